This is an optimization exercise on Yosys and OpenROAD, whose aim is small area, not a production implementation. Only simulation tests tie the RTL to the original design; equivalence was not proved. Runs are listed by start time; runs that overlapped did not see each other's results, and the first one shown may already differ from the original design. The series may have gaps, and a smaller design here may also do less where the tests do not look. Power and IR drop assume default switching activity.

==> flow/design.v <==
`timescale 1ns / 1ps
module maze_selector(
    input clk,
    input reset,
    input [7:0] sel,
    input send,
    output reg [maze_flat:0] maze,
    output reg [maze_player_dim:0] player_start,
    output reg [maze_player_dim:0] player_end
    );
localparam maze_flat = 399;
localparam maze_player_dim = 9;
localparam [maze_flat:0] MAZE_1 = {
	20'b10111111111111111111,
	20'b10000001000000101011,
	20'b11111101111110101011,
	20'b10000101000010000001,
	20'b11110001011010101101,
	20'b10010101001010101001,
	20'b11011101011111101011,
	20'b10000001000011000101,
	20'b10111111111100011101,
	20'b10000000000001011101,
	20'b11111101111111000001,
	20'b10000000010000011101,
	20'b11011101000111111001,
	20'b10100001010100000011,
	20'b10001101110001111111,
	20'b11110001000101000001,
	20'b10000100011000010111,
	20'b11110111000010100001,
	20'b10000001000010001101,
	20'b11111111111111111101};
localparam [maze_player_dim:0] START_1 = 10'b0000100000;
localparam [maze_player_dim:0] END_1 = 10'b1001010011;
localparam [maze_flat:0] MAZE_2 = {
	20'b11111111111111111111,
	20'b00001000000000000011,
	20'b11101110111111111101,
	20'b10001010001000001001,
	20'b10111010101011111101,
	20'b10100010101000001001,
	20'b10101111101011111011,
	20'b10001000100010001001,
	20'b10111110101110111111,
	20'b10100000001000001001,
	20'b10101011101011101101,
	20'b10001010001010100001,
	20'b11111111101110101111,
	20'b10000000001000000001,
	20'b10111110101110111011,
	20'b10101000100000001001,
	20'b11101011111011101011,
	20'b10001000001000101001,
	20'b10101111101011100000,
	20'b11111111111111111111};
localparam [maze_player_dim:0] START_2 = 10'b0000000001;
localparam [maze_player_dim:0] END_2 = 10'b1001110010;
localparam [maze_flat:0] MAZE_3 = {
	20'b11111111111111111111,
	20'b00000000000000100011,
	20'b11101110111111111011,
	20'b10001000000000100011,
	20'b11111011111010101111,
	20'b10000010101010001011,
	20'b10101110101110111011,
	20'b10100010000010001001,
	20'b11111010101111101011,
	20'b10000000100010000011,
	20'b10101110101111111111,
	20'b10100010100000000011,
	20'b11101110111110111011,
	20'b10100010001000001001,
	20'b10101011101111101111,
	20'b10001010100000100001,
	20'b10111010101110101011,
	20'b10101000100010101011,
	20'b10101011111010101000,
	20'b11111111111111111111};
localparam [maze_player_dim:0] START_3 = 10'b0000000001;
localparam [maze_player_dim:0] END_3 = 10'b1001110010;
localparam [maze_flat:0] MAZE_4 = {
	20'b11111111111111111111,
	20'b00000000100010001001,
	20'b10111110101011101101,
	20'b10001010101000001001,
	20'b10111010111011101011,
	20'b10100000101010000011,
	20'b10111011101011101111,
	20'b10100000100010101001,
	20'b10101011101110111011,
	20'b10101010100010100011,
	20'b11101010111010111011,
	20'b10101000100000001011,
	20'b10101110111011111011,
	20'b10001010001000100001,
	20'b11111010111110111011,
	20'b10100010000010000011,
	20'b10111011111011111011,
	20'b10100000000010000111,
	20'b10111110111000110000,
	20'b11111111111111111111};
localparam [maze_player_dim:0] START_4 = 10'b0000000001;
localparam [maze_player_dim:0] END_4 = 10'b1001110010;
localparam [maze_flat:0] MAZE_5 = {
	20'b11111111111111111111,
	20'b00000000100000000001,
	20'b11101011101111111011,
	20'b10001000100000001011,
	20'b10111010111011111011,
	20'b10001010100000001001,
	20'b11101111101111101011,
	20'b10000000001000101011,
	20'b10111010111010111011,
	20'b10100010001010100011,
	20'b10111011111011101111,
	20'b10001000100010001111,
	20'b10111110101111111111,
	20'b10000010001010001011,
	20'b10111010111010101011,
	20'b10100010000010100011,
	20'b11101010111010110111,
	20'b10001010001000100011,
	20'b11111011101111101000,
	20'b11111111111111111111};
localparam [maze_player_dim:0] START_5 = 10'b0000000001;
localparam [maze_player_dim:0] END_5 = 10'b1001110010;
localparam [maze_flat:0] MAZE_6 = {
	20'b11111111111111111111,
	20'b00100000000000100001,
	20'b10101111101011101111,
	20'b10001000101010000011,
	20'b11111110101010101011,
	20'b10000010001010101001,
	20'b10111111111010101011,
	20'b10001010100000101001,
	20'b10111010101110111111,
	20'b10001010001010100001,
	20'b11101011111010101101,
	20'b10001000100010001001,
	20'b10101011101111101011,
	20'b10100000101010001011,
	20'b11101110101010111111,
	20'b10001000101000001001,
	20'b11111010101111100011,
	20'b10000010001000001001,
	20'b11111111101111101100,
	20'b11111111111111111111};
localparam [maze_player_dim:0] START_6 = 10'b0000000001;
localparam [maze_player_dim:0] END_6 = 10'b1001110010;
localparam [maze_flat:0] MAZE_7 = {
	20'b11111111111111111111,
	20'b00001000000010001001,
	20'b10111111101010101011,
	20'b10000000001000100011,
	20'b11101111101111111011,
	20'b10001000101000001011,
	20'b10111110101111101011,
	20'b10100000100010101001,
	20'b11101111111010101111,
	20'b10100000000000100011,
	20'b10111111101010101111,
	20'b10000000101010001011,
	20'b11111110111010111011,
	20'b10000000100010000011,
	20'b10111011101110111111,
	20'b10101000001000000001,
	20'b10101011111011111111,
	20'b10001010000000000011,
	20'b11101110111011111000,
	20'b11111111111111111111};
localparam [maze_player_dim:0] START_7 = 10'b0000000001;
localparam [maze_player_dim:0] END_7 = 10'b1001110010;
localparam [maze_flat:0] MAZE_8 = {
	20'b11111111111111111111,
	20'b00000010000000001001,
	20'b10101110111111101011,
	20'b10101000101000101001,
	20'b10101010101011101011,
	20'b10101010101000101011,
	20'b10101011101110111111,
	20'b10101000001010000001,
	20'b10111111101011111011,
	20'b10001010001010101001,
	20'b10111010111010101011,
	20'b10101000101010100011,
	20'b10101011101010111011,
	20'b10000010100010100011,
	20'b11101110101110111011,
	20'b10001000000000001001,
	20'b10111011101111101101,
	20'b10101010100010000001,
	20'b10101010111011111100,
	20'b11111111111111111111};
localparam [maze_player_dim:0] START_8 = 10'b0000000001;
localparam [maze_player_dim:0] END_8 = 10'b1001110010;
localparam [maze_flat:0] MAZE_DEFAULT = {
	20'b11111111111111111111,
	20'b10000000000000000001,
	20'b10000000000000000001,
	20'b10000000000000000001,
	20'b10000000000000000001,
	20'b10000000000000000001,
	20'b10000000000000000001,
	20'b10000000000000000001,
	20'b10000000000000000001,
	20'b10000000000000000001,
	20'b10000000000000000001,
	20'b10000000000000000001,
	20'b10000000000000000001,
	20'b10000000000000000001,
	20'b10000000000000000001,
	20'b10000000000000000001,
	20'b10000000000000000001,
	20'b10000000000000000001,
	20'b10000000000000000001,
	20'b11111111111111111111};
localparam [maze_player_dim:0] START_DEFAULT = 10'b0100101001;
localparam [maze_player_dim:0] END_DEFAULT = 10'b0100101000;
always @* begin
	case(sel)
		8'b00000001: player_start = START_1;
		8'b00000010: player_start = START_2;
		8'b00000100: player_start = START_3;
		8'b00001000: player_start = START_4;
		8'b00010000: player_start = START_5;
		8'b00100000: player_start = START_6;
		8'b01000000: player_start = START_7;
		8'b10000000: player_start = START_8;
		default: player_start = START_DEFAULT;
	endcase
end
always @(posedge clk) begin
	if (reset || send) begin
		case(sel)
			8'b00000001:begin
				maze <= MAZE_1;
				player_end <= END_1;
			end
			8'b00000010:begin
				maze <= MAZE_2;
				player_end <= END_2;
			end
			8'b00000100:begin
				maze <= MAZE_3;
				player_end <= END_3;
			end
			8'b00001000:begin
				maze <= MAZE_4;
				player_end <= END_4;
			end
			8'b00010000:begin
				maze <= MAZE_5;
				player_end <= END_5;
			end
			8'b00100000:begin
				maze <= MAZE_6;
				player_end <= END_6;
			end
			8'b01000000:begin
				maze <= MAZE_7;
				player_end <= END_7;
			end
			8'b10000000:begin
				maze <= MAZE_8;
				player_end <= END_8;
			end
			default: begin
				maze <= MAZE_DEFAULT;
				player_end <= END_DEFAULT;
			end
		endcase
	end
end
endmodule
module hvsync_generator(clk, en, reset,vga_h_sync, vga_v_sync, inDisplayArea, CounterX, CounterY);
input clk;
input en;
input reset;
output vga_h_sync, vga_v_sync;
output inDisplayArea;
output [9:0] CounterX;
output [9:0] CounterY;
reg [9:0] CounterX;
reg [9:0] CounterY;
reg vga_HS;
reg vga_VS;
reg inDisplayArea;
always @(posedge clk)
begin
   if(reset)
      CounterX <= 0;
   else if(en) begin
      if(CounterX==10'h320)
         CounterX <= 0;
      else
         CounterX <= CounterX +1;
   end
end
always @(posedge clk)
begin
   if(reset)
      CounterY<=0;
   else if(en) begin
      if(CounterY==10'h209)     
         CounterY<=0;
      else if(CounterX==10'h320)     
         CounterY <= CounterY + 1;
   end
end
always @(posedge clk)
begin
   if(reset) begin
      vga_HS <= 0;
      vga_VS <= 0;
   end
   else if(en) begin
      vga_HS <= (CounterX>655 && CounterX<752); 	 
      vga_VS <= (CounterY==490 ||CounterY==491); 	 
   end
end
always @(posedge clk)
   if(reset)
      inDisplayArea<=0;
   else if(en)
      inDisplayArea <= (CounterX<640) && (CounterY<480);
assign vga_h_sync = ~vga_HS;
assign vga_v_sync = ~vga_VS;
endmodule
`timescale 1ns / 1ps
module display(clk, pix_en, flash_en, maze, player_pos, reset,vga_h_sync,vga_v_sync, vga_r, vga_g, vga_b, player_end, win
    );
localparam maze_width = 20;
localparam maze_height = 20;
localparam maze_dim = 19;
localparam maze_flat = 399;
localparam maze_player_dim = 9;
localparam maze_player_dim_split = 4;
input clk;
input pix_en;
input flash_en;
input [maze_flat:0] maze;
input [maze_player_dim:0] player_pos;
input reset;
output vga_h_sync;
output vga_v_sync;
input [maze_player_dim:0] player_end;
input win;
output reg [2:0] vga_r;
output reg [2:0] vga_g;
output reg [1:0] vga_b;
reg [maze_dim:0] maze_expand[maze_dim:0];
integer index_i;
integer index_j;
always@* begin
			for (index_i = 0; index_i < maze_width; index_i = index_i +1) begin
				for (index_j = 0; index_j < maze_height; index_j = index_j +1) begin
					maze_expand[index_i][index_j] = maze[index_i*maze_width+index_j];
				end
			end
end
wire inDisplayArea;
wire [9:0] CounterX;
wire [9:0] CounterY;
hvsync_generator uut (
		.clk(clk),
		.en(pix_en),
		.reset(reset),
		.vga_h_sync(vga_h_sync),
		.vga_v_sync(vga_v_sync),
		.inDisplayArea(inDisplayArea),
		.CounterX(CounterX),
		.CounterY(CounterY)
	);
reg [maze_player_dim_split:0] x;
reg [maze_player_dim_split:0] y;
reg [2:0] player_x;
reg [2:0] player_y;
reg [maze_player_dim_split:0] player_x_end;
reg [maze_player_dim_split:0] player_y_end;
reg [maze_player_dim_split:0] player_x_pos;
reg [maze_player_dim_split:0] player_y_pos;
reg green;
reg blue;
reg red;
reg flash;
always @* begin
	player_x_end = player_end[maze_player_dim_split+maze_player_dim_split+1:maze_player_dim_split+1];
	player_y_end = player_end[maze_player_dim_split:0];
	player_x_pos = player_pos[maze_player_dim_split+maze_player_dim_split+1:maze_player_dim_split+1];
	player_y_pos = player_pos[maze_player_dim_split:0];
	x = 0;
	y = 0;
	player_x = 0;
	player_y = 0;
	if(CounterX > 80 && CounterX <560 && inDisplayArea) begin
		x = (CounterX-80)/(480/maze_width);
		y = CounterY/(480/maze_width);
		player_x = (CounterX-(x*(480/maze_width)-80)/6);
		player_y = (CounterY-(x*(480/maze_width))/6);
		if(player_x_pos == x && player_y_pos == y && player_x > 0 && player_x < 7 && player_y > 0 && player_y < 7)
			blue = 1;
		else
			blue = 0;
		if((x == player_x_end && y == player_y_end) || (win && flash))
			red = 1;
		else
			red = 0;
		green = maze_expand[y][x];
	end
	else begin
		green = 0;
		blue = 0;
		red = 0;
	end
end
wire g = green;
wire b = blue;
wire r = red;
always @(posedge clk)
begin
	if (reset) begin
		vga_g <= 0;
		vga_r <= 0;
		vga_b <= 0;
	end
	else if (pix_en) begin
		vga_g[2:0] <= {g,g,g};
		vga_r[2:0] <= {r,r,r};
		vga_b[1:0] <= {b,b};
	end
end
always @ (posedge clk) begin
	if (reset)
		flash <= 0;
	else if (flash_en)
		flash <= ~flash;
end
endmodule
`timescale 1ns / 1ps
module player_logic(
	 input reset,
    input [maze_flat:0] maze,
    output reg [maze_player_dim:0] player_pos_out,
	 input [maze_player_dim:0] player_start,
	 input [maze_player_dim:0] player_end,
    input btnU,
    input btnD,
    input btnR,
    input btnL,
	 input btnC,
    input clk,
	 output reg win,
	 output reg rst,
	 output reg move
    );
localparam maze_width = 20;
localparam maze_height = 20;
localparam maze_flat = 399;
localparam maze_player_dim = 9;
localparam maze_player_dim_split = 4;
localparam DEBOUNCE_BITS = 10;
reg [DEBOUNCE_BITS-1:0] clk_debouncedv;
reg clk_debounce;
reg clk_debounce_d;
reg[2:0] step_U;
reg[2:0] step_L;
reg[2:0] step_D;
reg[2:0] step_R;
reg[2:0] step_C;
always @ (posedge clk) begin
	if (reset) begin
		clk_debouncedv <= 0;
		clk_debounce <= 0;
		clk_debounce_d <= 0;
	end
	else begin
		clk_debouncedv <= clk_debouncedv + 1;
		clk_debounce<=clk_debouncedv[DEBOUNCE_BITS-1];
		clk_debounce_d<=clk_debounce;
	end
end
always @ (posedge clk) begin
		  if (reset)
			 begin
				 step_U[2:0]  <= 0;
				 step_L[2:0]  <= 0;
				 step_D[2:0]  <= 0;
				 step_R[2:0]  <= 0;
				 step_C[2:0]  <= 0;
			 end
		   else if (clk_debounce)  
			 begin
				 step_U[2:0]  <= {btnU, step_U[2:1]};
				 step_L[2:0]  <= {btnL, step_L[2:1]};
				 step_D[2:0]  <= {btnD, step_D[2:1]};
				 step_R[2:0]  <= {btnR, step_R[2:1]};
				 step_C[2:0]  <= {btnC, step_C[2:1]};
			 end
		end
		wire is_btnU_posedge;
		assign is_btnU_posedge = ~ step_U[0] & step_U[1];
		wire is_btnL_posedge;
		assign is_btnL_posedge = ~ step_L[0] & step_L[1];
		wire is_btnD_posedge;
		assign is_btnD_posedge = ~ step_D[0] & step_D[1];
		wire is_btnR_posedge;
		assign is_btnR_posedge = ~ step_R[0] & step_R[1];
		wire is_btnC_posedge;
		assign is_btnC_posedge = ~ step_C[0] & step_C[1];
reg [maze_player_dim_split:0] playerX;
reg [maze_player_dim_split:0] playerY;
reg [maze_player_dim:0] next_pos;
reg next_rst;
reg next_move;
reg do_move;
reg [1:0] dir;
always @* begin
	next_pos = player_pos_out;
	next_rst = 0;
	next_move = 0;
	do_move = 0;
	dir = 0;
	if (clk_debounce_d && is_btnC_posedge) begin
		next_pos = player_start;
		next_rst = 1;
	end
	else if (clk_debounce_d && is_btnU_posedge) begin
		do_move = 1;
		dir = 3;
	end
	else if (clk_debounce_d && is_btnL_posedge) begin
		do_move = 1;
		dir = 0;
	end
	else if (clk_debounce_d && is_btnD_posedge) begin
		do_move = 1;
		dir = 1;
	end
	else if (clk_debounce_d && is_btnR_posedge) begin
		do_move = 1;
		dir = 2;
	end
	playerX = player_pos_out[maze_player_dim_split+maze_player_dim_split+1:maze_player_dim_split+1];
	playerY = player_pos_out[maze_player_dim_split:0];
	case(dir)
	0: playerX= playerX-1;
	1: playerY= playerY+1;
	2: playerX= playerX+1;
	3: playerY= playerY-1;
	endcase
	if (do_move) begin
		next_move = 1;
		if(playerX < maze_width && playerY < maze_height)
		begin
			if(maze[playerY*maze_width+playerX]==0 && player_pos_out != player_end)
			begin
				next_pos[maze_player_dim_split+maze_player_dim_split+1:maze_player_dim_split+1] = playerX;
				next_pos[maze_player_dim_split:0] = playerY;
			end
		end
	end
end
always @ (posedge clk) begin
	if (reset) begin
		player_pos_out <= player_start;
		rst <= 0;
		move <= 0;
		win <= 0;
	end
	else begin
		player_pos_out <= next_pos;
		rst <= next_rst;
		move <= next_move;
		win <= (next_pos == player_end);
	end
end
endmodule
`timescale 1ns / 1ps
module score(
	 input reset,
    input move,
    input win,
    input rst,
	 input clk,
    output reg [3:0] anode,
    output reg [7:0] cathode
    );
localparam DISP_COUNT = 2000;
localparam ONE_COUNT = 50000;
reg [15:0] score;
reg first_move;
reg clk_disp;
reg [10:0] clk_dispdv;
reg clk_one;
reg [15:0] clk_onedv;
always @ (posedge clk) begin
	if (reset) begin
		clk_dispdv <= 0;
		clk_disp <= 0;
		clk_onedv <= 0;
		clk_one <= 0;
	end
	else begin
		clk_dispdv <= clk_dispdv +1;
		if(clk_dispdv == DISP_COUNT) begin
			clk_disp <= ~clk_disp;
			clk_dispdv <= 0;
		end
		clk_onedv <= clk_onedv + 1;
		if(clk_onedv == ONE_COUNT) begin
			clk_one <= ~clk_one;
			clk_onedv <= 0;
		end
	end
end
wire disp_en = (clk_dispdv == DISP_COUNT) && !clk_disp;
reg [1:0] move_on;
reg [1:0] time_on;
reg [15:0] s;
reg fm;
reg [1:0] mo;
reg [1:0] to;
always @* begin
	s = score;
	fm = first_move;
	if(rst) begin
		s = 16'b1001100110011001;
		fm=0;
	end
	mo = {move_on[0], move};
	to = {time_on[0], clk_one};
	if(mo == 2'b01&& !win ) begin
				if(s[11:8] > 0)
					s[11:8] = s[11:8] - 1;
				else
				begin
					s[11:8] = 4'b1001;
					if(s[15:12] > 0)
						s[15:12] = s[15:12] - 1;
					else
						s[15:0] = 0;
				end
		fm = 1;
	end
	if (to == 2'b01 && !win && fm)begin
		if(s[3:0] > 0)
		s [3:0] = s[3:0] - 1;
		else
		begin
			s[3:0] = 4'b1001;
			if(s[7:4] > 0)
				s[7:4] = s[7:4] - 1;
			else
			begin
				s[7:4] = 4'b1001;
				if(s[11:8] > 0)
					s[11:8] = s[11:8] - 1;
				else
				begin
					s[11:8] = 4'b1001;
					if(s[15:12] > 0)
						s[15:12] = s[15:12] - 1;
					else
						s[15:0] = 0;
				end
			end
		end
	end
end
always @ (posedge clk) begin
	if (reset) begin
		score <= 16'b1001100110011001;
		first_move <= 0;
		move_on <= 0;
		time_on <= 0;
	end
	else begin
		score <= s;
		first_move <= fm;
		move_on <= mo;
		time_on <= to;
	end
end
reg [1:0] counter;
reg [1:0] cnt_next;
reg [3:0] usedDigits;
reg [3:0] anode_next;
always @* begin
	cnt_next = counter + 1;
	case(cnt_next)
		2'b00: begin
					anode_next = 4'b1110;
					usedDigits = score[3:0];
				 end
		2'b01: begin
					anode_next = 4'b1101;
					usedDigits = score[7:4];
				 end
		2'b10: begin
					anode_next = 4'b1011;
					usedDigits = score[11:8];
				 end
		default: begin
					anode_next = 4'b0111;
					usedDigits = score[15:12];
				 end
	endcase
end
always @ (posedge clk) begin
	if (reset) begin
		counter <= 0;
		anode <= 4'b1111;
		cathode <= 8'b11111111;
	end
	else if (disp_en) begin
		counter <= cnt_next;
		anode <= anode_next;
		case(usedDigits)
			4'b0000: cathode <= 8'b11000000;
			4'b0001: cathode <= 8'b11111001;
			4'b0010: cathode <= 8'b10100100;
			4'b0011: cathode <= 8'b10110000;
			4'b0100: cathode <= 8'b10011001;
			4'b0101: cathode <= 8'b10010010;
			4'b0110: cathode <= 8'b10000010;
			4'b0111: cathode <= 8'b11111000;
			4'b1000: cathode <= 8'b10000000;
			4'b1001: cathode <= 8'b10010000;
			4'b1111: cathode <= 8'b11111111;
			default: cathode <= cathode;
		endcase
	end
end
endmodule
`timescale 1ns / 1ps
module Maze(clk, rst, sw, BtnC, BtnU, BtnD, BtnL, BtnR, seg, an, vga_r, vga_g, vga_b, vga_h_sync, vga_v_sync
    );
localparam maze_width = 20;
localparam maze_height = 20;
localparam maze_dim = 19;
localparam maze_flat = 399;
localparam maze_player_dim = 9;
localparam maze_player_dim_split = 4;
localparam FLASH_BIT = 16;
input clk;
input rst;
input [7:0] sw;
input BtnC, BtnU, BtnD, BtnL, BtnR;
output wire [7:0] seg;
output wire [3:0] an;
output wire [2:0] vga_r;
output wire [2:0] vga_g;
output wire [1:0] vga_b;
output wire vga_h_sync;
output wire vga_v_sync;
	reg [27:0]	clk_div;
	always @ (posedge clk)
	begin : CLOCK_DIVIDER
		if (rst)
			clk_div <= 0;
		else
			clk_div <= clk_div + 1'b1;
	end
	wire pix_en = (clk_div[1:0] == 2'b01);
	wire flash_en = (clk_div[FLASH_BIT:0] == {1'b0, {FLASH_BIT{1'b1}}});
wire [maze_flat:0] maze;
wire win;
wire game_rst;
wire move;
wire [maze_player_dim:0] player_pos;
wire [maze_player_dim:0] player_start;
wire [maze_player_dim:0] player_end;
maze_selector select (
		.clk(clk),
		.reset(rst),
		.sel(sw),
		.send(game_rst),
		.maze(maze),
		.player_start(player_start),
		.player_end(player_end)
	);
display disp (
		.clk(clk),
		.pix_en(pix_en),
		.flash_en(flash_en),
		.maze(maze),
		.player_pos(player_pos),
		.reset(rst),
		.vga_h_sync(vga_h_sync),
		.vga_v_sync(vga_v_sync),
		.vga_r(vga_r),
		.vga_g(vga_g),
		.vga_b(vga_b),
		.player_end(player_end),
		.win(win)
	);
player_logic plogic (
		.reset(rst),
		.maze(maze),
		.player_pos_out(player_pos),
		.player_start(player_start),
		.player_end(player_end),
		.btnU(BtnU),
		.btnD(BtnD),
		.btnR(BtnR),
		.btnL(BtnL),
		.btnC(BtnC),
		.clk(clk),
		.win(win),
		.rst(game_rst),
		.move(move)
	);
	score score (
		.reset(rst),
		.move(move),
		.win(win),
		.rst(game_rst),
		.clk(clk),
		.anode(an),
		.cathode(seg)
	);
endmodule
==> flow/run.sh <==
#!/bin/bash
# synth_recipe.tcl (not shown) runs the flow's synth.tcl, then flattens the netlist and writes it again
# the make line also repeats each setting of config.mk as NAME=value (left out here)
make -C /OpenROAD-flow-scripts/flow DESIGN_CONFIG=/design/flow/config.mk WORK_HOME=/design/flow/orfs CLKGATE_MAP_FILE= SYNTH_SCRIPT=/design/flow/synth_recipe.tcl finish
==> flow/config.mk <==
export PLATFORM = sky130hd
export DESIGN_NAME = Maze
export DESIGN_NICKNAME = Maze
export VERILOG_FILES = /design/flow/design.v
export SDC_FILE = /design/flow/constraint.sdc
export NUM_CORES = 4
export LEC_CHECK = 0
export CAP_MARGIN = 20
export CORE_MARGIN = 2
export CORE_UTILIZATION = 40
export SLEW_MARGIN = 20
==> flow/constraint.sdc <==
create_clock -name core_clock -period 11.0 [get_ports {clk}]
set_input_delay 2.2000 -clock core_clock [delete_from_list [all_inputs] [get_ports {clk}]]
set_output_delay 2.2000 -clock core_clock [all_outputs]
set_load 0.01 [all_outputs]
==> results of run 1 <==
[flip-flops by register name, indices dropped and copies added, names as in the netlist, 4 cells and up]
name                   cells
select.maze              127
clk_div                   17
score.clk_onedv           16
score.score               16
score.clk_dispdv          11
disp.uut.CounterX         10
disp.uut.CounterY         10
plogic.clk_debouncedv     10
plogic.player_pos_out     10
score.cathode              7
score.anode                4
select.player_end          4
[routing by layer]
metal  routed length, um  vias to the layer above  global-route usage (%)
met5                   0                        -                       0
li1                    -                     9059                       -
met1               29700                     9337                    35.1
met3                5620                      220                    4.00
met4                3900                        0                    13.2
met2               31800                      940                    42.3
[timing repair]
action,CTS,global route
setup endpoints to repair,0,1
setup buffers,0,9
resized for setup,0,29
[worst register-to-register path: cells and delay by family, from the launching register on]
| family | cells | cell delay [ns] |
|---|---|---|
| simple gates | 15 | 2.76 |
| fa+ha+maj | 6 | 1.85 |
| buf+inv | 4 | 0.66 |
| compound gates | 16 | 3.74 |
| mux | 2 | 0.58 |
| flops | 1 | 0.35 |
| xor+xnor | 2 | 0.33 |
[kinds of logic (layout without fill, tap and decap cells)]
| kind of cell | after synthesis | in the layout | share of synthesized area [%] |
|---|---|---|---|
| adder cells (fa/ha/maj) | 71 | 71 | 4.66 |
| flip-flops | 276 | 276 | 34.1 |
| buffers and inverters | 243 | 257 | 4.81 |
| AO/OA/AOI/OAI | 630 | 630 | 21.6 |
| multiplexers | 70 | 70 | 4.00 |
| AND/OR/NAND/NOR | 1055 | 1055 | 25.2 |
| XOR/XNOR | 128 | 128 | 5.69 |
| other | 1 | 1 | 0.0187 |
[layout make-up]
cell class	instances	area, um2
clock buffers	38	842
clock inverters	19	151
fillers	4993	27500
inverters	95	357
multi-input cells	1955	12500
flip-flops and latches	276	6840
well taps	672	841
repair buffers	105	877
[through the flow]
step | power (mW) | hold slack [ns]
floorplan | 1.24 | 0.398
global placement | 1.31 | 0.410
detailed placement | 1.31 | 0.430
CTS | 2.33 | 0.443
global route | 2.39 | 0.462
finish | 2.32 | 0.433
[cells in the final DEF, fill, tap and decap left out, drive strengths merged, types with 25 or more instances in the layout]
cell type | netlist | layout
edfxtp | 131 | 131
clkbuf | 111 | 38
o21ai | 120 | 120
o211ai | 27 | 27
dfxtp | 145 | 145
or3 | 26 | 26
nand4 | 35 | 35
buf | 37 | 71
a31oi | 37 | 37
nor2 | 287 | 287
xnor2 | 68 | 68
mux2i | 46 | 46
a21oi | 152 | 152
ha | 62 | 62
and3 | 29 | 29
nand2 | 332 | 332
xor2 | 59 | 59
clkdlybuf4s50 | 0 | 34
inv | 88 | 93
nor3 | 60 | 60
nor2b | 25 | 25
nand3 | 116 | 116
a22oi | 45 | 45
[power by group]
part           switching, mW  total [mW]  internal (mW)
clock                  0.456        1.03          0.571
sequential            0.0396        1.14           1.10
combinational         0.0980       0.148         0.0504
[path summary, 6_finish.rpt]
path,to,startpoint,cells past startpoint,slack [ns]
worst max register to register,disp.vga_b[0],disp.uut.CounterX[4],45,0.60
worst min register to register,plogic.clk_debouncedv[0],plogic.clk_debouncedv[0],1,0.43
worst max-delay path,disp.vga_b[0],disp.uut.CounterX[4],45,0.60
worst min-delay path,plogic.clk_debouncedv[0],plogic.clk_debouncedv[0],1,0.43
==> summary.md, run 1 <==
| Metric | Value |
|---|---|
| Leading post-synthesis cells by cell area | sky130_fd_sc_hd__edfxtp_1, sky130_fd_sc_hd__dfxtp_1, sky130_fd_sc_hd__nand2_1 |
| Total nets after synthesis | 2558 |
| Worst Setup Start Kind | register |
| Max-slew headroom | between 15 and 20% |
| Number of buffers created by CTS | 31 |
| Count of placed standard cells in the final layout, fillers left out | between 3000 and 4000 |
| Placed cell areas | 21200 um2 |
| Unique masters post-synth | 113 |
| HPWL reported at the end of detailed placement | 51800 um |
| Layout cells sized above 1 | under 10% |
| Final RePlAce weighted congestion | approximately 1.1 |
| Most common cell in the synthesized netlist | sky130_fd_sc_hd__nand2_1 |
| Initial Util | 40.3% |
| Sequential fraction of the synthesis area | 34.1% |
| DRT iter0 DRCs | between 2000 and 2500 |
| Final cycle utilization of the critical path | between 90% and 100% |
| Diode count | 0 |
| Maximum fanout count along the critical path | 13 |
| Highest clock frequency the design can meet | about 96 MHz |
| Clock Root Buffer | sky130_fd_sc_hd__clkbuf_16 |
| Max H-tree Level | 1 |
| ANT nets after route | 0 |
| Final worst clock skew | 0.0230 ns |
| Average vias per placed instance | between 6 and 7 |
| Leakage | about 8.7 nW |
| Total negative slack | 0 ns |
| Total routing resource utilization after global routing | 26.5% |
| Syn avg cell area | approximately 8.1 um2 |
| Top flip-flop cell by instance count after synthesis | sky130_fd_sc_hd__dfxtp_1 |
| Critical-path cell with the highest stage delay | sky130_fd_sc_hd__fa_1 |
| Worst hold path class | reg2reg |
| Area growth from synthesis to layout | 11.6% |
| Type of destination of the critical path | register |
| Min Clock Period, post-route | around 10 ns |
| PnR worst setup slack | 0.599 ns |
| Syn. warnings | 7 |
| Die area | 52000 um2 |
| Number of hold violations in the final report | 0 |
| Input/output buffers | 35 |
| Final Slew Violations | 0 |
| Worst setup path category | reg2reg |
| CTS Hold Bufs | 0 |
| Maximum number of pins on one net before global-route repair | 83 |
| Worst-Skew Late Latency | slightly above 0.6 ns |
| Proportion of synthesized flip-flops having asynchronous set or reset | 0% |
| Netlist area before placement | around 20000 um2 |
| Clock slew at the register clock pins of the worst setup and hold paths | 0.08 ns |
| Inst Count DP | around 3100 |
| Die outline width | 228 um |
| Number of flops mapped to enable cells by yosys | roughly 130 |
| Pre-CTS setup slack | ~0.17 ns |
| First drt pass iteration count | 7 |
| Area fraction of the dominant cell type after synthesis | about a fifth |
| Number of nets at the end of the flow | around 2500 |
| Final Setup Violations | 0 |
| Post-detailed-route DRC marker count | 0 |
| Cell types with the highest counts after synthesis | sky130_fd_sc_hd__nand2_1, sky130_fd_sc_hd__nor2_1, sky130_fd_sc_hd__a21oi_1, sky130_fd_sc_hd__dfxtp_1, sky130_fd_sc_hd__edfxtp_1 |
| Post-Route WL | just over 70000 um |
| Global route overflow | 0 |
| Max capacitance violation total | 0 |
| Top cell type by total area after synthesis | sky130_fd_sc_hd__edfxtp_1 |
| Largest stage delay on the critical path | around 0.56 ns |
| Power density over cell area | a little over 100 nW/um2 |
| Synth Register Bits | approximately 280 |
| Final design instance area without fill | approximately 22000 um2 |
| Routed via count | 19600 |
| Vias in the first global route | ~19000 |
| # IOs | 37 |
| Share of the core filled with cells in the final layout | 44.9% |
| Gate count of the mapped netlist | 2474 |
| CTS Sinks | between 200 and 300 |
| Worst-Margin Slew | 1.26 ns |
| Clock Tree Buf Depth | 3 |
| Arrival time worst endpoint | between 10 and 15 ns |
| Routed length per instance | 22.5 um |
| Site Rows | between 80 and 90 |
| First-pass GRT wire length | between 100000 and 150000 um |
| Peak VDD IR | 0.105 mV |
| Number of buffer and inverter instances along the worst setup path | 4 |
| Critical path required time | roughly 12 ns |
| Die extent in y | between 200 and 250 um |
| Placeable core region | approximately 50000 um2 |
| Family with the most delay on the worst path | compound AO/OA/AOI/OAI gates |
| Most frequent CP cell | sky130_fd_sc_hd__ha_1 |
| Antenna violations before repair | 0 |
| Result of the run | finished clean |
| TritonCTS clock tree | done |
==> run 2, diff against run 1 <==
==> flow/design.v (replaced) <==
`timescale 1ns / 1ps
module maze_selector(
    input clk,
    input reset,
    input [7:0] sel,
    input send,
    input rom_player,
    input [4:0] player_row,
    input [4:0] display_row,
    output [19:0] row,
    output [9:0] player_start,
    output [9:0] player_end
    );
reg [3:0] idx;
reg [3:0] sel_idx;
always @* begin
	case(sel)
		8'b00000001: sel_idx = 4'd0;
		8'b00000010: sel_idx = 4'd1;
		8'b00000100: sel_idx = 4'd2;
		8'b00001000: sel_idx = 4'd3;
		8'b00010000: sel_idx = 4'd4;
		8'b00100000: sel_idx = 4'd5;
		8'b01000000: sel_idx = 4'd6;
		8'b10000000: sel_idx = 4'd7;
		default: sel_idx = 4'd8;
	endcase
end
wire load = reset || send;
wire [3:0] idx_next = load ? sel_idx : idx;
always @(posedge clk) begin
	if (load)
		idx <= sel_idx;
end
maze_rows rom (
		.idx(rom_player ? idx : idx_next),
		.y(rom_player ? player_row : display_row),
		.row(row)
	);
assign player_start = (sel_idx == 4'd0) ? 10'd32 : sel_idx[3] ? 10'd297 : 10'd1;
assign player_end = (idx == 4'd0) ? 10'd595 : idx[3] ? 10'd296 : 10'd626;
endmodule
module maze_rows(
    input [3:0] idx,
    input [4:0] y,
    output reg [19:0] row
    );
always @* begin
	case ({idx[2:0], y})
		8'd0: row = 20'b11111111111111111101;
		8'd1: row = 20'b10000001000010001101;
		8'd2: row = 20'b11110111000010100001;
		8'd3: row = 20'b10000100011000010111;
		8'd4: row = 20'b11110001000101000001;
		8'd5: row = 20'b10001101110001111111;
		8'd6: row = 20'b10100001010100000011;
		8'd7: row = 20'b11011101000111111001;
		8'd8: row = 20'b10000000010000011101;
		8'd9: row = 20'b11111101111111000001;
		8'd10: row = 20'b10000000000001011101;
		8'd11: row = 20'b10111111111100011101;
		8'd12: row = 20'b10000001000011000101;
		8'd13: row = 20'b11011101011111101011;
		8'd14: row = 20'b10010101001010101001;
		8'd15: row = 20'b11110001011010101101;
		8'd16: row = 20'b10000101000010000001;
		8'd17: row = 20'b11111101111110101011;
		8'd18: row = 20'b10000001000000101011;
		8'd19: row = 20'b10111111111111111111;
		8'd32: row = 20'b11111111111111111111;
		8'd33: row = 20'b10101111101011100000;
		8'd34: row = 20'b10001000001000101001;
		8'd35: row = 20'b11101011111011101011;
		8'd36: row = 20'b10101000100000001001;
		8'd37: row = 20'b10111110101110111011;
		8'd38: row = 20'b10000000001000000001;
		8'd39: row = 20'b11111111101110101111;
		8'd40: row = 20'b10001010001010100001;
		8'd41: row = 20'b10101011101011101101;
		8'd42: row = 20'b10100000001000001001;
		8'd43: row = 20'b10111110101110111111;
		8'd44: row = 20'b10001000100010001001;
		8'd45: row = 20'b10101111101011111011;
		8'd46: row = 20'b10100010101000001001;
		8'd47: row = 20'b10111010101011111101;
		8'd48: row = 20'b10001010001000001001;
		8'd49: row = 20'b11101110111111111101;
		8'd50: row = 20'b00001000000000000011;
		8'd51: row = 20'b11111111111111111111;
		8'd64: row = 20'b11111111111111111111;
		8'd65: row = 20'b10101011111010101000;
		8'd66: row = 20'b10101000100010101011;
		8'd67: row = 20'b10111010101110101011;
		8'd68: row = 20'b10001010100000100001;
		8'd69: row = 20'b10101011101111101111;
		8'd70: row = 20'b10100010001000001001;
		8'd71: row = 20'b11101110111110111011;
		8'd72: row = 20'b10100010100000000011;
		8'd73: row = 20'b10101110101111111111;
		8'd74: row = 20'b10000000100010000011;
		8'd75: row = 20'b11111010101111101011;
		8'd76: row = 20'b10100010000010001001;
		8'd77: row = 20'b10101110101110111011;
		8'd78: row = 20'b10000010101010001011;
		8'd79: row = 20'b11111011111010101111;
		8'd80: row = 20'b10001000000000100011;
		8'd81: row = 20'b11101110111111111011;
		8'd82: row = 20'b00000000000000100011;
		8'd83: row = 20'b11111111111111111111;
		8'd96: row = 20'b11111111111111111111;
		8'd97: row = 20'b10111110111000110000;
		8'd98: row = 20'b10100000000010000111;
		8'd99: row = 20'b10111011111011111011;
		8'd100: row = 20'b10100010000010000011;
		8'd101: row = 20'b11111010111110111011;
		8'd102: row = 20'b10001010001000100001;
		8'd103: row = 20'b10101110111011111011;
		8'd104: row = 20'b10101000100000001011;
		8'd105: row = 20'b11101010111010111011;
		8'd106: row = 20'b10101010100010100011;
		8'd107: row = 20'b10101011101110111011;
		8'd108: row = 20'b10100000100010101001;
		8'd109: row = 20'b10111011101011101111;
		8'd110: row = 20'b10100000101010000011;
		8'd111: row = 20'b10111010111011101011;
		8'd112: row = 20'b10001010101000001001;
		8'd113: row = 20'b10111110101011101101;
		8'd114: row = 20'b00000000100010001001;
		8'd115: row = 20'b11111111111111111111;
		8'd128: row = 20'b11111111111111111111;
		8'd129: row = 20'b11111011101111101000;
		8'd130: row = 20'b10001010001000100011;
		8'd131: row = 20'b11101010111010110111;
		8'd132: row = 20'b10100010000010100011;
		8'd133: row = 20'b10111010111010101011;
		8'd134: row = 20'b10000010001010001011;
		8'd135: row = 20'b10111110101111111111;
		8'd136: row = 20'b10001000100010001111;
		8'd137: row = 20'b10111011111011101111;
		8'd138: row = 20'b10100010001010100011;
		8'd139: row = 20'b10111010111010111011;
		8'd140: row = 20'b10000000001000101011;
		8'd141: row = 20'b11101111101111101011;
		8'd142: row = 20'b10001010100000001001;
		8'd143: row = 20'b10111010111011111011;
		8'd144: row = 20'b10001000100000001011;
		8'd145: row = 20'b11101011101111111011;
		8'd146: row = 20'b00000000100000000001;
		8'd147: row = 20'b11111111111111111111;
		8'd160: row = 20'b11111111111111111111;
		8'd161: row = 20'b11111111101111101100;
		8'd162: row = 20'b10000010001000001001;
		8'd163: row = 20'b11111010101111100011;
		8'd164: row = 20'b10001000101000001001;
		8'd165: row = 20'b11101110101010111111;
		8'd166: row = 20'b10100000101010001011;
		8'd167: row = 20'b10101011101111101011;
		8'd168: row = 20'b10001000100010001001;
		8'd169: row = 20'b11101011111010101101;
		8'd170: row = 20'b10001010001010100001;
		8'd171: row = 20'b10111010101110111111;
		8'd172: row = 20'b10001010100000101001;
		8'd173: row = 20'b10111111111010101011;
		8'd174: row = 20'b10000010001010101001;
		8'd175: row = 20'b11111110101010101011;
		8'd176: row = 20'b10001000101010000011;
		8'd177: row = 20'b10101111101011101111;
		8'd178: row = 20'b00100000000000100001;
		8'd179: row = 20'b11111111111111111111;
		8'd192: row = 20'b11111111111111111111;
		8'd193: row = 20'b11101110111011111000;
		8'd194: row = 20'b10001010000000000011;
		8'd195: row = 20'b10101011111011111111;
		8'd196: row = 20'b10101000001000000001;
		8'd197: row = 20'b10111011101110111111;
		8'd198: row = 20'b10000000100010000011;
		8'd199: row = 20'b11111110111010111011;
		8'd200: row = 20'b10000000101010001011;
		8'd201: row = 20'b10111111101010101111;
		8'd202: row = 20'b10100000000000100011;
		8'd203: row = 20'b11101111111010101111;
		8'd204: row = 20'b10100000100010101001;
		8'd205: row = 20'b10111110101111101011;
		8'd206: row = 20'b10001000101000001011;
		8'd207: row = 20'b11101111101111111011;
		8'd208: row = 20'b10000000001000100011;
		8'd209: row = 20'b10111111101010101011;
		8'd210: row = 20'b00001000000010001001;
		8'd211: row = 20'b11111111111111111111;
		8'd224: row = 20'b11111111111111111111;
		8'd225: row = 20'b10101010111011111100;
		8'd226: row = 20'b10101010100010000001;
		8'd227: row = 20'b10111011101111101101;
		8'd228: row = 20'b10001000000000001001;
		8'd229: row = 20'b11101110101110111011;
		8'd230: row = 20'b10000010100010100011;
		8'd231: row = 20'b10101011101010111011;
		8'd232: row = 20'b10101000101010100011;
		8'd233: row = 20'b10111010111010101011;
		8'd234: row = 20'b10001010001010101001;
		8'd235: row = 20'b10111111101011111011;
		8'd236: row = 20'b10101000001010000001;
		8'd237: row = 20'b10101011101110111111;
		8'd238: row = 20'b10101010101000101011;
		8'd239: row = 20'b10101010101011101011;
		8'd240: row = 20'b10101000101000101001;
		8'd241: row = 20'b10101110111111101011;
		8'd242: row = 20'b00000010000000001001;
		8'd243: row = 20'b11111111111111111111;
		default: row = 20'hfffff;
	endcase
	if (idx[3])
		row = (y == 5'd0 || y >= 5'd19) ? 20'hfffff : 20'h80001;
end
endmodule
module hvsync_generator(clk, en, reset, vga_h_sync, vga_v_sync, active, x, y, ux, uy, next_row);
input clk;
input en;
input reset;
output vga_h_sync, vga_v_sync;
output active;        
output [4:0] x;       
output [4:0] y;       
output [2:0] ux;      
output [2:0] uy;      
output [4:0] next_row;  
reg [2:0] ux;
reg [1:0] xt;
reg [5:0] xq;
reg [2:0] uy;
reg [1:0] yt;
reg [4:0] yq;
wire x_zero = (xq == 6'd60) && (xt == 2'd2) && (ux == 3'd0);    
wire x_end  = (xq == 6'd30) && (xt == 2'd0) && (ux == 3'd0);    
wire y_end  = (yq == 5'd21) && (yt == 2'd2) && (uy == 3'd1);    
always @(posedge clk)
begin
   if(reset || (en && x_end)) begin
      ux <= 3'd0;
      xt <= 2'd2;
      xq <= 6'd60;
   end
   else if(en) begin
      ux <= ux + 3'd1;
      if(ux == 3'd7) begin
         if(xt == 2'd2) begin
            xt <= 2'd0;
            xq <= xq + 6'd1;
         end
         else
            xt <= xt + 2'd1;
      end
   end
end
always @(posedge clk)
begin
   if(reset || (en && y_end)) begin
      uy <= 3'd0;
      yt <= 2'd0;
      yq <= 5'd0;
   end
   else if(en && x_end) begin
      uy <= uy + 3'd1;
      if(uy == 3'd7) begin
         if(yt == 2'd2) begin
            yt <= 2'd0;
            yq <= yq + 5'd1;
         end
         else
            yt <= yt + 2'd1;
      end
   end
end
wire hs = ((xq == 6'd24) && !(xt == 2'd0 && ux == 3'd0)) ||
          (xq == 6'd25) || (xq == 6'd26) || (xq == 6'd27) ||
          ((xq == 6'd28) && (xt == 2'd0) && (ux == 3'd0));
wire vs_band = (yq == 5'd20) && (yt == 2'd1);                     
wire vs = vs_band && (((uy == 3'd2) && !x_zero) || (uy == 3'd3) || ((uy == 3'd4) && x_zero));
assign vga_h_sync = ~hs;
assign vga_v_sync = ~vs;
assign x = xq[4:0];
assign y = yq;
assign active = (xq[5] == 1'b0) && (xq <= 6'd19) && !(xq == 6'd0 && xt == 2'd0 && ux == 3'd0) && (yq <= 5'd19);
wire line_last_of_row = (yt == 2'd2) && (uy == 3'd7);
assign next_row = (yq >= 5'd20) ? 5'd0 :
                  (xq[5] || xq <= 6'd19) ? yq :
                  (yq == 5'd19 && line_last_of_row) ? 5'd0 :
                  yq + {4'd0, line_last_of_row};
endmodule
`timescale 1ns / 1ps
module display(clk, pix_en, flash, rom_player, row, display_row, player_pos, reset, vga_h_sync, vga_v_sync, vga_r, vga_g, vga_b, player_end, win
    );
input clk;
input pix_en;
input flash;
input rom_player;
input [19:0] row;
output [4:0] display_row;
input [9:0] player_pos;
input reset;
output vga_h_sync;
output vga_v_sync;
input [9:0] player_end;
input win;
output reg [2:0] vga_r;
output reg [2:0] vga_g;
output reg [1:0] vga_b;
wire active;
wire [4:0] x;
wire [4:0] y;
wire [2:0] ux;
wire [2:0] uy;
hvsync_generator uut (
		.clk(clk),
		.en(pix_en),
		.reset(reset),
		.vga_h_sync(vga_h_sync),
		.vga_v_sync(vga_v_sync),
		.active(active),
		.x(x),
		.y(y),
		.ux(ux),
		.uy(uy),
		.next_row(display_row)
	);
reg [19:0] maze_row;
always @(posedge clk)
	if (!rom_player)
		maze_row <= row;
wire wall = maze_row[x];
wire [4:0] px = player_pos[9:5];
wire [4:0] py = player_pos[4:0];
wire [4:0] ex = player_end[9:5];
wire [4:0] ey = player_end[4:0];
wire [2:0] c = (px[4:2] == 3'd0) ? (px[0] ? 3'd1 : 3'd5) : (px[0] ? 3'd6 : 3'd2);
wire [2:0] player_x = ux - c;
wire [2:0] player_y = uy ^ {px[0], 2'b00};
wire blue = active && (x == px) && (y == py) &&
            (player_x != 3'd0) && (player_x != 3'd7) &&
            (player_y != 3'd0) && (player_y != 3'd7);
wire red = active && ((x == ex && y == ey) || (win && flash));
wire green = active && wall;
always @(posedge clk)
begin
	if (reset) begin
		vga_g <= 0;
		vga_r <= 0;
		vga_b <= 0;
	end
	else if (pix_en) begin
		vga_g[2:0] <= {green,green,green};
		vga_r[2:0] <= {red,red,red};
		vga_b[1:0] <= {blue,blue};
	end
end
endmodule
`timescale 1ns / 1ps
module player_logic(
	 input reset,
    output rom_player,
    output [4:0] rom_row,
    input [19:0] row,
    output reg [9:0] player_pos_out,
	 input [9:0] player_start,
	 input [9:0] player_end,
    input btnU,
    input btnD,
    input btnR,
    input btnL,
	 input btnC,
    input clk,
	 input debounce_bit,
	 output reg win,
	 output reg rst,
	 output reg move
    );
reg clk_debounce;
reg clk_debounce_d;
reg[2:0] step_U;
reg[2:0] step_L;
reg[2:0] step_D;
reg[2:0] step_R;
reg[2:0] step_C;
always @ (posedge clk) begin
	if (reset) begin
		clk_debounce <= 0;
		clk_debounce_d <= 0;
	end
	else begin
		clk_debounce <= debounce_bit;
		clk_debounce_d <= clk_debounce;
	end
end
always @ (posedge clk) begin
		  if (reset)
			 begin
				 step_U[2:0]  <= 0;
				 step_L[2:0]  <= 0;
				 step_D[2:0]  <= 0;
				 step_R[2:0]  <= 0;
				 step_C[2:0]  <= 0;
			 end
		   else if (clk_debounce)  
			 begin
				 step_U[2:0]  <= {btnU, step_U[2:1]};
				 step_L[2:0]  <= {btnL, step_L[2:1]};
				 step_D[2:0]  <= {btnD, step_D[2:1]};
				 step_R[2:0]  <= {btnR, step_R[2:1]};
				 step_C[2:0]  <= {btnC, step_C[2:1]};
			 end
		end
wire pC = clk_debounce_d & ~step_C[0] & step_C[1];
wire pU = clk_debounce_d & ~step_U[0] & step_U[1];
wire pL = clk_debounce_d & ~step_L[0] & step_L[1];
wire pD = clk_debounce_d & ~step_D[0] & step_D[1];
wire pR = clk_debounce_d & ~step_R[0] & step_R[1];
wire mU = ~pC & pU;
wire mL = ~pC & ~pU & pL;
wire mD = ~pC & ~pU & ~pL & pD;
wire mR = ~pC & ~pU & ~pL & ~pD & pR;
wire do_move = mU | mL | mD | mR;
wire [4:0] px = player_pos_out[9:5];
wire [4:0] py = player_pos_out[4:0];
wire [4:0] tx = mL ? px - 5'd1 : mR ? px + 5'd1 : px;
wire [4:0] ty = mU ? py - 5'd1 : mD ? py + 5'd1 : py;
wire qU = ~step_U[1] & step_U[2];
wire qL = ~qU & ~step_L[1] & step_L[2];
wire qD = ~qU & ~qL & ~step_D[1] & step_D[2];
wire qR = ~qU & ~qL & ~qD & ~step_R[1] & step_R[2];
wire [4:0] sx = player_start[9:5];
wire [4:0] sy = player_start[4:0];
wire [4:0] qx = qL ? sx - 5'd1 : qR ? sx + 5'd1 : sx;
wire [4:0] qy = qU ? sy - 5'd1 : qD ? sy + 5'd1 : sy;
assign rom_player = ~reset & (pC | (do_move & ~rst));
assign rom_row = pC ? qy : ty;
wire [4:0] col = pC ? qx : tx;
wire rom_wall = (col >= 5'd20) ? 1'b1 : row[col];
reg pre_wall;
always @ (posedge clk)
	if (pC)
		pre_wall <= rom_wall;
wire wall = rst ? pre_wall : rom_wall;
reg [9:0] next_pos;
always @* begin
	if (pC)
		next_pos = player_start;
	else if (do_move && !wall && player_pos_out != player_end)
		next_pos = {tx, ty};
	else
		next_pos = player_pos_out;
end
always @ (posedge clk) begin
	if (reset) begin
		player_pos_out <= player_start;
		rst <= 0;
		move <= 0;
		win <= 0;
	end
	else begin
		player_pos_out <= next_pos;
		rst <= pC;
		move <= do_move;
		win <= (next_pos == player_end);
	end
end
endmodule
`timescale 1ns / 1ps
module score(
	 input reset,
    input move,
    input win,
    input rst,
	 input clk,
    output reg [3:0] anode,
    output reg [7:0] cathode
    );
localparam DISP_COUNT = 2000;
localparam ONE_COUNT = 50000;
reg [15:0] score;
reg first_move;
reg clk_disp;
reg [10:0] clk_dispdv;
reg clk_one;
reg [15:0] clk_onedv;
always @ (posedge clk) begin
	if (reset) begin
		clk_dispdv <= 0;
		clk_disp <= 0;
		clk_onedv <= 0;
		clk_one <= 0;
	end
	else begin
		clk_dispdv <= clk_dispdv +1;
		if(clk_dispdv == DISP_COUNT) begin
			clk_disp <= ~clk_disp;
			clk_dispdv <= 0;
		end
		clk_onedv <= clk_onedv + 1;
		if(clk_onedv == ONE_COUNT) begin
			clk_one <= ~clk_one;
			clk_onedv <= 0;
		end
	end
end
wire disp_en = (clk_dispdv == DISP_COUNT) && !clk_disp;
reg move_on;
reg time_on;
reg [15:0] s;
reg fm;
always @* begin
	s = score;
	fm = first_move;
	if(rst) begin
		s = 16'b1001100110011001;
		fm=0;
	end
	if(move && !move_on && !win ) begin
				if(s[11:8] > 0)
					s[11:8] = s[11:8] - 1;
				else
				begin
					s[11:8] = 4'b1001;
					if(s[15:12] > 0)
						s[15:12] = s[15:12] - 1;
					else
						s[15:0] = 0;
				end
		fm = 1;
	end
	if (clk_one && !time_on && !win && fm)begin
		if(s[3:0] > 0)
		s [3:0] = s[3:0] - 1;
		else
		begin
			s[3:0] = 4'b1001;
			if(s[7:4] > 0)
				s[7:4] = s[7:4] - 1;
			else
			begin
				s[7:4] = 4'b1001;
				if(s[11:8] > 0)
					s[11:8] = s[11:8] - 1;
				else
				begin
					s[11:8] = 4'b1001;
					if(s[15:12] > 0)
						s[15:12] = s[15:12] - 1;
					else
						s[15:0] = 0;
				end
			end
		end
	end
end
always @ (posedge clk) begin
	if (reset) begin
		score <= 16'b1001100110011001;
		first_move <= 0;
		move_on <= 0;
		time_on <= 0;
	end
	else begin
		score <= s;
		first_move <= fm;
		move_on <= move;
		time_on <= clk_one;
	end
end
reg [1:0] counter;
reg [1:0] cnt_next;
reg [3:0] digit;
reg [3:0] usedDigits;
always @* begin
	cnt_next = counter + 1;
	case(cnt_next)
		2'b00: usedDigits = score[3:0];
		2'b01: usedDigits = score[7:4];
		2'b10: usedDigits = score[11:8];
		default: usedDigits = score[15:12];
	endcase
end
always @ (posedge clk) begin
	if (reset) begin
		counter <= 0;
		digit <= 4'b1111;
	end
	else if (disp_en) begin
		counter <= cnt_next;
		digit <= usedDigits;
	end
end
always @* begin
	if (digit == 4'b1111)
		anode = 4'b1111;
	else
		case(counter)
			2'b00: anode = 4'b1110;
			2'b01: anode = 4'b1101;
			2'b10: anode = 4'b1011;
			default: anode = 4'b0111;
		endcase
	case(digit)
		4'b0000: cathode = 8'b11000000;
		4'b0001: cathode = 8'b11111001;
		4'b0010: cathode = 8'b10100100;
		4'b0011: cathode = 8'b10110000;
		4'b0100: cathode = 8'b10011001;
		4'b0101: cathode = 8'b10010010;
		4'b0110: cathode = 8'b10000010;
		4'b0111: cathode = 8'b11111000;
		4'b1000: cathode = 8'b10000000;
		4'b1001: cathode = 8'b10010000;
		default: cathode = 8'b11111111;
	endcase
end
endmodule
`timescale 1ns / 1ps
module Maze(clk, rst, sw, BtnC, BtnU, BtnD, BtnL, BtnR, seg, an, vga_r, vga_g, vga_b, vga_h_sync, vga_v_sync
    );
input clk;
input rst;
input [7:0] sw;
input BtnC, BtnU, BtnD, BtnL, BtnR;
output wire [7:0] seg;
output wire [3:0] an;
output wire [2:0] vga_r;
output wire [2:0] vga_g;
output wire [1:0] vga_b;
output wire vga_h_sync;
output wire vga_v_sync;
	reg [17:0]	clk_div;
	always @ (posedge clk)
	begin : CLOCK_DIVIDER
		if (rst)
			clk_div <= 0;
		else
			clk_div <= clk_div + 1'b1;
	end
	wire pix_en = (clk_div[1:0] == 2'b01);
	wire flash = clk_div[17] ^ clk_div[16];
wire rom_player;
wire [4:0] player_row;
wire [4:0] display_row;
wire [19:0] maze_row;
wire win;
wire game_rst;
wire move;
wire [9:0] player_pos;
wire [9:0] player_start;
wire [9:0] player_end;
maze_selector select (
		.clk(clk),
		.reset(rst),
		.sel(sw),
		.send(game_rst),
		.rom_player(rom_player),
		.player_row(player_row),
		.display_row(display_row),
		.row(maze_row),
		.player_start(player_start),
		.player_end(player_end)
	);
display disp (
		.clk(clk),
		.pix_en(pix_en),
		.flash(flash),
		.rom_player(rom_player),
		.row(maze_row),
		.display_row(display_row),
		.player_pos(player_pos),
		.reset(rst),
		.vga_h_sync(vga_h_sync),
		.vga_v_sync(vga_v_sync),
		.vga_r(vga_r),
		.vga_g(vga_g),
		.vga_b(vga_b),
		.player_end(player_end),
		.win(win)
	);
player_logic plogic (
		.reset(rst),
		.rom_player(rom_player),
		.rom_row(player_row),
		.row(maze_row),
		.player_pos_out(player_pos),
		.player_start(player_start),
		.player_end(player_end),
		.btnU(BtnU),
		.btnD(BtnD),
		.btnR(BtnR),
		.btnL(BtnL),
		.btnC(BtnC),
		.clk(clk),
		.debounce_bit(clk_div[9]),
		.win(win),
		.rst(game_rst),
		.move(move)
	);
	score score (
		.reset(rst),
		.move(move),
		.win(win),
		.rst(game_rst),
		.clk(clk),
		.anode(an),
		.cathode(seg)
	);
endmodule
--- a/flow/config.mk
+++ b/flow/config.mk
@@ -5,7 +5,9 @@
 export SDC_FILE = /design/flow/constraint.sdc
 export NUM_CORES = 4
 export LEC_CHECK = 0
+export ABC_AREA = 1
 export CAP_MARGIN = 20
 export CORE_MARGIN = 2
-export CORE_UTILIZATION = 40
+export CORE_UTILIZATION = 60
 export SLEW_MARGIN = 20
+export SYNTH_MEMORY_MAX_BITS = 16384
==> run 2 against run 1 <==
  * Flip-flop and latch count shrank 118
  * Sequential share of layout area fell by 5.8 points
  * Synthesized area fell by 37%
  * Via count decreased by 28%
  * Maximum frequency rose by 41%
  * Die area decreased by 57%
==> summary.md, run 2 <==
| Metric | Value |
|---|---|
| Result of the run | finished clean |
| Most common cell after layout, fill and taps aside | sky130_fd_sc_hd__nand2_1 |
| Worst R2R Path Depth | 33 (-27%) |
| Path length in cells of the critical path | 32 (-29%) |
| Area fraction of the dominant cell type after synthesis | 21.6% (+2.0 points) |
| Final design instance area without fill | 13700 um2 (-39%) |
| ANT nets after route | 0 (unchanged) |
| Die area | 22400 um2 (-57%) |
| Area growth from synthesis to layout | 7.36% |
| Syn. warnings | 7 (unchanged) |
| First-pass GRT wire length | 65700 um (-40%) |
| Number of buffer and inverter instances along the worst setup path | 6 (+2) |
| PnR worst setup slack | 3.60 ns (+3.00 ns) |
| Arrival time worst endpoint | 7.77 ns (-3.13 ns) |
| Total routing resource utilization after global routing | 36.8% (+10 points) |
| Register name with the most flops | disp.maze_row |
| Max capacitance violation total | 0 (unchanged) |
| Unique masters post-synth | 57 (-50%) |
| Worst Setup Start Kind | primary input |
| Number of flops mapped to enable cells by yosys | 21 (-84%) |
| Max H-tree Level | 4 (+3) |
| Layout cells sized above 1 | 6.43% (-2.9 points) |
| Input/output buffers | 35 (unchanged) |
| Post-cts sizing count | 0 (unchanged) |
| Most frequent CP cell | sky130_fd_sc_hd__nand2_1 |
| Power density over cell area | 95.8 nW/um2 (-7.4%) |
| Number of buffers created by CTS | 17 (-45%) |
| Max-slew headroom | 47.5% (+32 points) |
| Die extent in y | 150 um (-34%) |
| Worst hold path class | reg2reg |
| Routed via count | 14100 (-28%) |
| Hold Worst Slack | 0.443 ns (+0.00915 ns) |
| Antenna violations before repair | 0 (unchanged) |
| Proportion of synthesized flip-flops having asynchronous set or reset | 0% (unchanged) |
| Clock Tree Buf Depth | 2 (-1) |
| Netlist area before placement | 12700 um2 (-37%) |
| Placed cell areas | 13000 um2 (-38%) |
| RSZ-0062 raised after global routing | false |
| Family with the most delay on the worst path | simple AND/OR/NAND/NOR gates |
| Clock Root Buffer | sky130_fd_sc_hd__clkbuf_16 |
| Min Clock Period, post-route | 7.40 ns (-3.00 ns) |
| Cell types with the highest counts after synthesis | sky130_fd_sc_hd__nand2_1, sky130_fd_sc_hd__nand3_1, sky130_fd_sc_hd__inv_1, sky130_fd_sc_hd__nor2_1, sky130_fd_sc_hd__dfxtp_1 |
| Site Rows | 53 (-35%) |
| Top cell type by total area after synthesis | sky130_fd_sc_hd__dfxtp_1 |
| Count of cells along the worst hold path | 2 (+1) |
| Gate count of the mapped netlist | 2070 (-16%) |
| Largest stage delay on the critical path | 0.53 ns (-0.03 ns) |
| Critical-path cell with the highest stage delay | sky130_fd_sc_hd__inv_2 |
| Post-detailed-route DRC marker count | 0 (unchanged) |
| Count of placed standard cells in the final layout, fillers left out | 2343 (-26%) |
| Global route overflow | 0 (unchanged) |
| DRT iter0 DRCs | 1717 (-20%) |
| TritonCTS clock tree | done |
| Routed length per instance | 17.7 um (-22%) |
| Clock slew at the register clock pins of the worst setup and hold paths | 0.07 ns (about the same) |
| Synth Register Bits | 158 (-43%) |
| CTS Hold Bufs | 0 (unchanged) |
| Final worst clock skew | 0.0165 ns (-0.00648 ns) |
| Pre-CTS setup slack | 3.46 ns (+3.29 ns) |
| Flip-flop count of the largest register, all copies and words added | 20 (-84%) |
| Syn avg cell area | 6.14 um2 (-24%) |
| Die outline width | 150 um (-34%) |
| Worst-Skew Late Latency | 0.43 ns (-0.18 ns) |
| CTS Sinks | 158 (-43%) |
| Vias in the first global route | 12700 (-32%) |
| Maximum fanout count along the critical path | 39 (+26) |
| Sequential fraction of the synthesis area | 26.5% (-7.5 points) |
| Initial Util | 60.9% (+21 points) |
| Placeable core region | 20900 um2 (-58%) |
| Highest clock frequency the design can meet | 135 MHz (+41%) |
| Final Setup Violations | 0 (unchanged) |
| Inst Count DP | 2311 (-25%) |
| # IOs | 37 (unchanged) |
| HPWL reported at the end of detailed placement | 30200 um (-42%) |
| Maximum number of pins on one net before global-route repair | 47 (-43%) |
| Post-Route WL | 41400 um (-42%) |
| Diode count | 0 (unchanged) |
| Total negative slack | 0 ns (unchanged) |
| First drt pass iteration count | 8 (+1) |
| Post-CTS setup repair buffer count | 0 (unchanged) |
| Leading post-synthesis cells by cell area | sky130_fd_sc_hd__dfxtp_1, sky130_fd_sc_hd__nand2_1, sky130_fd_sc_hd__nand3_1 |
| Number of nets at the end of the flow | 2119 (-17%) |
| Worst setup path category | in2reg |
| Number of hold violations in the final report | 0 (unchanged) |
| Commonest non-fill, non-tap cells in the layout | sky130_fd_sc_hd__nand2_1, sky130_fd_sc_hd__nand3_1, sky130_fd_sc_hd__inv_1 |
| Final cycle utilization of the critical path | 67.3% (-27 points) |
| Leakage | 6.22 nW (-29%) |
| Worst-Margin Slew | 0.787 ns (-0.471 ns) |
| Top flip-flop cell by instance count after synthesis | sky130_fd_sc_hd__dfxtp_1 |
| Total nets after synthesis | 2134 (-17%) |
| Peak VDD IR | 0.108 mV (+2.5%) |
| Most common cell in the synthesized netlist | sky130_fd_sc_hd__nand2_1 |
| Average vias per placed instance | 6.03 (-2.6%) |
| Type of destination of the critical path | register |
| Final RePlAce weighted congestion | 1.06 (-0.92%) |
| Critical path required time | 11.37 ns (-0.13 ns) |
| Final Slew Violations | 0 (unchanged) |
| Registers with the most flip-flops | disp.maze_row x20, clk_div x18 |
run 2: cell types whose count changed in the layout (fill, tap and decap cells not counted), moves of 43 or more:
cell	delta
sky130_fd_sc_hd__xnor2_1	-62
sky130_fd_sc_hd__inv_1	+149
sky130_fd_sc_hd__nand3_1	+144
sky130_fd_sc_hd__nand2_1	+261
sky130_fd_sc_hd__edfxtp_1	-110
sky130_fd_sc_hd__a22oi_1	-43
sky130_fd_sc_hd__nor2_1	-83
sky130_fd_sc_hd__mux2i_1	-43
sky130_fd_sc_hd__buf_4	-60
run 2: worst paths after layout:
| kind | start | endpoint | slack, ns |
|---|---|---|---|
| worst max-delay path | rst | plogic.win | 3.60 |
| worst max register to register | disp.uut.uy[0] | plogic.win | 5.10 |
| worst min-delay path | plogic.move | score.move_on | 0.44 |
| worst min register to register | plogic.move | score.move_on | 0.44 |
run 2: routing by layer:
metal  wire length (um)  track usage (%)  vias up
li1                   -                -     6744
met5                  0             1.14        -
met2              18300             57.5      884
met1              16800             48.4     6330
met3               4570             10.0      170
met4               1640             13.7        0
run 2: kinds of logic (layout without fill, tap and decap cells):
kind of cell               Yosys count  in the layout  synth area share (%)
AOI/OAI and AO/OA                  297            297                  13.4
xor gates and xnor gates            23             23                  1.58
adders and majority gates           49             49                  4.88
buffers and inverters              336            334                  11.1
DFF                                158            158                  26.5
muxes                                2              2                 0.167
other                                1              1                0.0295
and+or+nand+nor                   1204           1204                  42.3
run 2: where the power goes:
part	switching (mW)	leakage [nW]	internal (mW)
Sequential	0.00774	1.29	0.593
Clock	0.265	0.292	0.343
Combinational	0.0670	4.64	0.0329
run 2: final cells by class:
cell class / count / area (um2)
clock buffer: 21 / 480
clock inverter: 11 / 120
fill: 1892 / 7230
inverter: 257 / 965
multi-input combinational: 1576 / 7950
sequential: 158 / 3370
tap: 275 / 344
timing repair buffer: 45 / 425
run 2: worst min-delay path, stage by stage, from the launching register on:
cell and delay [ns]:
sky130_fd_sc_hd__dfxtp_1 0.30, sky130_fd_sc_hd__inv_1 0.06, sky130_fd_sc_hd__nor2_1 0.04
run 2: stage by stage:
| stage | power, mW | util [%] |
|---|---|---|
| finish | 1.31 | 65.4 |
| global route | 1.35 | 65.4 |
| CTS | 1.31 | 65.3 |
| detailed placement | 0.710 | 62.5 |
| global placement | 0.708 | 62.5 |
| floorplan | 0.681 | - |
==> run 3: too many edits to list; what changed since run 2 <==
flow/design.v: 708 -> 6498 lines; modules unchanged: 0
  Maze: edited, 91 -> 6497 lines, shown in part
  removed: maze_selector, maze_rows, hvsync_generator, display, player_logic, score
  code outside the modules changed too, not shown
==> module Maze as of run 3, first 106 of 6497 lines <==
module Maze(clk, rst, sw, BtnC, BtnU, BtnD, BtnL, BtnR, seg, an, vga_r, vga_g, vga_b, vga_h_sync, vga_v_sync);
  input clk;
  wire clk;
  input rst;
  wire rst;
  input [7:0] sw;
  wire [7:0] sw;
  input BtnC;
  wire BtnC;
  input BtnU;
  wire BtnU;
  input BtnD;
  wire BtnD;
  input BtnL;
  wire BtnL;
  input BtnR;
  wire BtnR;
  output [7:0] seg;
  wire [7:0] seg;
  output [3:0] an;
  wire [3:0] an;
  output [2:0] vga_r;
  wire [2:0] vga_r;
  output [2:0] vga_g;
  wire [2:0] vga_g;
  output [1:0] vga_b;
  wire [1:0] vga_b;
  output vga_h_sync;
  wire vga_h_sync;
  output vga_v_sync;
  wire vga_v_sync;
  wire [17:0] clk_div;
  reg [19:0] disp_maze_row ;
  reg [9:0] disp_player_pos ;
  wire [2:0] disp_player_y ;
  reg [2:0] disp_uut_ux ;
  wire [2:0] disp_uut_uy ;
  reg [4:0] disp_uut_x ;
  wire [5:0] disp_uut_xq ;
  reg [1:0] disp_uut_xt ;
  reg [4:0] disp_uut_y ;
  reg [1:0] disp_uut_yt ;
  reg disp_win ;
  reg game_rst;
  reg move;
  wire [3:0] n0;
  wire n1;
  wire n10;
  wire n100;
  wire n1000;
  wire n1001;
  wire n1002;
  wire n1003;
  wire n1004;
  wire n1005;
  wire n1006;
  wire n1007;
  wire n1008;
  wire n1009;
  wire n101;
  wire n1010;
  wire n1011;
  wire n1012;
  wire n1013;
  wire n1014;
  wire n1015;
  wire n1016;
  wire n1017;
  wire n1018;
  wire n1019;
  wire n102;
  wire n1020;
  wire n1021;
  wire n1022;
  wire n1023;
  wire n1024;
  wire n1025;
  wire n1026;
  wire n1027;
  wire n1028;
  wire n1029;
  wire n103;
  wire n1030;
  wire n1031;
  wire n1032;
  wire n1033;
  wire n1034;
  wire n1035;
  wire n1036;
  wire n1037;
  wire n1038;
  wire n1039;
  wire n104;
  wire n1040;
  wire n1041;
  wire n1042;
  wire n1043;
  wire n1044;
  wire n1045;
  wire n1046;
  wire n1047;
  wire n1048;
  wire n1049;
  wire n105;
  wire n1050;
  wire n1051;
--- a/flow/config.mk
+++ b/flow/config.mk
@@ -8,6 +8,5 @@
 export ABC_AREA = 1
 export CAP_MARGIN = 20
 export CORE_MARGIN = 2
-export CORE_UTILIZATION = 60
+export CORE_UTILIZATION = 65
 export SLEW_MARGIN = 20
-export SYNTH_MEMORY_MAX_BITS = 16384
==> run 3 against run 2 <==
  * Clock power shrank 4.1%
  * Via count down 15%
  * Sequential share of layout area increased by 3.6 points
  * First-iteration DRC count is 29% higher
  * Worst setup slack worse by 0.47 ns
  * Clock skew decreased by 0.0052 ns
  * Non-clock buffer count down 6
  * Critical endpoint is now disp_win
  * Largest power group unchanged
==> summary.md, run 3 <==
| Metric | Value |
|---|---|
| Result of the run | finished clean |
| Worst setup path category | in2reg |
| Proportion of synthesized flip-flops having asynchronous set or reset | 0% (unchanged) |
| Die outline width | 130 um (-13%) |
| ANT nets after route | 0 (unchanged) |
| CTS Hold Bufs | 0 (unchanged) |
| Worst-Skew Late Latency | 0.44 ns (about the same) |
| Site Rows | 46 (-13%) |
| Vias in the first global route | 11200 (-12%) |
| Cell types with the highest counts after synthesis | sky130_fd_sc_hd__nand2_1, sky130_fd_sc_hd__inv_1, sky130_fd_sc_hd__nor2_1, sky130_fd_sc_hd__nand3_1, sky130_fd_sc_hd__dfxtp_1 |
| Clock Tree Buf Depth | 2 (unchanged) |
| Top flip-flop cell by instance count after synthesis | sky130_fd_sc_hd__dfxtp_1 |
| Total negative slack | 0 ns (unchanged) |
| Global routing met1 resource utilization | 55.7% (+7.2 points) |
| Peak VDD IR | 0.104 mV (-3.4%) |
| Met3 track demand over resource in global routing | 18.2% (+8.2 points) |
| Total nets after synthesis | 1636 (-23%) |
| Max-slew headroom | 26.9% (-21 points) |
| First-pass GRT wire length | 60100 um (-8.5%) |
| Syn. warnings | 1 (-6) |
| Initial Util | 65.9% (+5.0 points) |
| Final Slew Violations | 0 (unchanged) |
| Unique masters post-synth | 67 (+18%) |
| Register-to-register setup slack | 4.84 ns (-0.26 ns) |
| Post-Route WL | 39100 um (-5.6%) |
| Top cell type by total area after synthesis | sky130_fd_sc_hd__dfxtp_1 |
| Most common cell in the synthesized netlist | sky130_fd_sc_hd__nand2_1 |
| Maximum number of pins on one net before global-route repair | 33 (-30%) |
| Number of hold violations in the final report | 0 (unchanged) |
| Clock Root Buffer | sky130_fd_sc_hd__clkbuf_16 |
| Power density over cell area | 111 nW/um2 (+16%) |
| Netlist area before placement | 10400 um2 (-18%) |
| Worst Setup Start Kind | primary input |
| Layout cells sized above 1 | 8.40% (+2.0 points) |
| Clock slew at the register clock pins of the worst setup and hold paths | 0.06 ns (about the same) |
| Sequential fraction of the synthesis area | 30.9% (+4.4 points) |
| Routed via count | 12000 (-15%) |
| Area growth from synthesis to layout | 9.38% |
| Placeable core region | 15800 um2 (-25%) |
| Antenna violations before repair | 0 (unchanged) |
| Final cycle utilization of the critical path | 71.6% (+4.3 points) |
| Post-CTS setup repair buffer count | 0 (unchanged) |
| Total routing resource utilization after global routing | 46.6% (+9.8 points) |
| Most frequent CP cell | sky130_fd_sc_hd__nand2_1 |
| Arrival time worst endpoint | 8.25 ns (+0.48 ns) |
| Syn avg cell area | 6.53 um2 (+6.3%) |
| Met2 Track Usage GR | 70.8% (+13 points) |
| PnR worst setup slack | 3.13 ns (-0.474 ns) |
| RSZ-0062 raised after global routing | false |
| Max capacitance violation total | 0 (unchanged) |
| Worst-Margin Slew | 1.09 ns (+0.300 ns) |
| First drt pass iteration count | 13 (+5) |
| Synth Register Bits | 151 (-4.4%) |
| Die extent in y | 130 um (-13%) |
| Post-cts sizing count | 0 (unchanged) |
| Critical path required time | 11.37 ns (about the same) |
| Global route overflow | 0 (unchanged) |
| DRT iter0 DRCs | 2211 (+29%) |
| Pre-CTS setup slack | 3.13 ns (-0.324 ns) |
| Area fraction of the dominant cell type after synthesis | 25.4% (+3.9 points) |
| Largest stage delay on the critical path | 0.55 ns (+0.02 ns) |
| Final worst clock skew | 0.0113 ns (-0.00517 ns) |
| Post-detailed-route DRC marker count | 0 (unchanged) |
| Leakage | 5.02 nW (-19%) |
| # IOs | 37 (unchanged) |
| Diode count | 0 (unchanged) |
| Commonest non-fill, non-tap cells in the layout | sky130_fd_sc_hd__nand2_1, sky130_fd_sc_hd__inv_1, sky130_fd_sc_hd__nor2_1 |
| Gate count of the mapped netlist | 1590 (-23%) |
| Leading post-synthesis cells by cell area | sky130_fd_sc_hd__dfxtp_1, sky130_fd_sc_hd__nand2_1, sky130_fd_sc_hd__inv_1 |
| Critical-path cell with the highest stage delay | sky130_fd_sc_hd__o21ai_0 |
| Average vias per placed instance | 6.53 (+8.3%) |
| Min Clock Period, post-route | 7.87 ns (+0.474 ns) |
| HPWL reported at the end of detailed placement | 28300 um (-6.4%) |
| Max H-tree Level | 4 (unchanged) |
| Routed length per instance | 21.3 um (+20%) |
| Highest clock frequency the design can meet | 127 MHz (-6.0%) |
| Most common cell after layout, fill and taps aside | sky130_fd_sc_hd__nand2_1 |
| Maximum fanout count along the critical path | 14 (-64%) |
| Number of buffers created by CTS | 17 (unchanged) |
| TritonCTS clock tree | done |
| Type of destination of the critical path | register |
| CTS Sinks | 151 (-4.4%) |
| GRT Max-Usage Layer | met2 |
| Final Setup Violations | 0 (unchanged) |
| Die area | 17000 um2 (-24%) |
| Number of nets at the end of the flow | 1654 (-22%) |
| Final RePlAce weighted congestion | 1.19 (+11%) |
| Number of flops mapped to enable cells by yosys | 19 (-9.5%) |
| Total power draw | 1.27 mW (-3.2%) |
| Input/output buffers | 35 (unchanged) |
| Worst hold path class | reg2reg |
==> run 3: cell count changes after synthesis, moves of 12 or more <==
| cell | change |
|---|---|
| sky130_fd_sc_hd__o22ai_1 | +20 |
| sky130_fd_sc_hd__a21oi_1 | -43 |
| sky130_fd_sc_hd__nand4_1 | -15 |
| sky130_fd_sc_hd__nand3_1 | -126 |
| sky130_fd_sc_hd__ha_1 | -17 |
| sky130_fd_sc_hd__nand2_1 | -249 |
| sky130_fd_sc_hd__nand2_2 | +12 |
| sky130_fd_sc_hd__xor2_1 | -12 |
| sky130_fd_sc_hd__clkbuf_1 | -17 |
==> run 3: metal layers <==
layer	vias up	routed length, um
li1	5255	-
met5	-	26
met4	2	2960
met2	1041	16600
met3	329	5720
met1	5365	13800
==> run 3: area by class of cell <==
cell class,count,area [um2]
clock buffer,18,429
fill,1254,4410
timing repair buffer,39,380
multi-input combinational,1144,5960
sequential,151,3210
inverter,255,962
tap,216,270
clock inverter,13,146
==> run 3: logic make-up after synthesis <==
logic type,share of synthesized area [%]
buffers and inverters,11.7
xor gates and xnor gates,0.927
DFF,30.9
adders and majority gates,3.73
AOI/OAI and AO/OA,16.4
other,0.0361
and+or+nand+nor,36.3
==> run 3: power by group <==
| part | switching [mW] | internal [mW] | leakage, nW |
|---|---|---|---|
| logic | 0.0749 | 0.0322 | 3.52 |
| registers | 0.0115 | 0.565 | 1.22 |
| clock network | 0.247 | 0.336 | 0.279 |
| total | 0.333 | 0.933 | 5.02 |
==> run 3: through the flow <==
step           hold slack, ns  util, %  std cells  instance area, um2
3_5_place_dp            0.421     68.4       1805               10800
3_3_place_gp            0.412     68.4       1805               10800
6_report                0.436     72.1       1836               11400
2_1_floorplan           0.403        -       1590               10400
4_1_cts                 0.437     72.1       1836               11400
5_1_grt                 0.450     72.1       1836               11400
==> run 3: final timing paths <==
path,end,cells after the start,start
worst min-delay path,score_move_on,2,move
worst min register to register,score_move_on,2,move
worst max-delay path,disp_win,29,rst
worst max register to register,disp_win,33,disp_uut_x[2]
==> run 3: worst max-delay path: cells and delay by family <==
kind                     cells  cell delay, ns
buffers and inverters        3            1.29
adder cells (fa/ha/maj)      1            0.40
AO/OA/AOI/OAI                3            1.10
AND/OR/NAND/NOR             22            3.23
## Run 4: large edit since run 3, in outline
flow/design.v: 6498 -> 6372 lines; modules unchanged: 0
  Maze: edited, 6497 -> 6371 lines, shown in part
==> module Maze as of run 4, first 106 of 6371 lines <==
module Maze(clk, rst, sw, BtnC, BtnU, BtnD, BtnL, BtnR, seg, an, vga_r, vga_g, vga_b, vga_h_sync, vga_v_sync);
  input clk;
  wire clk;
  input rst;
  wire rst;
  input [7:0] sw;
  wire [7:0] sw;
  input BtnC;
  wire BtnC;
  input BtnU;
  wire BtnU;
  input BtnD;
  wire BtnD;
  input BtnL;
  wire BtnL;
  input BtnR;
  wire BtnR;
  output [7:0] seg;
  wire [7:0] seg;
  output [3:0] an;
  wire [3:0] an;
  output [2:0] vga_r;
  wire [2:0] vga_r;
  output [2:0] vga_g;
  wire [2:0] vga_g;
  output [1:0] vga_b;
  wire [1:0] vga_b;
  output vga_h_sync;
  wire vga_h_sync;
  output vga_v_sync;
  wire vga_v_sync;
  wire [17:0] clk_div;
  reg [19:0] disp_maze_row ;
  reg [9:0] disp_player_pos ;
  wire [2:0] disp_player_y ;
  reg [2:0] disp_uut_ux ;
  wire [2:0] disp_uut_uy ;
  reg [4:0] disp_uut_x ;
  wire [5:0] disp_uut_xq ;
  reg [1:0] disp_uut_xt ;
  reg [4:0] disp_uut_y ;
  reg [1:0] disp_uut_yt ;
  reg disp_win ;
  reg game_rst;
  reg move;
  wire [3:0] n0;
  wire n1;
  wire n10;
  wire n100;
  wire n1000;
  wire n1001;
  wire n1002;
  wire n1003;
  wire n1004;
  wire n1005;
  wire n1006;
  wire n1007;
  wire n1008;
  wire n1009;
  wire n101;
  wire n1010;
  wire n1011;
  wire n1012;
  wire n1013;
  wire n1014;
  wire n1015;
  wire n1016;
  wire n1017;
  wire n1018;
  wire n1019;
  wire n102;
  wire n1020;
  wire n1021;
  wire n1022;
  wire n1023;
  wire n1024;
  wire n1025;
  wire n1026;
  wire n1027;
  wire n1028;
  wire n1029;
  wire n103;
  wire n1030;
  wire n1031;
  wire n1032;
  wire n1033;
  wire n1034;
  wire n1035;
  wire n1036;
  wire n1037;
  wire n1038;
  wire n1039;
  wire n104;
  wire n1040;
  wire n1041;
  wire n1042;
  wire n1043;
  wire n1044;
  wire n1045;
  wire n1046;
  wire n1047;
  wire n1048;
  wire n1049;
  wire n105;
  wire n1050;
  wire n1051;
removed: flow/run.sh
==> flow/flow/run.sh (new file) <==
#!/bin/bash
# Own flow: the standard layout (standard.sh), with these changes:
#  - after the standard synthesis (run unchanged), the combinational cells of its netlist
#    are mapped again by ABC with an area-only script (flow/remap.tcl, flow/remap.abc);
#    every flip-flop instance stays as the standard synthesis made it (name, cell, nets),
#    which flow/fixq.py checks, and Yosys proves the new netlist equivalent to the
#    standard one (flow/equiv.tcl); if either check fails the standard netlist is used;
#  - the port buffers are sky130_fd_sc_hd__buf_1 (BUFFER_PORTS_ARGS) instead of the
#    cell buffer_ports picks by itself;
#  - clock tree synthesis inserts no dummy loads (CTS_ARGS: the standard arguments,
#    with the CTS_BUF_LIST of config.mk, plus -dont_use_dummy_load).
# Logs: std_synth.log, remap_yosys.log, fixq.log, equiv_yosys.log and flow_make.log here;
# each ORFS step also logs under orfs/logs/.
set -euo pipefail
W=$(pwd)
R="$W/orfs/results/$FLOW_PLATFORM/Maze/base"
L="$W/orfs/logs/$FLOW_PLATFORM/Maze/base"
YOSYS=/OpenROAD-flow-scripts/tools/install/yosys/bin/yosys
[[ -x $YOSYS ]] || YOSYS=yosys
export BUFFER_PORTS_ARGS="-buffer_cell sky130_fd_sc_hd__buf_1"
export CTS_ARGS="-sink_clustering_enable -repair_clock_nets -buf_list {sky130_fd_sc_hd__clkbuf_4 sky130_fd_sc_hd__clkbuf_8} -dont_use_dummy_load"

# 1. the standard synthesis
bash "$W/standard.sh" "$R/1_2_yosys.v" > "$W/std_synth.log" 2>&1
cp "$R/1_2_yosys.v" "$W/1_2_yosys_standard.v"

# 2. area-only remapping of the combinational cells
export REMAP_LIB="$FLOW_HOME/platforms/$FLOW_PLATFORM/lib/sky130_fd_sc_hd__tt_025C_1v80.lib"
export REMAP_IN="$W/1_2_yosys_standard.v"
export REMAP_OUT="$W/1_2_yosys_remap.v"
export REMAP_SCRIPT="$W/flow/remap.abc"
export REMAP_TOP="$FLOW_TOP"
export REMAP_DONT_USE="$(grep -o -- '-dont_use [^ ]*' "$L/1_2_yosys.log" | awk '{print $2}' | sort -u | tr '\n' ' ')"
export REMAP_SEQ="$(grep -oE 'sky130_fd_sc_hd__[a-z0-9_]+' "$W/1_2_yosys_standard.v" | sort -u | grep -E '__(e?df|dl|sdf)' | tr '\n' ' ')"
use_remap=0
if "$YOSYS" -c "$W/flow/remap.tcl" > "$W/remap_yosys.log" 2>&1 &&
   python3 "$W/flow/fixq.py" "$W/1_2_yosys_standard.v" "$W/1_2_yosys_remap.v" "$W/1_2_yosys_fixed.v" > "$W/fixq.log" 2>&1 &&
   EQ_GOLD="$W/1_2_yosys_standard.v" EQ_GATE="$W/1_2_yosys_fixed.v" "$YOSYS" -c "$W/flow/equiv.tcl" > "$W/equiv_yosys.log" 2>&1; then
  use_remap=1
fi
echo "use_remap=$use_remap" > "$W/remap_used.txt"
if [[ $use_remap == 1 ]]; then
  cp "$W/1_2_yosys_fixed.v" "$R/1_2_yosys.v"
fi

# 3. the rest of the standard layout
bash "$W/standard.sh" > "$W/flow_make.log" 2>&1
==> flow/flow/equiv.tcl (new file) <==
# yosys -c equiv.tcl : proves the remapped netlist equivalent to the standard one
# (flip-flops paired by name); ends with an error if it cannot.
set lib $::env(REMAP_LIB)
yosys read_liberty -ignore_miss_func $lib
yosys read_verilog $::env(EQ_GOLD)
yosys rename $::env(REMAP_TOP) gold
yosys read_verilog $::env(EQ_GATE)
yosys rename $::env(REMAP_TOP) gate
yosys hierarchy -check
yosys flatten gold gate
yosys opt_clean
yosys equiv_make gold gate eq
yosys hierarchy -top eq
yosys equiv_simple -undef
yosys equiv_induct -undef
yosys equiv_status -assert
==> flow/flow/fixq.py (new file) <==
#!/usr/bin/env python3
# fixq.py STANDARD.v REMAPPED.v OUT.v
# Checks that the remapped netlist keeps every flip-flop of the standard synthesis (same
# instance names, same cell types, same clock) and gives each flip-flop's output net its
# standard name again. Exits 1 if the flip-flops differ.
import re, sys
std, rem, out = sys.argv[1:4]
def flops(txt):
    d = {}
    for m in re.finditer(r'(sky130_fd_sc_hd__\w+)\s+(\S+)\s*\((.*?)\);', txt, re.S):
        cell = m.group(1)
        if not re.search(r'__(e?df|dl|sdf)', cell):
            continue
        pins = {k: v.strip() for k, v in re.findall(r'\.(\w+)\(([^)]*)\)', m.group(3))}
        d[m.group(2)] = (cell, pins.get('Q'), pins.get('CLK'))
    return d
s_txt, r_txt = open(std).read(), open(rem).read()
a, b = flops(s_txt), flops(r_txt)
if set(a) != set(b) or any(a[k][0] != b[k][0] or a[k][2] != b[k][2] for k in a):
    print('fixq: flip-flops differ from the standard synthesis')
    sys.exit(1)
def tok(n):
    return n if not n.startswith('\\') else n + ' '
for k in a:
    want, have = a[k][1], b[k][1]
    if want == have:
        continue
    used = (re.escape(want) + r'\s') if want.startswith('\\') else (r'(?<![\w\\$.])' + re.escape(want) + r'(?![\w\[$])')
    if re.search(used, r_txt):
        print('fixq: name', want, 'already used')
        sys.exit(1)
    pat = (re.escape(have) + r'(?=\s)') if have.startswith('\\') else (r'(?<![\w\\$.])' + re.escape(have) + r'(?![\w\[])')
    r_txt = re.sub(pat, lambda m: tok(want), r_txt)
    print('fixq: renamed', have, '->', want)
open(out, 'w').write(r_txt)
b = flops(r_txt)
assert all(a[k] == b[k] for k in a), 'fixq: rename failed'
print('fixq: %d flip-flops kept' % len(a))
==> flow/flow/remap.abc (new file) <==
strash
dch -f
map -a
topo
dnsize -c
==> flow/flow/remap.tcl (new file) <==
# yosys -c remap.tcl : re-maps the combinational cells of a mapped netlist with an area-only
# ABC script, keeping every flip-flop instance (name and cell) as it is.
set lib $::env(REMAP_LIB)
set in $::env(REMAP_IN)
set out $::env(REMAP_OUT)
set script $::env(REMAP_SCRIPT)
set dont_use $::env(REMAP_DONT_USE)
yosys read_liberty -ignore_miss_func $lib
yosys read_verilog -defer $in
yosys hierarchy -top $::env(REMAP_TOP)
# keep the sequential cells (those whose liberty model holds a flip-flop or latch)
foreach m [split $::env(REMAP_SEQ) " "] {
  if {$m ne ""} { yosys setattr -mod -set keep_hierarchy 1 $m }
}
yosys flatten
yosys rename -hide w:*.*
yosys opt_clean -purge
set du {}
foreach c $dont_use { lappend du -dont_use $c }
yosys abc -script $script -liberty $lib {*}$du
yosys splitnets
yosys opt_clean -purge
yosys hilomap -singleton -hicell sky130_fd_sc_hd__conb_1 HI -locell sky130_fd_sc_hd__conb_1 LO
yosys insbuf -buf sky130_fd_sc_hd__buf_4 A X
yosys opt_clean -purge
yosys select -module $::env(REMAP_TOP)
yosys tee -o $out.stat stat -liberty $lib
yosys write_verilog -noattr -noexpr -nohex -nodec -selected $out
==> flow/standard.sh (new file) <==
#!/bin/bash
# synth_recipe.tcl (not shown) runs the flow's synth.tcl, then flattens the netlist and writes it again
# the make line also repeats each setting of config.mk as NAME=value (left out here)
make -C /OpenROAD-flow-scripts/flow DESIGN_CONFIG=/design/flow/config.mk WORK_HOME=/design/flow/orfs CLKGATE_MAP_FILE= SYNTH_SCRIPT=/design/flow/synth_recipe.tcl "${@:-finish}"
--- a/flow/config.mk
+++ b/flow/config.mk
@@ -8,5 +8,6 @@
 export ABC_AREA = 1
 export CAP_MARGIN = 20
 export CORE_MARGIN = 2
-export CORE_UTILIZATION = 65
+export CORE_UTILIZATION = 45
+export CTS_BUF_LIST = sky130_fd_sc_hd__clkbuf_4 sky130_fd_sc_hd__clkbuf_8
 export SLEW_MARGIN = 20
==> run 4 against run 3 <==
  * Synthesized cell count down 13%
  * Still clean on timing, DRC and antenna
  * Worst setup slack got worse by 2.0 ns
  * Largest cell class unchanged
  * Utilization down 21 points
  * Register-to-register slack got worse by 2.3 ns
  * Combinational power increased by 13%
  * Non-clock buffer count is 30 higher
  * Global-route usage shrank 15 points
  * Sequential power hardly changed
==> summary.md, run 4 <==
| Metric | Value |
|---|---|
| Max capacitance violation total | 0 (unchanged) |
| Post-detailed-route DRC marker count | 0 (unchanged) |
| CTS Sinks | 151 (unchanged) |
| Routed via count | 10200 (-15%) |
| First drt pass iteration count | 6 (-7) |
| Area growth from synthesis to layout | 9.90% |
| Initial Util | 46.1% (-20 points) |
| Netlist area before placement | 9010 um2 (-13%) |
| Arrival time worst endpoint | 10.24 ns (+1.99 ns) |
| Post-Route WL | 33200 um (-15%) |
| Placed cell areas | 9660 um2 (-10%) |
| Die area | 21200 um2 (+24%) |
| Critical register-to-register path startpoint | disp_uut_yt[1] |
| Highest routed metal layer | met4 |
| Met2 routed wirelength | 13900 um (-16%) |
| Peak VDD IR | 0.0778 mV (-25%) |
| Post-cts sizing count | 0 (unchanged) |
| Number of buffers created by CTS | 17 (unchanged) |
| Max H-tree Level | 4 (unchanged) |
| Worst R2R Path Depth | 55 (+67%) |
| End point of the worst hold path | score_clk_onedv[6] |
| CTS Hold Bufs | 0 (unchanged) |
| Site Rows | 51 (+11%) |
| Critical path required time | 11.32 ns (-0.05 ns) |
| Total routing resource utilization after global routing | 31.4% (-15 points) |
| Final RePlAce weighted congestion | 1.10 (-7.2%) |
| Final worst clock skew | 0.0348 ns (+0.0235 ns) |
| Register-to-register setup slack | 2.50 ns (-2.34 ns) |
| Global route overflow | 0 (unchanged) |
| Total negative slack | 0 ns (unchanged) |
| Result of the run | finished clean |
| Clock Tree Buf Depth | 2 (unchanged) |
| # IOs | 37 (unchanged) |
| TritonCTS clock tree | done |
| Antenna violations before repair | 0 (unchanged) |
| Routed length per instance | 19.2 um (-9.7%) |
| Final cycle utilization of the critical path | 90.2% (+19 points) |
| Die outline width | 146 um (+12%) |
| Clock slew at the register clock pins of the worst setup and hold paths | 0.07 ns (about the same) |
| Maximum number of pins on one net before global-route repair | 32 (-3.0%) |
| Sw Share | 27.5% (+1.2 points) |
| Routed length on met3 | 2850 um (-50%) |
| Power density over cell area | 103 nW/um2 (-7.4%) |
| Reg-to-reg endpoint | disp_win |
| RSZ-0062 raised after global routing | false |
| Layout cells sized above 1 | 3.76% (-4.6 points) |
| Type of destination of the critical path | register |
| Diode count | 0 (unchanged) |
| DRT iter0 DRCs | 916 (-59%) |
| Worst-Margin Slew | 0.983 ns (-0.104 ns) |
| Average vias per placed instance | 5.90 (-9.7%) |
| Syn avg cell area | 6.50 um2 (-0.51%) |
| Final Setup Violations | 0 (unchanged) |
| Worst Setup Start Kind | primary input |
| Max-slew headroom | 32.8% (+5.9 points) |
| Share of the core filled with cells in the final layout | 50.7% (-21 points) |
| Worst hold path class | reg2reg |
| Count of cells along the worst hold path | 2 (unchanged) |
| Largest stage delay on the critical path | 0.51 ns (-0.04 ns) |
| Switching power summed over all nets | 0.281 mW (-16%) |
| Start point of the worst hold path | score_clk_onedv[5] |
| Input/output buffers | 35 (unchanged) |
| ANT nets after route | 0 (unchanged) |
| Commonest non-fill, non-tap cells in the layout | sky130_fd_sc_hd__nor2_1, sky130_fd_sc_hd__clkinv_1, sky130_fd_sc_hd__nand2_1 |
| Highest clock frequency the design can meet | 101 MHz (-21%) |
| Die extent in y | 146 um (+12%) |
| Final design instance area without fill | 9900 um2 (-13%) |
| Worst-Skew Late Latency | 0.45 ns (about the same) |
| Min Clock Period, post-route | 9.92 ns (+2.05 ns) |
| Number of nets at the end of the flow | 1480 (-11%) |
| Clock share of power | 31.6% (-14 points) |
| Critical-path cell with the highest stage delay | sky130_fd_sc_hd__clkinv_1 |
| Gate count of the mapped netlist | 1386 (-13%) |
| Placeable core region | 19500 um2 (+24%) |
| Final Slew Violations | 0 (unchanged) |
| Logic pwr share | 11.9% (+3.4 points) |
| Leakage | 3.39 nW (-33%) |
| Total nets after synthesis | 1401 (-14%) |
| Syn. warnings | 1 (unchanged) |
| Sequential group share of total power | 56.5% (+11 points) |
| Vias in the first global route | 9401 (-16%) |
| Internal Dissipation | 0.740 mW (-21%) |
| Worst setup path category | in2reg |
| Number of hold violations in the final report | 0 (unchanged) |
| Post-CTS setup repair buffer count | 0 (unchanged) |
| Clock Root Buffer | sky130_fd_sc_hd__clkbuf_8 |
| First-pass GRT wire length | 52600 um (-13%) |
| Most common cell after layout, fill and taps aside | sky130_fd_sc_hd__nor2_1 |
| Routed length on met1 | 14600 um (+6.1%) |
| HPWL reported at the end of detailed placement | 26400 um (-6.6%) |
| Maximum fanout count along the critical path | 9 (-5) |
==> run 4: how the worst max path moves through the flow <==
stage	startpoint	end	slack, ns	cells after the start
floorplan	rst	disp_win	0.98	49
global placement	sw[6]	disp_win	0.68	46
detailed placement	sw[6]	disp_win	0.56	46
CTS	sw[6]	disp_win	1.01	46
global route	sw[7]	disp_win	0.12	46
finish	sw[6]	disp_win	1.08	46
==> run 4: routing by layer <==
layer,track usage [%],vias to the layer above
li1,-,4876
met1,42.4,4616
met2,48.2,550
met3,6.43,154
met4,14.8,0
met5,0,-
==> run 4: layout make-up <==
cell class	instances	area, um2
fillers	2035	9620
multi-input cells	978	4810
flip-flops and latches	151	3210
inverters	248	931
repair buffers	69	387
well taps	265	332
clock buffers	17	234
==> run 4: power by group through the flow <==
stage,clock network [mW],registers [mW],logic [mW]
CTS,0.329,0.576,0.119
global placement,0,0.589,0.119
finish,0.323,0.577,0.121
floorplan,0,0.585,0.0811
detailed placement,0,0.589,0.118
global route,0.349,0.578,0.134
==> run 4: through the flow <==
| step | worst slack [ns] | instances | power [mW] | hold slack [ns] |
|---|---|---|---|---|
| floorplan | 0.981 | 1386 | 0.666 | 0.397 |
| global placement | 0.679 | 1711 | 0.708 | 0.407 |
| detailed placement | 0.559 | 1711 | 0.707 | 0.409 |
| CTS | 1.01 | 1728 | 1.02 | 0.419 |
| global route | 0.124 | 1728 | 1.06 | 0.439 |
| finish | 1.08 | 1728 | 1.02 | 0.421 |
==> run 4: critical path: cells and delay by family <==
kind / cells / cell delay [ns]
buf+inv: 10 / 1.70
simple gates: 20 / 3.45
compound gates: 16 / 2.92
==> run 5, diff against run 4 <==
==> flow/run.sh (new file) <==
#!/bin/bash
# synth_recipe.tcl (not shown) runs the flow's synth.tcl, then flattens the netlist and writes it again
# the make line also repeats each setting of config.mk as NAME=value (left out here)
make -C /OpenROAD-flow-scripts/flow DESIGN_CONFIG=/design/flow/config.mk WORK_HOME=/design/flow/orfs CLKGATE_MAP_FILE= SYNTH_SCRIPT=/design/flow/synth_recipe.tcl finish
removed: flow/flow/run.sh
removed: flow/flow/equiv.tcl
removed: flow/flow/fixq.py
removed: flow/flow/remap.abc
removed: flow/flow/remap.tcl
removed: flow/standard.sh
==> run 5 against run 4 <==
  * Clock-buffer cell count up 1
  * Worst setup slack better by 1.8 ns
  * Total power is 13% higher
  * Utilization is 0.96 points lower
  * Critical path depth decreased by 15
  * Wire length is 7.8% higher
  * Flip-flop and latch count is the same
  * Combinational power increased by 34%
  * Non-clock buffer count fell by 33
  * Cell area rose by 9.7%
  * Synthesized area rose by 11%
  * Clock power grew 29%
  * Critical path type unchanged
  * Highest routed layer unchanged
==> summary.md, run 5 <==
| Metric | Value |
|---|---|
| Total routing resource utilization after global routing | 30.5% (-0.85 points) |
| Fraction of synthesized area in multiplexers | 0% |
| Maximum fanout count along the critical path | 16 (+7) |
| Post-CTS setup repair buffer count | 0 (unchanged) |
| Commonest non-fill, non-tap cells in the layout | sky130_fd_sc_hd__nand2_1, sky130_fd_sc_hd__inv_1, sky130_fd_sc_hd__nor2_1 |
| Highest clock frequency the design can meet | 123 MHz (+22%) |
| Die outline width | 153 um (+5.3%) |
| Most common cell in the synthesized netlist | sky130_fd_sc_hd__nand2_1 |
| Most common cell after layout, fill and taps aside | sky130_fd_sc_hd__nand2_1 |
| Critical path required time | 11.41 ns (+0.09 ns) |
| Layout cells sized above 1 | 8.59% (+4.8 points) |
| Die extent in y | 153 um (+5.3%) |
| Area fraction of the dominant cell type after synthesis | about a quarter |
| Diode count | 0 (unchanged) |
| Simple-gate share of the synthesized area | between 30% and 40% |
| Synth Register Bits | around 150 |
| Top flip-flop cell by instance count after synthesis | sky130_fd_sc_hd__dfxtp_1 |
| Start point of the worst hold path | score_clk_dispdv[9] |
| Final worst clock skew | 0.0195 ns (-0.0154 ns) |
| Leading post-synthesis cells by cell area | sky130_fd_sc_hd__dfxtp_1, sky130_fd_sc_hd__nand2_1, sky130_fd_sc_hd__inv_1 |
| Syn avg cell area | 6.69 um2 (+2.9%) |
| DRT iter0 DRCs | 1111 (+21%) |
| RSZ-0062 raised after global routing | false |
| Number of buffers created by CTS | 17 (unchanged) |
| Worst Setup Start Kind | primary input |
| Placeable core region | 21800 um2 (+12%) |
| Critical register-to-register path startpoint | disp_uut_x[2] |
| Number of flops mapped to enable cells by yosys | 19 |
| Final cycle utilization of the critical path | 73.8% (-16 points) |
| Arrival time worst endpoint | 8.53 ns (-1.71 ns) |
| Syn. warnings | 1 (unchanged) |
| Post-Synth XOR/XNOR Area | less than 1% |
| Internal Dissipation | 0.786 mW (+6.3%) |
| Final RePlAce weighted congestion | 1.13 (+2.8%) |
| Max-slew headroom | 31.1% (-1.7 points) |
| TritonCTS clock tree | done |
| Clock Root Buffer | sky130_fd_sc_hd__clkbuf_8 |
| Routed length per instance | 19.8 um (+3.2%) |
| Max capacitance violation total | 0 (unchanged) |
| Sequential fraction of the synthesis area | between 30% and 40% |
| Total nets after synthesis | 1549 (+11%) |
| Type of destination of the critical path | register |
| Adder-cell share of the synthesized area | under 10% |
| Clock slew at the register clock pins of the worst setup and hold paths | 0.10 ns (+0.03 ns) |
| CTS Sinks | 151 (unchanged) |
| Die area | 23500 um2 (+11%) |
| Peak VDD IR | 0.0574 mV (-26%) |
| Main combinational cell family by area after synthesis | simple AND/OR/NAND/NOR gates |
| Input/output buffers | 35 (unchanged) |
| Proportion of synthesized flip-flops having asynchronous set or reset | 0% |
| Maximum number of pins on one net before global-route repair | 33 (+3.1%) |
| Cell types with the highest counts after synthesis | sky130_fd_sc_hd__nand2_1, sky130_fd_sc_hd__inv_1, sky130_fd_sc_hd__nor2_1, sky130_fd_sc_hd__dfxtp_1, sky130_fd_sc_hd__o21ai_0 |
| Routed via count | 10500 (+3.0%) |
| Worst hold path class | reg2reg |
| Leakage | 4.67 nW (+38%) |
| Post-detailed-route DRC marker count | 0 (unchanged) |
| Post-cts sizing count | 0 (unchanged) |
| Worst-Margin Slew | 1.03 ns (+0.0496 ns) |
| Number of hold violations in the final report | 0 (unchanged) |
| Largest stage delay on the critical path | 0.82 ns (+0.31 ns) |
| ANT nets after route | 0 (unchanged) |
| Antenna violations before repair | 0 (unchanged) |
| Number of nets at the end of the flow | 1564 (+5.7%) |
| Sw Share | 32.0% (+4.4 points) |
| Worst setup path category | in2reg |
| Area growth from synthesis to layout | 8.46% |
| Site Rows | 54 (+5.9%) |
| Clock Tree Buf Depth | 2 (unchanged) |
| Worst-Skew Late Latency | 0.47 ns (+0.02 ns) |
| Vias in the first global route | 9774 (+4.0%) |
| First-pass GRT wire length | 56000 um (+6.5%) |
| Min Clock Period, post-route | 8.12 ns (-1.80 ns) |
| Power density over cell area | 106 nW/um2 (+3.2%) |
| Global route overflow | 0 (unchanged) |
| Post-synthesis compound-gate area fraction | around 18% |
| Total negative slack | 0 ns (unchanged) |
| CP startpoint | rst |
| Final Slew Violations | 0 (unchanged) |
| Initial Util | 45.9% (-0.27 points) |
| Final Setup Violations | 0 (unchanged) |
| Result of the run | finished clean |
| HPWL reported at the end of detailed placement | 27800 um (+5.3%) |
| Clock share of power | 36.0% (+4.4 points) |
| Netlist area before placement | 10000 um2 (+11%) |
| First drt pass iteration count | 6 (unchanged) |
| Critical-path cell with the highest stage delay | sky130_fd_sc_hd__clkdlybuf4s50_1 |
| Gate count of the mapped netlist | 1497 (+8.0%) |
| Post-Route WL | 35800 um (+7.8%) |
| Share of the core filled with cells in the final layout | 49.8% (-0.96 points) |
| CTS Hold Bufs | 0 (unchanged) |
| # IOs | 37 (unchanged) |
| Logic pwr share | 14.0% (+2.1 points) |
| Average vias per placed instance | 5.82 (-1.4%) |
| Switching power summed over all nets | 0.370 mW (+31%) |
| Most frequent CP cell | sky130_fd_sc_hd__nand2_1 |
| Unique masters post-synth | 66 |
| Sequential group share of total power | 50.0% (-6.5 points) |
| Max H-tree Level | 4 (unchanged) |
| Top cell type by total area after synthesis | sky130_fd_sc_hd__dfxtp_1 |
-- run 5: changes by cell type in the layout (fill, tap and decap cells not counted), moves of 17 or more --
cell | before | now
sky130_fd_sc_hd__nand2_2 | 0 | 17
sky130_fd_sc_hd__nand3_1 | 59 | 104
sky130_fd_sc_hd__inv_2 | 0 | 29
sky130_fd_sc_hd__clkdlybuf4s50_1 | 0 | 35
sky130_fd_sc_hd__nand2_1 | 165 | 274
sky130_fd_sc_hd__o21ai_0 | 125 | 108
sky130_fd_sc_hd__a21oi_1 | 96 | 72
sky130_fd_sc_hd__buf_4 | 34 | 1
sky130_fd_sc_hd__ha_1 | 0 | 37
sky130_fd_sc_hd__nor3_1 | 61 | 34
sky130_fd_sc_hd__clkinv_1 | 248 | 3
sky130_fd_sc_hd__nor2_1 | 290 | 200
sky130_fd_sc_hd__inv_1 | 0 | 212
sky130_fd_sc_hd__buf_1 | 35 | 0
-- run 5: final cells by class --
type / count / area, um2
clock buffer: 18 / 248
inverter: 246 / 927
fill: 2278 / 11000
tap: 280 / 350
clock inverter: 14 / 120
timing repair buffer: 36 / 358
multi-input combinational: 1060 / 5640
sequential: 151 / 3210
-- run 5: logic make-up (layout without fill, tap and decap cells) --
| family | Yosys count | count (layout) |
|---|---|---|
| AOI/OAI and AO/OA | 298 | 298 |
| DFF | 151 | 151 |
| and+or+nand+nor | 713 | 713 |
| other | 1 | 1 |
| adders and majority gates | 37 | 37 |
| buffers and inverters | 286 | 314 |
| xor gates and xnor gates | 11 | 11 |
-- run 5: metal layers --
metal	up-vias	track usage [%]	wire [um]
met4	0	16.6	2140
li1	4996	-	-
met3	165	5.25	2900
met1	4774	40.8	15400
met2	568	47.1	15300
met5	-	0	0
-- run 5: final timing paths --
kind / endpoint / slack [ns] / cells after the start
max: disp_win / 2.88 / 31
min: score_clk_dispdv[10] / 0.43 / 2
max reg2reg: disp_win / 4.47 / 37
min reg2reg: score_clk_dispdv[10] / 0.43 / 2
-- run 5: worst max-delay path, delay by kind of cell --
kind,cells,cell delay [ns]
and+or+nand+nor,22,3.28
buffers and inverters,4,1.26
AOI/OAI and AO/OA,5,1.80
-- run 5: metrics by stage --
stage                     worst slack, ns  instance area (um2)  power, mW  hold WS, ns  std cells
after floorplan                      4.81                10000      0.703        0.406       1497
after global placement               2.48                10500      0.750        0.418       1773
after detailed placement             2.69                10500      0.749        0.420       1773
after CTS                            3.17                10900       1.16        0.434       1805
after global routing                 2.37                10900       1.21        0.447       1805
final                                2.88                10900       1.16        0.434       1805
-- run 5: power by group through the flow --
stage / logic, mW / registers [mW] / clock network [mW]
after detailed placement: 0.159 / 0.590 / 0
after global placement: 0.160 / 0.590 / 0
after floorplan: 0.117 / 0.586 / 0
after global routing: 0.181 / 0.579 / 0.445
after CTS: 0.159 / 0.578 / 0.423
final: 0.162 / 0.578 / 0.416
==> run 6, diff against run 5 <==
==> flow/flow/run.sh (new file) <==
#!/bin/bash
# Own flow: the standard layout (standard.sh), with these changes:
#  - after the standard synthesis (run unchanged), the combinational cells of its netlist
#    are mapped again by ABC with area-only scripts (flow/remap.tcl, flow/remap_*.abc);
#    every flip-flop instance stays as the standard synthesis made it (name, cell, nets),
#    which flow/fixq.py checks, and Yosys proves the new netlist equivalent to the
#    standard one (flow/equiv.tcl); the smallest mapping that passes both is used, and
#    the standard netlist if none does;
#  - the port buffers are sky130_fd_sc_hd__buf_1 (BUFFER_PORTS_ARGS) instead of the
#    cell buffer_ports picks by itself;
#  - clock tree synthesis inserts no dummy loads (CTS_ARGS: the standard arguments,
#    with the CTS_BUF_LIST of config.mk, plus -dont_use_dummy_load).
# Logs: std_synth.log, remap_*_yosys.log, remap_*_fixq.log, remap_*_equiv_yosys.log and
# flow_make.log here;
# each ORFS step also logs under orfs/logs/.
set -euo pipefail
W=$(pwd)
R="$W/orfs/results/$FLOW_PLATFORM/Maze/base"
L="$W/orfs/logs/$FLOW_PLATFORM/Maze/base"
YOSYS=/OpenROAD-flow-scripts/tools/install/yosys/bin/yosys
[[ -x $YOSYS ]] || YOSYS=yosys
export BUFFER_PORTS_ARGS="-buffer_cell sky130_fd_sc_hd__buf_1"
export CTS_ARGS="-sink_clustering_enable -repair_clock_nets -buf_list {sky130_fd_sc_hd__clkbuf_4 sky130_fd_sc_hd__clkbuf_8} -dont_use_dummy_load"

# 1. the standard synthesis
bash "$W/standard.sh" "$R/1_2_yosys.v" > "$W/std_synth.log" 2>&1
cp "$R/1_2_yosys.v" "$W/1_2_yosys_standard.v"

# 2. area-only remapping of the combinational cells: each script flow/remap_*.abc maps the
#    logic once; the smallest result that keeps the flip-flops and proves equivalent is used
export REMAP_LIB="$FLOW_HOME/platforms/$FLOW_PLATFORM/lib/sky130_fd_sc_hd__tt_025C_1v80.lib"
export REMAP_IN="$W/1_2_yosys_standard.v"
export REMAP_TOP="$FLOW_TOP"
export REMAP_DONT_USE="$(grep -o -- '-dont_use [^ ]*' "$L/1_2_yosys.log" | awk '{print $2}' | sort -u | tr '\n' ' ')"
export REMAP_SEQ="$(grep -oE 'sky130_fd_sc_hd__[a-z0-9_]+' "$W/1_2_yosys_standard.v" | sort -u | grep -E '__(e?df|dl|sdf)' | tr '\n' ' ')"
: > "$W/remap_areas.txt"
for s in "$W"/flow/remap_*.abc; do
  n=$(basename "$s" .abc)
  if REMAP_SCRIPT="$s" REMAP_OUT="$W/$n.v" "$YOSYS" -c "$W/flow/remap.tcl" > "$W/${n}_yosys.log" 2>&1; then
    a=$(awk '/Chip area/ {print $NF}' "$W/$n.v.stat")
    if [[ -n $a ]]; then echo "$a $n" >> "$W/remap_areas.txt"; fi
  fi
done
use_remap=none
for n in $(sort -n "$W/remap_areas.txt" | awk '{print $2}'); do
  if python3 "$W/flow/fixq.py" "$W/1_2_yosys_standard.v" "$W/$n.v" "$W/${n}_fixed.v" > "$W/${n}_fixq.log" 2>&1 &&
     EQ_GOLD="$W/1_2_yosys_standard.v" EQ_GATE="$W/${n}_fixed.v" "$YOSYS" -c "$W/flow/equiv.tcl" > "$W/${n}_equiv_yosys.log" 2>&1; then
    use_remap=$n
    cp "$W/${n}_fixed.v" "$R/1_2_yosys.v"
    break
  fi
done
echo "use_remap=$use_remap" > "$W/remap_used.txt"

# 3. the rest of the standard layout
bash "$W/standard.sh" > "$W/flow_make.log" 2>&1
==> flow/flow/equiv.tcl (new file) <==
# yosys -c equiv.tcl : proves the remapped netlist equivalent to the standard one
# (flip-flops paired by name); ends with an error if it cannot.
set lib $::env(REMAP_LIB)
yosys read_liberty -ignore_miss_func $lib
yosys read_verilog $::env(EQ_GOLD)
yosys rename $::env(REMAP_TOP) gold
yosys read_verilog $::env(EQ_GATE)
yosys rename $::env(REMAP_TOP) gate
yosys hierarchy -check
yosys flatten gold gate
yosys opt_clean
yosys equiv_make gold gate eq
yosys hierarchy -top eq
yosys equiv_simple -undef
yosys equiv_induct -undef
yosys equiv_status -assert
==> flow/flow/fixq.py (new file) <==
#!/usr/bin/env python3
# fixq.py STANDARD.v REMAPPED.v OUT.v
# Checks that the remapped netlist keeps every flip-flop of the standard synthesis (same
# instance names, same cell types, same clock) and gives each flip-flop's output net its
# standard name again. Exits 1 if the flip-flops differ.
import re, sys
std, rem, out = sys.argv[1:4]
def flops(txt):
    d = {}
    for m in re.finditer(r'(sky130_fd_sc_hd__\w+)\s+(\S+)\s*\((.*?)\);', txt, re.S):
        cell = m.group(1)
        if not re.search(r'__(e?df|dl|sdf)', cell):
            continue
        pins = {k: v.strip() for k, v in re.findall(r'\.(\w+)\(([^)]*)\)', m.group(3))}
        d[m.group(2)] = (cell, pins.get('Q'), pins.get('CLK'))
    return d
s_txt, r_txt = open(std).read(), open(rem).read()
a, b = flops(s_txt), flops(r_txt)
if set(a) != set(b) or any(a[k][0] != b[k][0] or a[k][2] != b[k][2] for k in a):
    print('fixq: flip-flops differ from the standard synthesis')
    sys.exit(1)
def tok(n):
    return n if not n.startswith('\\') else n + ' '
for k in a:
    want, have = a[k][1], b[k][1]
    if want == have:
        continue
    used = (re.escape(want) + r'\s') if want.startswith('\\') else (r'(?<![\w\\$.])' + re.escape(want) + r'(?![\w\[$])')
    if re.search(used, r_txt):
        print('fixq: name', want, 'already used')
        sys.exit(1)
    pat = (re.escape(have) + r'(?=\s)') if have.startswith('\\') else (r'(?<![\w\\$.])' + re.escape(have) + r'(?![\w\[])')
    r_txt = re.sub(pat, lambda m: tok(want), r_txt)
    print('fixq: renamed', have, '->', want)
open(out, 'w').write(r_txt)
b = flops(r_txt)
assert all(a[k] == b[k] for k in a), 'fixq: rename failed'
print('fixq: %d flip-flops kept' % len(a))
==> flow/flow/remap.tcl (new file) <==
# yosys -c remap.tcl : re-maps the combinational cells of a mapped netlist with an area-only
# ABC script, keeping every flip-flop instance (name and cell) as it is.
set lib $::env(REMAP_LIB)
set in $::env(REMAP_IN)
set out $::env(REMAP_OUT)
set script $::env(REMAP_SCRIPT)
set dont_use $::env(REMAP_DONT_USE)
yosys read_liberty -ignore_miss_func $lib
yosys read_verilog -defer $in
yosys hierarchy -top $::env(REMAP_TOP)
# keep the sequential cells (those whose liberty model holds a flip-flop or latch)
foreach m [split $::env(REMAP_SEQ) " "] {
  if {$m ne ""} { yosys setattr -mod -set keep_hierarchy 1 $m }
}
yosys flatten
yosys rename -hide w:*.*
yosys opt_clean -purge
set du {}
foreach c $dont_use { lappend du -dont_use $c }
yosys abc -script $script -liberty $lib {*}$du
yosys splitnets
yosys opt_clean -purge
yosys hilomap -singleton -hicell sky130_fd_sc_hd__conb_1 HI -locell sky130_fd_sc_hd__conb_1 LO
yosys insbuf -buf sky130_fd_sc_hd__buf_4 A X
yosys opt_clean -purge
yosys select -module $::env(REMAP_TOP)
yosys tee -o $out.stat stat -liberty $lib
yosys write_verilog -noattr -noexpr -nohex -nodec -selected $out
==> flow/flow/remap_amap.abc (new file) <==
strash
dch -f
amap
topo
dnsize -c
==> flow/flow/remap_map.abc (new file) <==
strash
dch -f
map -a
topo
dnsize -c
==> flow/flow/remap_nf.abc (new file) <==
strash
&get -n
&dch -f
&nf -a -R 1000
&put
dnsize -c
==> flow/standard.sh (new file) <==
#!/bin/bash
# synth_recipe.tcl (not shown) runs the flow's synth.tcl, then flattens the netlist and writes it again
# the make line also repeats each setting of config.mk as NAME=value (left out here)
make -C /OpenROAD-flow-scripts/flow DESIGN_CONFIG=/design/flow/config.mk WORK_HOME=/design/flow/orfs CLKGATE_MAP_FILE= SYNTH_SCRIPT=/design/flow/synth_recipe.tcl "${@:-finish}"
removed: flow/run.sh
==> run 6 against run 5 <==
  * Still clean
  * Sequential power shrank 0.9%
  * Critical path depth grew 12
  * Die area shrank 13%
  * Sequential share of layout area grew 3.8 points
  * Clock skew grew 0.026 ns
  * Clock power shrank 24%
  * Worst hold slack lost 0.011 ns
  * Cell area shrank 11%
  * Combinational power shrank about 40%
  * Critical endpoint unchanged
  * Highest routed layer unchanged
==> summary.md, run 6 <==
| Metric | Value |
|---|---|
| Commonest non-fill, non-tap cells in the layout | sky130_fd_sc_hd__nor2_1, sky130_fd_sc_hd__clkinv_1, sky130_fd_sc_hd__dfxtp_1 |
| Site Rows | 50 (-7.4%) |
| ANT nets after route | 0 (unchanged) |
| Switching power summed over all nets | 0.258 mW (-30%) |
| Routed length per instance | 20.6 um (+4.0%) |
| Peak VDD IR | 0.0621 mV (+8.2%) |
| Max H-tree Level | 4 (unchanged) |
| Critical-path cell with the highest stage delay | sky130_fd_sc_hd__o31ai_1 |
| Worst hold path class | reg2reg |
| Placeable core region | 18800 um2 (-14%) |
| Post-detailed-route DRC marker count | 0 (unchanged) |
| Area growth from synthesis to layout | 10.9% |
| Syn. warnings | 1 (unchanged) |
| Clock Tree Buf Depth | 2 (unchanged) |
| Final cycle utilization of the critical path | 91.6% (+18 points) |
| Total nets after synthesis | 1278 (-17%) |
| Syn avg cell area | 6.88 um2 (+2.9%) |
| Maximum fanout count along the critical path | 13 (-3) |
| Final Setup Violations | 0 (unchanged) |
| Most common cell after layout, fill and taps aside | sky130_fd_sc_hd__nor2_1 |
| Number of nets at the end of the flow | 1364 (-13%) |
| Worst-Margin Slew | 1.01 ns (-0.0192 ns) |
| Die extent in y | 143 um (-6.7%) |
| Antenna violations before repair | 0 (unchanged) |
| Result of the run | finished clean |
| Critical path required time | 11.32 ns (-0.09 ns) |
| Vias in the first global route | 9096 (-6.9%) |
| Gate count of the mapped netlist | 1263 (-16%) |
| PnR worst setup slack | 0.929 ns (-1.95 ns) |
| CTS Sinks | 151 (unchanged) |
| Worst-Skew Late Latency | 0.45 ns (-0.02 ns) |
| Post-Route WL | 33100 um (-7.4%) |
| Routed via count | 9892 (-5.8%) |
| Final Slew Violations | 0 (unchanged) |
| Total negative slack | 0 ns (unchanged) |
| Maximum number of pins on one net before global-route repair | 31 (-6.1%) |
| Die outline width | 143 um (-6.7%) |
| Arrival time worst endpoint | 10.39 ns (+1.86 ns) |
| DRT iter0 DRCs | 1354 (+22%) |
| Register-to-register setup slack | 2.24 ns (-2.23 ns) |
| Highest clock frequency the design can meet | 99.3 MHz (-19%) |
| CTS Hold Bufs | 0 (unchanged) |
| Clock slew at the register clock pins of the worst setup and hold paths | 0.08 ns (-0.02 ns) |
| Sw Share | 26.1% (-5.9 points) |
| Final RePlAce weighted congestion | 1.12 (-1.1%) |
| Internal Dissipation | 0.730 mW (-7.1%) |
| Die area | 20400 um2 (-13%) |
| Leakage | 3.29 nW (-29%) |
| Diode count | 0 (unchanged) |
| Clock share of power | 32.2% (-3.8 points) |
| TritonCTS clock tree | done |
| Post-cts sizing count | 0 (unchanged) |
| Power density over cell area | 103 nW/um2 (-3.7%) |
| Initial Util | 46.1% (+0.26 points) |
| Sequential group share of total power | 58.0% (+8.0 points) |
| Max capacitance violation total | 0 (unchanged) |
| Layout cells sized above 1 | 4.60% (-4.0 points) |
| Min Clock Period, post-route | 10.07 ns (+1.95 ns) |
| Worst Setup Start Kind | primary input |
| Total routing resource utilization after global routing | 32.9% (+2.4 points) |
| Pre-CTS setup slack | 0.712 ns (-1.98 ns) |
| Largest stage delay on the critical path | 0.64 ns (-0.18 ns) |
| HPWL reported at the end of detailed placement | 25900 um (-6.7%) |
| First drt pass iteration count | 8 (+2) |
| First-pass GRT wire length | 51200 um (-8.4%) |
| Input/output buffers | 35 (unchanged) |
| Clock Root Buffer | sky130_fd_sc_hd__clkbuf_8 |
| Max-slew headroom | 32.3% (+1.2 points) |
| Logic pwr share | 9.8% (-4.2 points) |
| Post-CTS setup repair buffer count | 0 (unchanged) |
| Worst setup path category | in2reg |
| Type of destination of the critical path | register |
| # IOs | 37 (unchanged) |
| Most frequent CP cell | sky130_fd_sc_hd__nor2_1 |
| Average vias per placed instance | 6.16 (+5.8%) |
| Worst R2R Path Depth | 48 (+30%) |
| Final worst clock skew | 0.0454 ns (+0.0259 ns) |
| RSZ-0062 raised after global routing | false |
| Number of hold violations in the final report | 0 (unchanged) |
| Count of cells along the worst hold path | 2 (unchanged) |
| Global route overflow | 0 (unchanged) |
| Netlist area before placement | 8690 um2 (-13%) |
| Number of buffers created by CTS | 17 (unchanged) |
[run 6: changes by cell type in the layout (fill, tap and decap cells not counted), sizes merged, moves of 19 or more]
cell	before	now
clkinv	14	179
o21ai	120	101
and3	1	27
ha	37	0
o22ai	15	48
nor3	34	64
nor2	217	286
inv	246	0
clkdlybuf4s50	35	0
buf	1	75
nand2	300	100
nand3	114	28
[run 6: path summary, 6_finish.rpt]
check / start / end
setup / recovery: sw[3] / disp_win
hold / removal: plogic_debounce_bit / plogic_clk_debounce
setup reg to reg: disp_uut_x[2] / disp_win
hold reg to reg: plogic_debounce_bit / plogic_clk_debounce
[run 6: final cells by class]
type                            count  area [um2]
Multi-Input combinational cell    924        4750
Sequential cell                   151        3210
Fill cell                        1925        9200
Clock buffer                       17         234
Timing Repair Buffer               76         440
Tap cell                          260         325
Inverter                          179         672
[run 6: power by group through the flow]
stage,Sequential (mW),Clock (mW),Combinational [mW]
finish,0.573,0.318,0.0970
global route,0.573,0.350,0.105
CTS,0.572,0.328,0.0935
detailed placement,0.585,0,0.0929
global placement,0.585,0,0.0938
floorplan,0.581,0,0.0601
[run 6: layer usage]
| metal | wire length, um | share of wire (%) | track usage, % |
|---|---|---|---|
| met1 | 14400 | 44 | 45.9 |
| met2 | 13700 | 41 | 47.9 |
| met4 | 1470 | 4.4 | 14.9 |
| met3 | 3570 | 11 | 8.08 |
| met5 | 0 | 0 | 0 |
[run 6: worst max-delay path, delay by kind of cell]
family                 cells  cell delay [ns]
AOI/OAI and AO/OA         19             4.20
buffers and inverters      9             1.24
and+or+nand+nor           15             2.75
[run 6: per-stage QoR]
stage | cell area [um2] | hold slack, ns | power (mW) | std cells | util, %
after floorplan | 8690 | 0.397 | 0.642 | 1263 | -
after global placement | 9400 | 0.410 | 0.679 | 1590 | 49.9
after detailed placement | 9400 | 0.412 | 0.678 | 1590 | 49.9
after global routing | 9640 | 0.438 | 1.03 | 1607 | 51.2
final | 9640 | 0.423 | 0.988 | 1607 | 51.2
after CTS | 9630 | 0.423 | 0.993 | 1607 | 51.1
--- run 7: outline of the changes from run 6 ---
flow/design.v: 6372 -> 6228 lines; modules unchanged: 0
  Maze: edited, 6371 -> 6227 lines, shown in part
==> module Maze as of run 7, first 106 of 6227 lines <==
module Maze(clk, rst, sw, BtnC, BtnU, BtnD, BtnL, BtnR, seg, an, vga_r, vga_g, vga_b, vga_h_sync, vga_v_sync);
  input clk;
  wire clk;
  input rst;
  wire rst;
  input [7:0] sw;
  wire [7:0] sw;
  input BtnC;
  wire BtnC;
  input BtnU;
  wire BtnU;
  input BtnD;
  wire BtnD;
  input BtnL;
  wire BtnL;
  input BtnR;
  wire BtnR;
  output [7:0] seg;
  wire [7:0] seg;
  output [3:0] an;
  wire [3:0] an;
  output [2:0] vga_r;
  wire [2:0] vga_r;
  output [2:0] vga_g;
  wire [2:0] vga_g;
  output [1:0] vga_b;
  wire [1:0] vga_b;
  output vga_h_sync;
  wire vga_h_sync;
  output vga_v_sync;
  wire vga_v_sync;
  wire [17:0] clk_div;
  reg [19:0] disp_maze_row ;
  reg [9:0] disp_player_pos ;
  wire [2:0] disp_player_y ;
  reg [2:0] disp_uut_ux ;
  wire [2:0] disp_uut_uy ;
  reg [4:0] disp_uut_x ;
  wire [5:0] disp_uut_xq ;
  reg [1:0] disp_uut_xt ;
  reg [4:0] disp_uut_y ;
  reg [1:0] disp_uut_yt ;
  reg disp_win ;
  reg game_rst;
  reg move;
  wire [3:0] n0;
  wire n1;
  wire n10;
  wire n100;
  wire n1000;
  wire n1001;
  wire n1002;
  wire n1003;
  wire n1004;
  wire n1005;
  wire n1006;
  wire n1007;
  wire n1008;
  wire n1009;
  wire n101;
  wire n1010;
  wire n1011;
  wire n1012;
  wire n1013;
  wire n1014;
  wire n1015;
  wire n1016;
  wire n1017;
  wire n1018;
  wire n1019;
  wire n102;
  wire n1020;
  wire n1021;
  wire n1022;
  wire n1023;
  wire n1024;
  wire n1025;
  wire n1026;
  wire n1027;
  wire n1028;
  wire n1029;
  wire n103;
  wire n1030;
  wire n1031;
  wire n1032;
  wire n1033;
  wire n1034;
  wire n1035;
  wire n1036;
  wire n1037;
  wire n1038;
  wire n1039;
  wire n104;
  wire n1040;
  wire n1041;
  wire n1042;
  wire n1043;
  wire n1044;
  wire n1045;
  wire n1046;
  wire n1047;
  wire n1048;
  wire n1049;
  wire n105;
  wire n1050;
  wire n1051;
==> flow/flow/remap_ds.abc (new file) <==
strash
&get -n
&deepsyn -S 1 -T 300
&put
dch -f
amap
topo
dnsize -c
==> run 7 against run 6 <==
  * Synthesized cell count down 4.5%
  * Via count shrank 2.9%
  * Flip-flop and latch count unchanged
  * Global-route usage decreased by 0.87 points
  * Clock power down 2%
  * Critical path depth shrank 5
  * Register-to-register slack got worse by 0.52 ns
  * Cell area is 1.9% lower
  * Non-clock buffer count up 4
  * Total power fell by 2.7%
  * First-iteration DRC count is 1.0% lower
  * Maximum frequency shrank 0.11%
  * Critical path type unchanged
  * Critical endpoint unchanged
==> summary.md, run 7 <==
| Metric | Value |
|---|---|
| Number of buffers created by CTS | 17 (unchanged) |
| Final RePlAce weighted congestion | 1.09 (-2.3%) |
| Netlist area before placement | 8510 um2 (-2.0%) |
| Post-detailed-route DRC marker count | 0 (unchanged) |
| Final Setup Violations | 0 (unchanged) |
| Leakage | 3.14 nW (-4.5%) |
| Max capacitance violation total | 0 (unchanged) |
| Placeable core region | 18600 um2 (-1.0%) |
| Maximum fanout count along the critical path | 8 (-5) |
| Die outline width | 142 um (-0.97%) |
| Clock Tree Buf Depth | 2 (unchanged) |
| Power density over cell area | 102 nW/um2 (-0.88%) |
| Average vias per placed instance | 6.29 (+2.1%) |
| Site Rows | 50 (unchanged) |
| RSZ-0062 raised after global routing | false |
| Critical register-to-register path startpoint | plogic_step_L[1] |
| TritonCTS clock tree | done |
| Antenna violations before repair | 0 (unchanged) |
| Maximum number of pins on one net before global-route repair | 38 (+23%) |
| Type of destination of the critical path | register |
| Final cycle utilization of the critical path | 91.6% (+0.097 points) |
| Syn. warnings | 1 (unchanged) |
| Pre-CTS setup slack | 0.827 ns (+0.114 ns) |
| Layout cells sized above 1 | 5.02% (+0.42 points) |
| Gate count of the mapped netlist | 1206 (-4.5%) |
| Final worst clock skew | 0.0425 ns (-0.00292 ns) |
| Arrival time worst endpoint | 10.37 ns (-0.02 ns) |
| Max H-tree Level | 4 (unchanged) |
| Worst setup path category | in2reg |
| Post-CTS setup repair buffer count | 0 (unchanged) |
| Commonest non-fill, non-tap cells in the layout | sky130_fd_sc_hd__nor2_1, sky130_fd_sc_hd__clkinv_1, sky130_fd_sc_hd__dfxtp_1 |
| Start point of the worst hold path | move |
| Post-Route WL | 31600 um (-4.6%) |
| PnR worst setup slack | 0.919 ns (-0.0107 ns) |
| Register-to-register setup slack | 1.72 ns (-0.52 ns) |
| Vias in the first global route | 9007 (-0.98%) |
| Worst Setup Start Kind | primary input |
| HPWL reported at the end of detailed placement | 24600 um (-5.1%) |
| Worst-Skew Late Latency | 0.46 ns (about the same) |
| Area growth from synthesis to layout | 11.0% |
| Routed length per instance | 20.7 um (+0.38%) |
| Post-cts sizing count | 0 (unchanged) |
| CTS Hold Bufs | 0 (unchanged) |
| # IOs | 37 (unchanged) |
| Result of the run | finished clean |
| Global route overflow | 0 (unchanged) |
| Input/output buffers | 35 (unchanged) |
| DRT iter0 DRCs | 1340 (-1.0%) |
| Count of cells along the worst hold path | 2 (unchanged) |
| GRT Max-Usage Layer | met2 |
| Met2 Track Usage GR | 49.2% (+1.4 points) |
| Critical-path cell with the highest stage delay | sky130_fd_sc_hd__o311ai_0 |
| Die area | 20000 um2 (-1.9%) |
| Global routing met1 resource utilization | 43.2% (-2.7 points) |
| ANT nets after route | 0 (unchanged) |
| Initial Util | 45.7% (-0.46 points) |
| Most common cell after layout, fill and taps aside | sky130_fd_sc_hd__nor2_1 |
| First drt pass iteration count | 7 (-1) |
| Routed via count | 9605 (-2.9%) |
| Total routing resource utilization after global routing | 32.0% (-0.87 points) |
| CTS Sinks | 151 (unchanged) |
| Met3 track demand over resource in global routing | 7.29% (-0.79 points) |
| Share of the core filled with cells in the final layout | 50.7% (-0.46 points) |
| Largest stage delay on the critical path | 0.57 ns (-0.07 ns) |
| Peak VDD IR | 0.0763 mV (+23%) |
| Worst-Margin Slew | 0.939 ns (-0.0744 ns) |
| Number of hold violations in the final report | 0 (unchanged) |
| End point of the worst hold path | score_move_on |
| Clock slew at the register clock pins of the worst setup and hold paths | 0.06 ns (-0.02 ns) |
| Min Clock Period, post-route | 10.08 ns (+0.0107 ns) |
| Reg-to-reg endpoint | disp_win |
| Highest clock frequency the design can meet | 99.2 MHz (-0.11%) |
| Syn avg cell area | 7.06 um2 (+2.6%) |
| Critical path required time | 11.29 ns (-0.03 ns) |
| Max-slew headroom | 37.2% (+4.9 points) |
| Clock Root Buffer | sky130_fd_sc_hd__clkbuf_8 |
| Diode count | 0 (unchanged) |
| Worst R2R Path Depth | 43 (-10%) |
| Total negative slack | 0 ns (unchanged) |
| First-pass GRT wire length | 49700 um (-2.9%) |
| Number of nets at the end of the flow | 1311 (-3.9%) |
| Die extent in y | 142 um (-0.97%) |
| Worst hold path class | reg2reg |
| Final Slew Violations | 0 (unchanged) |
| Total nets after synthesis | 1221 (-4.5%) |
==> run 7: layout make-up <==
cell class	count	area [um2]
inverters	178	668
well taps	234	293
repair buffers	80	470
clock buffers	17	234
fillers	1865	9190
multi-input cells	868	4590
flip-flops and latches	151	3200
==> run 7: per-layer routing <==
metal | up-vias | share of wire [%]
met4 | 0 | 4.5
met3 | 128 | 11
li1 | 4516 | -
met2 | 644 | 42
met1 | 4317 | 42
met5 | - | 0
==> run 7: through the flow <==
step                power, mW  hold slack, ns  std cells  instance area [um2]
finish                  0.961           0.417       1528                 9450
CTS                     0.964           0.420       1528                 9450
global placement        0.658           0.405       1511                 9220
global route            0.997           0.447       1528                 9450
floorplan               0.626           0.398       1206                 8510
detailed placement      0.657           0.411       1511                 9220
==> run 7: power breakdown <==
group,internal (mW),switching (mW)
Sequential,0.562,0.00627
Combinational,0.0243,0.0555
Clock,0.136,0.177
Total,0.722,0.239
==> run 7: worst max path at each step <==
stage | start | end | slack (ns) | cells after the start
2_1_floorplan | rst | disp_win | 0.60 | 38
3_3_place_gp | sw[3] | disp_win | 0.94 | 38
5_1_grt | sw[5] | disp_win | 0.03 | 41
4_1_cts | sw[3] | disp_win | 1.23 | 38
6_report | sw[3] | disp_win | 0.92 | 38
3_5_place_dp | sw[3] | disp_win | 0.83 | 38
==> run 7: critical path: cells and delay by family <==
| family | cells | cell delay (ns) |
|---|---|---|
| compound gates | 19 | 4.56 |
| simple gates | 10 | 1.81 |
| buf+inv | 9 | 1.78 |
==> run 8, diff against run 7 <==
--- a/flow/config.mk
+++ b/flow/config.mk
@@ -6,8 +6,8 @@
 export NUM_CORES = 4
 export LEC_CHECK = 0
 export ABC_AREA = 1
-export CAP_MARGIN = 20
+export CAP_MARGIN = 10
 export CORE_MARGIN = 2
 export CORE_UTILIZATION = 45
 export CTS_BUF_LIST = sky130_fd_sc_hd__clkbuf_4 sky130_fd_sc_hd__clkbuf_8
-export SLEW_MARGIN = 20
+export SLEW_MARGIN = 10
==> run 8 against run 7 <==
  * Critical path type unchanged
  * Largest cell class unchanged
  * Sequential power is essentially flat
  * Cell area is the same
  * Worst hold slack did not move
  * Flip-flop and latch count is the same
  * Synthesized cell count unchanged
  * Via count did not move
==> summary.md, run 8 <==
| Metric | Value |
|---|---|
| Layout cells sized above 1 | 5.02% (unchanged) |
| Crit path capture | disp_win |
| Syn avg cell area | 7.06 um2 (unchanged) |
| Die area | 20000 um2 (unchanged) |
| Total routing resource utilization after global routing | 32.0% (unchanged) |
| Critical register-to-register path startpoint | plogic_step_L[1] |
| First drt pass iteration count | 7 (unchanged) |
| Total power draw | 0.961 mW (unchanged) |
| Max-slew headroom | 37.2% (unchanged) |
| Type of destination of the critical path | register |
| Critical-path cell with the highest stage delay | sky130_fd_sc_hd__o311ai_0 |
| CP startpoint | sw[3] |
| Leakage | 3.14 nW (unchanged) |
| Netlist area before placement | 8510 um2 (unchanged) |
| Final Slew Violations | 0 (unchanged) |
| Register-to-register setup slack | 1.72 ns (about the same) |
| Post-cts sizing count | 0 (unchanged) |
| Highest clock frequency the design can meet | 99.2 MHz (unchanged) |
| Max capacitance violation total | 0 (unchanged) |
| Share of the core filled with cells in the final layout | 50.7% (unchanged) |
| RSZ-0062 raised after global routing | false |
| Gate count of the mapped netlist | 1206 (unchanged) |
| Worst hold path class | reg2reg |
| Worst-Skew Late Latency | 0.46 ns (about the same) |
| Power density over cell area | 102 nW/um2 (unchanged) |
| Routed length per instance | 20.7 um (unchanged) |
| ANT nets after route | 0 (unchanged) |
| Input/output buffers | 35 (unchanged) |
| Total negative slack | 0 ns (unchanged) |
| Largest stage delay on the critical path | 0.57 ns (about the same) |
| Average vias per placed instance | 6.29 (unchanged) |
| Final Setup Violations | 0 (unchanged) |
| Area growth from synthesis to layout | 11.0% (unchanged) |
| Maximum number of pins on one net before global-route repair | 38 (unchanged) |
| Worst R2R Path Depth | 43 (unchanged) |
| Vias in the first global route | 9007 (unchanged) |
| Worst-Margin Slew | 0.939 ns (unchanged) |
| HPWL reported at the end of detailed placement | 24600 um (unchanged) |
| Syn. warnings | 1 (unchanged) |
| Final RePlAce weighted congestion | 1.09 (unchanged) |
| Most common cell after layout, fill and taps aside | sky130_fd_sc_hd__nor2_1 |
| Max H-tree Level | 4 (unchanged) |
| Total of fill cells in the finished design | 1865 (unchanged) |
| Global route overflow | 0 (unchanged) |
| Commonest non-fill, non-tap cells in the layout | sky130_fd_sc_hd__nor2_1, sky130_fd_sc_hd__clkinv_1, sky130_fd_sc_hd__dfxtp_1 |
| Clock slew at the register clock pins of the worst setup and hold paths | 0.06 ns (about the same) |
| First-pass GRT wire length | 49700 um (unchanged) |
| DRT iter0 DRCs | 1340 (unchanged) |
| Routed via count | 9605 (unchanged) |
| Peak VDD IR | 0.0763 mV (unchanged) |
| Total nets after synthesis | 1221 (unchanged) |
| Post-Route WL | 31600 um (unchanged) |
| CTS Hold Bufs | 0 (unchanged) |
| Placeable core region | 18600 um2 (unchanged) |
| Number of nets at the end of the flow | 1311 (unchanged) |
| Final worst clock skew | 0.0425 ns (unchanged) |
| Clock Tree Buf Depth | 2 (unchanged) |
| Clock Root Buffer | sky130_fd_sc_hd__clkbuf_8 |
| Number of buffers created by CTS | 17 (unchanged) |
| Pre-CTS setup slack | 0.827 ns (unchanged) |
| Result of the run | finished clean |
| Maximum fanout count along the critical path | 8 (unchanged) |
| TritonCTS clock tree | done |
| Worst Setup Start Kind | primary input |
| Diode count | 0 (unchanged) |
| Post-detailed-route DRC marker count | 0 (unchanged) |
| Die extent in y | 142 um (unchanged) |
| Worst setup path category | in2reg |
| Arrival time worst endpoint | 10.37 ns (about the same) |
| Final cycle utilization of the critical path | 91.6% (unchanged) |
| Critical path required time | 11.29 ns (about the same) |
| Antenna violations before repair | 0 (unchanged) |
| Reg-to-reg endpoint | disp_win |
| CTS Sinks | 151 (unchanged) |
| # IOs | 37 (unchanged) |
| Initial Util | 45.7% (unchanged) |
| Site Rows | 50 (unchanged) |
| Post-CTS setup repair buffer count | 0 (unchanged) |
| Die outline width | 142 um (unchanged) |
| Min Clock Period, post-route | 10.08 ns (unchanged) |
| PnR worst setup slack | 0.919 ns (unchanged) |
| Number of hold violations in the final report | 0 (unchanged) |
run 8: cell type report:
class	instances	area (um2)	share of cell area, %
Tap cell	234	293	3.10
Multi-Input combinational cell	868	4590	48.5
Inverter	178	668	7.07
Timing Repair Buffer	80	470	4.98
Clock buffer	17	234	2.47
Sequential cell	151	3200	33.9
run 8: per-stage QoR:
stage	hold WS [ns]	std cells	area, um2
after CTS	0.420	1528	9450
after global placement	0.405	1511	9220
after global routing	0.447	1528	9450
after detailed placement	0.411	1511	9220
after floorplan	0.398	1206	8510
final	0.417	1528	9450
run 8: layer usage:
layer  vias to the layer above  global-route usage [%]  routed length (um)
li1                       4516                       -                   -
met1                      4317                    43.2               13200
met2                       644                    49.2               13400
met3                       128                    7.29                3570
met4                         0                    14.1                1420
met5                         -                       0                   0
run 8: how the worst min path moves through the flow:
stage	startpoint	to	slack (ns)	cells past startpoint
global placement	score_clk_onedv[8]	score_clk_onedv[9]	0.40	2
floorplan	score_clk_onedv[8]	score_clk_onedv[9]	0.40	2
CTS	move	score_move_on	0.42	2
finish	move	score_move_on	0.42	2
global route	move	score_move_on	0.45	2
detailed placement	score_clk_onedv[11]	score_clk_onedv[12]	0.41	2
run 8: power by group:
group,internal [mW],leakage [nW],switching (mW)
combinational,0.0243,1.80,0.0555
clock,0.136,0.122,0.177
sequential,0.562,1.22,0.00627
run 8: critical path, delay by kind of cell:
| kind | cells | cell delay [ns] |
|---|---|---|
| AOI/OAI and AO/OA | 19 | 4.56 |
| and+or+nand+nor | 10 | 1.81 |
| buffers and inverters | 9 | 1.78 |
==> run 9, diff against run 8 <==
==> flow/design.v: back to that of run 4 <==
removed: flow/flow/remap_ds.abc
==> run 9 against run 8 <==
  * Critical path depth is 8 higher
  * Via count grew 3.1%
  * Clock skew up 0.0017 ns
  * Sequential power is 0.9% higher
  * Clock power rose by 2%
  * Largest cell class unchanged
  * Highest routed layer unchanged
==> summary.md, run 9 <==
| Metric | Value |
|---|---|
| Global route overflow | 0 (unchanged) |
| Area growth from synthesis to layout | 10.9% |
| Final cycle utilization of the critical path | 91.7% (about the same) |
| Number of buffers created by CTS | 17 (unchanged) |
| Vias in the first global route | 9096 (+0.99%) |
| Placeable core region | 18800 um2 (+1.0%) |
| Worst Setup Start Kind | primary input |
| Min Clock Period, post-route | 10.09 ns (+0.00636 ns) |
| Final worst clock skew | 0.0441 ns (+0.00168 ns) |
| TritonCTS clock tree | done |
| Post-Route WL | 33100 um (+4.8%) |
| Gate count of the mapped netlist | 1263 (+4.7%) |
| Logic pwr share | 9.8% (+1.5 points) |
| Number of nets at the end of the flow | 1365 (+4.1%) |
| Total negative slack | 0 ns (unchanged) |
| Die extent in y | 143 um (+0.98%) |
| Commonest non-fill, non-tap cells in the layout | sky130_fd_sc_hd__nor2_1, sky130_fd_sc_hd__clkinv_1, sky130_fd_sc_hd__dfxtp_1 |
| Clock share of power | 32.3% (-0.3 points) |
| Worst-Skew Late Latency | 0.45 ns (about the same) |
| First drt pass iteration count | 6 (-1) |
| Syn. warnings | 1 (unchanged) |
| Routed via count | 9905 (+3.1%) |
| Final Slew Violations | 0 (unchanged) |
| Final design instance area without fill | 9640 um2 (+1.9%) |
| Netlist area before placement | 8690 um2 (+2.0%) |
| Diode count | 0 (unchanged) |
| Sequential group share of total power | 57.9% (-1.2 points) |
| Initial Util | 46.1% (+0.46 points) |
| Post-cts sizing count | 0 (unchanged) |
| Max capacitance violation total | 0 (unchanged) |
| PnR worst setup slack | 0.912 ns (-0.00636 ns) |
| DRT iter0 DRCs | 1287 (-4.0%) |
| Post-CTS setup repair buffer count | 0 (unchanged) |
| RSZ-0062 raised after global routing | false |
| Final Setup Violations | 0 (unchanged) |
| Final RePlAce weighted congestion | 1.12 (+2.3%) |
| Internal Dissipation | 0.730 mW (+1.1%) |
| Clock Root Buffer | sky130_fd_sc_hd__clkbuf_8 |
| Arrival time worst endpoint | 10.41 ns (+0.04 ns) |
| CTS Hold Bufs | 0 (unchanged) |
| Maximum number of pins on one net before global-route repair | 31 (-18%) |
| Switching power summed over all nets | 0.260 mW (+8.6%) |
| Maximum fanout count along the critical path | 13 (+5) |
| Placed cell areas | 9400 um2 (+1.9%) |
| Sw Share | 26.2% (+1.4 points) |
| Max-slew headroom | 33.3% (-3.9 points) |
| Average vias per placed instance | 6.16 (-2.0%) |
| Critical path required time | 11.32 ns (+0.03 ns) |
| Antenna violations before repair | 0 (unchanged) |
| Critical-path cell with the highest stage delay | sky130_fd_sc_hd__o31ai_1 |
| Clock Tree Buf Depth | 2 (unchanged) |
| HPWL reported at the end of detailed placement | 25900 um (+5.4%) |
| Most frequent CP cell | sky130_fd_sc_hd__nor2_1 |
| Routed length per instance | 20.6 um (-0.42%) |
| Clock slew at the register clock pins of the worst setup and hold paths | 0.08 ns (+0.02 ns) |
| Syn avg cell area | 6.88 um2 (-2.6%) |
| Total nets after synthesis | 1278 (+4.7%) |
| CTS Sinks | 151 (unchanged) |
| Total routing resource utilization after global routing | 32.9% (+0.87 points) |
| Layout cells sized above 1 | 4.60% (-0.42 points) |
| Number of hold violations in the final report | 0 (unchanged) |
| Pre-CTS setup slack | 0.712 ns (-0.114 ns) |
| Worst hold path class | reg2reg |
| Largest stage delay on the critical path | 0.64 ns (+0.07 ns) |
| Site Rows | 50 (unchanged) |
| Result of the run | finished clean |
| Peak VDD IR | 0.0626 mV (-18%) |
| Die outline width | 143 um (+0.98%) |
| Max H-tree Level | 4 (unchanged) |
| Type of destination of the critical path | register |
| Power density over cell area | 103 nW/um2 (+1.0%) |
| Leakage | 3.30 nW (+4.8%) |
| Highest clock frequency the design can meet | 99.1 MHz (about the same) |
| Post-detailed-route DRC marker count | 0 (unchanged) |
| Worst-Margin Slew | 0.998 ns (+0.0593 ns) |
| First-pass GRT wire length | 51200 um (+3.0%) |
| Share of the core filled with cells in the final layout | 51.2% (+0.46 points) |
| Die area | 20400 um2 (+2.0%) |
| # IOs | 37 (unchanged) |
| Worst setup path category | in2reg |
| Most common cell after layout, fill and taps aside | sky130_fd_sc_hd__nor2_1 |
| ANT nets after route | 0 (unchanged) |
| Input/output buffers | 35 (unchanged) |
run 9: worst max-delay path, delay by kind of cell:
| family | cells | cell delay [ns] |
|---|---|---|
| compound gates | 19 | 3.74 |
| simple gates | 18 | 3.15 |
| buf+inv | 9 | 1.31 |
run 9: per-stage QoR:
step / std cells / total power [mW] / hold slack, ns
global placement: 1590 / 0.679 / 0.410
detailed placement: 1590 / 0.678 / 0.412
finish: 1608 / 0.990 / 0.423
floorplan: 1263 / 0.642 / 0.397
CTS: 1607 / 0.993 / 0.423
global route: 1608 / 1.03 / 0.438
run 9: power by group through the flow:
stage,sequential [mW],combinational [mW],clock [mW]
4_1_cts,0.572,0.0935,0.328
6_report,0.573,0.0970,0.320
2_1_floorplan,0.581,0.0601,0
3_5_place_dp,0.585,0.0929,0
3_3_place_gp,0.585,0.0938,0
5_1_grt,0.573,0.105,0.350
run 9: metal layers:
| layer | vias up | GRT usage, % | part of all wire [%] |
|---|---|---|---|
| li1 | 4663 | - | - |
| met1 | 4497 | 45.9 | 44 |
| met2 | 617 | 47.9 | 41 |
| met3 | 128 | 8.08 | 11 |
| met4 | 0 | 14.9 | 4.3 |
| met5 | - | 0 | 0 |
run 9: area by class of cell:
type,instances,area [um2]
clock buffers,17,234
repair buffers,77,445
multi-input cells,924,4750
well taps,260,325
fillers,1926,9200
inverters,179,672
flip-flops and latches,151,3210
run 9: worst paths after layout:
path	from	endpoint	slack [ns]	depth (start not counted)
max	sw[3]	disp_win	0.91	46
min	plogic_debounce_bit	plogic_clk_debounce	0.42	2
max reg2reg	disp_uut_x[2]	disp_win	2.22	51
min reg2reg	plogic_debounce_bit	plogic_clk_debounce	0.42	2
==> run 10, diff against run 9 <==
==> flow/flow/remap_ds.abc (new file) <==
strash
&get -n
&deepsyn -S 1 -T 300
&put
dch -f
amap
topo
dnsize -c
--- a/flow/config.mk
+++ b/flow/config.mk
@@ -6,8 +6,8 @@
 export NUM_CORES = 4
 export LEC_CHECK = 0
 export ABC_AREA = 1
-export CAP_MARGIN = 10
+export CAP_MARGIN = 20
 export CORE_MARGIN = 2
 export CORE_UTILIZATION = 45
 export CTS_BUF_LIST = sky130_fd_sc_hd__clkbuf_4 sky130_fd_sc_hd__clkbuf_8
-export SLEW_MARGIN = 10
+export SLEW_MARGIN = 20
==> run 10 against run 9 <==
  * Sequential power barely moved
  * Cell count fell by 4.8%
  * Worst setup slack got worse by 0.19 ns
  * Die area fell by 0.93%
  * Largest power group unchanged
  * Clock skew fell by 0.0078 ns
  * Flip-flop and latch count did not move
  * Non-clock buffer count fell by 6
==> summary.md, run 10 <==
| Metric | Value |
|---|---|
| Highest clock frequency the design can meet | 97.3 MHz (-1.9%) |
| Leakage | 3.16 nW (-4.0%) |
| Pre-CTS setup slack | 0.464 ns (-0.248 ns) |
| Peak VDD IR | 0.0766 mV (+22%) |
| Critical-path cell with the highest stage delay | sky130_fd_sc_hd__a2111oi_0 |
| Total routing resource utilization after global routing | 31.1% (-1.8 points) |
| Critical path required time | 11.32 ns (about the same) |
| Worst-Margin Slew | 1.03 ns (+0.0311 ns) |
| Worst Setup Start Kind | primary input |
| Max capacitance violation total | 0 (unchanged) |
| PnR worst setup slack | 0.721 ns (-0.191 ns) |
| Number of nets at the end of the flow | 1313 (-3.8%) |
| RSZ-0062 raised after global routing | false |
| Gate count of the mapped netlist | 1217 (-3.6%) |
| # IOs | 37 (unchanged) |
| Total power draw | 0.974 mW (-1.6%) |
| Commonest non-fill, non-tap cells in the layout | sky130_fd_sc_hd__nor2_1, sky130_fd_sc_hd__clkinv_1, sky130_fd_sc_hd__dfxtp_1 |
| Netlist area before placement | 8600 um2 (-0.97%) |
| Number of buffers created by CTS | 17 (unchanged) |
| DRT iter0 DRCs | 1313 (+2.0%) |
| ANT nets after route | 0 (unchanged) |
| Syn. warnings | 1 (unchanged) |
| Die area | 20200 um2 (-0.93%) |
| Largest stage delay on the critical path | 0.53 ns (-0.11 ns) |
| Arrival time worst endpoint | 10.60 ns (+0.19 ns) |
| Final worst clock skew | 0.0363 ns (-0.00785 ns) |
| Syn avg cell area | 7.07 um2 (+2.8%) |
| Internal Dissipation | 0.727 mW (-0.49%) |
| Clock slew at the register clock pins of the worst setup and hold paths | 0.06 ns (-0.02 ns) |
| Clock share of power | 32.1% (-0.2 points) |
| Most frequent CP cell | sky130_fd_sc_hd__nor2_1 |
| Initial Util | 46.0% (-0.14 points) |
| Routed length per instance | 20.5 um (-0.48%) |
| Average vias per placed instance | 6.36 (+3.2%) |
| Area growth from synthesis to layout | 10.1% |
| HPWL reported at the end of detailed placement | 23900 um (-7.7%) |
| Routed via count | 9731 (-1.8%) |
| Count of cells along the worst hold path | 2 (unchanged) |
| Type of destination of the critical path | register |
| Sw Share | 25.4% (-0.82 points) |
| Worst hold path class | reg2reg |
| Result of the run | finished clean |
| Clock Root Buffer | sky130_fd_sc_hd__clkbuf_8 |
| First drt pass iteration count | 7 (+1) |
| Maximum number of pins on one net before global-route repair | 36 (+16%) |
| Power density over cell area | 103 nW/um2 (+0.11%) |
| Post-CTS setup repair buffer count | 0 (unchanged) |
| Total negative slack | 0 ns (unchanged) |
| Final RePlAce weighted congestion | 1.15 (+3.0%) |
| Antenna violations before repair | 0 (unchanged) |
| CTS Sinks | 151 (unchanged) |
| Number of hold violations in the final report | 0 (unchanged) |
| Input/output buffers | 35 (unchanged) |
| Die outline width | 142 um (-0.47%) |
| Count of placed standard cells in the final layout, fillers left out | 1531 (-4.8%) |
| Sequential group share of total power | 58.6% (+0.7 points) |
| Global route overflow | 0 (unchanged) |
| Max H-tree Level | 4 (unchanged) |
| Switching power summed over all nets | 0.247 mW (-4.7%) |
| Logic pwr share | 9.2% (-0.6 points) |
| Final cycle utilization of the critical path | 93.4% (+1.7 points) |
| Placeable core region | 18700 um2 (-0.66%) |
| Worst-Skew Late Latency | 0.45 ns (about the same) |
| TritonCTS clock tree | done |
| Max-slew headroom | 30.7% (-2.5 points) |
| Die extent in y | 142 um (-0.47%) |
| Maximum fanout count along the critical path | 13 (unchanged) |
| Layout cells sized above 1 | 4.32% (-0.28 points) |
| Total of fill cells in the finished design | 1911 (-0.78%) |
| Worst R2R Path Depth | 44 (-14%) |
| Final Slew Violations | 0 (unchanged) |
| Clock Tree Buf Depth | 2 (unchanged) |
| Worst setup path category | in2reg |
| Post-detailed-route DRC marker count | 0 (unchanged) |
| Most common cell after layout, fill and taps aside | sky130_fd_sc_hd__nor2_1 |
| Inst Count DP | 1513 (-4.8%) |
| Min Clock Period, post-route | 10.28 ns (+0.191 ns) |
| Final Setup Violations | 0 (unchanged) |
| Total nets after synthesis | 1232 (-3.6%) |
| Post-Route WL | 31400 um (-5.2%) |
| Site Rows | 50 (unchanged) |
| CTS Hold Bufs | 0 (unchanged) |
| Vias in the first global route | 8958 (-1.5%) |
| First-pass GRT wire length | 48500 um (-5.3%) |
run 10: stage by stage:
stage | instance area, um2 | utilization, % | hold WS [ns]
floorplan | 8600 | - | 0.397
global placement | 9230 | 49.4 | 0.404
detailed placement | 9230 | 49.4 | 0.409
CTS | 9470 | 50.6 | 0.422
global route | 9470 | 50.6 | 0.436
finish | 9470 | 50.6 | 0.420
run 10: worst max-delay path: cells and delay by family:
family	cells	cell delay, ns
compound gates	20	5.11
buf+inv	6	0.99
simple gates	12	2.29
run 10: final timing paths:
check,slack [ns],start,endpoint
max,0.72,sw[7],disp_win
min,0.42,move,score_move_on
max reg2reg,2.05,plogic_step_L[1],disp_win
min reg2reg,0.42,move,score_move_on
run 10: routing by layer:
metal | part of all wire (%) | routed length (um) | track usage [%] | vias up
met3 | 9.9 | 3110 | 8.58 | 161
met5 | 0 | 0 | 0 | -
met2 | 42 | 13300 | 47.2 | 592
met1 | 43 | 13400 | 40.4 | 4431
li1 | - | - | - | 4547
met4 | 5.2 | 1640 | 16.0 | 0
run 10: final cells by class:
type | count | area [um2] | area share (%)
sequential | 151 | 3210 | 33.9
inverter | 185 | 694 | 7.33
multi-input combinational | 872 | 4630 | 48.9
timing repair buffer | 71 | 403 | 4.25
antenna | 1 | 2.50 | 0.0264
tap | 234 | 293 | 3.09
clock buffer | 17 | 234 | 2.47
run 10: power by group through the flow:
stage	clock, mW	combinational, mW	sequential (mW)
final	0.313	0.0900	0.571
after global routing	0.345	0.0968	0.572
after CTS	0.322	0.0863	0.571
after detailed placement	0	0.0859	0.583
after global placement	0	0.0878	0.583
after floorplan	0	0.0545	0.580
run 10: timing repair:
action / 4_1_cts / 5_1_grt
hold endpoints to repair: 0 / 0
resized for setup: 0 / 1
setup endpoints to repair: 0 / 1

[re-timing with driven ports]
The flow's constraints put no driver on any port. The routed layouts listed below were extracted and timed again, unchanged, in two steps. Step 1 sets driving cells, clkbuf_16 on the clock port and buf_2 on the other inputs (assumed; they add their load-dependent delay and slew). Step 2 adds t to the input delays and takes it off the output delays; t is the mean of the earliest and latest rising clock arrival at the registers after step 1. Input paths then give back, and output paths get back, about the clock's delay inside the block. Slacks: no drivers / after step 1 / after step 2; pairs: no drivers / after step 1.
| run | shift t [ns] | setup WS [ns] | worst hold slack (ns) | worst slew at a driven data input, ns |
|---|---|---|---|---|
| run 1 | 0.656 | 0.599 / 0.599 / 0.599 | 0.433 / 0.433 / 0.433 | 0.03 |
| run 2 | 0.479 | 3.600 / 3.631 / 3.152 | 0.443 / 0.443 / 0.443 | 0.04 |
| run 3 | 0.480 | 3.126 / 3.150 / 2.670 | 0.436 / 0.436 / 0.436 | 0.04 |
| run 4 | 0.475 | 1.079 / 1.098 / 0.623 | 0.421 / 0.421 / 0.421 | 0.04 |
| run 5 | 0.504 | 2.878 / 2.898 / 2.394 | 0.434 / 0.434 / 0.434 | 0.03 |
| run 6 | 0.469 | 0.929 / 0.948 / 0.479 | 0.423 / 0.423 / 0.423 | 0.04 |
| run 7 | 0.480 | 0.919 / 0.944 / 0.464 | 0.417 / 0.417 / 0.417 | 0.03 |
| run 8 | 0.480 | 0.919 / 0.944 / 0.464 | 0.417 / 0.417 / 0.417 | 0.03 |
| run 9 | 0.471 | 0.912 / 0.931 / 0.460 | 0.423 / 0.423 / 0.423 | 0.04 |
| run 10 | 0.471 | 0.721 / 0.742 / 0.271 | 0.420 / 0.420 / 0.420 | 0.03 |
After both steps every run listed still meets setup and hold. The setup slack of run 5, which loses most, moves by +0.020 ns with the drivers and by -0.484 ns with both steps.
